From an optimization exercise on the open Yosys and OpenROAD flow, aimed at small area; shortcuts taken in it are not production practice.
At most, simulation tests tie the RTL to the original design; equivalence was not proved.
The runs stand in the order in which they began. Some may have run side by side, so a run need not build on the results above it, and the first need not be the original design.
Not every run is shown, and edits may drop behaviour that the tests do not exercise.
The RTL of runs 5 and 8 was laid out without a check of its function.
No activity file was given, so power comes from the tool's default toggle rates.

===== flow/design.v =====
module key_control( input         Clk,                 
                             Reset,               
                             fe,                  
               input [7:0]   keycode,keycode_2,
               output logic  left,attack,thump,next,ok);
	 logic[1:0] left_in,left_in_1,attack_in,thump_in;
	 enum logic [10:0] {RIGHT,LEFT,ATTACK,ATTACK_1,ATTACK_2,ATTACK_3,ATTACK_4,ATTACK_5,THUMP} curr_state, next_state;
   logic[15:0] key;
	logic left_pre;
	assign key={keycode_2,keycode};
	always_ff @ (posedge Clk)
   begin
        if (Reset)
            curr_state<=RIGHT;
		  else
            curr_state<=next_state;
   end
	always_ff @ (posedge Clk)
	begin
		if (Reset)
		begin
			left_in_1<=2'b0;
			left_pre<=1'b0;
		end
		else if (fe)
		begin
			left_in_1 <= left_in;
			left_pre<=left;
		end
	end
   always_comb
    begin
	   next_state=curr_state;
	 	left_in=left_in_1;
			attack_in=2'b0;
			thump_in=2'b0;
			thump=1'b0;
			left=1'b0;
			attack=1'b0;
			next=1'b0;
			ok=1'b0;
	case (key)
		16'h04:  
		begin
			left_in=2'b1;
			attack_in=2'b0;
			thump_in=2'b0;
		end
		16'h28:
		begin
			ok=1'b1;
		end
		16'h07:  
		begin
			left_in=2'b0;
			attack_in=2'b0;
			thump_in=2'b0;
		end
		16'h0d:
		begin
			attack_in=2'b1;
			thump_in=2'b0;
		end
		16'h2c:
		begin
			next=1'b1;
		end
		16'h0e:
		begin
			thump_in=2'b1;
			attack_in=2'b0;
		end
		16'h041a, 16'h1a04, 16'h0416, 16'h1604, 16'h0704:
		begin
			left_in=2'b1;
			attack_in=2'b0;
			thump_in=2'b0;
		end
		16'h0716, 16'h1607, 16'h071a, 16'h1a07, 16'h0407:
		begin
			left_in=2'b0;
			attack_in=2'b0;
			thump_in=2'b0;
		end
		default : ;
	endcase
	 	case (curr_state)
		RIGHT:
		begin
		if(attack_in==2'b1)
			next_state=ATTACK;
		else if(thump_in==2'b1)
			next_state=THUMP;
		else if (left_in==2'b1)
			next_state=LEFT;
		end
		LEFT:
		begin
		if(attack_in==2'b1)
			next_state=ATTACK;
		else if(thump_in==2'b1)
			next_state=THUMP;
		else if(left_in==2'b0)
			next_state=RIGHT;
			end
		ATTACK:   next_state=ATTACK_1;
		ATTACK_1: next_state=ATTACK_2;
		ATTACK_2: next_state=ATTACK_3;
		ATTACK_3: next_state=ATTACK_4;
		ATTACK_4: next_state=ATTACK_5;
		ATTACK_5:
		begin
		next_state=RIGHT;
		if(left_pre)
			next_state=LEFT;
		end
		THUMP:
		begin
		next_state=RIGHT;
		if(left_pre)
			next_state=LEFT;
		end
		default: ;
	endcase
	case (curr_state)
		RIGHT:
		begin
			left=1'b0;
			attack=1'b0;
		end
		LEFT:
		begin
			left=1'b1;
			attack=1'b0;
		end
		ATTACK, ATTACK_1, ATTACK_2, ATTACK_3, ATTACK_4, ATTACK_5:
		begin
		   attack=1'b1;
			left=left_pre;
		end
		THUMP:
		begin
		   thump=1'b1;
			attack=1'b0;
			left=left_pre;
		end
		default: ;
	endcase
	 end
endmodule
module ISDU (  input logic Clk,Reset,fe,attack,
					input [7:0]   keycode,keycode_2,
				   output logic [7:0]  state,
					output logic fly
				);
   logic[15:0] key;
	assign key={keycode_2,keycode};
	typedef enum logic [10:0] {
						start1_1, 
						start1_2, 
						start2_1, 
						start2_2, 
						start3_1, 
						start3_2, 
						attack_11_1, 
						attack_11_2, 
						attack_12_1, 
						attack_12_2, 
                  attack_12_3, 
						attack_21_1, 
						attack_21_2, 
						attack_22_1, 
                  attack_22_2, 
						attack_23_1, 
						attack_23_2, 
                  attack_23_3 
						} isdu_state_t;
	isdu_state_t State, Next_state, Next_c;
	logic set_zero, set_zero_c, fly_c;
	logic [7:0] state_c;
	logic[5:0] counter;
   always_ff @ (posedge Clk)
	begin
	if (Reset)
		counter<=6'b0;
	else if (fe)
	begin
		counter<=counter+6'd1;
		if(set_zero)
			counter<=6'b0;
	end
	end
	always_ff @ (posedge Clk)
	begin
		if (Reset)
			State <= start1_1;
		else
			State <= Next_state;
	end
	always_ff @ (posedge Clk)
	begin
		if (Reset)
		begin
			Next_state <= start1_1;
			state <= 8'h01;
			fly <= 1'b0;
			set_zero <= 1'b0;
		end
		else if (fe)
		begin
			Next_state <= Next_c;
			state <= state_c;
			fly <= fly_c;
			set_zero <= set_zero_c;
		end
	end
	always_comb
	begin
		set_zero_c=1'b0;
      state_c=8'h01;
		fly_c=1'b0;
		Next_c = State;
		case (State)
			start1_1:
            begin
            if(attack==1'b1)
                Next_c=attack_11_1;
            else
                Next_c=start1_2;
            end
         start1_2:
				begin
            if(attack==1'b1)
                Next_c=attack_11_1;
            else if(counter==6'd30)
                Next_c=start2_1;
				end
			start2_1:
            begin
				if(attack==1'b1)
					 Next_c=attack_11_1;
				else
					Next_c=start2_2;
            end
			start2_2:
				begin
				if(attack==1'b1)
					 Next_c=attack_11_1;
				else if(counter==6'd30)
					 Next_c=start3_1;
				end
			start3_1:
			   Next_c=start3_2;
			start3_2:
			   Next_c=start1_1;
		  	attack_11_1:
				begin
				Next_c=attack_11_2;
				set_zero_c=1'b1;
				end
			attack_11_2:
				begin
				if(counter==6'd10)
					Next_c=attack_12_1;
				end
			attack_12_1:
				begin
				Next_c=attack_12_2;
				set_zero_c=1'b1;
				end
			attack_12_2:
				begin
				if(counter==6'd10)
					Next_c=attack_12_3;
				end
			attack_12_3:
			begin
				if(key==16'h0d)
					Next_c=attack_21_1;
				else
					Next_c=start1_1;
			end
			attack_21_1:
				Next_c=attack_21_2;
			attack_21_2:
				begin
				if(counter==6'd10)
					Next_c=attack_22_1;
				end
			attack_22_1:
				Next_c=attack_22_2;
			attack_22_2:
			begin
			if(counter==6'd10)
				Next_c=attack_23_1;
			end
			attack_23_1:
				Next_c=attack_23_2;
			attack_23_2:
				begin
				if(counter==6'd20)
					Next_c=attack_23_3;
				end
			attack_23_3:
			begin
			if(key==16'h0d)
				Next_c=attack_11_1;
		   else
				Next_c=start1_1;
			end
			default : ;
		endcase
		case (State)
			start1_1 :
					begin
					state_c=8'h01;
               set_zero_c=1'b1;
					end
			start1_2 :
					state_c=8'h01;
			start2_1:
					begin
					state_c=8'h02;
               set_zero_c=1'b1;
					end
			start2_2 :
					state_c=8'h02;
			start3_1 :
					begin
					state_c=8'h03;
               set_zero_c=1'b1;
					end
			start3_2 :
					state_c=8'h03;
			attack_11_1:
			begin
					state_c=8'h05;
					set_zero_c=1'b1;
			end
			attack_11_2:
					state_c=8'h05;
			attack_12_1:
			begin
					state_c=8'h06;
					set_zero_c=1'b1;
			end
			attack_12_2:
					state_c=8'h06;
         attack_12_3:
					state_c=8'h06;
			attack_21_1:
			begin
					state_c=8'h07;
					set_zero_c=1'b1;
			end
			attack_21_2:
					state_c=8'h07;
			attack_22_1:
			begin
					state_c=8'h08;
					set_zero_c=1'b1;
			end
         attack_22_2:
					state_c=8'h08;
			attack_23_1:
			begin
					state_c=8'h09;
					set_zero_c=1'b1;
			end
			attack_23_2:
			begin
					state_c=8'h09;
					fly_c=1'b1;
			end
			attack_23_3:
				   state_c=8'h09;
			default : ;
		endcase
	end
endmodule
module level_state (
input logic Clk,fe,next,Reset,ok,
output logic[10:0] offset,
output logic level_reset,success,level
);
logic me_dead;
assign me_dead=1'b0;
enum logic [3:0] {LEVEL1,TRAN12,LEVEL2,SUCCESS,FAIL} State, Next_state;
always_ff @ (posedge Clk)
	begin
		if (Reset)
			State <= LEVEL1;
		else if (fe)
			State <= Next_state;
	end
always_comb begin
	Next_state =State;
	offset=11'd0;
	success=1'b0;
	level=1'b0;
	level_reset=1'b0;
    case (State)
        LEVEL1:
            begin
            if(next)
              Next_state =  TRAN12;
            end
        TRAN12:
            begin
            Next_state =  LEVEL2;
				level_reset=1'b1;
            end
		  LEVEL2:
            begin
            if(ok)
                Next_state = SUCCESS;
				 else if(me_dead)
				    Next_state = FAIL;
            end
		  SUCCESS:
		  begin
				if(next)
				Next_state =  LEVEL1;
		  end
		  FAIL:
		  begin
				if(next)
				Next_state =  LEVEL1;
		  end
        default:
            Next_state = State;
	endcase
    case(State)
        LEVEL1:
            offset=11'd0;
        TRAN12:
				offset=11'd480;
        LEVEL2:
		  begin
				offset=11'd480;
				level=1'b1;
		  end
		  SUCCESS:
		  begin
				success=1'b1;
				offset=11'd480;
		  end
		  FAIL:
				offset=11'd480;
		  default: ;
	endcase
end
endmodule
module  ball ( input         Clk,                 
                             Reset,               
                             Pos_Reset,           
                             fe,                  
               input [9:0]   DrawX, DrawY,        
               input [7:0]   keycode,keycode_2,
					input [10:0]  Screen_X_Min,
					input [7:0]   state,
					input left,level,
               output logic  is_ball,
					output logic [10:0]  roll,
					output logic [15:0]  relative_address,
					output logic [10:0]  Ball_X_Pos,Ball_Y_Pos
					);
    parameter [10:0] Map_width = 11'd1000;
    logic     [10:0] Screen_X_Max;      
	 parameter [10:0] Screen_Y_Min = 11'd170;        
    parameter [10:0] Screen_Y_Max = 11'd479;      
    parameter [10:0] Ball_X_Step = 11'd5;       
    parameter [10:0] Ball_Y_Step = 11'd5;       
    parameter [10:0] Ball_X_Size = 11'd40;         
	 parameter [10:0] Ball_Y_Size = 11'd50;         
	 parameter [10:0] Attack_Width = 11'd100;
	 parameter [10:0] Attack_Height = 11'd100;
    parameter [10:0] zero = 11'd0;
    logic [10:0] Ball_X_Motion, Ball_Y_Motion, Ball_X_Motion_c, Ball_Y_Motion_c;
    logic [10:0] Ball_X_Pos_in,  Ball_Y_Pos_in ;
	 logic [10:0] roll_c;
	assign Screen_X_Max = Screen_X_Min + 11'd639;
    always_ff @ (posedge Clk)
    begin
        if (Pos_Reset)
        begin
            Ball_X_Pos <= 11'd100;
            Ball_Y_Pos <= 11'd230;
        end
        else
        begin
            Ball_X_Pos <= Ball_X_Pos_in;
            Ball_Y_Pos <= Ball_Y_Pos_in;
        end
    end
   logic[15:0] key;
	assign key={keycode_2,keycode};
	always_ff @ (posedge Clk)
	begin
		if (Reset)
		begin
			roll <= 11'd0;
			Ball_X_Motion <= 11'd0;
			Ball_Y_Motion <= 11'd0;
			Ball_X_Pos_in <= 11'd100;
			Ball_Y_Pos_in <= 11'd230;
		end
		else if (fe)
		begin
			roll <= roll_c;
			Ball_X_Motion <= Ball_X_Motion_c;
			Ball_Y_Motion <= Ball_Y_Motion_c;
			Ball_X_Pos_in <= Ball_X_Pos + Ball_X_Motion_c;
			Ball_Y_Pos_in <= Ball_Y_Pos + Ball_Y_Motion_c;
		end
	end
	always_comb
	begin
		roll_c = Ball_X_Motion;
		if(Ball_X_Pos_in<11'd320 || Ball_X_Pos_in>(Map_width-11'd320))
			roll_c = 11'b0;
	end
	always_comb
		begin
				Ball_X_Motion_c = Ball_X_Motion;
				Ball_Y_Motion_c = Ball_Y_Motion;
				if( Ball_Y_Pos + Ball_Y_Size >= Screen_Y_Max&&((keycode==8'h16)||(keycode_2==8'h16)))   
				begin
                Ball_Y_Motion_c = 11'd0;
					 Ball_X_Motion_c = 11'd0;
				end
            else if ( Ball_Y_Pos <= Screen_Y_Min + Ball_Y_Size &&((keycode==8'h1a)||(keycode_2==8'h1a)))   
				begin
                Ball_Y_Motion_c = 11'd0;
					 Ball_X_Motion_c = 11'd0;
				end
            else if( Ball_X_Pos + Ball_X_Size >= Screen_X_Max&&((keycode==8'h07)||(keycode_2==8'h07)))   
				begin
            	 Ball_X_Motion_c = 11'd0;
					 Ball_Y_Motion_c = 11'd0;
				end
            else if ( Ball_X_Pos <= Screen_X_Min +  Ball_X_Size&&((keycode==8'h04)||(keycode_2==8'h04)))  
				begin
                Ball_X_Motion_c = 11'd0;
					 Ball_Y_Motion_c = 11'd0;
				end
				else if( level&& (Ball_Y_Pos + Ball_Y_Size) == 11'd320 &&((keycode==8'h1a)||(keycode_2==8'h1a)) && Ball_X_Pos<=(11'd558+Ball_X_Size))
				begin
                Ball_Y_Motion_c = 11'd0;
				end
				else
				begin
             case (key)
					16'h04:  
					begin
								 Ball_X_Motion_c = (~(Ball_X_Step)+1'b1);
								 Ball_Y_Motion_c = zero;
					end
					16'h07:  
					begin
								 Ball_X_Motion_c = Ball_X_Step;
								 Ball_Y_Motion_c = zero;
					end
					16'h1a:  
					begin
								 Ball_Y_Motion_c = (~(Ball_Y_Step) + 1'b1);
								 Ball_X_Motion_c = zero;
					end
					16'h16:  
					begin
								 Ball_Y_Motion_c = Ball_Y_Step;
								 Ball_X_Motion_c = zero;
					end
					16'h041a, 16'h1a04:  
					begin
								 Ball_X_Motion_c = (~(Ball_X_Step)+1'b1);
								 Ball_Y_Motion_c = (~(Ball_Y_Step) + 1'b1);
					end
					16'h0416, 16'h1604:  
					begin
								 Ball_Y_Motion_c = Ball_Y_Step;
								 Ball_X_Motion_c = (~(Ball_X_Step)+1'b1);
					end
					16'h0716, 16'h1607:  
					begin
								 Ball_X_Motion_c = Ball_X_Step;
								 Ball_Y_Motion_c = Ball_Y_Step;
					end
					16'h071a, 16'h1a07:  
					begin
								 Ball_Y_Motion_c = (~(Ball_Y_Step) + 1'b1);
								 Ball_X_Motion_c = Ball_X_Step;
					end
					16'h0704:  
					begin
								 Ball_X_Motion_c = Ball_X_Step;
								 Ball_Y_Motion_c = zero;
					end
					16'h0407:  
					begin
								 Ball_X_Motion_c = (~(Ball_X_Step)+1'b1);
								 Ball_Y_Motion_c = zero;
					end
					16'h1a16:  
					begin
								 Ball_Y_Motion_c = (~(Ball_Y_Step) + 1'b1);
								 Ball_X_Motion_c = zero;
					end
					16'h161a:  
					begin
								 Ball_Y_Motion_c = Ball_Y_Step;
								 Ball_X_Motion_c = zero;
					end
					default:
					begin
								 Ball_Y_Motion_c = zero;
								 Ball_X_Motion_c = zero;
					end
				endcase
				end
        end
    int DistX, DistY;
	 int Width_left;
	 int Width_right;
	 int Width_half_height;
    assign DistX = DrawX+Screen_X_Min - Ball_X_Pos;
    assign DistY = DrawY - Ball_Y_Pos;
    always_comb begin
		  Width_left=Ball_X_Size;
		  Width_right=Ball_X_Size;
		  Width_half_height=Ball_Y_Size;
		  if(state>=8'h05)
			  begin
			  Width_left=Ball_X_Size;
			  Width_right=Attack_Width-Width_left;
			  Width_half_height=Attack_Height/11'd2;
			  if(left)
				  begin
				  Width_right=Ball_X_Size;
				  Width_left=Attack_Width-Width_right;
				  Width_half_height=Attack_Height/11'd2;
				  end
			  end
		  if (DistX<Width_right && DistX+Width_left>0 &&  DistY*DistY < Width_half_height*Width_half_height)
            is_ball = 1'b1;
        else
            is_ball = 1'b0;
		  relative_address=16'hffff;
        if(is_ball)
			  begin
			  relative_address=(DrawX+Screen_X_Min +Ball_X_Size- Ball_X_Pos)+ (DistY+Width_half_height)*(Width_left+Width_right);
			  if(left)
					relative_address=(Ball_X_Size-DrawX-Screen_X_Min + Ball_X_Pos)+ (DistY+Width_half_height)*(Width_left+Width_right);
			  end
	end
endmodule
module  Background( input    Clk,                 
                             Reset,               
                             fe,                  
					 input [10:0]   roll,offset,
                input [9:0]   DrawX, DrawY,        
			       output logic [19:0]  relative_address,
                output logic [10:0]  Screen_X_Min
                    );
    logic [10:0] Screen_X_Min_update, Screen_X_Min_c;
	 parameter[10:0] Map_width=11'd1000;
	 parameter[10:0] Screen_width=11'd640;
    always_ff @(posedge Clk ) begin
        if(Reset)
            Screen_X_Min<=11'd10;
        else
            Screen_X_Min<=Screen_X_Min_update;
    end
    always_ff @(posedge Clk ) begin
        if(Reset)
            Screen_X_Min_update<=11'd10;
        else if(fe)
            Screen_X_Min_update<=Screen_X_Min_c;
    end
    always_comb begin
        Screen_X_Min_c=Screen_X_Min+roll;
		  if(Screen_X_Min_c<11'd5)
                Screen_X_Min_c=11'd5;
		  else if(Screen_X_Min_c>(Map_width-Screen_width))
				    Screen_X_Min_c=Map_width-Screen_width;
	 end
 assign relative_address=(Screen_X_Min+DrawX)+(DrawY+offset)*Map_width;
endmodule
module  Little_Boss ( input         Clk,                 
                             Reset,               
                             frame_clk,           
               input [9:0]   DrawX, DrawY,        
					input logic [9:0] main_X_Pos,main_Y_Pos,
               output logic  is_enemy,
					output logic[15:0]  relative_address
              );
    parameter [9:0] Screen_X_Center = 10'd320;   
    parameter [9:0] Screen_Y_Center = 10'd240;   
    parameter [9:0] Ball_X_Step = 10'd2;       
    parameter [9:0] Ball_Y_Step = 10'd1;       
    parameter [9:0] Ball_X_Size = 10'd30;         
    parameter [9:0] Ball_Y_Size = 10'd46;         
    logic [9:0] Ball_X_Pos, Ball_X_Motion, Ball_Y_Pos, Ball_Y_Motion;
    logic [9:0] Ball_X_Pos_in, Ball_X_Motion_in, Ball_Y_Pos_in, Ball_Y_Motion_in;
    logic frame_clk_delayed, frame_clk_rising_edge;
    always_ff @ (posedge Clk) begin
        if (Reset) begin
            frame_clk_delayed <= 1'b0;
            frame_clk_rising_edge <= 1'b0;
        end else begin
            frame_clk_delayed <= frame_clk;
            frame_clk_rising_edge <= (frame_clk == 1'b1) && (frame_clk_delayed == 1'b0);
        end
    end
    always_ff @ (posedge Clk)
    begin
        if (Reset)
        begin
            Ball_X_Pos <= Screen_X_Center;
            Ball_Y_Pos <= Screen_Y_Center;
            Ball_X_Motion <= Ball_X_Step;
            Ball_Y_Motion <= Ball_Y_Step;
        end
        else
        begin
            Ball_X_Pos <= Ball_X_Pos_in;
            Ball_Y_Pos <= Ball_Y_Pos_in;
            Ball_X_Motion <= Ball_X_Motion_in;
            Ball_Y_Motion <= Ball_Y_Motion_in;
        end
    end
    always_comb
    begin
        Ball_X_Pos_in = Ball_X_Pos;
        Ball_Y_Pos_in = Ball_Y_Pos;
        Ball_X_Motion_in = Ball_X_Motion;
        Ball_Y_Motion_in = Ball_Y_Motion;
		 if (frame_clk_rising_edge)
		 begin
        if ((Ball_Y_Pos>main_Y_Pos-Ball_X_Size&&Ball_Y_Pos<main_Y_Pos+Ball_X_Size)&&(Ball_X_Pos>main_X_Pos-Ball_X_Size&&Ball_X_Pos<main_X_Pos+Ball_X_Size))
        begin
        Ball_X_Pos_in = Ball_X_Pos;
        Ball_Y_Pos_in = Ball_Y_Pos;
        end
		  else
		  begin
				Ball_Y_Motion_in = 10'd0;
				Ball_X_Motion_in = 10'd0;
				if(main_X_Pos>Ball_X_Pos)
					Ball_X_Motion_in=Ball_X_Step;
				if(main_Y_Pos>Ball_Y_Pos)
					Ball_Y_Motion_in=Ball_Y_Step;
				if(main_X_Pos<Ball_X_Pos)
					Ball_X_Motion_in=(~(Ball_X_Step) + 1'b1);
				if(main_Y_Pos<Ball_Y_Pos)
					Ball_Y_Motion_in=(~(Ball_Y_Step) + 1'b1);
				Ball_X_Pos_in = Ball_X_Pos + Ball_X_Motion;
				Ball_Y_Pos_in = Ball_Y_Pos + Ball_Y_Motion;
		  end
		  end
    end
    int DistX, DistY;
    assign DistX = DrawX - Ball_X_Pos;
    assign DistY = DrawY - Ball_Y_Pos;
    always_comb begin
        if ( DistX*DistX < 900 &&  DistY*DistY < 2116  )
            is_enemy = 1'b1;
        else
            is_enemy = 1'b0;
        relative_address=16'b0;
        if(is_enemy)
            relative_address=(DrawX-Ball_X_Pos+Ball_X_Size)+ (DrawY- Ball_Y_Pos+Ball_Y_Size)*10'd60;
	 end
endmodule
module enemy ( input         Clk,                 
                             Reset,               
                             frame_clk,           
                             fe,                  
               input [9:0]   DrawX, DrawY,        
               input [10:0]  Screen_X_Min,
					input [10:0]  S_X_Pos, S_Y_Pos,
					input [10:0]  Ball_X_Pos, Ball_Y_Pos,
					input attack,fly,left,
					output logic  is_enemy,enemy_left,beida,is_en_blood_bar,
					output logic[15:0]  relative_address,
               output logic[1:0] en_move
				  );
    localparam [10:0] Map_width=11'd1000;
	 localparam [10:0] Map_X_Min=11'd0000;
    parameter [10:0] Screen_Y_Min = 11'd170;        
    parameter [10:0] Screen_Y_Max = 11'd479;      
    parameter [10:0] En_X_Step = 11'd2;       
    parameter [10:0] En_Y_Step = 11'd2;       
    parameter [10:0] En_X_Size = 11'd30;         
    parameter [10:0] En_Y_Size = 11'd46;         
	 logic beida_t,enemy_left_in,back;
	 logic beida_c,enemy_left_in_c,back_c;
	 logic [1:0] en_move_c;
	 logic[9:0] inner_counter,counter;
    logic [10:0] En_X_Pos, En_Y_Pos, En_Y_Motion;
    logic [10:0] En_X_Pos_in, En_X_Motion, En_X_Motion_in, En_Y_Pos_in, En_Y_Motion_in;
	 int DX, DY;
    assign DX = Ball_X_Pos-En_X_Pos;
    assign DY = Ball_Y_Pos-En_Y_Pos;
	 assign beida_t=(attack && (DX*DX)<((32+50)*(32+50)) && (DY*DY)<((47+50)*(47+50)));
	 typedef enum logic [3:0] {NORMAL_11,NORMAL_12,NORMAL_21,NORMAL_22,NORMAL_31,NORMAL_32,BEIDA,BACK} en_state_t;
	 en_state_t curr_state, next_state, next_state_c;
	always_ff @ (posedge Clk)
	begin
	if(Reset)
	begin
		curr_state<=NORMAL_11;
		enemy_left<=1'b0;
	end
	else
	begin
		curr_state<=next_state;
		enemy_left<=enemy_left_in;
	end
	end
	always_ff @ (posedge Clk)
	begin
	if (Reset)
	begin
		counter<=10'd0;
		inner_counter<=10'd0;
		beida<=1'b0;
		back<=1'b0;
		next_state<=NORMAL_11;
		enemy_left_in<=1'b0;
		en_move<=2'b00;
	end
	else if (fe)
	begin
		counter<=inner_counter;
		inner_counter<=counter+10'd1;
		beida<=beida_c;
		back<=back_c;
		next_state<=next_state_c;
		enemy_left_in<=enemy_left_in_c;
		en_move<=en_move_c;
	end
	end
	always_comb
	begin
	 beida_c=1'b0;
	 back_c=1'b0;
	 next_state_c=curr_state;
	 enemy_left_in_c=~(En_X_Motion_in==En_X_Step);
	 en_move_c=2'b11;
	 case(curr_state)
     NORMAL_11, NORMAL_21, NORMAL_31:
                begin
					 if(curr_state==NORMAL_11) next_state_c=NORMAL_12;
					 if(curr_state==NORMAL_21) next_state_c=NORMAL_22;
					 if(curr_state==NORMAL_31) next_state_c=NORMAL_32;
					 if(beida_t)
						next_state_c=BEIDA;
                end
	  NORMAL_12:
                begin
					 if(counter==10'd10)
						next_state_c=NORMAL_21;
					 if(beida_t)
						next_state_c=BEIDA;
                end
	  NORMAL_22:
                begin
					 if(counter==10'd10)
						next_state_c=NORMAL_31;
					 if(beida_t)
						next_state_c=BEIDA;
                end
	  NORMAL_32:
                begin
					 if(counter==10'd10)
						next_state_c=NORMAL_11;
					 if(beida_t)
						next_state_c=BEIDA;
                end
	  BEIDA:
                begin
					 if(fly)
						next_state_c=BACK;
					 else if(counter==10'd25)
						next_state_c=NORMAL_11;
                end
		BACK:
						next_state_c=NORMAL_11;
		default: ;
	endcase
	case (curr_state)
	  NORMAL_11, NORMAL_12:
                en_move_c=2'b00;
     NORMAL_21, NORMAL_22:
                en_move_c=2'b01;
     NORMAL_31, NORMAL_32:
                en_move_c=2'b10;
	  BEIDA:
					 beida_c=1'b1;
	  BACK:
					 begin
					 back_c=1'b1;
					 beida_c=1'b1;
					 end
	  default: ;
	endcase
	end
    logic frame_clk_delayed, frame_clk_rising_edge;
    always_ff @ (posedge Clk) begin
        if (Reset) begin
            frame_clk_delayed <= 1'b0;
            frame_clk_rising_edge <= 1'b0;
        end else begin
            frame_clk_delayed <= frame_clk;
            frame_clk_rising_edge <= (frame_clk == 1'b1) && (frame_clk_delayed == 1'b0);
        end
    end
    always_ff @ (posedge Clk)
    begin
        if (Reset)
        begin
            En_X_Pos <= S_X_Pos;
            En_Y_Pos <= S_Y_Pos;
            En_X_Motion <= En_X_Step;
            En_Y_Motion <= En_Y_Step;
        end
        else
        begin
            En_X_Pos <= En_X_Pos_in;
            En_Y_Pos <= En_Y_Pos_in;
            En_X_Motion <= En_X_Motion_in;
            En_Y_Motion <= En_Y_Motion_in;
        end
    end
    always_comb
    begin
        En_X_Pos_in = En_X_Pos;
        En_Y_Pos_in = En_Y_Pos;
        En_X_Motion_in = En_X_Motion;
        En_Y_Motion_in = En_Y_Motion;
        if (frame_clk_rising_edge)
        begin
				if( En_Y_Pos + En_Y_Size >= Screen_Y_Max)   
                En_Y_Motion_in = (~(En_Y_Step) + 1'b1);
            else if ( En_Y_Pos <= Screen_Y_Min + En_Y_Size)   
                En_Y_Motion_in = En_Y_Step;
            else if( En_X_Pos + En_X_Size >= Map_width)   
                En_X_Motion_in = (~(En_X_Step) + 1'b1);
            else if ( En_X_Pos <= Map_X_Min +  En_X_Size)  
                En_X_Motion_in = En_X_Step;
				if(~beida)
				begin
				En_X_Pos_in = En_X_Pos + En_X_Motion;
				En_Y_Pos_in = En_Y_Pos + En_Y_Motion;
				end
				else if(back)
				begin
					if(~left)
						En_X_Pos_in = En_X_Pos +11'd7;
					else
						En_X_Pos_in = En_X_Pos +~(11'd7)+11'd1;
				end
        end
    end
    int DistX, DistY;
    assign DistX = DrawX+Screen_X_Min - En_X_Pos;
    assign DistY = DrawY - En_Y_Pos;
    always_comb
	 begin
	 is_en_blood_bar=1'b0;
	 if(DistY+60>=0 && DistY+50<=0 && DistX+25<=50 && DistX+25>=0)
			is_en_blood_bar=1'b1;
	  if ( DistX*DistX < 900 &&  DistY*DistY < 2116  )
			is_enemy = 1'b1;
	  else
			is_enemy = 1'b0;
	  relative_address=16'hffff;
	  if(is_enemy)
		  begin
		  relative_address=(Screen_X_Min+DrawX+En_X_Size-En_X_Pos)+ (DrawY+En_Y_Size- En_Y_Pos)*(En_X_Size*2);
		  if(enemy_left)
		  relative_address=(En_X_Pos+En_X_Size-Screen_X_Min-DrawX)+ (DrawY+En_Y_Size- En_Y_Pos)*(En_X_Size*2);
		  end
	 end
endmodule
module blood_bar (
    input Clk,
    input[6:0] blood,
    input [9:0] DrawX, DrawY,
    output logic is_blood_bar,
    output logic white_q,
    output logic [15:0] relative_addr
);
logic white;
always_ff @ (posedge Clk) begin
	white_q<=white;
	relative_addr<=DrawX+ DrawY*10'd68;
end
always_comb begin
    is_blood_bar=(DrawX<10'd68 && DrawY<10'd86);
    white=1'b0;
    if(DrawX>blood && DrawX<10'd64 && DrawY>10'd74 && DrawY<10'd82)
        white=1'b1;
end
endmodule
module RGB_SUCCESS (input success,
                  input [9:0]   DrawX, DrawY,        
                  output logic [17:0] address,
                  output logic show_success);
int DistX, DistY;
always_comb begin
DistX = DrawX - 300;
DistY = DrawY - 200;
address=DistX+145+(DistY+172)*(291);
show_success=1'b0;
if(success && (DistX*DistX) < (145 *145) &&  (DistY*DistY) < (172*172))
    show_success=1'b1;
end
endmodule
module dadnme_engine (
    input  logic        Clk,
    input  logic        Reset,         
    input  logic        vs,            
    input  logic [7:0]  keycode, keycode_2,
    input  logic [9:0]  DrawX, DrawY,  
    output logic        is_ball,
    output logic [15:0] me_addr,
    output logic [7:0]  me_state,
    output logic        is_enemy,
    output logic [15:0] en_addr,
    output logic [1:0]  en_move,
    output logic        en_beida,
    output logic        is_en_blood_bar,
    output logic        is_enemy3,
    output logic [15:0] en_addr3,
    output logic        is_blood_bar,
    output logic [15:0] bb_addr,
    output logic        bb_white,
    output logic [19:0] bg_addr,
    output logic        show_success,
    output logic [17:0] success_addr,
    output logic        level
);
    logic vs_q, fe;
    always_ff @ (posedge Clk) begin
        if (Reset) vs_q <= 1'b0;
        else       vs_q <= vs;
    end
    assign fe = vs & ~vs_q;
    logic left, attack, thump, next, ok, fly;
    logic [7:0] state;
    logic [10:0] Screen_X_Min, roll, offset;
    logic [10:0] Ball_X_Pos, Ball_Y_Pos;
    logic level_reset, success;
    key_control key_contro(.Clk(Clk), .Reset(Reset), .fe(fe), .keycode(keycode), .keycode_2(keycode_2),
                           .left(left), .attack(attack), .thump(thump), .next(next), .ok(ok));
    ISDU state_machine(.Clk(Clk), .Reset(Reset), .fe(fe), .attack(attack), .keycode(keycode), .keycode_2(keycode_2),
                       .state(state), .fly(fly));
    assign me_state = state;
    level_state ls(.Clk(Clk), .fe(fe), .next(next), .Reset(Reset), .ok(ok),
                   .offset(offset), .level_reset(level_reset), .success(success), .level(level));
    ball ball_instance(.Clk(Clk), .Reset(Reset), .Pos_Reset(Reset || level_reset), .fe(fe),
                       .DrawX(DrawX), .DrawY(DrawY), .keycode(keycode), .keycode_2(keycode_2),
                       .Screen_X_Min(Screen_X_Min), .state(state), .left(left), .level(level),
                       .is_ball(is_ball), .roll(roll), .relative_address(me_addr),
                       .Ball_X_Pos(Ball_X_Pos), .Ball_Y_Pos(Ball_Y_Pos));
    Background bg(.Clk(Clk), .Reset(Reset), .fe(fe), .roll(roll), .offset(offset),
                  .DrawX(DrawX), .DrawY(DrawY), .relative_address(bg_addr), .Screen_X_Min(Screen_X_Min));
    Little_Boss lb(.Clk(Clk), .Reset(Reset), .frame_clk(vs), .DrawX(DrawX), .DrawY(DrawY),
                   .main_X_Pos(Ball_X_Pos[9:0]), .main_Y_Pos(Ball_Y_Pos[9:0]),
                   .is_enemy(is_enemy3), .relative_address(en_addr3));
    logic is_enemy1, is_enemy2, enemy_left1, enemy_left2, beida1, beida2;
    logic is_en_blood_bar1, is_en_blood_bar2;
    logic [15:0] en_addr1, en_addr2;
    logic [1:0] en_move1, en_move2;
    enemy en2(.Clk(Clk), .Reset(Reset), .frame_clk(vs), .fe(fe), .DrawX(DrawX), .DrawY(DrawY),
              .Screen_X_Min(Screen_X_Min), .S_X_Pos(11'd100), .S_Y_Pos(11'd200),
              .Ball_X_Pos(Ball_X_Pos), .Ball_Y_Pos(Ball_Y_Pos), .attack(attack), .fly(fly), .left(left),
              .is_enemy(is_enemy2), .enemy_left(enemy_left2), .beida(beida2), .is_en_blood_bar(is_en_blood_bar2),
              .relative_address(en_addr2), .en_move(en_move2));
    enemy en1(.Clk(Clk), .Reset(Reset), .frame_clk(vs), .fe(fe), .DrawX(DrawX), .DrawY(DrawY),
              .Screen_X_Min(Screen_X_Min), .S_X_Pos(11'd200), .S_Y_Pos(11'd100),
              .Ball_X_Pos(Ball_X_Pos), .Ball_Y_Pos(Ball_Y_Pos), .attack(attack), .fly(fly), .left(left),
              .is_enemy(is_enemy1), .enemy_left(enemy_left1), .beida(beida1), .is_en_blood_bar(is_en_blood_bar1),
              .relative_address(en_addr1), .en_move(en_move1));
    assign is_en_blood_bar = is_en_blood_bar1 || is_en_blood_bar2;
    assign is_enemy = is_enemy1 || is_enemy2;
    always_comb begin
        if ({is_enemy2, is_enemy1} == 2'b10) begin
            en_addr  = en_addr2;
            en_move  = en_move2;
            en_beida = beida2;
        end else begin
            en_addr  = en_addr1;
            en_move  = en_move1;
            en_beida = beida1;
        end
    end
    blood_bar me_bb(.Clk(Clk), .blood(7'd0), .DrawX(DrawX), .DrawY(DrawY),
                    .is_blood_bar(is_blood_bar), .white_q(bb_white), .relative_addr(bb_addr));
    RGB_SUCCESS rgb_s(.success(success), .DrawX(DrawX), .DrawY(DrawY),
                      .address(success_addr), .show_success(show_success));
endmodule

===== flow/run.sh =====
#!/bin/bash
# synth_recipe.tcl (not shown) runs the flow's synth.tcl, then flattens the netlist and writes it again
# the make line also repeats each setting of config.mk as NAME=value (left out here)
make -C /OpenROAD-flow-scripts/flow DESIGN_CONFIG=/design/flow/config.mk WORK_HOME=/design/flow/orfs CLKGATE_MAP_FILE= SYNTH_SCRIPT=/design/flow/synth_recipe.tcl finish

===== flow/config.mk =====
export PLATFORM = sky130hd
export DESIGN_NAME = dadnme_engine
export DESIGN_NICKNAME = dadnme_engine
export VERILOG_FILES = /design/flow/design.v
export SDC_FILE = /design/flow/constraint.sdc
export NUM_CORES = 4
export LEC_CHECK = 0
export CAP_MARGIN = 20
export CORE_MARGIN = 2
export CORE_UTILIZATION = 40
export SLEW_MARGIN = 20

===== flow/constraint.sdc =====
create_clock -name core_clock -period 25.0 [get_ports {Clk}]
set_input_delay 5.0000 -clock core_clock [delete_from_list [all_inputs] [get_ports {Clk}]]
set_output_delay 5.0000 -clock core_clock [all_outputs]
set_load 0.01 [all_outputs]

==> results.txt, run 1 <==
FP Rows 207; leading area contributor after synthesis fa_1; Congestion Overflow GR 0; setup bufs post-CTS 0; Yosys cell types 103; predominant post-synthesis flop cell dfxtp_1; first-pass GRT wire length 572,000 um; slew margin rel. 17.2%; DIE AREA 0.323 mm2; Post-synth EDFFs 0; Crit Path Class in2out; total CTS buffers 43; period utilization 97.2%; antenna-violating nets left 0; # hold bufs at CTS 0; post-synthesis cell area 0.127 mm2; CTS Buffer Depth 3; Die H 568 um; fmax 41.1 MHz; Post-Place Cell Area 0.134 mm2; Avg Inst Size Synth 8.58 um2; DR top layer met5; Critical Path Sink Type output pin; Seq/Total Area, Yosys 4.95%; CTS tree yes; vias in the first global route 101,081; port bufs 155; drt wl/cell 18.7 um; Final Hold Fails 0; Pre-antenna DRT Iters 6; DR iter-0 viols 5,881; Routed WL 357,000 um; H-tree depth reported by CTS 2; share of cells above drive strength 1 2.45%; Final Cell Area 0.136 mm2; CP top delay family adder cells; final setup TNS 0 ps; Tmin final 24,310 ps; worst hold path depth 1; Worst path depth 47; Worst R2R Path Depth 34; post-synthesis register bit count 315; Critical Path Fanout Max 37; wl on met1 160,000 um; most common cell in the netlist inv_1; Final nets 19,008; clock slew at reported path FFs 60 ps; WL met3 16,800 um; Final GP Congestion 0.995; DPL Wire Length 310,000 um; Clock Sinks 315; Vias/cell 5.10; status complete, no violations; Synth area leaders fa_1, ha_1, inv_1; Synth Warn # 10; startpoint types primary input; worst slew pin tran 1230 ps; I/O pins 160; asr flop ratio synth 0%; Worst Path Arrival 19,310 ps; Largest stage delay, worst path 800 ps; Worst Hold Slack 394 ps; Die X 568 um; most used cell, CP fa_1; Setup-failing EPs final 0; top cells by count, synth inv_1, fa_1, ha_1; Cells after Synth 14,845; post-synth top area share 37.0%; Via Count 97,525; initial antenna violation count 14; max-slew violation count 0; flop2flop setup slack 14,480 ps; DR DRC count 0; filler cell count 32,086; clock skew 53.2 ps; Worst path slowest cell o311ai_1; area grow syn2layout 6.64%; Req. time, crit path 20,000 ps; root buffer cell clkbuf_16; Core Area 0.318 mm2; Total Routing Usage GR 22.4%; post-CTS sizing 0; pin count of the biggest net entering global routing 96; Finished Core Util 42.8%; unrepaired setup endpoints after global routing no; max_cap viols 0; met2 WL 163,000 um; Worst-Skew Late Latency 620 ps; Initial Utilization 40.1%; buffer and inverter count on the worst path 11; HP Class reg2reg
worst register-to-register path, delay by kind of cell (launching register included):
kind                       cells  cell delay, ps
AOI/OAI and AO/OA             14            3320
xor gates and xnor gates       2             620
adders and majority gates      7            3220
buffers and inverters          5            1190
DFF                            1             650
muxes                          1             140
and+or+nand+nor                5            1260
state kept, by name, indices dropped and copies added (netlist names), 11 cells and up, named ones only:
register / cells
me_bb.relative_addr: 16
ball_instance.Ball_X_Motion: 11
ball_instance.Ball_X_Pos: 11
ball_instance.Ball_X_Pos_in: 11
ball_instance.Ball_Y_Pos: 11
ball_instance.Ball_Y_Pos_in: 11
ball_instance.roll: 11
bg.Screen_X_Min: 11
bg.Screen_X_Min_update: 11
en1.En_X_Motion: 11
en1.En_X_Pos: 11
en2.En_X_Motion: 11
en2.En_X_Pos: 11
state_machine.Next_state: 11
state_machine.State: 11
final cells by class:
| class | instances | area (um2) | area share (%) |
|---|---|---|---|
| Tap cell | 4180 | 5230 | 3.85 |
| Sequential cell | 315 | 6310 | 4.64 |
| Timing Repair Buffer | 323 | 2800 | 2.06 |
| Clock inverter | 21 | 253 | 0.186 |
| Multi-Input combinational cell | 10547 | 106000 | 78.2 |
| Clock buffer | 57 | 1190 | 0.875 |
| Antenna cell | 7 | 17.5 | 0.0129 |
| Inverter | 3688 | 13800 | 10.2 |
worst paths after layout:
path | from | end
worst max-delay path | DrawX[1] | en_addr[8]
worst min register to register | ball_instance.Ball_Y_Pos_in[7] | ball_instance.Ball_Y_Pos[7]
worst min-delay path | ball_instance.Ball_Y_Pos_in[7] | ball_instance.Ball_Y_Pos[7]
worst max register to register | en1.En_X_Pos[1] | en1.next_state[2]
kinds of logic (layout without fill, tap and decap cells):
kind of cell | count (synthesis) | after routing | synth area share [%]
buffers and inverters | 3986 | 4089 | 11.8
muxes | 67 | 67 | 0.545
adders and majority gates | 4052 | 4052 | 53.6
other | 2 | 12 | 0.00589
DFF | 315 | 315 | 4.95
and+or+nand+nor | 3371 | 3371 | 12.2
AOI/OAI and AO/OA | 2297 | 2297 | 11.6
xor gates and xnor gates | 755 | 755 | 5.27
placed cells by master (no fill, tap or decap), types with 151 or more instances in the layout:
cell type / n
a21o_1: 243
xor2_1: 192
nor2_1: 1035
dfxtp_1: 315
nand2_1: 1095
nand3_1: 162
buf_4: 168
a21oi_1: 711
xnor2_1: 552
fa_1: 2352
o21ai_0: 421
clkdlybuf4s50_1: 151
nor3_1: 199
nor2b_1: 170
inv_1: 3630
ha_1: 1699
nand2b_1: 158
metal layers:
metal	global-route usage, %	vias up
li1	-	46889
met1	30.2	47995
met5	0	-
met4	8.88	8
met3	2.21	467
met2	36.9	2166
per-stage QoR:
step	instances	setup WS, ps
3_5_place_dp	19053	581
6_report	19138	688
3_3_place_gp	19053	728
4_1_cts	19131	549
2_1_floorplan	14848	3610
5_1_grt	19137	14.8
Power of run 1 is not shown: default switching activity piles up to over one toggle a cycle in this logic, so the estimate is an artifact.
==> inputs of run 2 (changes only) <==
==> flow/design.v (replaced) <==
module dadnme_engine (
    input  logic        Clk,
    input  logic        Reset,         
    input  logic        vs,            
    input  logic [7:0]  keycode, keycode_2,
    input  logic [9:0]  DrawX, DrawY,  
    output logic        is_ball,
    output logic [15:0] me_addr,
    output logic [7:0]  me_state,
    output logic        is_enemy,
    output logic [15:0] en_addr,
    output logic [1:0]  en_move,
    output logic        en_beida,
    output logic        is_en_blood_bar,
    output logic        is_enemy3,
    output logic [15:0] en_addr3,
    output logic        is_blood_bar,
    output logic [15:0] bb_addr,
    output logic        bb_white,
    output logic [19:0] bg_addr,
    output logic        show_success,
    output logic [17:0] success_addr,
    output logic        level
);
    logic vs_q, fe_d;
    wire  fe = vs & ~vs_q;
    always_ff @(posedge Clk) begin
        vs_q <= ~Reset & vs;
        fe_d <= ~Reset & fe;
    end
    wire [15:0] key = {keycode_2, keycode};
    wire k_next = (key == 16'h002c);
    wire k_ok   = (key == 16'h0028);
    wire k_att  = (key == 16'h000d);
    wire k_th   = (key == 16'h000e);
    wire set_l  = (key == 16'h0004) | (key == 16'h041a) | (key == 16'h1a04) |
                  (key == 16'h0416) | (key == 16'h1604) | (key == 16'h0704);
    wire set_r  = (key == 16'h0007) | (key == 16'h0716) | (key == 16'h1607) |
                  (key == 16'h071a) | (key == 16'h1a07) | (key == 16'h0407);
    wire kA = (keycode == 8'h04) | (keycode_2 == 8'h04);
    wire kD = (keycode == 8'h07) | (keycode_2 == 8'h07);
    wire kW = (keycode == 8'h1a) | (keycode_2 == 8'h1a);
    wire kS = (keycode == 8'h16) | (keycode_2 == 8'h16);
    logic [2:0] kc_ph;
    logic       kc_l, left_in_1, left_pre;
    wire left_in = set_l | (~set_r & left_in_1);
    wire left    = (kc_ph == 3'd0) ? kc_l : left_pre;
    wire attack  = (kc_ph != 3'd0) & (kc_ph != 3'd7);
    always_ff @(posedge Clk) begin
        if (Reset) begin
            kc_ph <= 3'd0;
            kc_l  <= 1'b0;
        end else if (kc_ph == 3'd0) begin
            if (k_att)      kc_ph <= 3'd1;
            else if (k_th)  kc_ph <= 3'd7;
            kc_l <= left_in;
        end else if (kc_ph == 3'd6 || kc_ph == 3'd7) begin
            kc_ph <= 3'd0;
            kc_l  <= left_pre;
        end else begin
            kc_ph <= kc_ph + 3'd1;
        end
    end
    always_ff @(posedge Clk) begin
        if (Reset) begin
            left_in_1 <= 1'b0;
            left_pre  <= 1'b0;
        end else if (fe) begin
            left_in_1 <= left_in;
            left_pre  <= left;
        end
    end
    localparam [4:0] S11 = 5'd0,  S12 = 5'd1,  S21 = 5'd2,  S22 = 5'd3,
                     S31 = 5'd4,  S32 = 5'd5,
                     A111 = 5'd6,  A112 = 5'd7,
                     A121 = 5'd8,  A122 = 5'd9,  A123 = 5'd10,
                     A211 = 5'd11, A212 = 5'd12,
                     A221 = 5'd13, A222 = 5'd14,
                     A231 = 5'd15, A232 = 5'd16, A233 = 5'd17;
    logic [4:0] is_n, is_nc;
    logic [3:0] is_st, is_stc;
    logic       fly, set_zero, is_szc;
    logic [5:0] is_cnt;
    wire c10 = (is_cnt == 6'd10);
    wire c20 = (is_cnt == 6'd20);
    wire c30 = (is_cnt == 6'd30);
    always_comb begin
        is_nc = is_n;
        case (is_n)
            S11:  is_nc = attack ? A111 : S12;
            S12:  if (attack) is_nc = A111; else if (c30) is_nc = S21;
            S21:  is_nc = attack ? A111 : S22;
            S22:  if (attack) is_nc = A111; else if (c30) is_nc = S31;
            S31:  is_nc = S32;
            S32:  is_nc = S11;
            A111: is_nc = A112;
            A112: if (c10) is_nc = A121;
            A121: is_nc = A122;
            A122: if (c10) is_nc = A123;
            A123: is_nc = k_att ? A211 : S11;
            A211: is_nc = A212;
            A212: if (c10) is_nc = A221;
            A221: is_nc = A222;
            A222: if (c10) is_nc = A231;
            A231: is_nc = A232;
            A232: if (c20) is_nc = A233;
            A233: is_nc = k_att ? A111 : S11;
            default: ;
        endcase
        case (is_n)
            S11, S12:             is_stc = 4'd1;
            S21, S22:             is_stc = 4'd2;
            S31, S32:             is_stc = 4'd3;
            A111, A112:           is_stc = 4'd5;
            A121, A122, A123:     is_stc = 4'd6;
            A211, A212:           is_stc = 4'd7;
            A221, A222:           is_stc = 4'd8;
            A231, A232, A233:     is_stc = 4'd9;
            default:              is_stc = 4'd1;
        endcase
        case (is_n)
            S11, S21, S31, A111, A121, A211, A221, A231: is_szc = 1'b1;
            default:                                     is_szc = 1'b0;
        endcase
    end
    always_ff @(posedge Clk) begin
        if (Reset) begin
            is_n     <= S11;
            is_st    <= 4'd1;
            fly      <= 1'b0;
            set_zero <= 1'b0;
            is_cnt   <= 6'd0;
        end else if (fe) begin
            is_n     <= is_nc;
            is_st    <= is_stc;
            fly      <= (is_n == A232);
            set_zero <= is_szc;
            is_cnt   <= set_zero ? 6'd0 : is_cnt + 6'd1;
        end
    end
    assign me_state = {4'd0, is_st};
    wire me_att = (is_st >= 4'd5);
    logic [1:0] ls;
    always_ff @(posedge Clk) begin
        if (Reset) ls <= 2'd0;
        else if (fe) begin
            case (ls)
                2'd0: if (k_next) ls <= 2'd1;
                2'd1: ls <= 2'd2;
                2'd2: if (k_ok) ls <= 2'd3;
                2'd3: if (k_next) ls <= 2'd0;
            endcase
        end
    end
    assign level = (ls == 2'd2);
    wire success   = (ls == 2'd3);
    wire pos_reset = (ls == 2'd1);
    logic [8:0] sxm;
    logic [1:0] roll;      
    logic [1:0] sxm_d;     
    always_ff @(posedge Clk) begin
        if (Reset) begin
            sxm   <= 9'd10;
            sxm_d <= 2'b00;
        end else begin
            if (fe)
                sxm_d <= (roll[1] & ~(roll[0] ? (sxm == 9'd5) : (sxm == 9'd360))) ? roll : 2'b00;
            if (fe_d && sxm_d[1])
                sxm <= sxm_d[0] ? sxm - 9'd5 : sxm + 9'd5;
        end
    end
    logic [10:0] bx;
    logic [8:0]  by;           
    logic [1:0]  bxm, bym;     
    logic        roll_off;     
    logic [1:0]  bxm_c, bym_c;
    always_comb begin
        if (((by >= 9'd429) & kS) | ((by <= 9'd220) & kW) |
            (((bx + 11'd40) >= ({2'b0, sxm} + 11'd639)) & kD) |
            ((bx <= ({2'b0, sxm} + 11'd40)) & kA)) begin
            bxm_c = 2'b00;
            bym_c = 2'b00;
        end else if (level & (by == 9'd270) & kW & (bx <= 11'd598)) begin
            bxm_c = bxm;
            bym_c = 2'b00;
        end else begin
            bxm_c = 2'b00;
            bym_c = 2'b00;
            case (key)
                16'h0004, 16'h0407:          bxm_c = 2'b11;
                16'h0007, 16'h0704:          bxm_c = 2'b10;
                16'h001a, 16'h1a16:          bym_c = 2'b11;
                16'h0016, 16'h161a:          bym_c = 2'b10;
                16'h041a, 16'h1a04: begin bxm_c = 2'b11; bym_c = 2'b11; end
                16'h0416, 16'h1604: begin bxm_c = 2'b11; bym_c = 2'b10; end
                16'h0716, 16'h1607: begin bxm_c = 2'b10; bym_c = 2'b10; end
                16'h071a, 16'h1a07: begin bxm_c = 2'b10; bym_c = 2'b11; end
                default: ;
            endcase
        end
    end
    wire [10:0] bx_n = bxm[1] ? (bxm[0] ? bx - 11'd5 : bx + 11'd5) : bx;
    wire [8:0]  by_n = bym[1] ? (bym[0] ? by - 9'd5 : by + 9'd5) : by;
    always_ff @(posedge Clk) begin
        if (Reset) begin
            bxm      <= 2'b00;
            bym      <= 2'b00;
            roll     <= 2'b00;
            roll_off <= 1'b1;
        end else begin
            if (fe) begin
                bxm  <= bxm_c;
                bym  <= bym_c;
                roll <= roll_off ? 2'b00 : bxm;
            end
            if (fe_d)
                roll_off <= (bx_n < 11'd320) | (bx_n > 11'd680);
        end
    end
    always_ff @(posedge Clk) begin
        if (Reset | pos_reset) begin
            bx <= 11'd100;
            by <= 9'd230;
        end else if (fe_d) begin
            bx <= bx_n;
            by <= by_n;
        end
    end
    wire [10:0] xs  = {1'b0, DrawX} + {2'b0, sxm};                  
    wire [11:0] bdx = {1'b0, xs} - {1'b0, bx};                      
    wire [12:0] ba  = left ? 13'd40 - {bdx[11], bdx} : 13'd40 + {bdx[11], bdx};
    wire [10:0] bb  = {1'b0, DrawY} + 11'd50 - {2'b0, by};          
    wire ba_ok = ~ba[12] & (ba != 13'd0) & (ba <= (me_att ? 13'd99 : 13'd79));
    wire bb_ok = ~bb[10] & (bb != 11'd0) & (bb <= 11'd99);
    assign is_ball = ba_ok & bb_ok;
    wire [8:0]  bb5   = {2'b0, bb[6:0]} + {bb[6:0], 2'b0};            
    wire [13:0] me_a  = {7'd0, ba[6:0]} + {1'b0, bb5, 4'd0} + (me_att ? {3'd0, bb5, 2'd0} : 14'd0);
    assign me_addr = is_ball ? {2'b00, me_a} : 16'hffff;
    logic [10:0] fcnt;
    always_ff @(posedge Clk) begin
        if (Reset)   fcnt <= 11'd0;
        else if (fe) fcnt <= fcnt + 11'd1;
    end
    wire ec10 = (fcnt[10:1] == 10'd10);
    wire ec25 = (fcnt[10:1] == 10'd25);
    logic        is_e1, is_e2, el1, el2, bar1, bar2;
    logic [5:0]  s1, s2;
    logic [6:0]  t1, t2;
    logic [2:0]  p1, p2;
    dn_enemy #(.SX(11'd200), .SY(9'd100)) en1 (
        .Clk(Clk), .Reset(Reset), .fe(fe), .fe_d(fe_d), .xs(xs), .DrawY(DrawY),
        .bx(bx), .by(by), .attack(attack), .fly(fly), .left(left), .c10(ec10), .c25(ec25),
        .hit(is_e1), .bar(bar1), .s(s1), .t(t1), .el(el1), .p(p1));
    dn_enemy #(.SX(11'd100), .SY(9'd200)) en2 (
        .Clk(Clk), .Reset(Reset), .fe(fe), .fe_d(fe_d), .xs(xs), .DrawY(DrawY),
        .bx(bx), .by(by), .attack(attack), .fly(fly), .left(left), .c10(ec10), .c25(ec25),
        .hit(is_e2), .bar(bar2), .s(s2), .t(t2), .el(el2), .p(p2));
    assign is_enemy        = is_e1 | is_e2;
    assign is_en_blood_bar = bar1 | bar2;
    wire        sel2 = is_e2 & ~is_e1;
    wire [5:0]  es   = sel2 ? s2 : s1;
    wire [6:0]  et   = sel2 ? t2 : t1;
    wire        eel  = sel2 ? el2 : el1;
    wire [2:0]  ep   = sel2 ? p2 : p1;
    wire [5:0]  esx  = eel ? 6'd60 - es : es;
    wire [12:0] en_a = {7'd0, esx} + {et, 6'd0} - {4'd0, et, 2'd0};
    assign en_addr  = is_enemy ? {3'b000, en_a} : 16'hffff;
    assign en_move  = ep[2:1];
    assign en_beida = ep[2] & ep[1];
    logic [9:0] lbx, lby;
    logic [1:0] lbxm, lbym;    
    wire  [9:0] mx = bx[9:0];
    wire  [9:0] my = {1'b0, by};
    always_ff @(posedge Clk) begin
        if (Reset) begin
            lbx  <= 10'd320;
            lby  <= 10'd240;
            lbxm <= 2'b10;
            lbym <= 2'b10;
        end else if (fe_d) begin
            if (!((lby > my - 10'd30) && (lby < my + 10'd30) &&
                  (lbx > mx - 10'd30) && (lbx < mx + 10'd30))) begin
                lbxm <= (mx > lbx) ? 2'b10 : (mx < lbx) ? 2'b11 : 2'b00;
                lbym <= (my > lby) ? 2'b10 : (my < lby) ? 2'b11 : 2'b00;
                lbx  <= lbxm[1] ? (lbxm[0] ? lbx - 10'd2 : lbx + 10'd2) : lbx;
                lby  <= lbym[1] ? (lbym[0] ? lby - 10'd1 : lby + 10'd1) : lby;
            end
        end
    end
    wire [10:0] lba = {1'b0, DrawX} + 11'd30 - {1'b0, lbx};
    wire [10:0] lbb = {1'b0, DrawY} + 11'd46 - {1'b0, lby};
    assign is_enemy3 = ~lba[10] & (lba != 11'd0) & (lba <= 11'd59) &
                       ~lbb[10] & (lbb != 11'd0) & (lbb <= 11'd91);
    wire [12:0] lb_a = {7'd0, lba[5:0]} + {lbb[6:0], 6'd0} - {4'd0, lbb[6:0], 2'd0};
    assign en_addr3 = is_enemy3 ? {3'b000, lb_a} : 16'h0000;
    wire [11:0] y3 = {2'b0, DrawY} + {1'b0, DrawY, 1'b0};             
    assign bg_addr = {DrawY, 10'd0} + {9'd0, xs} - {5'd0, y3, 3'd0} +
                     ((ls != 2'd0) ? 20'd480000 : 20'd0);
    wire [14:0] y17 = {5'd0, DrawY} + {1'b0, DrawY, 4'd0};                  
    always_ff @(posedge Clk) begin
        bb_addr  <= {6'd0, DrawX} + {y17[13:0], 2'd0};
        bb_white <= (DrawX != 10'd0) & (DrawX < 10'd64) & (DrawY > 10'd74) & (DrawY < 10'd82);
    end
    assign is_blood_bar = (DrawX < 10'd68) & (DrawY < 10'd86);
    assign success_addr = {8'd0, DrawX} + {y17[13:0], 4'd0} + {3'd0, y17} + {7'd0, DrawY, 1'b0} - 18'd8303;
    assign show_success = success & (DrawX >= 10'd156) & (DrawX <= 10'd444) &
                          (DrawY >= 10'd29) & (DrawY <= 10'd371);
endmodule
module dn_enemy #(parameter [10:0] SX = 11'd200, parameter [8:0] SY = 9'd100) (
    input  logic        Clk, Reset, fe, fe_d,
    input  logic [10:0] xs,           
    input  logic [9:0]  DrawY,
    input  logic [10:0] bx,
    input  logic [8:0]  by,
    input  logic        attack, fly, left, c10, c25,
    output logic        hit, bar, el,
    output logic [5:0]  s,            
    output logic [6:0]  t,            
    output logic [2:0]  p             
);
    localparam [2:0] N11 = 3'd0, N12 = 3'd1, N21 = 3'd2, N22 = 3'd3,
                     N31 = 3'd4, N32 = 3'd5, BEIDA = 3'd6, BACK = 3'd7;
    logic [2:0]  n, nc;
    logic [10:0] ex;
    logic [8:0]  ey;              
    logic        xm, ym;          
    wire [11:0] dx = {1'b0, bx} - {1'b0, ex};
    wire [9:0]  dy = {1'b0, by} - {1'b0, ey};
    wire [11:0] dxo = dx + 12'd81;
    wire [9:0]  dyo = dy + 10'd96;
    wire near = (dxo <= 12'd162) & (dyo <= 10'd192);
    wire beida_t = attack & near;
    always_comb begin
        nc = n;
        case (n)
            N11: nc = N12;
            N12: if (c10) nc = N21;
            N21: nc = N22;
            N22: if (c10) nc = N31;
            N31: nc = N32;
            N32: if (c10) nc = N11;
            BEIDA: if (fly) nc = BACK; else if (c25) nc = N11;
            BACK: nc = N11;
        endcase
        if (beida_t && !(n == BEIDA || n == BACK)) nc = BEIDA;
    end
    wire beida = p[2] & p[1];
    wire back  = &p;
    always_ff @(posedge Clk) begin
        if (Reset) begin
            n  <= N11;
            p  <= N11;
            el <= 1'b0;
            ex <= SX;
            ey <= SY;
            xm <= 1'b0;
            ym <= 1'b0;
        end else begin
            if (fe) begin
                n <= nc;
                p <= n;
            end
            if (fe_d) begin
                el <= xm;
                if (ey >= 9'd433)      ym <= 1'b1;
                else if (ey <= 9'd216) ym <= 1'b0;
                else if ((ex + 11'd30) >= 11'd1000) xm <= 1'b1;
                else if (ex <= 11'd30) xm <= 1'b0;
                if (!beida) begin
                    ex <= xm ? ex - 11'd2 : ex + 11'd2;
                    ey <= ym ? ey - 9'd2 : ey + 9'd2;
                end else if (back) begin
                    ex <= left ? ex - 11'd7 : ex + 11'd7;
                end
            end
        end
    end
    wire [12:0] sa = {2'b0, xs} + 13'd30 - {2'b0, ex};      
    wire [10:0] ta = {1'b0, DrawY} + 11'd46 - {2'b0, ey};    
    assign hit = ~sa[12] & (sa != 13'd0) & (sa <= 13'd59) &
                 ~ta[10] & (ta != 11'd0) & (ta <= 11'd91);
    wire [10:0] tao = ta + 11'd14;
    assign bar = ~sa[12] & (sa >= 13'd5) & (sa <= 13'd55) &
                 (tao <= 11'd10);
    assign s = sa[5:0];
    assign t = ta[6:0];
endmodule
==> run 2 against run 1 <==
Net effect: maximum frequency increased by 26%; critical endpoint is now en_addr[12]; synthesized cell count decreased by 76%; clock skew decreased by 36 ps; highest routed layer is now met4; register-to-register slack improved by 6000 ps; worst hold slack improved by 61 ps; core utilization increased by 2.3 points.
==> results.txt, run 2 <==
most used routing layer met2; grt met1 use 31.9% (+1.7 points); largest family of logic cells by synthesized area adder cells; slew margin rel. 35.1% (+18 points); unrepaired setup endpoints after global routing no; most common cell after layout, fill and taps aside ha_1; first-pass GRT wire length 129,000 um (-78%); H-tree depth reported by CTS 4 (+2); FP Rows 95 (-54%); asr flop ratio synth 0% (unchanged); Worst path slowest cell clkdlybuf4s50_1; post-CTS sizing 0 (unchanged); met3 GRT Util 2.55% (+0.33 points); predominant post-synthesis flop cell dfxtp_1; top cells by count, synth ha_1, inv_1, nor2_1; post-synthesis register bit count 173 (-45%); Final GP Congestion 0.968 (-2.6%); Critical Path Sink Type output pin; Seq/Total Area, Yosys 12.6% (+7.7 points); Total Routing Usage GR 22.8% (+0.42 points); fin cells 4,549 (-76%); max_cap viols 0 (unchanged); drt wl/cell 17.9 um (-3.9%); vias in the first global route 23,576 (-77%); DIE AREA 0.0706 mm2 (-78%); Die H 266 um (-53%); worst slew pin tran 959 ps (-270 ps); share of cells above drive strength 1 3.29% (+0.84 points); Worst Path Arrival 14,350 ps (-4960 ps); Clock Sinks 173 (-45%); DR DRC count 0 (unchanged); Synth area leaders ha_1, dfxtp_1, xnor2_1; Critical Path Fanout Max 16 (-57%); Initial Utilization 40.6% (+0.43 points); Post-synth EDFFs 0 (unchanged); Largest register FFs 16 (unchanged); leading area contributor after synthesis ha_1; diode count 0 (-7); XOR/XNOR Fraction of Synth Area 9.30% (+4.0 points); Core Area 0.0675 mm2 (-79%); Cells after Synth 3,555 (-76%); Max VDD drop 0.0463 mV; period utilization 77.4% (-20 points); port bufs 152 (-1.9%); max-slew violation count 0 (unchanged); startpoint types primary input; setup bufs post-CTS 0 (unchanged); Worst-Skew Late Latency 500 ps (-120 ps); Yosys cell types 99 (-3.9%); Req. time, crit path 20,000 ps (about the same); Crit Path Class in2out; Via Count 25,590 (-74%); DPL Wire Length 66,000 um (-79%); CTS tree yes; Tmin final 19,350 ps (-4970 ps); Final Hold Fails 0 (unchanged); clock slew at reported path FFs 70 ps (about the same); final setup TNS 0 ps (unchanged); Largest stage delay, worst path 680 ps (-120 ps); antenna-violating nets left 0 (unchanged); adder-cell share of the synthesized area 27.8% (-26 points); Synth Warn # 3 (-7); root buffer cell clkbuf_16; simple-gate share of the synthesized area 19.0% (+6.8 points); pin count of the biggest net entering global routing 62 (-35%); status complete, no violations; clock skew 17.4 ps (-35.8 ps); Most flops, register bb_addr; HP Class reg2reg; initial antenna violation count 1 (-13); Congestion Overflow GR 0 (unchanged); total CTS buffers 17 (-60%); Die X 266 um (-53%); post-synthesis cell area 0.0274 mm2 (-79%); most common cell in the netlist ha_1; Global Route met2 Usage 36.8% (-0.067 points); fmax 51.7 MHz (+26%); area grow syn2layout 11.2%; PD cells 58.0 mW/mm2; Avg Inst Size Synth 7.70 um2 (-10%); I/O pins 160 (unchanged); Setup-failing EPs final 0 (unchanged); mux share of post-synthesis cell area 1.59% (+1.0 points); CTS Buffer Depth 2 (-1); Compound-Gate Fraction of Synth Area 23.1% (+12 points); most frequent cells in the layout ha_1, inv_1, nor2_1; Vias/cell 5.63 (+10%); post-synth top area share 23.9% (-13 points); Final nets 4,278 (-77%); cell leakage power 13.5 nW; Pre-antenna DRT Iters 6 (unchanged); Routed WL 81,600 um (-77%); # hold bufs at CTS 0 (unchanged); placed insts 4,517 (-76%); DR iter-0 viols 1,723 (-71%)
[run 2: changes by cell type in the layout (fill, tap and decap cells not counted), moves of 166 or more]
cell     change
inv_1     -3265
fa_1      -2299
ha_1      -1176
nand2_1    -872
nor2_1     -749
a21oi_1    -452
xnor2_1    -340
o21ai_0    -233
a21o_1     -166
[run 2: layer usage]
metal  vias to the layer above  wire (um)
met5                         -          0
met4                         0       2070
met3                       106       3600
met2                       584      36200
met1                     11983      39700
li1                      12917          -
[run 2: worst paths after layout]
check,to,start,slack (ps),cells past startpoint
hold / removal,roll[1],roll[1],460,2
setup / recovery,en_addr[12],DrawX[0],5650,36
hold reg to reg,roll[1],roll[1],460,2
setup reg to reg,en2.n[0],bx[1],20440,16
[run 2: kinds of logic after synthesis]
kind of cell | Yosys count
AO/OA/AOI/OAI | 965
AND/OR/NAND/NOR | 1044
other | 1
XOR/XNOR | 290
adder cells (fa/ha/maj) | 576
multiplexers | 41
buffers and inverters | 465
flip-flops | 173
[run 2: cell type report]
class,instances,area (um2)
Tap cell,873,1090
Sequential cell,173,3460
Clock inverter,14,201
Clock buffer,18,439
Timing Repair Buffer,177,1710
Fill cell,6880,37100
Inverter,371,1390
Multi-Input combinational cell,2923,22200
[run 2: per-stage QoR]
step | total power [mW] | area, um2 | util [%] | hold slack (ps) | setup slack, ps
5_1_grt | 1.92 | 30500 | 45.1 | 489 | 5000
3_3_place_gp | 1.46 | 29800 | 44.2 | 439 | 5930
3_5_place_dp | 1.46 | 29800 | 44.2 | 445 | 5760
4_1_cts | 1.77 | 30500 | 45.1 | 455 | 5760
6_report | 1.77 | 30500 | 45.1 | 455 | 5650
2_1_floorplan | 1.13 | 27400 | - | 427 | 8000
[run 2: report_power, final]
group	internal [mW]	total (mW)	switching (mW)
Clock	0.164	0.302	0.138
Sequential	0.297	0.325	0.0280
Combinational	0.518	1.14	0.621
Total	0.979	1.77	0.787
[run 2: critical path: cells and delay by family]
family | cells | cell delay, ps
buf+inv | 2 | 1160
fa+ha+maj | 5 | 1690
compound gates | 16 | 3050
simple gates | 8 | 1920
mux | 3 | 1040
xor+xnor | 2 | 500
==> inputs of run 3 (changes only) <==
==> flow/design.v (replaced) <==
module dadnme_engine (
    input  logic        Clk,
    input  logic        Reset,         
    input  logic        vs,            
    input  logic [7:0]  keycode, keycode_2,
    input  logic [9:0]  DrawX, DrawY,  
    output logic        is_ball,
    output logic [15:0] me_addr,
    output logic [7:0]  me_state,
    output logic        is_enemy,
    output logic [15:0] en_addr,
    output logic [1:0]  en_move,
    output logic        en_beida,
    output logic        is_en_blood_bar,
    output logic        is_enemy3,
    output logic [15:0] en_addr3,
    output logic        is_blood_bar,
    output logic [15:0] bb_addr,
    output logic        bb_white,
    output logic [19:0] bg_addr,
    output logic        show_success,
    output logic [17:0] success_addr,
    output logic        level
);
    function automatic [24:0] add(input [23:0] x, input [23:0] y, input ci);
        logic c;
        c = ci;
        for (int i = 0; i < 24; i++) begin
            add[i] = x[i] ^ y[i] ^ c;
            c = (x[i] & y[i]) | (c & (x[i] ^ y[i]));
        end
        add[24] = c;
    endfunction
    function automatic logic uge(input [23:0] x, input [23:0] y);
        logic r;
        r = 1'b1;
        for (int i = 0; i < 24; i++)
            r = (x[i] ^ y[i]) ? x[i] : r;
        uge = r;
    endfunction
    function automatic logic sge(input [23:0] x, input [23:0] y);
        sge = uge({~x[23], x[22:0]}, {~y[23], y[22:0]});
    endfunction
    function automatic logic sin(input [23:0] x, input [23:0] lo, input [23:0] hi);
        sin = sge(x, lo) & sge(hi, x);
    endfunction
    logic vs_q, fe_d;
    wire  fe = vs & ~vs_q;
    always_ff @(posedge Clk) begin
        vs_q <= ~Reset & vs;
        fe_d <= ~Reset & fe;
    end
    wire [15:0] key = {keycode_2, keycode};
    wire k_next = (key == 16'h002c);
    wire k_ok   = (key == 16'h0028);
    wire k_att  = (key == 16'h000d);
    wire k_th   = (key == 16'h000e);
    wire set_l  = (key == 16'h0004) | (key == 16'h041a) | (key == 16'h1a04) |
                  (key == 16'h0416) | (key == 16'h1604) | (key == 16'h0704);
    wire set_r  = (key == 16'h0007) | (key == 16'h0716) | (key == 16'h1607) |
                  (key == 16'h071a) | (key == 16'h1a07) | (key == 16'h0407);
    wire kA = (keycode == 8'h04) | (keycode_2 == 8'h04);
    wire kD = (keycode == 8'h07) | (keycode_2 == 8'h07);
    wire kW = (keycode == 8'h1a) | (keycode_2 == 8'h1a);
    wire kS = (keycode == 8'h16) | (keycode_2 == 8'h16);
    logic [2:0] kc_ph;
    logic       kc_l, left_in_1, left_pre;
    wire left_in = set_l | (~set_r & left_in_1);
    wire left    = (kc_ph == 3'd0) ? kc_l : left_pre;
    wire attack  = (kc_ph != 3'd0) & (kc_ph != 3'd7);
    always_ff @(posedge Clk) begin
        if (Reset) begin
            kc_ph <= 3'd0;
            kc_l  <= 1'b0;
        end else if (kc_ph == 3'd0) begin
            if (k_att)      kc_ph <= 3'd1;
            else if (k_th)  kc_ph <= 3'd7;
            kc_l <= left_in;
        end else if (kc_ph == 3'd6 || kc_ph == 3'd7) begin
            kc_ph <= 3'd0;
            kc_l  <= left_pre;
        end else begin
            kc_ph <= add({21'd0, kc_ph}, 24'd0, 1'b1);
        end
    end
    always_ff @(posedge Clk) begin
        if (Reset) begin
            left_in_1 <= 1'b0;
            left_pre  <= 1'b0;
        end else if (fe) begin
            left_in_1 <= left_in;
            left_pre  <= left;
        end
    end
    localparam [4:0] S11  = {3'd1, 2'd0}, S12  = {3'd1, 2'd1},
                     S21  = {3'd2, 2'd0}, S22  = {3'd2, 2'd1},
                     S31  = {3'd3, 2'd0}, S32  = {3'd3, 2'd1},
                     A111 = {3'd5, 2'd0}, A112 = {3'd5, 2'd1},
                     A121 = {3'd6, 2'd0}, A122 = {3'd6, 2'd1}, A123 = {3'd6, 2'd2},
                     A211 = {3'd7, 2'd0}, A212 = {3'd7, 2'd1},
                     A221 = {3'd0, 2'd0}, A222 = {3'd0, 2'd1},
                     A231 = {3'd4, 2'd0}, A232 = {3'd4, 2'd1}, A233 = {3'd4, 2'd2};
    logic [4:0] is_n, is_nc, is_p;
    logic [5:0] is_cnt;
    wire c10 = (is_cnt == 6'd10);
    wire c20 = (is_cnt == 6'd20);
    wire c30 = (is_cnt == 6'd30);
    always_comb begin
        is_nc = is_n;
        case (is_n)
            S11:  is_nc = attack ? A111 : S12;
            S12:  if (attack) is_nc = A111; else if (c30) is_nc = S21;
            S21:  is_nc = attack ? A111 : S22;
            S22:  if (attack) is_nc = A111; else if (c30) is_nc = S31;
            S31:  is_nc = S32;
            S32:  is_nc = S11;
            A111: is_nc = A112;
            A112: if (c10) is_nc = A121;
            A121: is_nc = A122;
            A122: if (c10) is_nc = A123;
            A123: is_nc = k_att ? A211 : S11;
            A211: is_nc = A212;
            A212: if (c10) is_nc = A221;
            A221: is_nc = A222;
            A222: if (c10) is_nc = A231;
            A231: is_nc = A232;
            A232: if (c20) is_nc = A233;
            A233: is_nc = k_att ? A111 : S11;
            default: ;
        endcase
    end
    wire [2:0] is_g     = is_p[4:2];
    wire       set_zero = (is_p[1:0] == 2'd0);
    wire       fly      = (is_p == A232);
    always_ff @(posedge Clk) begin
        if (Reset) begin
            is_n   <= S11;
            is_p   <= S12;
            is_cnt <= 6'd0;
        end else if (fe) begin
            is_n   <= is_nc;
            is_p   <= is_n;
            is_cnt <= set_zero ? 6'd0 : add({18'd0, is_cnt}, 24'd0, 1'b1);
        end
    end
    assign me_state = {4'd0, ~is_g[1] & ~is_g[0], is_g[2] & (is_g[1] | is_g[0]),
                       is_g[1], is_g[0] | (is_g[2] & ~is_g[1])};
    wire me_att = is_g[2] | ~(is_g[1] | is_g[0]);       
    logic [1:0] ls;
    always_ff @(posedge Clk) begin
        if (Reset) ls <= 2'd0;
        else if (fe) begin
            case (ls)
                2'd0: if (k_next) ls <= 2'd1;
                2'd1: ls <= 2'd2;
                2'd2: if (k_ok) ls <= 2'd3;
                2'd3: if (k_next) ls <= 2'd0;
            endcase
        end
    end
    assign level = (ls == 2'd2);
    wire success   = (ls == 2'd3);
    wire pos_reset = (ls == 2'd1);
    logic [8:0] sxm30;
    logic [1:0] roll;      
    logic [1:0] sxm_d;     
    always_ff @(posedge Clk) begin
        if (Reset) begin
            sxm30 <= 9'd40;
        end else begin
            if (fe)
                sxm_d <= (roll[1] & ~(roll[0] ? (sxm30 == 9'd35) : (sxm30 == 9'd390))) ? roll : 2'b00;
            if (fe_d && sxm_d[1])
                sxm30 <= add({15'd0, sxm30}, sxm_d[0] ? 24'hfffffb : 24'd5, 1'b0);
        end
    end
    logic [10:0] bx;
    logic [8:0]  byq;
    logic [1:0]  bxm, bym;     
    logic        roll_off;     
    logic [1:0]  bxm_c, bym_c;
    wire  [24:0] bsx = add({13'd0, bx}, ~{15'd0, sxm30}, 1'b1);    
    always_comb begin
        if ((uge({15'd0, byq}, 24'd379) & kS) | (uge(24'd170, {15'd0, byq}) & kW) |
            (uge(24'd2007, {13'd0, bx}) & sge(bsx[23:0], 24'd569) & kD) |
            (sge(24'd10, bsx[23:0]) & kA)) begin
            bxm_c = 2'b00;
            bym_c = 2'b00;
        end else if (level & (byq == 9'd220) & kW & uge(24'd598, {13'd0, bx})) begin
            bxm_c = bxm;
            bym_c = 2'b00;
        end else begin
            bxm_c = 2'b00;
            bym_c = 2'b00;
            case (key)
                16'h0004, 16'h0407:          bxm_c = 2'b11;
                16'h0007, 16'h0704:          bxm_c = 2'b10;
                16'h001a, 16'h1a16:          bym_c = 2'b11;
                16'h0016, 16'h161a:          bym_c = 2'b10;
                16'h041a, 16'h1a04: begin bxm_c = 2'b11; bym_c = 2'b11; end
                16'h0416, 16'h1604: begin bxm_c = 2'b11; bym_c = 2'b10; end
                16'h0716, 16'h1607: begin bxm_c = 2'b10; bym_c = 2'b10; end
                16'h071a, 16'h1a07: begin bxm_c = 2'b10; bym_c = 2'b11; end
                default: ;
            endcase
        end
    end
    wire [24:0] bx_n  = add({13'd0, bx},  {24{bxm[1] & bxm[0]}} & 24'hfffffb | {24{bxm[1] & ~bxm[0]}} & 24'd5, 1'b0);
    wire [24:0] byq_n = add({15'd0, byq}, {24{bym[1] & bym[0]}} & 24'hfffffb | {24{bym[1] & ~bym[0]}} & 24'd5, 1'b0);
    always_ff @(posedge Clk) begin
        if (Reset) begin
            roll     <= 2'b00;
            roll_off <= 1'b1;
        end else begin
            if (fe)
                roll <= roll_off ? 2'b00 : bxm;
            if (fe_d)
                roll_off <= ~uge({13'd0, bx_n[10:0]}, 24'd320) | ~uge(24'd680, {13'd0, bx_n[10:0]});
        end
    end
    always_ff @(posedge Clk) begin
        if (fe) begin
            bxm <= bxm_c;
            bym <= bym_c;
        end
    end
    always_ff @(posedge Clk) begin
        if (Reset | pos_reset) begin
            bx  <= 11'd100;
            byq <= 9'd180;
        end else if (fe_d) begin
            bx  <= bx_n[10:0];
            byq <= byq_n[8:0];
        end
    end
    wire [24:0] xs30 = add({14'd0, DrawX}, {15'd0, sxm30}, 1'b0);            
    wire [24:0] d30  = add({13'd0, xs30[10:0]}, ~{13'd0, bx}, 1'b1);         
    wire [24:0] bb   = add({14'd0, DrawY}, ~{15'd0, byq}, 1'b1);             
    wire al = me_att & left, ar = me_att & ~left;
    wire ba_ok = (sge(d30[23:0], -24'sd9) | (al & sge(d30[23:0], -24'sd29))) &
                 (sge(24'd69, d30[23:0]) | (ar & sge(24'd89, d30[23:0])));
    wire bb_ok = sin(bb[23:0], 24'd1, 24'd99);
    assign is_ball = ba_ok & bb_ok;
    wire [24:0] ba   = add({17'd0, d30[6:0] ^ {7{left}}}, left ? 24'd71 : 24'd10, 1'b0);
    wire [24:0] bb5  = add({17'd0, bb[6:0]}, {15'd0, bb[6:0], 2'd0}, 1'b0);   
    wire [24:0] bbt  = add({11'd0, bb5[8:0], 4'd0}, me_att ? {13'd0, bb5[8:0], 2'd0} : 24'd0, 1'b0);
    wire [24:0] me_a = add({10'd0, bbt[13:0]}, {17'd0, ba[6:0]}, 1'b0);
    assign me_addr = is_ball ? {2'b00, me_a[13:0]} : 16'hffff;
    logic [10:0] fcnt;
    always_ff @(posedge Clk) begin
        if (Reset)   fcnt <= 11'd0;
        else if (fe) fcnt <= add({13'd0, fcnt}, 24'd0, 1'b1);
    end
    wire ec10 = (fcnt[10:1] == 10'd10);
    wire ec25 = (fcnt[10:1] == 10'd25);
    logic        is_e1, is_e2, el1, el2, bar1, bar2;
    logic [5:0]  s1, s2;
    logic [6:0]  t1, t2;
    logic [2:0]  p1, p2;
    dn_enemy #(.SX(11'd200), .SYQ(9'd54)) en1 (
        .Clk(Clk), .Reset(Reset), .fe(fe), .fe_d(fe_d), .xs30(xs30[10:0]), .DrawY(DrawY),
        .bx(bx), .byq(byq), .attack(attack), .fly(fly), .left(left), .c10(ec10), .c25(ec25),
        .hit(is_e1), .bar(bar1), .s(s1), .t(t1), .el(el1), .p(p1));
    dn_enemy #(.SX(11'd100), .SYQ(9'd154)) en2 (
        .Clk(Clk), .Reset(Reset), .fe(fe), .fe_d(fe_d), .xs30(xs30[10:0]), .DrawY(DrawY),
        .bx(bx), .byq(byq), .attack(attack), .fly(fly), .left(left), .c10(ec10), .c25(ec25),
        .hit(is_e2), .bar(bar2), .s(s2), .t(t2), .el(el2), .p(p2));
    assign is_enemy        = is_e1 | is_e2;
    assign is_en_blood_bar = bar1 | bar2;
    wire        sel2 = is_e2 & ~is_e1;
    wire [5:0]  es   = sel2 ? s2 : s1;
    wire [6:0]  et   = sel2 ? t2 : t1;
    wire        eel  = sel2 ? el2 : el1;
    wire [2:0]  ep   = sel2 ? p2 : p1;
    wire [24:0] esx  = add({18'd0, es ^ {6{eel}}}, eel ? 24'd61 : 24'd0, 1'b0);
    wire [24:0] et15 = add({13'd0, et, 4'd0}, ~{17'd0, et}, 1'b1);
    wire [24:0] en_a = add({11'd0, et15[10:0], 2'd0}, {18'd0, esx[5:0]}, 1'b0);
    assign en_addr  = is_enemy ? {3'b000, en_a[12:0]} : 16'hffff;
    assign en_move  = ep[2:1];
    assign en_beida = ep[2] & ep[1];
    logic [9:0] lbx;
    logic [8:0] lbyq;
    logic [1:0] lbxm, lbym;    
    wire  [24:0] lbdx = add({14'd0, bx[9:0]}, ~{14'd0, lbx}, 1'b1);     
    wire  [24:0] lbdy = add({15'd0, lbyq}, ~{15'd0, byq}, 1'b1);        
    wire  lb_near = uge({14'd0, bx[9:0]}, 24'd30) & uge(24'd993, {14'd0, bx[9:0]}) &
                    sin(lbdx[23:0], -24'sd29, 24'd29) & sin(lbdy[23:0], -24'sd25, 24'd33);
    wire  lbx_gt = sge(lbdx[23:0], 24'd1);      
    wire  lbx_lt = sge(-24'sd1, lbdx[23:0]);    
    wire  lby_gt = sge(24'd3, lbdy[23:0]);      
    wire  lby_lt = sge(lbdy[23:0], 24'd5);      
    wire  [24:0] lbx_n  = add({14'd0, lbx}, {24{lbxm[1] & lbxm[0]}} & 24'hfffffe | {24{lbxm[1] & ~lbxm[0]}} & 24'd2, 1'b0);
    wire  [24:0] lbyq_n = add({15'd0, lbyq}, {24{lbym[1] & lbym[0]}} | {23'd0, lbym[1] & ~lbym[0]}, 1'b0);
    always_ff @(posedge Clk) begin
        if (Reset) begin
            lbx  <= 10'd320;
            lbyq <= 9'd194;
            lbxm <= 2'b10;
            lbym <= 2'b10;
        end else if (fe_d && !lb_near) begin
            lbxm <= {lbx_gt | lbx_lt, lbx_lt};
            lbym <= {lby_gt | lby_lt, lby_lt};
            lbx  <= lbx_n[9:0];
            lbyq <= lbyq_n[8:0];
        end
    end
    wire [24:0] lba  = add({14'd0, DrawX}, ~{14'd0, lbx}, 1'b1);       
    wire [24:0] lbb  = add({14'd0, DrawY}, ~{15'd0, lbyq}, 1'b1);      
    assign is_enemy3 = sin(lba[23:0], -24'sd29, 24'd29) & sin(lbb[23:0], 24'd1, 24'd91);
    wire [24:0] lbs  = add({18'd0, lba[5:0]}, 24'd30, 1'b0);
    wire [24:0] lt15 = add({13'd0, lbb[6:0], 4'd0}, ~{17'd0, lbb[6:0]}, 1'b1);
    wire [24:0] lb_a = add({11'd0, lt15[10:0], 2'd0}, {18'd0, lbs[5:0]}, 1'b0);
    assign en_addr3 = is_enemy3 ? {3'b000, lb_a[12:0]} : 16'h0000;
    wire [24:0] y3  = add({14'd0, DrawY}, {13'd0, DrawY, 1'b0}, 1'b0);      
    wire [24:0] bg1 = add({4'd0, DrawY, 10'd0}, {13'd0, xs30[10:0]}, 1'b0);
    wire [24:0] bg2 = add(bg1[23:0], ~{9'd0, y3[11:0], 3'd0}, 1'b1);
    wire [24:0] bg3 = add(bg2[23:0], (ls != 2'd0) ? 24'd479970 : 24'hffffe2, 1'b0);
    assign bg_addr = bg3[19:0];
    wire [24:0] y17 = add({14'd0, DrawY}, {10'd0, DrawY, 4'd0}, 1'b0);      
    wire [24:0] bbx = add({14'd0, DrawX}, {8'd0, y17[13:0], 2'd0}, 1'b0);   
    always_ff @(posedge Clk) begin
        bb_addr  <= bbx[15:0];
        bb_white <= (DrawX != 10'd0) & ~DrawX[9] & ~DrawX[8] & ~DrawX[7] & ~DrawX[6] &
                    uge({14'd0, DrawY}, 24'd75) & uge(24'd81, {14'd0, DrawY});
    end
    assign is_blood_bar = ~uge({14'd0, DrawX}, 24'd68) & ~uge({14'd0, DrawY}, 24'd86);
    wire [24:0] sc1 = add({14'd0, DrawX}, {13'd0, DrawY, 1'b0}, 1'b0);
    wire [24:0] sc2 = add(sc1[23:0], {9'd0, y17[14:0]}, 1'b0);
    wire [24:0] sc3 = add(sc2[23:0], {6'd0, y17[13:0], 4'd0}, 1'b0);
    wire [24:0] sc4 = add(sc3[23:0], 24'hffdf91, 1'b0);
    assign success_addr = sc4[17:0];
    assign show_success = success & uge({14'd0, DrawX}, 24'd156) & uge(24'd444, {14'd0, DrawX}) &
                          uge({14'd0, DrawY}, 24'd29) & uge(24'd371, {14'd0, DrawY});
endmodule
module dn_enemy #(parameter [10:0] SX = 11'd200, parameter [8:0] SYQ = 9'd54) (
    input  logic        Clk, Reset, fe, fe_d,
    input  logic [10:0] xs30,         
    input  logic [9:0]  DrawY,
    input  logic [10:0] bx,
    input  logic [8:0]  byq,          
    input  logic        attack, fly, left, c10, c25,
    output logic        hit, bar, el,
    output logic [5:0]  s,            
    output logic [6:0]  t,            
    output logic [2:0]  p             
);
    function automatic [24:0] add(input [23:0] x, input [23:0] y, input ci);
        logic c;
        c = ci;
        for (int i = 0; i < 24; i++) begin
            add[i] = x[i] ^ y[i] ^ c;
            c = (x[i] & y[i]) | (c & (x[i] ^ y[i]));
        end
        add[24] = c;
    endfunction
    function automatic logic uge(input [23:0] x, input [23:0] y);
        logic r;
        r = 1'b1;
        for (int i = 0; i < 24; i++)
            r = (x[i] ^ y[i]) ? x[i] : r;
        uge = r;
    endfunction
    function automatic logic sge(input [23:0] x, input [23:0] y);
        sge = uge({~x[23], x[22:0]}, {~y[23], y[22:0]});
    endfunction
    function automatic logic sin(input [23:0] x, input [23:0] lo, input [23:0] hi);
        sin = sge(x, lo) & sge(hi, x);
    endfunction
    localparam [2:0] N11 = 3'd0, N12 = 3'd1, N21 = 3'd2, N22 = 3'd3,
                     N31 = 3'd4, N32 = 3'd5, BEIDA = 3'd6, BACK = 3'd7;
    logic [2:0]  n, nc;
    logic [10:0] ex;
    logic [8:0]  eyq;
    logic        xm, ym;          
    wire [24:0] dx = add({13'd0, bx}, ~{13'd0, ex}, 1'b1);       
    wire [24:0] dy = add({15'd0, byq}, ~{15'd0, eyq}, 1'b1);     
    wire near = sin(dx[23:0], -24'sd81, 24'd81) & sin(dy[23:0], -24'sd100, 24'd92);
    wire beida_t = attack & near;
    always_comb begin
        nc = n;
        case (n)
            N11: nc = N12;
            N12: if (c10) nc = N21;
            N21: nc = N22;
            N22: if (c10) nc = N31;
            N31: nc = N32;
            N32: if (c10) nc = N11;
            BEIDA: if (fly) nc = BACK; else if (c25) nc = N11;
            BACK: nc = N11;
        endcase
        if (beida_t && !(n == BEIDA || n == BACK)) nc = BEIDA;
    end
    wire beida = p[2] & p[1];
    wire back  = &p;
    wire [23:0] ex_step = ~beida ? (xm ? 24'hfffffe : 24'd2) :
                          back   ? (left ? 24'hfffff9 : 24'd7) : 24'd0;
    wire [24:0] ex_n  = add({13'd0, ex}, ex_step, 1'b0);
    wire [24:0] eyq_n = add({15'd0, eyq}, ~beida ? (ym ? 24'hfffffe : 24'd2) : 24'd0, 1'b0);
    always_ff @(posedge Clk) begin
        if (Reset) begin
            n   <= N11;
            p   <= N11;
            el  <= 1'b0;
            ex  <= SX;
            eyq <= SYQ;
            xm  <= 1'b0;
            ym  <= 1'b0;
        end else begin
            if (fe) begin
                n <= nc;
                p <= n;
            end
            if (fe_d) begin
                el <= xm;
                if (uge({15'd0, eyq}, 24'd387))      ym <= 1'b1;
                else if (uge(24'd170, {15'd0, eyq})) ym <= 1'b0;
                else if (uge({13'd0, ex}, 24'd970) & uge(24'd2017, {13'd0, ex})) xm <= 1'b1;
                else if (uge(24'd30, {13'd0, ex}))   xm <= 1'b0;
                ex  <= ex_n[10:0];
                eyq <= eyq_n[8:0];
            end
        end
    end
    wire [24:0] sa = add({13'd0, xs30}, ~{13'd0, ex}, 1'b1);       
    wire [24:0] ta = add({14'd0, DrawY}, ~{15'd0, eyq}, 1'b1);     
    assign hit = sin(sa[23:0], 24'd1, 24'd59) & sin(ta[23:0], 24'd1, 24'd91);
    assign bar = sin(sa[23:0], 24'd5, 24'd55) & sin(ta[23:0], -24'sd14, -24'sd4);
    assign s = sa[5:0];
    assign t = ta[6:0];
endmodule
==> run 3 against run 2 <==
Net effect: maximum frequency fell by 7.1%; worst hold slack better by 6.3 ps; sequential cell count down 3; sequential power shrank 1%; power shrank 22%; first-iteration DRC count is 50% lower; core utilization up 0.94 points; largest power group unchanged; critical path depth is 5 higher; critical path type unchanged.
==> results.txt, run 3 <==
Most flops, register bb_addr; predominant post-synthesis flop cell dfxtp_1; Initial Utilization 40.5% (-0.11 points); CTS Buffer Depth 2 (unchanged); final setup TNS 0 ps (unchanged); antenna-violating nets left 0 (unchanged); placed insts 2,691 (-40%); Total Routing Usage GR 22.3% (-0.47 points); fin cells 2,723 (-40%); Cells after Synth 1,986 (-44%); Max VDD drop 0.135 mV (+190%); DR top layer met4; Req. time, crit path 20,000 ps (about the same); HP Start roll[1]; DR iter-0 viols 857 (-50%); Worst-Skew Late Latency 460 ps (-40 ps); Crit Path Class in2out; FF-to-FF End en2.n[1]; Worst R2R Path Depth 24 (+8); Gate power share 56.9% (-7.6 points); leading area contributor after synthesis fa_1; Core Area 0.0465 mm2 (-31%); Worst path slowest cell clkdlybuf4s50_1; max_cap viols 0 (unchanged); Net Sw Frac 41.1% (-3.4 points); Yosys cell types 87 (-12%); I/O pins 160 (unchanged); Synth area leaders fa_1, dfxtp_1, ha_1; slew margin rel. 32.6% (-2.5 points); flop2flop setup slack 18,600 ps (-1840 ps); Critical Path Fanout Max 17 (+1); initial antenna violation count 0 (-1); Final Hold Fails 0 (unchanged); diode count 0 (unchanged); Final nets 2,601 (-39%); share of total power in sequential cells 23.3% (+4.9 points); Worst Hold End roll[1]; buffer and inverter count on the worst path 7 (+5); post-synth top area share 31.4% (+7.5 points); Critical Path Sink Type output pin; Vias/cell 5.25 (-6.7%); DR DRC count 0 (unchanged); vias in the first global route 14,693 (-38%); setup bufs post-CTS 0 (unchanged); most used cell, CP fa_1; pin count of the biggest net entering global routing 74 (+19%); post-CTS sizing 0 (unchanged); Largest stage delay, worst path 670 ps (about the same); Routed WL 52,400 um (-36%); Avg Inst Size Synth 9.46 um2 (+23%); Sw Pwr 0.567 mW (-28%); Tot Pwr 1.38 mW (-22%); filler cell count 4,489 (-35%); final setup slack of the worst path 4180 ps (-1480 ps); clock slew at reported path FFs 70 ps (about the same); max-slew violation count 0 (unchanged); CP top delay family adder cells; Largest register FFs 16 (unchanged); post-synthesis register bit count 170 (-1.7%); Synth Warn # 3 (unchanged); most frequent cells in the layout inv_1, fa_1, ha_1; Setup WS pre-CTS 4190 ps (-1570 ps); area grow syn2layout 13.8%; DIE AREA 0.0487 mm2 (-31%); most common cell in the netlist inv_1; reg2reg start bx[0]; met2 WL 24,600 um (-32%); PD cells 64.4 mW/mm2 (+11%); Seq/Total Area, Yosys 18.4% (+5.8 points); worst hold path depth 2 (unchanged); first-pass GRT wire length 82,700 um (-36%); Worst Path Arrival 15,820 ps (+1470 ps); fmax 48.0 MHz (-7.1%); startpoint types primary input; Die X 221 um (-17%); post-synthesis cell area 0.0188 mm2 (-31%); DPL Wire Length 43,000 um (-35%); Clock Sinks 170 (-1.7%); drt wl/cell 19.2 um (+7.3%); unrepaired setup endpoints after global routing no; H-tree depth reported by CTS 4 (unchanged); period utilization 83.3% (+5.9 points); total CTS buffers 17 (unchanged); Pint 0.811 mW (-17%); worst slew pin tran 1010 ps (+51.7 ps); root buffer cell clkbuf_16; Finished Core Util 46.1% (+0.94 points); Clock power frac 19.7% (+2.6 points); WL met3 3180 um (-12%); most common cell after layout, fill and taps aside inv_1; CTS tree yes; Congestion Overflow GR 0 (unchanged); Tmin final 20,820 ps (+1480 ps); # hold bufs at CTS 0 (unchanged); Setup-failing EPs final 0 (unchanged); share of cells above drive strength 1 3.64% (+0.35 points); HP Class reg2reg; Via Count 14,291 (-44%); clock skew 7.78 ps (-9.65 ps); asr flop ratio synth 0% (unchanged); Final GP Congestion 0.897 (-7.4%); Pre-antenna DRT Iters 7 (+1); cell leakage power 9.20 nW (-32%); top cells by count, synth inv_1, fa_1, dfxtp_1, ha_1, nand2_1; Post-synth EDFFs 6 (+6); Die H 221 um (-17%); port bufs 152 (unchanged); FP Rows 79 (-17%); wl on met1 23,600 um (-41%); status complete, no violations
[run 3: cell count changes after synthesis, moves of 69 or more]
cell and change:
a21oi_1 -182, nor2_1 -163, o21ai_0 -130, ha_1 -359
fa_1 +242, nand2_1 -77, nor3_1 -69, xnor2_1 -177
[run 3: worst max path at each step]
stage                   from     endpoint  slack (ps)  cells past startpoint
floorplan           DrawX[0]  en_addr[12]        6050                     41
detailed placement  DrawX[0]  en_addr[12]        4190                     39
global placement    DrawX[0]  en_addr[12]        4320                     41
global route        DrawX[0]  en_addr[12]        3430                     41
CTS                 DrawX[0]  en_addr[12]        4150                     39
finish              DrawX[0]  en_addr[12]        4180                     41
[run 3: kinds of logic after synthesis]
group / share of synthesized area (%)
AO/OA/AOI/OAI: 10.4
XOR/XNOR: 2.24
adder cells (fa/ha/maj): 42.3
buffers and inverters: 9.37
flip-flops: 18.4
multiplexers: 2.97
other: 0.0200
AND/OR/NAND/NOR: 14.2
[run 3: final cells by class]
class	instances	area [um2]	area share [%]
Tap cell	607	759	3.55
Timing Repair Buffer	165	1620	7.56
Multi-Input combinational cell	1381	13600	63.5
Inverter	368	1380	6.46
Sequential cell	170	3470	16.2
Clock buffer	18	429	2.01
Clock inverter	14	149	0.696
[run 3: power groups by stage]
stage	clock network (mW)	registers, mW	logic, mW
after CTS	0.276	0.321	0.794
after detailed placement	0	0.327	0.787
after global placement	0	0.327	0.775
after floorplan	0	0.318	0.486
after global routing	0.288	0.324	0.892
final	0.272	0.321	0.785
[run 3: through the flow]
stage | hold slack, ps | area [um2]
after detailed placement | 450 | 20800
after floorplan | 414 | 18800
after global placement | 447 | 20800
final | 462 | 21400
after CTS | 460 | 21400
after global routing | 475 | 21400
[run 3: tightest hold or removal path, stage by stage (launching register included)]
cell     delay, ps
dfxtp_1        320
nand2_1         50
a21oi_1         50
[run 3: routing by layer]
metal | track usage, % | vias up
met5 | 0 | -
li1 | - | 6759
met4 | 5.73 | 0
met1 | 30.0 | 7105
met2 | 36.8 | 372
met3 | 4.49 | 55
==> inputs of run 4 (changes only) <==
--- a/flow/config.mk
+++ b/flow/config.mk
@@ -7,5 +7,5 @@
 export LEC_CHECK = 0
 export CAP_MARGIN = 20
 export CORE_MARGIN = 2
-export CORE_UTILIZATION = 40
+export CORE_UTILIZATION = 70
 export SLEW_MARGIN = 20
==> run 4 against run 3 <==
Net effect: critical path depth unchanged; non-clock buffer count decreased by 3; clock skew increased by 14 ps; sequential cell count unchanged; clock power increased by 1%; synthesized cell count unchanged; area after synthesis unchanged; sequential share of layout area increased by 0.26 points; sequential power about the same; first-iteration DRC count increased by 61%.
==> results.txt, run 4 <==
Synth Warn # 3 (unchanged); worst slew pin tran 948 ps (-62.6 ps); drt wl/cell 21.4 um (+11%); Total Routing Usage GR 38.6% (+16 points); most common cell in the netlist inv_1; most frequent cells in the layout inv_1, fa_1, ha_1; Final GP Congestion 0.966 (+7.8%); Routed WL 52,400 um (+0.11%); Most flops, register bb_addr; Setup-failing EPs final 0 (unchanged); HP Class reg2reg; reg2reg start kc_ph[0]; Worst path slowest cell clkdlybuf4s50_1; crit path capture en_addr[12]; Synth area leaders fa_1, dfxtp_1, ha_1; total CTS buffers 17 (unchanged); DR DRC count 0 (unchanged); DR iter-0 viols 1,382 (+61%); Worst Hold Slack 475 ps (+13.6 ps); CP top delay family adder cells; max_cap viols 0 (unchanged); Die H 168 um (-24%); Seq/Total Area, Yosys 18.4% (unchanged); post-CTS sizing 0 (unchanged); first-pass GRT wire length 83,700 um (+1.2%); post-synthesis register bit count 170 (unchanged); Tmin final 21,240 ps (+421 ps); initial antenna violation count 1 (+1); DIE AREA 0.0282 mm2 (-42%); setup bufs post-CTS 0 (unchanged); startpoint types primary input; Worst Path Arrival 16,240 ps (+420 ps); Largest stage delay, worst path 680 ps (about the same); cell leakage power 9.20 nW (about the same); Congestion Overflow GR 0 (unchanged); worst hold path depth 2 (unchanged); fmax 47.1 MHz (-2.0%); flop2flop setup slack 18,500 ps (-100 ps); slew margin rel. 36.8% (+4.2 points); Worst-Skew Late Latency 460 ps (about the same); Avg Inst Size Synth 9.46 um2 (unchanged); post-synthesis cell area 0.0188 mm2 (unchanged); unrepaired setup endpoints after global routing no; CP startpoint DrawX[0]; Max VDD drop 0.100 mV (-26%); # hold bufs at CTS 0 (unchanged); pin count of the biggest net entering global routing 76 (+2.7%); Critical Path Fanout Max 17 (unchanged); CTS tree yes; port bufs 152 (unchanged); Post-synth EDFFs 6 (unchanged); period utilization 85.0% (+1.7 points); area grow syn2layout 12.0%; clock slew at reported path FFs 80 ps (about the same); Yosys cell types 87 (unchanged); Core Area 0.0262 mm2 (-44%); Final Hold Fails 0 (unchanged); DPL Wire Length 41,600 um (-3.4%); Via Count 15,310 (+7.1%); antenna-violating nets left 0 (unchanged); diode count 0 (unchanged); Die X 168 um (-24%); predominant post-synthesis flop cell dfxtp_1; status complete, no violations; most common cell after layout, fill and taps aside inv_1; root buffer cell clkbuf_16; FF-to-FF End en1.ex[10]; share of cells above drive strength 1 3.55% (-0.089 points); Final nets 2,598 (-0.12%); vias in the first global route 15,835 (+7.8%); CTS Buffer Depth 2 (unchanged); final setup TNS 0 ps (unchanged); I/O pins 160 (unchanged); Vias/cell 6.25 (+19%); most used cell, CP fa_1; H-tree depth reported by CTS 4 (unchanged); Worst path depth 41 (unchanged); FP Rows 59 (-25%); PD cells 65.5 mW/mm2 (+1.7%); Critical Path Sink Type output pin; Initial Utilization 71.7% (+31 points); Largest register FFs 16 (unchanged); buffer and inverter count on the worst path 7 (unchanged); clock skew 22.3 ps (+14.5 ps); Pre-antenna DRT Iters 8 (+1); Clock Sinks 170 (unchanged); Crit Path Class in2out; asr flop ratio synth 0% (unchanged); max-slew violation count 0 (unchanged); post-synth top area share 31.4% (unchanged); leading area contributor after synthesis fa_1; top cells by count, synth inv_1, fa_1, dfxtp_1, ha_1, nand2_1; Req. time, crit path 20,000 ps (about the same); Cells after Synth 1,986 (unchanged); Worst R2R Path Depth 19 (-21%)
-- run 4: cell counts after synthesis --
Identical to the previous run, type by type.
-- run 4: worst min-delay path by stage --
stage	slack, ps	end	startpoint
CTS	470	en2.p[0]	en2.p[0]
global route	500	en2.p[0]	en2.p[0]
floorplan	410	fe_d	vs_q
global placement	440	roll[1]	roll[1]
finish	480	en2.p[0]	en2.p[0]
detailed placement	460	en2.p[0]	en2.p[0]
-- run 4: kinds of logic (layout without fill, tap and decap cells) --
kind of cell / count (synthesis) / count (layout) / share of synthesized area (%)
AOI/OAI and AO/OA: 289 / 289 / 10.4
buffers and inverters: 441 / 562 / 9.37
xor gates and xnor gates: 48 / 48 / 2.24
and+or+nand+nor: 523 / 523 / 14.2
muxes: 55 / 55 / 2.97
DFF: 170 / 170 / 18.4
other: 1 / 7 / 0.0200
adders and majority gates: 459 / 459 / 42.3
-- run 4: routing by layer --
| metal | track usage, % | share of wire, % | up-vias |
|---|---|---|---|
| li1 | - | - | 6771 |
| met1 | 49.9 | 38 | 7514 |
| met2 | 64.3 | 48 | 833 |
| met3 | 8.09 | 9.8 | 192 |
| met4 | 15.5 | 4.1 | 0 |
| met5 | 0 | 0 | - |
-- run 4: cell type report --
type	instances	area, um2
clock buffer	17	425
clock inverter	15	176
fill	1631	5150
inverter	368	1380
multi-input combinational	1381	13600
sequential	170	3470
tap	335	419
timing repair buffer	162	1590
-- run 4: stage by stage --
step           setup slack (ps)  instances  instance area, um2  power (mW)  utilization [%]
2_1_floorplan              6050       1992               18800       0.804                -
3_3_place_gp               4340       2416               20500        1.07             78.0
3_5_place_dp               3970       2416               20500        1.10             78.0
4_1_cts                    3810       2448               21100        1.38             80.3
5_1_grt                    3080       2448               21100        1.49             80.3
6_report                   3760       2448               21100        1.38             80.3
-- run 4: power breakdown --
part	internal [mW]	switching, mW	leakage (nW)
Sequential	0.293	0.0296	1.40
Combinational	0.371	0.410	7.50
Clock	0.135	0.141	0.291
-- run 4: worst min-delay path: stages (launching register included) --
cell	delay [ps]
dfxtp_1	330
nand2_1	50
a21oi_1	50
==> inputs of run 5 (changes only) <==
--- a/flow/design.v
+++ b/flow/design.v
@@ -273,8 +273,7 @@
     wire        eel  = sel2 ? el2 : el1;
     wire [2:0]  ep   = sel2 ? p2 : p1;
     wire [24:0] esx  = add({18'd0, es ^ {6{eel}}}, eel ? 24'd61 : 24'd0, 1'b0);
-    wire [24:0] et15 = add({13'd0, et, 4'd0}, ~{17'd0, et}, 1'b1);
-    wire [24:0] en_a = add({11'd0, et15[10:0], 2'd0}, {18'd0, esx[5:0]}, 1'b0);
+    wire [24:0] en_a = add({11'd0, et, esx[5:0]}, ~{15'd0, et, 2'd0}, 1'b1);
     assign en_addr  = is_enemy ? {3'b000, en_a[12:0]} : 16'hffff;
     assign en_move  = ep[2:1];
     assign en_beida = ep[2] & ep[1];
@@ -308,8 +307,7 @@
     wire [24:0] lbb  = add({14'd0, DrawY}, ~{15'd0, lbyq}, 1'b1);      
     assign is_enemy3 = sin(lba[23:0], -24'sd29, 24'd29) & sin(lbb[23:0], 24'd1, 24'd91);
     wire [24:0] lbs  = add({18'd0, lba[5:0]}, 24'd30, 1'b0);
-    wire [24:0] lt15 = add({13'd0, lbb[6:0], 4'd0}, ~{17'd0, lbb[6:0]}, 1'b1);
-    wire [24:0] lb_a = add({11'd0, lt15[10:0], 2'd0}, {18'd0, lbs[5:0]}, 1'b0);
+    wire [24:0] lb_a = add({11'd0, lbb[6:0], lbs[5:0]}, ~{15'd0, lbb[6:0], 2'd0}, 1'b1);
     assign en_addr3 = is_enemy3 ? {3'b000, lb_a[12:0]} : 16'h0000;
     wire [24:0] y3  = add({14'd0, DrawY}, {13'd0, DrawY, 1'b0}, 1'b0);      
     wire [24:0] bg1 = add({4'd0, DrawY, 10'd0}, {13'd0, xs30[10:0]}, 1'b0);
==> flow/flow/run.sh (new file) <==
#!/bin/bash
# Standard layout; only the port buffers use the smallest buffer cell
# (buf_1) instead of the one buffer_ports picks by default.
set -euo pipefail
bash standard.sh "BUFFER_PORTS_ARGS=-buffer_cell sky130_fd_sc_hd__buf_1" finish > standard_flow.log 2>&1
==> flow/standard.sh (new file) <==
#!/bin/bash
# synth_recipe.tcl (not shown) runs the flow's synth.tcl, then flattens the netlist and writes it again
# the make line also repeats each setting of config.mk as NAME=value (left out here)
make -C /OpenROAD-flow-scripts/flow DESIGN_CONFIG=/design/flow/config.mk WORK_HOME=/design/flow/orfs CLKGATE_MAP_FILE= SYNTH_SCRIPT=/design/flow/synth_recipe.tcl "${@:-finish}"
removed: flow/run.sh
==> run 5 against run 4 <==
Net effect: still clean on timing, DRC and antenna; clock power fell by 2%; first-iteration DRC count grew 1.1%; global-route usage fell by 2.2 points; routed wire length down 6.0%; count of clock-buffer cells in the layout up 1; register-to-register slack improved by 250 ps; non-clock buffer count down 2; worst setup slack better by 490 ps; sequential cell count is the same; cell count fell by 1.2%; area after synthesis decreased by 1.7%; core utilization decreased by 4.2 points; critical endpoint unchanged; largest cell class unchanged; highest routed layer unchanged.
==> results.txt, run 5 <==
Synth area leaders fa_1, dfxtp_1, ha_1; Routed WL 49,300 um (-6.0%); Worst-Skew Late Latency 450 ps (about the same); Worst path slowest cell fa_1; total CTS buffers 17 (unchanged); diode count 0 (unchanged); Seq/Total Area, Yosys 18.7% (+0.32 points); Die H 166 um (-0.83%); drt wl/cell 20.4 um (-4.9%); status complete, no violations; Tot Pwr 1.25 mW (-9.2%); initial antenna violation count 0 (-1); worst slew pin tran 1060 ps (+109 ps); clock slew at reported path FFs 80 ps (about the same); CTS Buffer Depth 2 (unchanged); PD cells 63.3 mW/mm2 (-3.4%); cell leakage power 8.57 nW (-6.8%); Most flops, register bb_addr; worst hold path depth 2 (unchanged); Pre-antenna DRT Iters 6 (-2); Post-synth EDFFs 6 (unchanged); most common cell in the netlist inv_1; reg2reg start bx[1]; CP startpoint DrawX[0]; DR iter-0 viols 1,397 (+1.1%); FP Rows 59 (unchanged); DIE AREA 0.0277 mm2 (-1.7%); Core Area 0.0260 mm2 (-0.85%); most frequent cells in the layout inv_1, fa_1, nand2_1; leading area contributor after synthesis fa_1; Critical Path Fanout Max 24 (+7); Yosys cell types 99 (+14%); Req. time, crit path 20,000 ps (about the same); flop2flop setup slack 18,750 ps (+250 ps); vias in the first global route 15,022 (-5.1%); startpoint types primary input; Largest stage delay, worst path 540 ps (-140 ps); Setup-failing EPs final 0 (unchanged); root buffer cell clkbuf_16; max-slew violation count 0 (unchanged); Largest register FFs 16 (unchanged); predominant post-synthesis flop cell dfxtp_1; Clock Sinks 170 (unchanged); Tmin final 20,760 ps (-487 ps); Synth Warn # 3 (unchanged); Final nets 2,551 (-1.8%); Die X 166 um (-0.83%); Vias/cell 6.10 (-2.5%); HP Class reg2reg; Max VDD drop 0.109 mV (+8.8%); post-synth top area share 32.0% (+0.54 points); slew margin rel. 29.5% (-7.3 points); share of cells above drive strength 1 4.08% (+0.53 points); Crit Path Class in2out; final setup TNS 0 ps (unchanged); period utilization 83.0% (-1.9 points); port bufs 152 (unchanged); area grow syn2layout 7.14%; most used cell, CP fa_1; I/O pins 160 (unchanged); Via Count 14,751 (-3.7%); Initial Utilization 71.1% (-0.62 points); most common cell after layout, fill and taps aside inv_1; top cells by count, synth inv_1, fa_1, nand2_1; Worst R2R Path Depth 23 (+4); Post-Place Cell Area 0.0192 mm2 (-6.1%); post-synthesis cell area 0.0185 mm2 (-1.7%); H-tree depth reported by CTS 4 (unchanged); HP Start roll[1]; Cells after Synth 1,961 (-1.3%); fmax 48.2 MHz (+2.3%); Worst Hold End roll[1]; Avg Inst Size Synth 9.42 um2 (-0.45%); DR DRC count 0 (unchanged); pin count of the biggest net entering global routing 72 (-5.3%); setup bufs post-CTS 0 (unchanged); antenna-violating nets left 0 (unchanged); Critical Path Sink Type output pin; post-synthesis register bit count 170 (unchanged); FF-to-FF End en2.n[1]; Final GP Congestion 0.964 (-0.21%); Final Hold Fails 0 (unchanged); unrepaired setup endpoints after global routing no; Final Cell Area 0.0198 mm2 (-6.0%); asr flop ratio synth 0% (unchanged); # hold bufs at CTS 0 (unchanged); Congestion Overflow GR 0 (unchanged); DPL Wire Length 39,100 um (-5.9%); post-CTS sizing 0 (unchanged); Total Routing Usage GR 36.4% (-2.2 points); max_cap viols 0 (unchanged); CTS tree yes; Worst Path Arrival 15,760 ps (-480 ps); first-pass GRT wire length 78,800 um (-5.8%); clock skew 17.2 ps (-5.10 ps)
## run 5: cell count changes after synthesis, moves of 7 or more
cell,change
and2_1,-10
inv_1,-19
a211oi_1,-7
nand2_1,+23
ha_1,-18
and3_1,+7
nand3_1,-7
a221oi_1,-8
## run 5: area by class of cell
class                      count  area [um2]
multi-input combinational   1366       13400
fill                        1886        6190
sequential                   170        3470
inverter                     356        1340
timing repair buffer         160         634
clock buffer                  18         429
tap                          335         419
clock inverter                14         154
## run 5: power by group
part	total, mW	switching (mW)	internal, mW
combinational	0.660	0.394	0.266
sequential	0.322	0.0288	0.293
clock	0.271	0.137	0.134
total	1.25	0.560	0.693
## run 5: worst max-delay path by stage
stage,slack (ps),end
2_1_floorplan,5270,en_addr[12]
3_3_place_gp,4510,en_addr[12]
3_5_place_dp,4290,en_addr[12]
4_1_cts,4270,en_addr[12]
5_1_grt,3660,en_addr[12]
6_report,4240,en_addr[12]
## run 5: cell families (layout without fill, tap and decap cells)
kind of cell / Yosys count / after routing / synth area share, %
muxes: 48 / 48 / 2.66
other: 1 / 7 / 0.0203
xor gates and xnor gates: 47 / 47 / 2.23
and+or+nand+nor: 538 / 538 / 14.8
adders and majority gates: 441 / 441 / 41.9
DFF: 170 / 170 / 18.7
buffers and inverters: 431 / 548 / 9.11
AOI/OAI and AO/OA: 285 / 285 / 10.6
## run 5: worst max-delay path, delay by kind of cell
family                     cells  cell delay [ps]
AOI/OAI and AO/OA              5              950
xor gates and xnor gates       1              140
adders and majority gates     22             7400
buffers and inverters         11             1410
muxes                          1              140
and+or+nand+nor                4              690
## run 5: per-stage QoR
step / worst slack, ps / instances / hold WS, ps / util [%]
after floorplan: 5270 / 1967 / 432 / -
after global placement: 4510 / 2387 / 443 / 73.9
after detailed placement: 4290 / 2387 / 446 / 73.9
after CTS: 4270 / 2419 / 460 / 76.2
after global routing: 3660 / 2419 / 496 / 76.2
final: 4240 / 2419 / 465 / 76.2
## run 5: routing by layer
| layer | wire length [um] | global-route usage [%] | up-vias |
|---|---|---|---|
| met4 | 2550 | 16.9 | 0 |
| met3 | 3950 | 6.89 | 159 |
| met5 | 0 | 0 | - |
| met2 | 23300 | 59.3 | 652 |
| met1 | 19500 | 47.5 | 7288 |
| li1 | - | - | 6652 |
==> inputs of run 6 (changes only) <==
--- a/flow/design.v
+++ b/flow/design.v
@@ -219,7 +219,10 @@
         end
     end
     always_ff @(posedge Clk) begin
-        if (fe) begin
+        if (Reset) begin
+            bxm <= 2'b00;
+            bym <= 2'b00;
+        end else if (fe) begin
             bxm <= bxm_c;
             bym <= bym_c;
         end
@@ -277,34 +280,34 @@
     assign en_addr  = is_enemy ? {3'b000, en_a[12:0]} : 16'hffff;
     assign en_move  = ep[2:1];
     assign en_beida = ep[2] & ep[1];
-    logic [9:0] lbx;
-    logic [8:0] lbyq;
+    logic [8:0] nlh;           
+    logic [8:0] nlq;           
     logic [1:0] lbxm, lbym;    
-    wire  [24:0] lbdx = add({14'd0, bx[9:0]}, ~{14'd0, lbx}, 1'b1);     
-    wire  [24:0] lbdy = add({15'd0, lbyq}, ~{15'd0, byq}, 1'b1);        
+    wire  [24:0] lbdx = add({14'd0, bx[9:0]}, {{14{1'b1}}, nlh, 1'b1}, 1'b1);    
+    wire  [24:0] lbdy = add({15'd0, byq}, {{15{1'b1}}, nlq}, 1'b1);             
     wire  lb_near = uge({14'd0, bx[9:0]}, 24'd30) & uge(24'd993, {14'd0, bx[9:0]}) &
-                    sin(lbdx[23:0], -24'sd29, 24'd29) & sin(lbdy[23:0], -24'sd25, 24'd33);
+                    sin(lbdx[23:0], -24'sd29, 24'd29) & sin(lbdy[23:0], -24'sd33, 24'd25);
     wire  lbx_gt = sge(lbdx[23:0], 24'd1);      
     wire  lbx_lt = sge(-24'sd1, lbdx[23:0]);    
-    wire  lby_gt = sge(24'd3, lbdy[23:0]);      
-    wire  lby_lt = sge(lbdy[23:0], 24'd5);      
-    wire  [24:0] lbx_n  = add({14'd0, lbx}, {24{lbxm[1] & lbxm[0]}} & 24'hfffffe | {24{lbxm[1] & ~lbxm[0]}} & 24'd2, 1'b0);
-    wire  [24:0] lbyq_n = add({15'd0, lbyq}, {24{lbym[1] & lbym[0]}} | {23'd0, lbym[1] & ~lbym[0]}, 1'b0);
+    wire  lby_gt = sge(lbdy[23:0], -24'sd3);    
+    wire  lby_lt = sge(-24'sd5, lbdy[23:0]);    
+    wire  [24:0] nlh_n = add({15'd0, nlh}, {24{lbxm[1] & ~lbxm[0]}} | {23'd0, lbxm[1] & lbxm[0]}, 1'b0);
+    wire  [24:0] nlq_n = add({15'd0, nlq}, {24{lbym[1] & ~lbym[0]}} | {23'd0, lbym[1] & lbym[0]}, 1'b0);
     always_ff @(posedge Clk) begin
         if (Reset) begin
-            lbx  <= 10'd320;
-            lbyq <= 9'd194;
+            nlh  <= ~9'd160;
+            nlq  <= ~9'd194;
             lbxm <= 2'b10;
             lbym <= 2'b10;
         end else if (fe_d && !lb_near) begin
             lbxm <= {lbx_gt | lbx_lt, lbx_lt};
             lbym <= {lby_gt | lby_lt, lby_lt};
-            lbx  <= lbx_n[9:0];
-            lbyq <= lbyq_n[8:0];
+            nlh  <= nlh_n[8:0];
+            nlq  <= nlq_n[8:0];
         end
     end
-    wire [24:0] lba  = add({14'd0, DrawX}, ~{14'd0, lbx}, 1'b1);       
-    wire [24:0] lbb  = add({14'd0, DrawY}, ~{15'd0, lbyq}, 1'b1);      
+    wire [24:0] lba  = add({14'd0, DrawX}, {{14{1'b1}}, nlh, 1'b1}, 1'b1);    
+    wire [24:0] lbb  = add({14'd0, DrawY}, {{15{1'b1}}, nlq}, 1'b1);          
     assign is_enemy3 = sin(lba[23:0], -24'sd29, 24'd29) & sin(lbb[23:0], 24'd1, 24'd91);
     wire [24:0] lbs  = add({18'd0, lba[5:0]}, 24'd30, 1'b0);
     wire [24:0] lb_a = add({11'd0, lbb[6:0], lbs[5:0]}, ~{15'd0, lbb[6:0], 2'd0}, 1'b1);
@@ -367,11 +370,11 @@
     localparam [2:0] N11 = 3'd0, N12 = 3'd1, N21 = 3'd2, N22 = 3'd3,
                      N31 = 3'd4, N32 = 3'd5, BEIDA = 3'd6, BACK = 3'd7;
     logic [2:0]  n, nc;
-    logic [10:0] ex;
-    logic [8:0]  eyq;
+    logic [10:0] nex;             
+    logic [7:0]  neh;             
     logic        xm, ym;          
-    wire [24:0] dx = add({13'd0, bx}, ~{13'd0, ex}, 1'b1);       
-    wire [24:0] dy = add({15'd0, byq}, ~{15'd0, eyq}, 1'b1);     
+    wire [24:0] dx = add({13'd0, bx}, {{13{1'b1}}, nex}, 1'b1);          
+    wire [24:0] dy = add({15'd0, byq}, {{15{1'b1}}, neh, 1'b1}, 1'b1);   
     wire near = sin(dx[23:0], -24'sd81, 24'd81) & sin(dy[23:0], -24'sd100, 24'd92);
     wire beida_t = attack & near;
     always_comb begin
@@ -390,17 +393,17 @@
     end
     wire beida = p[2] & p[1];
     wire back  = &p;
-    wire [23:0] ex_step = ~beida ? (xm ? 24'hfffffe : 24'd2) :
-                          back   ? (left ? 24'hfffff9 : 24'd7) : 24'd0;
-    wire [24:0] ex_n  = add({13'd0, ex}, ex_step, 1'b0);
-    wire [24:0] eyq_n = add({15'd0, eyq}, ~beida ? (ym ? 24'hfffffe : 24'd2) : 24'd0, 1'b0);
+    wire [23:0] nex_step = ~beida ? (xm ? 24'd2 : 24'hfffffe) :
+                           back   ? (left ? 24'd7 : 24'hfffff9) : 24'd0;
+    wire [24:0] nex_n = add({13'd0, nex}, nex_step, 1'b0);
+    wire [24:0] neh_n = add({16'd0, neh}, ~beida ? (ym ? 24'd1 : 24'hffffff) : 24'd0, 1'b0);
     always_ff @(posedge Clk) begin
         if (Reset) begin
             n   <= N11;
             p   <= N11;
             el  <= 1'b0;
-            ex  <= SX;
-            eyq <= SYQ;
+            nex <= ~SX;
+            neh <= ~SYQ[8:1];
             xm  <= 1'b0;
             ym  <= 1'b0;
         end else begin
@@ -410,17 +413,17 @@
             end
             if (fe_d) begin
                 el <= xm;
-                if (uge({15'd0, eyq}, 24'd387))      ym <= 1'b1;
-                else if (uge(24'd170, {15'd0, eyq})) ym <= 1'b0;
-                else if (uge({13'd0, ex}, 24'd970) & uge(24'd2017, {13'd0, ex})) xm <= 1'b1;
-                else if (uge(24'd30, {13'd0, ex}))   xm <= 1'b0;
-                ex  <= ex_n[10:0];
-                eyq <= eyq_n[8:0];
+                if (uge(24'd61, {16'd0, neh}))       ym <= 1'b1;    
+                else if (uge({16'd0, neh}, 24'd170)) ym <= 1'b0;    
+                else if (uge({13'd0, nex}, 24'd30) & uge(24'd1077, {13'd0, nex})) xm <= 1'b1;   
+                else if (uge({13'd0, nex}, 24'd2017)) xm <= 1'b0;   
+                nex <= nex_n[10:0];
+                neh <= neh_n[7:0];
             end
         end
     end
-    wire [24:0] sa = add({13'd0, xs30}, ~{13'd0, ex}, 1'b1);       
-    wire [24:0] ta = add({14'd0, DrawY}, ~{15'd0, eyq}, 1'b1);     
+    wire [24:0] sa = add({13'd0, xs30}, {{13{1'b1}}, nex}, 1'b1);         
+    wire [24:0] ta = add({14'd0, DrawY}, {{15{1'b1}}, neh, 1'b1}, 1'b1);  
     assign hit = sin(sa[23:0], 24'd1, 24'd59) & sin(ta[23:0], 24'd1, 24'd91);
     assign bar = sin(sa[23:0], 24'd5, 24'd55) & sin(ta[23:0], -24'sd14, -24'sd4);
     assign s = sa[5:0];
==> flow/flow/run.sh (replaced) <==
#!/bin/bash
# The standard layout (standard.sh) with two changes:
# - synthesis runs Yosys's synth with -noabc, so the gate-level adders are
#   not restructured before ORFS's full-adder extraction (the final ABC
#   mapping still runs); registers and their names are unchanged;
# - the port buffers use the smallest buffer cell, buf_1.
set -euo pipefail
bash standard.sh "SYNTH_ARGS=-noabc" "BUFFER_PORTS_ARGS=-buffer_cell sky130_fd_sc_hd__buf_1" finish > standard_flow.log 2>&1
==> run 6 against run 5 <==
Net effect: clock power up 4%; global-route usage fell by 1.1 points; power down 5.9%; count of clock-buffer cells in the layout is 1 lower; sequential share of layout area grew 0.11 points; still clean.
==> results.txt, run 6 <==
HP Class reg2reg; post-synthesis register bit count 170 (unchanged); asr flop ratio synth 0% (unchanged); slew margin rel. 34.1% (+4.6 points); DR iter-0 viols 1,142 (-18%); Sw Pwr 0.509 mW (-9.0%); area grow syn2layout 8.34%; Clock Sinks 170 (unchanged); Vias/cell 6.13 (+0.56%); Setup-failing EPs final 0 (unchanged); top cells by count, synth fa_1, inv_1, dfxtp_1; Tmin final 22,220 ps (+1460 ps); cell leakage power 7.79 nW (-9.1%); fmax 45.0 MHz (-6.6%); DR DRC count 0 (unchanged); I/O pins 160 (unchanged); Yosys cell types 87 (-12%); reg2reg start bx[0]; Clock power frac 24.0% (+2.4 points); Cells after Synth 1,768 (-9.8%); Final nets 2,392 (-6.2%); Avg Inst Size Synth 10.1 um2 (+7.7%); drt wl/cell 20.3 um (-0.31%); most common cell after layout, fill and taps aside fa_1; Total Routing Usage GR 35.3% (-1.1 points); Routed WL 45,500 um (-7.7%); Most flops, register bb_addr; Max VDD drop 0.105 mV (-4.2%); FP Rows 58 (-1.7%); placed insts 2,207 (-7.5%); Die H 164 um (-1.4%); Die X 164 um (-1.4%); DIE AREA 0.0269 mm2 (-2.8%); Post-synth EDFFs 2 (-4); Pre-antenna DRT Iters 6 (unchanged); share of total power in sequential cells 26.5% (+0.8 points); H-tree depth reported by CTS 4 (unchanged); setup bufs post-CTS 0 (unchanged); Critical Path Sink Type output pin; Crit Path Class in2out; diode count 0 (unchanged); pin count of the biggest net entering global routing 54 (-25%); Tot Pwr 1.18 mW (-5.9%); worst slew pin tran 987 ps (-70.9 ps); share of cells above drive strength 1 4.61% (+0.53 points); DPL Wire Length 35,500 um (-9.3%); most common cell in the netlist fa_1; Final Hold Fails 0 (unchanged); Worst path slowest cell fa_1; Synth area leaders fa_1, dfxtp_1, ha_1; Worst Path Arrival 17,220 ps (+1460 ps); startpoint types primary input; post-synthesis cell area 0.0179 mm2 (-2.9%); port bufs 152 (unchanged); Worst Hold End roll[1]; total CTS buffers 17 (unchanged); FF-to-FF End en2.n[1]; post-synth top area share 33.5% (+1.5 points); HP Start roll[1]; unrepaired setup endpoints after global routing no; status complete, no violations; worst hold path depth 2 (unchanged); clock slew at reported path FFs 90 ps (about the same); Gate power share 49.5% (-3.2 points); # hold bufs at CTS 0 (unchanged); CTS Buffer Depth 2 (unchanged); max-slew violation count 0 (unchanged); filler cell count 1,734 (-8.1%); root buffer cell clkbuf_16; Req. time, crit path 20,000 ps (about the same); first-pass GRT wire length 72,500 um (-8.0%); Largest stage delay, worst path 530 ps (about the same); predominant post-synthesis flop cell dfxtp_1; final setup TNS 0 ps (unchanged); Final GP Congestion 0.929 (-3.7%); period utilization 88.9% (+5.8 points); Critical Path Fanout Max 20 (-17%); most frequent cells in the layout fa_1, inv_1, dfxtp_1; flop2flop setup slack 17,850 ps (-900 ps); clock skew 17.5 ps (+0.328 ps); most used cell, CP fa_1; Via Count 13,730 (-6.9%); Congestion Overflow GR 0 (unchanged); Pint 0.669 mW (-3.4%); Worst-Skew Late Latency 450 ps (about the same); antenna-violating nets left 0 (unchanged); Synth Warn # 3 (unchanged); Worst R2R Path Depth 19 (-17%); Net Sw Frac 43.2% (-1.5 points); PD cells 60.6 mW/mm2 (-4.2%); Core Area 0.0252 mm2 (-3.1%); CTS tree yes; leading area contributor after synthesis fa_1; initial antenna violation count 0 (unchanged); vias in the first global route 13,817 (-8.0%); post-CTS sizing 0 (unchanged); max_cap viols 0 (unchanged); Seq/Total Area, Yosys 19.1% (+0.33 points); fin cells 2,239 (-7.4%); Initial Utilization 71.3% (+0.16 points); Largest register FFs 16 (unchanged)
run 6: changes by cell type in the layout (fill, tap and decap cells not counted), sizes merged, moves of 7 or more:
cell    delta
nand3b    +10
xnor2     -12
nor2b     +13
nor4       -8
mux2i     +33
inv      -178
a211oi     -8
buf       +15
ha        +11
and3       -7
nor2      -21
nand2     -14
o21ai     -11
nand2b     -9
run 6: worst max-delay path, delay by kind of cell:
family / cells / cell delay, ps
mux: 2 / 800
simple gates: 4 / 1230
fa+ha+maj: 25 / 9390
buf+inv: 4 / 760
run 6: logic make-up (layout without fill, tap and decap cells):
kind of cell / Yosys count / in the layout / synth area share (%)
other cells: 1 / 7 / 0.0209
flops: 170 / 170 / 19.1
simple gates: 509 / 509 / 14.8
compound gates: 259 / 259 / 9.42
buf+inv: 250 / 385 / 5.61
xor+xnor: 39 / 39 / 1.90
fa+ha+maj: 457 / 457 / 44.4
mux: 83 / 83 / 4.75
run 6: final cells by class:
cell class              instances  area (um2)  share of cell area [%]
multi-input cells            1354       13600                    69.8
inverters                     179         672                    3.46
clock buffers                  17         425                    2.19
flip-flops and latches        170        3430                    17.6
repair buffers                174         737                    3.79
well taps                     330         413                    2.12
clock inverters                15         196                    1.01
run 6: layer usage:
| metal | part of all wire [%] | global-route usage, % |
|---|---|---|
| met1 | 40 | 45.9 |
| met3 | 8.7 | 7.35 |
| met2 | 48 | 58.0 |
| met4 | 4.0 | 14.2 |
| met5 | 0 | 0 |
run 6: per-stage QoR:
stage	instance area, um2	hold WS, ps	utilization [%]	setup WS, ps
after detailed placement	18800	441	74.6	2830
after global routing	19400	470	77.2	2280
after global placement	18800	435	74.6	3060
final	19400	453	77.2	2780
after floorplan	18000	428	-	4010
after CTS	19400	453	77.1	2790
run 6: power groups by stage:
stage / Clock (mW) / Sequential (mW) / Combinational (mW)
2_1_floorplan: 0 / 0.310 / 0.408
3_3_place_gp: 0 / 0.318 / 0.556
3_5_place_dp: 0 / 0.318 / 0.574
4_1_cts: 0.285 / 0.312 / 0.583
5_1_grt: 0.295 / 0.315 / 0.667
6_report: 0.283 / 0.312 / 0.584
run 6: worst max path at each step:
stage / from / endpoint / slack (ps) / cells past startpoint
after floorplan: DrawX[0] / en_addr[12] / 4010 / 33
after global placement: DrawX[0] / en_addr[12] / 3060 / 35
after detailed placement: DrawX[0] / en_addr[12] / 2830 / 35
after CTS: DrawX[0] / en_addr[12] / 2790 / 35
after global routing: DrawX[0] / en_addr[12] / 2280 / 35
final: DrawX[0] / en_addr[12] / 2780 / 35
==> inputs of run 7 (changes only) <==
--- a/flow/config.mk
+++ b/flow/config.mk
@@ -8,4 +8,5 @@
 export CAP_MARGIN = 20
 export CORE_MARGIN = 2
 export CORE_UTILIZATION = 70
+export CTS_BUF_LIST = sky130_fd_sc_hd__clkbuf_8 sky130_fd_sc_hd__clkbuf_16
 export SLEW_MARGIN = 20
==> run 7 against run 6 <==
Net effect: die area is the same; worst hold slack is the same; count of clock-buffer cells in the layout is the same; area after synthesis is the same; sequential cell count is the same; highest routed layer unchanged; critical endpoint unchanged; design area is the same; power is the same.
==> results.txt, run 7 <==
Avg Inst Size Synth 10.1 um2 (unchanged); Worst path slowest cell fa_1; clock skew 17.5 ps (unchanged); most common cell in the netlist fa_1; Total Routing Usage GR 35.3% (unchanged); Die H 164 um (unchanged); H-tree depth reported by CTS 4 (unchanged); I/O pins 160 (unchanged); total CTS buffers 17 (unchanged); Cells after Synth 1,768 (unchanged); grt met1 use 45.9% (unchanged); Core Area 0.0252 mm2 (unchanged); Gate power share 49.5% (about the same); # hold bufs at CTS 0 (unchanged); PD cells 60.6 mW/mm2 (unchanged); Synth Warn # 3 (unchanged); Global Route met2 Usage 58.0% (unchanged); post-synthesis cell area 0.0179 mm2 (unchanged); Post-synth EDFFs 2 (unchanged); Most flops, register bb_addr; Via Count 13,730 (unchanged); setup bufs post-CTS 0 (unchanged); asr flop ratio synth 0% (unchanged); FP Rows 58 (unchanged); CTS Buffer Depth 2 (unchanged); Die X 164 um (unchanged); most used routing layer met2; Req. time, crit path 20,000 ps (about the same); startpoint types primary input; Clock Sinks 170 (unchanged); slew margin rel. 34.1% (unchanged); Critical Path Sink Type output pin; final setup TNS 0 ps (unchanged); status complete, no violations; most frequent cells in the layout fa_1, inv_1, dfxtp_1; Max VDD drop 0.105 mV (unchanged); share of cells above drive strength 1 4.61% (unchanged); Largest stage delay, worst path 530 ps (about the same); worst slew pin tran 987 ps (unchanged); pin count of the biggest net entering global routing 54 (unchanged); most common cell after layout, fill and taps aside fa_1; DR DRC count 0 (unchanged); Sw Pwr 0.509 mW (unchanged); max-slew violation count 0 (unchanged); DIE AREA 0.0269 mm2 (unchanged); predominant post-synthesis flop cell dfxtp_1; Pre-antenna DRT Iters 6 (unchanged); Tmin final 22,220 ps (unchanged); Net Sw Frac 43.2% (unchanged); share of total power in sequential cells 26.5% (about the same); cell leakage power 7.79 nW (unchanged); Clock power frac 24.0% (about the same); Final nets 2,392 (unchanged); top cells by count, synth fa_1, inv_1, dfxtp_1; final setup slack of the worst path 2780 ps (unchanged); most used cell, CP fa_1; Worst Path Arrival 17,220 ps (about the same); diode count 0 (unchanged); Setup WS pre-CTS 2830 ps (unchanged); Seq/Total Area, Yosys 19.1% (unchanged); Pint 0.669 mW (unchanged); port bufs 152 (unchanged); Crit Path Class in2out; Final GP Congestion 0.929 (unchanged); Final Hold Fails 0 (unchanged); Worst-Skew Late Latency 450 ps (about the same); HP Class reg2reg; unrepaired setup endpoints after global routing no; Critical Path Fanout Max 20 (unchanged); first-pass GRT wire length 72,500 um (unchanged); Vias/cell 6.13 (unchanged); area grow syn2layout 8.34% (unchanged); period utilization 88.9% (unchanged); fin cells 2,239 (unchanged); antenna-violating nets left 0 (unchanged); post-synthesis register bit count 170 (unchanged); Setup-failing EPs final 0 (unchanged); DR iter-0 viols 1,142 (unchanged); buffer and inverter count on the worst path 4 (unchanged); Congestion Overflow GR 0 (unchanged); initial antenna violation count 0 (unchanged); vias in the first global route 13,817 (unchanged); Worst Hold Slack 453 ps (unchanged); clock slew at reported path FFs 90 ps (about the same); Routed WL 45,500 um (unchanged); post-CTS sizing 0 (unchanged); drt wl/cell 20.3 um (unchanged); met3 GRT Util 7.35% (unchanged); Yosys cell types 87 (unchanged); Initial Utilization 71.3% (unchanged); max_cap viols 0 (unchanged); leading area contributor after synthesis fa_1; root buffer cell clkbuf_16; post-synth top area share 33.5% (unchanged); Largest register FFs 16 (unchanged); fmax 45.0 MHz (unchanged); CP top delay family adder cells; Synth area leaders fa_1, dfxtp_1, ha_1; filler cell count 1,734 (unchanged); placed insts 2,207 (unchanged); CTS tree yes; DPL Wire Length 35,500 um (unchanged)
run 7: cell type report:
type / count / area (um2) / share of cell area [%]
timing repair buffer: 174 / 737 / 3.79
inverter: 179 / 672 / 3.46
multi-input combinational: 1354 / 13600 / 69.8
clock buffer: 17 / 425 / 2.19
sequential: 170 / 3430 / 17.6
clock inverter: 15 / 196 / 1.01
tap: 330 / 413 / 2.12
run 7: metrics by stage:
stage | total power, mW | area (um2) | util [%]
after floorplan | 0.718 | 18000 | -
after global placement | 0.874 | 18800 | 74.6
after detailed placement | 0.893 | 18800 | 74.6
after CTS | 1.18 | 19400 | 77.1
after global routing | 1.28 | 19400 | 77.2
final | 1.18 | 19400 | 77.2
run 7: cells by family (layout without fill, tap and decap cells):
group           Yosys count  count (layout)  share of synthesized area, %
mux                      83              83                          4.75
buf+inv                 250             385                          5.61
simple gates            509             509                          14.8
flops                   170             170                          19.1
fa+ha+maj               457             457                          44.4
other cells               1               7                        0.0209
compound gates          259             259                          9.42
xor+xnor                 39              39                          1.90
run 7: power groups by stage:
stage	clock (mW)	combinational (mW)	sequential [mW]
after global placement	0	0.556	0.318
after floorplan	0	0.408	0.310
final	0.283	0.584	0.312
after detailed placement	0	0.574	0.318
after global routing	0.295	0.667	0.315
after CTS	0.285	0.583	0.312
run 7: layer usage:
| layer | wire length (um) | part of all wire, % |
|---|---|---|
| met1 | 18100 | 40 |
| met5 | 0 | 0 |
| met4 | 1800 | 4.0 |
| met2 | 21600 | 48 |
| met3 | 3940 | 8.7 |
run 7: tightest hold or removal path, stage by stage, from the launching register on:
cell	delay, ps
dfxtp_1	320
nand2_1	50
a21oi_1	50
run 7: final timing paths:
kind	start	cells past startpoint	endpoint	slack, ps
min reg2reg	roll[1]	2	roll[1]	450
min	roll[1]	2	roll[1]	450
max	DrawX[0]	35	en_addr[12]	2780
max reg2reg	bx[0]	19	en2.n[1]	17850
==> inputs of run 8 (changes only) <==
--- a/flow/design.v
+++ b/flow/design.v
@@ -256,18 +256,33 @@
     end
     wire ec10 = (fcnt[10:1] == 10'd10);
     wire ec25 = (fcnt[10:1] == 10'd25);
+    wire ec10_d = (fcnt == 11'd21) | (fcnt == 11'd22);
+    wire ec25_d = (fcnt == 11'd51) | (fcnt == 11'd52);
+    logic        attack_d, fly_d;
+    always_ff @(posedge Clk)
+        if (fe) begin
+            attack_d <= attack;
+            fly_d    <= fly;
+        end
+    logic [10:0] nex1, nex2;
+    logic [7:0]  neh1, neh2;
+    wire  [10:0] nex_s = fe_d ? nex2 : nex1;
+    wire  [7:0]  neh_s = fe_d ? neh2 : neh1;
+    wire  [24:0] e_dx  = add({13'd0, bx}, {{13{1'b1}}, nex_s}, 1'b1);            
+    wire  [24:0] e_dy  = add({15'd0, byq}, {{15{1'b1}}, neh_s, 1'b1}, 1'b1);     
+    wire  e_near = sin(e_dx[23:0], -24'sd81, 24'd81) & sin(e_dy[23:0], -24'sd100, 24'd92);
     logic        is_e1, is_e2, el1, el2, bar1, bar2;
     logic [5:0]  s1, s2;
     logic [6:0]  t1, t2;
     logic [2:0]  p1, p2;
     dn_enemy #(.SX(11'd200), .SYQ(9'd54)) en1 (
         .Clk(Clk), .Reset(Reset), .fe(fe), .fe_d(fe_d), .xs30(xs30[10:0]), .DrawY(DrawY),
-        .bx(bx), .byq(byq), .attack(attack), .fly(fly), .left(left), .c10(ec10), .c25(ec25),
-        .hit(is_e1), .bar(bar1), .s(s1), .t(t1), .el(el1), .p(p1));
+        .upd(fe), .beida_t(attack & e_near), .fly(fly), .left(left), .c10(ec10), .c25(ec25),
+        .hit(is_e1), .bar(bar1), .s(s1), .t(t1), .el(el1), .p(p1), .nex(nex1), .neh(neh1));
     dn_enemy #(.SX(11'd100), .SYQ(9'd154)) en2 (
         .Clk(Clk), .Reset(Reset), .fe(fe), .fe_d(fe_d), .xs30(xs30[10:0]), .DrawY(DrawY),
-        .bx(bx), .byq(byq), .attack(attack), .fly(fly), .left(left), .c10(ec10), .c25(ec25),
-        .hit(is_e2), .bar(bar2), .s(s2), .t(t2), .el(el2), .p(p2));
+        .upd(fe_d), .beida_t(attack_d & e_near), .fly(fly_d), .left(left), .c10(ec10_d), .c25(ec25_d),
+        .hit(is_e2), .bar(bar2), .s(s2), .t(t2), .el(el2), .p(p2), .nex(nex2), .neh(neh2));
     assign is_enemy        = is_e1 | is_e2;
     assign is_en_blood_bar = bar1 | bar2;
     wire        sel2 = is_e2 & ~is_e1;
@@ -335,12 +350,14 @@
 endmodule
 module dn_enemy #(parameter [10:0] SX = 11'd200, parameter [8:0] SYQ = 9'd54) (
     input  logic        Clk, Reset, fe, fe_d,
+    input  logic        upd,          
     input  logic [10:0] xs30,         
     input  logic [9:0]  DrawY,
-    input  logic [10:0] bx,
-    input  logic [8:0]  byq,          
-    input  logic        attack, fly, left, c10, c25,
+    input  logic        beida_t,      
+    input  logic        fly, left, c10, c25,
     output logic        hit, bar, el,
+    output logic [10:0] nex,          
+    output logic [7:0]  neh,          
     output logic [5:0]  s,            
     output logic [6:0]  t,            
     output logic [2:0]  p             
@@ -370,13 +387,7 @@
     localparam [2:0] N11 = 3'd0, N12 = 3'd1, N21 = 3'd2, N22 = 3'd3,
                      N31 = 3'd4, N32 = 3'd5, BEIDA = 3'd6, BACK = 3'd7;
     logic [2:0]  n, nc;
-    logic [10:0] nex;             
-    logic [7:0]  neh;             
     logic        xm, ym;          
-    wire [24:0] dx = add({13'd0, bx}, {{13{1'b1}}, nex}, 1'b1);          
-    wire [24:0] dy = add({15'd0, byq}, {{15{1'b1}}, neh, 1'b1}, 1'b1);   
-    wire near = sin(dx[23:0], -24'sd81, 24'd81) & sin(dy[23:0], -24'sd100, 24'd92);
-    wire beida_t = attack & near;
     always_comb begin
         nc = n;
         case (n)
@@ -407,10 +418,10 @@
             xm  <= 1'b0;
             ym  <= 1'b0;
         end else begin
-            if (fe) begin
-                n <= nc;
+            if (fe)
                 p <= n;
-            end
+            if (upd)
+                n <= nc;
             if (fe_d) begin
                 el <= xm;
                 if (uge(24'd61, {16'd0, neh}))       ym <= 1'b1;    
==> flow/flow/run.sh (replaced) <==
#!/bin/bash
# The standard layout (standard.sh) with these changes, none of which
# touches the registers or their names:
# - Yosys's synth runs with -noabc, so the gate-level adders reach ORFS's
#   full-adder extraction as written (the final ABC mapping still runs);
# - the final ABC mapping uses a copy of ORFS's scripts in which the
#   speed script's &nf mapping relaxes delay (-R 1000, -p) and the
#   closing buffer/upsize steps are dropped: the clock period is 25 ns and
#   the placer's repair still buffers and sizes what it needs;
# - the port buffers use the smallest buffer cell, buf_1.
set -euo pipefail
here=$(pwd)
rm -rf "$here/scripts_mod"
cp -r "$FLOW_HOME/scripts" "$here/scripts_mod"
python3 - "$here/scripts_mod/abc_speed.script" <<'PY'
import sys
p = sys.argv[1]
lines = open(p).read().split('\n')
out = []
for l in lines:
    t = l.strip()
    if t in ('buffer -c', 'upsize -c'):
        continue
    out.append('&nf -R 1000 -p' if t == '&nf' else l)
open(p, 'w').write('\n'.join(out))
PY
bash standard.sh "SCRIPTS_DIR=$here/scripts_mod" "SYNTH_ARGS=-noabc" \
    "BUFFER_PORTS_ARGS=-buffer_cell sky130_fd_sc_hd__buf_1" finish > standard_flow.log 2>&1
--- a/flow/config.mk
+++ b/flow/config.mk
@@ -8,5 +8,4 @@
 export CAP_MARGIN = 20
 export CORE_MARGIN = 2
 export CORE_UTILIZATION = 70
-export CTS_BUF_LIST = sky130_fd_sc_hd__clkbuf_8 sky130_fd_sc_hd__clkbuf_16
 export SLEW_MARGIN = 20
==> run 8 against run 7 <==
Net effect: design area shrank 2.7%; largest cell class unchanged; largest power group unchanged; worst hold slack gained 19 ps; power grew 0.35%; still clean on timing, DRC and antenna; register-to-register slack gained 150 ps; critical path type unchanged.
==> results.txt, run 8 <==
worst slew pin tran 1000 ps (+18.0 ps); Worst Path Arrival 17,340 ps (+120 ps); fin cells 2,260 (+0.94%); Initial Utilization 71.0% (-0.27 points); antenna-violating nets left 0 (unchanged); DPL Wire Length 35,500 um (+0.11%); max-slew violation count 0 (unchanged); Cells after Synth 1,740 (-1.6%); Synth area leaders fa_1, dfxtp_1, ha_1; Pre-antenna DRT Iters 6 (unchanged); Synth Warn # 3 (unchanged); Sw Pwr 0.511 mW (+0.36%); Avg Inst Size Synth 9.89 um2 (-2.5%); Max VDD drop 0.0671 mV (-36%); FP Rows 57 (-1.7%); final setup TNS 0 ps (unchanged); predominant post-synthesis flop cell dfxtp_1; max_cap viols 0 (unchanged); CTS Buffer Depth 2 (unchanged); Net Sw Frac 43.2% (about the same); # hold bufs at CTS 0 (unchanged); CP startpoint DrawX[0]; vias in the first global route 13,649 (-1.2%); PD cells 62.6 mW/mm2 (+3.2%); fmax 44.8 MHz (-0.55%); share of total power in sequential cells 26.7% (+0.2 points); Final nets 2,404 (+0.50%); initial antenna violation count 0 (unchanged); H-tree depth reported by CTS 4 (unchanged); Pint 0.672 mW (+0.35%); filler cell count 1,675 (-3.4%); post-synthesis cell area 0.0172 mm2 (-4.1%); Die H 161 um (-2.0%); Most flops, register bb_addr; Clock power frac 23.1% (-0.9 points); clock skew 17.2 ps (-0.314 ps); most frequent cells in the layout fa_1, nand2_1, clkinv_1; Final Hold Fails 0 (unchanged); pin count of the biggest net entering global routing 73 (+35%); leading area contributor after synthesis fa_1; slew margin rel. 32.8% (-1.3 points); Tmin final 22,340 ps (+123 ps); Routed WL 45,600 um (+0.34%); most common cell in the netlist fa_1; Via Count 13,836 (+0.77%); share of cells above drive strength 1 3.05% (-1.6 points); CTS tree yes; Largest register FFs 16 (unchanged); HP Start en1.p[2]; Yosys cell types 62 (-29%); DIE AREA 0.0259 mm2 (-4.0%); Largest stage delay, worst path 530 ps (about the same); placed insts 2,228 (+0.95%); Congestion Overflow GR 0 (unchanged); area grow syn2layout 9.86%; Vias/cell 6.12 (-0.16%); most used cell, CP fa_1; Critical Path Sink Type output pin; I/O pins 160 (unchanged); setup bufs post-CTS 0 (unchanged); Gate power share 50.2% (+0.7 points); Crit Path Class in2out; HP Class reg2reg; asr flop ratio synth 0% (unchanged); diode count 0 (unchanged); Setup-failing EPs final 0 (unchanged); multi-input logic area 0.0130 mm2 (-4.3%); unrepaired setup endpoints after global routing no; Final GP Congestion 0.914 (-1.6%); drt wl/cell 20.2 um (-0.59%); total CTS buffers 17 (unchanged); Post-synth EDFFs 4 (+2); Core Area 0.0242 mm2 (-3.7%); Die X 161 um (-2.0%); clock slew at reported path FFs 70 ps (-20 ps); Clock Sinks 172 (+1.2%); period utilization 89.4% (+0.49 points); post-CTS sizing 0 (unchanged); Critical Path Fanout Max 17 (-15%); Worst-Skew Late Latency 440 ps (about the same); root buffer cell clkbuf_16; Final Cell Area 0.0189 mm2 (-2.7%); Seq/Total Area, Yosys 20.2% (+1.2 points); post-synthesis register bit count 172 (+1.2%); port bufs 152 (unchanged); Register Area 0.00349 mm2 (+1.8%); most common cell after layout, fill and taps aside fa_1; Worst path slowest cell fa_1; Total Routing Usage GR 36.6% (+1.4 points); top cells by count, synth fa_1, nand2_1, clkinv_1; post-synth top area share 32.9% (-0.56 points); first-pass GRT wire length 73,100 um (+0.84%); DR iter-0 viols 1,270 (+11%); Req. time, crit path 20,000 ps (about the same); reg2reg start fe_d; startpoint types primary input; status complete, no violations; Post-Place Cell Area 0.0183 mm2 (-2.7%); cell leakage power 7.21 nW (-7.4%); DR DRC count 0 (unchanged)
[run 8: cell families (layout without fill, tap and decap cells)]
family | count (synthesis) | in the layout | share of synthesized area, %
buffers and inverters | 200 | 390 | 4.62
DFF | 172 | 172 | 20.2
muxes | 68 | 68 | 4.01
xor gates and xnor gates | 38 | 38 | 1.93
and+or+nand+nor | 577 | 577 | 16.0
other | 1 | 7 | 0.0218
AOI/OAI and AO/OA | 242 | 242 | 8.68
adders and majority gates | 442 | 442 | 44.5
[run 8: area by class of cell]
cell class / instances / share of cell area [%]
Tap cell: 324 / 2.14
Timing Repair Buffer: 174 / 3.91
Multi-Input combinational cell: 1374 / 68.7
Sequential cell: 172 / 18.4
Inverter: 184 / 3.65
Clock buffer: 17 / 2.25
Clock inverter: 15 / 0.913
[run 8: worst max-delay path: cells and delay by family]
| kind | cells | cell delay, ps |
|---|---|---|
| AND/OR/NAND/NOR | 4 | 1250 |
| multiplexers | 2 | 710 |
| buffers and inverters | 5 | 990 |
| adder cells (fa/ha/maj) | 24 | 9370 |
[run 8: stage by stage]
| step | worst slack, ps | total power [mW] | hold slack (ps) | util, % |
|---|---|---|---|---|
| 2_1_floorplan | 3420 | 0.726 | 422 | - |
| 3_3_place_gp | 3100 | 0.888 | 455 | 75.4 |
| 5_1_grt | 2250 | 1.28 | 506 | 78.0 |
| 3_5_place_dp | 2720 | 0.909 | 462 | 75.4 |
| 4_1_cts | 2700 | 1.18 | 473 | 77.9 |
| 6_report | 2660 | 1.18 | 473 | 78.0 |
[run 8: per-layer routing]
| layer | track usage, % | vias up | wire [um] |
|---|---|---|---|
| met5 | 0 | - | 0 |
| met4 | 14.5 | 0 | 1750 |
| met3 | 6.15 | 120 | 3470 |
| met2 | 60.1 | 638 | 22100 |
| met1 | 49.1 | 6817 | 18300 |
| li1 | - | 6261 | - |
[run 8: worst paths after layout]
kind,to,slack (ps),cells after the start
setup / recovery,en_addr[12],2660,35
hold / removal,en1.p[2],470,2
setup reg to reg,en1.n[0],18000,25
hold reg to reg,en1.p[2],470,2
[run 8: power by group through the flow]
stage | sequential (mW) | clock [mW] | combinational, mW
after floorplan | 0.320 | 0 | 0.405
after global placement | 0.322 | 0 | 0.567
after detailed placement | 0.322 | 0 | 0.587
after CTS | 0.316 | 0.275 | 0.593
after global routing | 0.319 | 0.284 | 0.675
final | 0.316 | 0.273 | 0.594
==> inputs of run 9 (changes only) <==
--- a/flow/design.v
+++ b/flow/design.v
@@ -161,17 +161,17 @@
     assign level = (ls == 2'd2);
     wire success   = (ls == 2'd3);
     wire pos_reset = (ls == 2'd1);
-    logic [8:0] sxm30;
+    logic [8:0] sxm;
     logic [1:0] roll;      
     logic [1:0] sxm_d;     
     always_ff @(posedge Clk) begin
         if (Reset) begin
-            sxm30 <= 9'd40;
+            sxm   <= 9'd10;
         end else begin
             if (fe)
-                sxm_d <= (roll[1] & ~(roll[0] ? (sxm30 == 9'd35) : (sxm30 == 9'd390))) ? roll : 2'b00;
+                sxm_d <= (roll[1] & ~(roll[0] ? (sxm == 9'd5) : (sxm == 9'd360))) ? roll : 2'b00;
             if (fe_d && sxm_d[1])
-                sxm30 <= add({15'd0, sxm30}, sxm_d[0] ? 24'hfffffb : 24'd5, 1'b0);
+                sxm   <= add({15'd0, sxm}, sxm_d[0] ? 24'hfffffb : 24'd5, 1'b0);
         end
     end
     logic [10:0] bx;
@@ -179,11 +179,11 @@
     logic [1:0]  bxm, bym;     
     logic        roll_off;     
     logic [1:0]  bxm_c, bym_c;
-    wire  [24:0] bsx = add({13'd0, bx}, ~{15'd0, sxm30}, 1'b1);    
+    wire  [24:0] bsx = add({13'd0, bx}, ~{15'd0, sxm}, 1'b1);      
     always_comb begin
         if ((uge({15'd0, byq}, 24'd379) & kS) | (uge(24'd170, {15'd0, byq}) & kW) |
-            (uge(24'd2007, {13'd0, bx}) & sge(bsx[23:0], 24'd569) & kD) |
-            (sge(24'd10, bsx[23:0]) & kA)) begin
+            (uge(24'd2007, {13'd0, bx}) & sge(bsx[23:0], 24'd599) & kD) |
+            (sge(24'd40, bsx[23:0]) & kA)) begin
             bxm_c = 2'b00;
             bym_c = 2'b00;
         end else if (level & (byq == 9'd220) & kW & uge(24'd598, {13'd0, bx})) begin
@@ -236,15 +236,15 @@
             byq <= byq_n[8:0];
         end
     end
-    wire [24:0] xs30 = add({14'd0, DrawX}, {15'd0, sxm30}, 1'b0);            
-    wire [24:0] d30  = add({13'd0, xs30[10:0]}, ~{13'd0, bx}, 1'b1);         
+    wire [24:0] xs   = add({14'd0, DrawX}, {15'd0, sxm}, 1'b0);              
+    wire [24:0] d0   = add({13'd0, xs[10:0]}, ~{13'd0, bx}, 1'b1);           
     wire [24:0] bb   = add({14'd0, DrawY}, ~{15'd0, byq}, 1'b1);             
     wire al = me_att & left, ar = me_att & ~left;
-    wire ba_ok = (sge(d30[23:0], -24'sd9) | (al & sge(d30[23:0], -24'sd29))) &
-                 (sge(24'd69, d30[23:0]) | (ar & sge(24'd89, d30[23:0])));
+    wire ba_ok = (sge(d0[23:0], -24'sd39) | (al & sge(d0[23:0], -24'sd59))) &
+                 (sge(24'd39, d0[23:0]) | (ar & sge(24'd59, d0[23:0])));
     wire bb_ok = sin(bb[23:0], 24'd1, 24'd99);
     assign is_ball = ba_ok & bb_ok;
-    wire [24:0] ba   = add({17'd0, d30[6:0] ^ {7{left}}}, left ? 24'd71 : 24'd10, 1'b0);
+    wire [24:0] ba   = add({17'd0, d0[6:0] ^ {7{left}}}, left ? 24'd41 : 24'd40, 1'b0);
     wire [24:0] bb5  = add({17'd0, bb[6:0]}, {15'd0, bb[6:0], 2'd0}, 1'b0);   
     wire [24:0] bbt  = add({11'd0, bb5[8:0], 4'd0}, me_att ? {13'd0, bb5[8:0], 2'd0} : 24'd0, 1'b0);
     wire [24:0] me_a = add({10'd0, bbt[13:0]}, {17'd0, ba[6:0]}, 1'b0);
@@ -276,11 +276,11 @@
     logic [6:0]  t1, t2;
     logic [2:0]  p1, p2;
     dn_enemy #(.SX(11'd200), .SYQ(9'd54)) en1 (
-        .Clk(Clk), .Reset(Reset), .fe(fe), .fe_d(fe_d), .xs30(xs30[10:0]), .DrawY(DrawY),
+        .Clk(Clk), .Reset(Reset), .fe(fe), .fe_d(fe_d), .xs(xs[10:0]), .DrawY(DrawY),
         .upd(fe), .beida_t(attack & e_near), .fly(fly), .left(left), .c10(ec10), .c25(ec25),
         .hit(is_e1), .bar(bar1), .s(s1), .t(t1), .el(el1), .p(p1), .nex(nex1), .neh(neh1));
     dn_enemy #(.SX(11'd100), .SYQ(9'd154)) en2 (
-        .Clk(Clk), .Reset(Reset), .fe(fe), .fe_d(fe_d), .xs30(xs30[10:0]), .DrawY(DrawY),
+        .Clk(Clk), .Reset(Reset), .fe(fe), .fe_d(fe_d), .xs(xs[10:0]), .DrawY(DrawY),
         .upd(fe_d), .beida_t(attack_d & e_near), .fly(fly_d), .left(left), .c10(ec10_d), .c25(ec25_d),
         .hit(is_e2), .bar(bar2), .s(s2), .t(t2), .el(el2), .p(p2), .nex(nex2), .neh(neh2));
     assign is_enemy        = is_e1 | is_e2;
@@ -290,7 +290,7 @@
     wire [6:0]  et   = sel2 ? t2 : t1;
     wire        eel  = sel2 ? el2 : el1;
     wire [2:0]  ep   = sel2 ? p2 : p1;
-    wire [24:0] esx  = add({18'd0, es ^ {6{eel}}}, eel ? 24'd61 : 24'd0, 1'b0);
+    wire [24:0] esx  = add({18'd0, es ^ {6{eel}}}, eel ? 24'd31 : 24'd30, 1'b0);    
     wire [24:0] en_a = add({11'd0, et, esx[5:0]}, ~{15'd0, et, 2'd0}, 1'b1);
     assign en_addr  = is_enemy ? {3'b000, en_a[12:0]} : 16'hffff;
     assign en_move  = ep[2:1];
@@ -328,21 +328,21 @@
     wire [24:0] lb_a = add({11'd0, lbb[6:0], lbs[5:0]}, ~{15'd0, lbb[6:0], 2'd0}, 1'b1);
     assign en_addr3 = is_enemy3 ? {3'b000, lb_a[12:0]} : 16'h0000;
     wire [24:0] y3  = add({14'd0, DrawY}, {13'd0, DrawY, 1'b0}, 1'b0);      
-    wire [24:0] bg1 = add({4'd0, DrawY, 10'd0}, {13'd0, xs30[10:0]}, 1'b0);
+    wire [24:0] bg1 = add({4'd0, DrawY, 10'd0}, {13'd0, xs[10:0]}, 1'b0);
     wire [24:0] bg2 = add(bg1[23:0], ~{9'd0, y3[11:0], 3'd0}, 1'b1);
-    wire [24:0] bg3 = add(bg2[23:0], (ls != 2'd0) ? 24'd479970 : 24'hffffe2, 1'b0);
+    wire [24:0] bg3 = add(bg2[23:0], (ls != 2'd0) ? 24'd480000 : 24'd0, 1'b0);
     assign bg_addr = bg3[19:0];
-    wire [24:0] y17 = add({14'd0, DrawY}, {10'd0, DrawY, 4'd0}, 1'b0);      
-    wire [24:0] bbx = add({14'd0, DrawX}, {8'd0, y17[13:0], 2'd0}, 1'b0);   
+    wire [24:0] bb1 = add({14'd0, DrawX}, {12'd0, DrawY, 2'd0}, 1'b0);
+    wire [24:0] bbx = add(bb1[23:0], {8'd0, DrawY, 6'd0}, 1'b0);
     always_ff @(posedge Clk) begin
         bb_addr  <= bbx[15:0];
         bb_white <= (DrawX != 10'd0) & ~DrawX[9] & ~DrawX[8] & ~DrawX[7] & ~DrawX[6] &
                     uge({14'd0, DrawY}, 24'd75) & uge(24'd81, {14'd0, DrawY});
     end
     assign is_blood_bar = ~uge({14'd0, DrawX}, 24'd68) & ~uge({14'd0, DrawY}, 24'd86);
-    wire [24:0] sc1 = add({14'd0, DrawX}, {13'd0, DrawY, 1'b0}, 1'b0);
-    wire [24:0] sc2 = add(sc1[23:0], {9'd0, y17[14:0]}, 1'b0);
-    wire [24:0] sc3 = add(sc2[23:0], {6'd0, y17[13:0], 4'd0}, 1'b0);
+    wire [24:0] sc1 = add({14'd0, DrawX}, {12'd0, y3[11:0]}, 1'b0);
+    wire [24:0] sc2 = add(sc1[23:0], {9'd0, DrawY, 5'd0}, 1'b0);
+    wire [24:0] sc3 = add(sc2[23:0], {6'd0, DrawY, 8'd0}, 1'b0);
     wire [24:0] sc4 = add(sc3[23:0], 24'hffdf91, 1'b0);
     assign success_addr = sc4[17:0];
     assign show_success = success & uge({14'd0, DrawX}, 24'd156) & uge(24'd444, {14'd0, DrawX}) &
@@ -351,7 +351,7 @@
 module dn_enemy #(parameter [10:0] SX = 11'd200, parameter [8:0] SYQ = 9'd54) (
     input  logic        Clk, Reset, fe, fe_d,
     input  logic        upd,          
-    input  logic [10:0] xs30,         
+    input  logic [10:0] xs,           
     input  logic [9:0]  DrawY,
     input  logic        beida_t,      
     input  logic        fly, left, c10, c25,
@@ -433,10 +433,10 @@
             end
         end
     end
-    wire [24:0] sa = add({13'd0, xs30}, {{13{1'b1}}, nex}, 1'b1);         
+    wire [24:0] sa = add({13'd0, xs}, {{13{1'b1}}, nex}, 1'b1);           
     wire [24:0] ta = add({14'd0, DrawY}, {{15{1'b1}}, neh, 1'b1}, 1'b1);  
-    assign hit = sin(sa[23:0], 24'd1, 24'd59) & sin(ta[23:0], 24'd1, 24'd91);
-    assign bar = sin(sa[23:0], 24'd5, 24'd55) & sin(ta[23:0], -24'sd14, -24'sd4);
+    assign hit = sin(sa[23:0], -24'sd29, 24'd29) & sin(ta[23:0], 24'd1, 24'd91);
+    assign bar = sin(sa[23:0], -24'sd25, 24'd25) & sin(ta[23:0], -24'sd14, -24'sd4);
     assign s = sa[5:0];
     assign t = ta[6:0];
 endmodule
==> run 9 against run 8 <==
Net effect: critical endpoint unchanged; largest power group unchanged; synthesized cell count rose by 0.80%; first-iteration DRC count fell by 3.1%; power rose by 0.35%; die area fell by 0.71%; sequential share of layout area rose by 0.16 points.
==> results.txt, run 9 <==
Critical Path Fanout Max 23 (+6); Seq/Total Area, Yosys 20.4% (+0.15 points); Req. time, crit path 20,000 ps (about the same); diode count 0 (unchanged); asr flop ratio synth 0% (unchanged); post-CTS sizing 0 (unchanged); antenna-violating nets left 0 (unchanged); Cells after Synth 1,754 (+0.80%); setup bufs post-CTS 0 (unchanged); HP Start roll[1]; most used cell, CP fa_1; total CTS buffers 17 (unchanged); placed insts 2,234 (+0.27%); post-synth top area share 32.0% (-0.93 points); Clock Sinks 172 (unchanged); fin cells 2,266 (+0.27%); Finished Core Util 77.8% (-0.21 points); status complete, no violations; Yosys cell types 63 (+1.6%); filler cell count 1,727 (+3.1%); period utilization 87.8% (-1.6 points); Worst path slowest cell nor2_2; Core Area 0.0241 mm2 (-0.59%); DPL Wire Length 34,800 um (-2.0%); Worst Hold End roll[1]; slew margin rel. 30.6% (-2.2 points); Die H 160 um (-0.36%); Pre-antenna DRT Iters 7 (+1); DR DRC count 0 (unchanged); CTS tree yes; drt wl/cell 19.6 um (-2.7%); Final GP Congestion 0.958 (+4.8%); clock skew 18.2 ps (+0.998 ps); clock slew at reported path FFs 70 ps (about the same); DIE AREA 0.0257 mm2 (-0.71%); Critical Path Sink Type output pin; vias in the first global route 13,898 (+1.8%); Worst-Skew Late Latency 440 ps (about the same); Tmin final 21,950 ps (-393 ps); Most flops, register bb_addr; reg2reg start fe_d; Total Routing Usage GR 35.9% (-0.67 points); Avg Inst Size Synth 9.74 um2 (-1.5%); H-tree depth reported by CTS 4 (unchanged); Crit Path Class in2out; Final Cell Area 0.0187 mm2 (-0.85%); first-pass GRT wire length 72,400 um (-1.0%); Congestion Overflow GR 0 (unchanged); I/O pins 160 (unchanged); Synth area leaders fa_1, dfxtp_1, ha_1; most frequent cells in the layout fa_1, nand2_1, clkinv_1; Via Count 13,919 (+0.60%); worst slew pin tran 1040 ps (+32.7 ps); Post-synth EDFFs 4 (unchanged); Post-Place Cell Area 0.0181 mm2 (-1.0%); startpoint types primary input; initial antenna violation count 0 (unchanged); unrepaired setup endpoints after global routing no; Setup-failing EPs final 0 (unchanged); top cells by count, synth fa_1, nand2_1, clkinv_1; HP Class reg2reg; DR iter-0 viols 1,231 (-3.1%); post-synthesis register bit count 172 (unchanged); Worst Hold Slack 462 ps (-10.1 ps); Setup WS pre-CTS 3130 ps (+412 ps); Largest register FFs 16 (unchanged); Vias/cell 6.14 (+0.33%); Max VDD drop 0.0648 mV (-3.4%); Worst R2R Path Depth 23 (-8.0%); FF-to-FF End en1.n[2]; max_cap viols 0 (unchanged); share of cells above drive strength 1 3.04% (-0.0094 points); flop2flop setup slack 17,780 ps (-220 ps); most common cell after layout, fill and taps aside fa_1; root buffer cell clkbuf_16; Initial Utilization 70.9% (-0.10 points); Final nets 2,388 (-0.67%); max-slew violation count 0 (unchanged); final setup slack of the worst path 3050 ps (+393 ps); Tot Pwr 1.19 mW (+0.35%); FP Rows 57 (unchanged); Worst Path Arrival 16,950 ps (-390 ps); area grow syn2layout 9.73%; Final Hold Fails 0 (unchanged); leading area contributor after synthesis fa_1; final setup TNS 0 ps (unchanged); most common cell in the netlist fa_1; Largest stage delay, worst path 810 ps (+280 ps); predominant post-synthesis flop cell dfxtp_1; worst hold path depth 2 (unchanged); port bufs 152 (unchanged); Die X 160 um (-0.36%); pin count of the biggest net entering global routing 52 (-29%); PD cells 63.3 mW/mm2 (+1.2%); post-synthesis cell area 0.0171 mm2 (-0.73%); # hold bufs at CTS 0 (unchanged); Routed WL 44,500 um (-2.5%); CTS Buffer Depth 2 (unchanged); cell leakage power 7.07 nW (-2.0%); Synth Warn # 3 (unchanged); fmax 45.6 MHz (+1.8%)
## run 9: worst max-delay path by stage
stage / cells past startpoint / start / to
2_1_floorplan: 33 / DrawX[0] / en_addr[12]
3_3_place_gp: 35 / DrawX[0] / en_addr[12]
3_5_place_dp: 35 / DrawX[0] / en_addr[12]
4_1_cts: 35 / DrawX[0] / en_addr[12]
5_1_grt: 35 / DrawX[0] / en_addr[12]
6_report: 35 / DrawX[0] / en_addr[12]
## run 9: layout make-up
class | count | area (um2) | area share [%]
tap | 324 | 405 | 2.16
sequential | 172 | 3490 | 18.6
clock inverter | 15 | 216 | 1.15
clock buffer | 17 | 425 | 2.27
timing repair buffer | 173 | 729 | 3.89
inverter | 182 | 683 | 3.64
multi-input combinational | 1383 | 12800 | 68.3
## run 9: kinds of logic (layout without fill, tap and decap cells)
family	after synthesis	in the layout	synth area share (%)
xor+xnor	50	50	2.56
simple gates	571	571	15.8
compound gates	272	272	9.83
mux	63	63	3.76
buf+inv	205	387	4.92
fa+ha+maj	420	420	42.8
other cells	1	7	0.0219
flops	172	172	20.4
## run 9: critical path: cells and delay by family
| kind | cells | cell delay (ps) |
|---|---|---|
| AO/OA/AOI/OAI | 1 | 140 |
| adder cells (fa/ha/maj) | 25 | 8950 |
| buffers and inverters | 3 | 590 |
| multiplexers | 2 | 590 |
| AND/OR/NAND/NOR | 4 | 1660 |
## run 9: per-layer routing
layer / up-vias / share of wire (%) / global-route usage, %
met5: - / 0 / 0
met4: 0 / 3.3 / 12.7
met3: 113 / 8.4 / 5.95
met2: 685 / 49 / 60.2
met1: 6802 / 40 / 47.9
li1: 6319 / - / -
## run 9: where the power goes
| part | internal [mW] | total, mW | leakage [nW] | switching [mW] |
|---|---|---|---|---|
| Clock | 0.147 | 0.287 | 0.305 | 0.140 |
| Sequential | 0.295 | 0.322 | 1.41 | 0.0273 |
| Combinational | 0.236 | 0.578 | 5.36 | 0.342 |
| Total | 0.678 | 1.19 | 7.07 | 0.509 |
==> inputs of run 10 (changes only) <==
--- a/flow/flow/run.sh
+++ b/flow/flow/run.sh
@@ -25,4 +25,5 @@
 open(p, 'w').write('\n'.join(out))
 PY
 bash standard.sh "SCRIPTS_DIR=$here/scripts_mod" "SYNTH_ARGS=-noabc" \
-    "BUFFER_PORTS_ARGS=-buffer_cell sky130_fd_sc_hd__buf_1" finish > standard_flow.log 2>&1
+    "BUFFER_PORTS_ARGS=-buffer_cell sky130_fd_sc_hd__buf_1" \
+    "CTS_ARGS=-sink_clustering_enable -repair_clock_nets -dont_use_dummy_load" finish > standard_flow.log 2>&1
==> run 10 against run 9 <==
Net effect: combinational power hardly changed; sequential power is essentially flat; maximum frequency about the same; critical path type unchanged.
==> results.txt, run 10 <==
Crit Path Class in2out; post-synthesis cell area 0.0171 mm2 (unchanged); top cells by count, synth fa_1, nand2_1, clkinv_1; first-pass GRT wire length 71,900 um (-0.69%); most used cell, CP fa_1; port bufs 152 (unchanged); Congestion Overflow GR 0 (unchanged); final setup TNS 0 ps (unchanged); Final Hold Fails 0 (unchanged); simple-gate share of the synthesized area 15.8% (unchanged); period utilization 87.8% (about the same); unrepaired setup endpoints after global routing no; Pre-antenna DRT Iters 5 (-2); Tmin final 21,960 ps (+9.93 ps); FP Rows 57 (unchanged); CTS tree yes; XOR/XNOR Fraction of Synth Area 2.56% (unchanged); Largest register FFs 16 (unchanged); Die H 160 um (unchanged); PD cells 60.6 mW/mm2 (-4.3%); leading area contributor after synthesis fa_1; HP Class reg2reg; Via Count 13,825 (-0.68%); Clock Sinks 172 (unchanged); startpoint types primary input; clock slew at reported path FFs 50 ps (-20 ps); Worst Path Arrival 16,960 ps (about the same); setup bufs post-CTS 0 (unchanged); Compound-Gate Fraction of Synth Area 9.83% (unchanged); share of cells above drive strength 1 2.28% (-0.75 points); post-CTS sizing 0 (unchanged); DR iter-0 viols 1,075 (-13%); antenna-violating nets left 0 (unchanged); post-synth top area share 32.0% (unchanged); DR DRC count 0 (unchanged); diode count 0 (unchanged); pin count of the biggest net entering global routing 52 (unchanged); Max VDD drop 0.0643 mV (-0.80%); most common cell after layout, fill and taps aside fa_1; Critical Path Fanout Max 23 (unchanged); Req. time, crit path 20,000 ps (about the same); most common cell in the netlist fa_1; asr flop ratio synth 0% (unchanged); Total Routing Usage GR 35.8% (-0.16 points); Critical Path Sink Type output pin; most frequent cells in the layout fa_1, nand2_1, clkinv_1; slew margin rel. 26.4% (-4.2 points); worst slew pin tran 1100 ps (+62.9 ps); H-tree depth reported by CTS 4 (unchanged); Vias/cell 6.14 (about the same); Seq/Total Area, Yosys 20.4% (unchanged); Core Area 0.0241 mm2 (unchanged); Worst path slowest cell nor2_2; post-synthesis register bit count 172 (unchanged); I/O pins 160 (unchanged); max-slew violation count 0 (unchanged); status complete, no violations; DIE AREA 0.0257 mm2 (unchanged); Initial Utilization 70.9% (unchanged); mux share of post-synthesis cell area 3.76% (unchanged); vias in the first global route 13,858 (-0.29%); Synth area leaders fa_1, dfxtp_1, ha_1; adder-cell share of the synthesized area 42.8% (unchanged); fmax 45.5 MHz (about the same); total CTS buffers 17 (unchanged); clock skew 30.8 ps (+12.6 ps); Worst-Skew Late Latency 440 ps (about the same); Most flops, register bb_addr; cell leakage power 6.98 nW (-1.3%); Setup-failing EPs final 0 (unchanged); Die X 160 um (unchanged); fin cells 2,251 (-0.66%); largest family of logic cells by synthesized area adder cells; placed insts 2,234 (unchanged); predominant post-synthesis flop cell dfxtp_1; initial antenna violation count 0 (unchanged); root buffer cell clkbuf_16; Cells after Synth 1,754 (unchanged); Avg Inst Size Synth 9.74 um2 (unchanged); # hold bufs at CTS 0 (unchanged); CTS Buffer Depth 2 (unchanged); Post-synth EDFFs 4 (unchanged); Synth Warn # 3 (unchanged); Final GP Congestion 0.958 (unchanged); drt wl/cell 19.7 um (+0.26%); area grow syn2layout 8.47%; max_cap viols 0 (unchanged); Largest stage delay, worst path 820 ps (about the same); DPL Wire Length 34,800 um (unchanged); Final nets 2,388 (unchanged); Routed WL 44,300 um (-0.40%); Yosys cell types 63 (unchanged)
run 10: logic make-up (layout without fill, tap and decap cells):
kind of cell    after synthesis  after routing
simple gates                571            571
fa+ha+maj                   420            420
compound gates              272            272
buf+inv                     205            372
flops                       172            172
mux                          63             63
xor+xnor                     50             50
other cells                   1              7
run 10: critical path: cells and delay by family:
| family | cells | cell delay (ps) |
|---|---|---|
| fa+ha+maj | 25 | 8950 |
| simple gates | 4 | 1680 |
| buf+inv | 3 | 600 |
| mux | 2 | 590 |
| compound gates | 1 | 150 |
run 10: cell type report:
cell class	instances	area, um2
Clock buffer	17	425
Fill cell	1777	5570
Inverter	182	683
Multi-Input combinational cell	1383	12800
Sequential cell	172	3490
Tap cell	324	405
Timing Repair Buffer	173	729
run 10: power breakdown:
part / internal, mW / total [mW] / switching [mW]
Clock: 0.118 / 0.223 / 0.105
Combinational: 0.236 / 0.578 / 0.341
Sequential: 0.295 / 0.322 / 0.0273
run 10: routing by layer:
| metal | vias to the layer above | share of wire (%) | GRT usage (%) |
|---|---|---|---|
| li1 | 6308 | - | - |
| met1 | 6775 | 40 | 46.9 |
| met2 | 620 | 48 | 60.2 |
| met3 | 122 | 7.8 | 6.83 |
| met4 | 0 | 3.6 | 12.6 |
| met5 | - | 0 | 0 |
run 10: per-stage QoR:
| stage | hold slack [ps] | setup slack (ps) | instance area [um2] | utilization (%) | total power, mW |
|---|---|---|---|---|---|
| after floorplan | 424 | 4000 | 17100 | - | 0.731 |
| after global placement | 443 | 3580 | 18100 | 75.1 | 0.876 |
| after detailed placement | 450 | 3130 | 18100 | 75.1 | 0.900 |
| after CTS | 458 | 3110 | 18500 | 76.8 | 1.12 |
| after global routing | 470 | 2530 | 18500 | 76.9 | 1.21 |
| final | 456 | 3040 | 18500 | 76.9 | 1.12 |
run 10: worst paths after layout:
path / cells past startpoint / endpoint / from / slack [ps]
min: 2 / roll[1] / roll[1] / 460
max: 35 / en_addr[12] / DrawX[0] / 3040
min reg2reg: 2 / roll[1] / roll[1] / 460
max reg2reg: 23 / en1.n[2] / fe_d / 17740
==> inputs of run 11 (changes only) <==
==> flow/flow/run.sh (replaced) <==
#!/bin/bash
# The standard layout (standard.sh) with these changes, none of which
# touches the registers or their names:
# - Yosys's synth runs with -noabc, so the gate-level adders reach ORFS's
#   full-adder extraction as written (the final ABC mapping still runs);
# - the final ABC mapping uses a copy of ORFS's scripts whose speed script
#   is turned towards area: &dc2 in place of &syn2, &nf with delay
#   relaxed (-R 1000 -p), four more rounds, and no closing buffer/upsize
#   (the clock period is 25 ns; the placer's repair still buffers and
#   sizes what it needs);
# - the port buffers use the smallest buffer cell, buf_1;
# - clock tree synthesis adds no dummy loads.
# Each tool's output is in standard_flow.log (and ORFS's own logs).
set -euo pipefail
here=$(pwd)
rm -rf "$here/scripts_mod"
cp -r "$FLOW_HOME/scripts" "$here/scripts_mod"
python3 - "$here/scripts_mod/abc_speed.script" <<'PY'
import sys
p = sys.argv[1]
out = []
for l in open(p).read().split('\n'):
    t = l.strip()
    if t in ('buffer -c', 'upsize -c'):
        continue
    if t == '&nf':
        l = '&nf -R 1000 -p'
    elif t == '&syn2':
        l = '&dc2'
    elif t == '&put':
        out += ['&st', '&dc2', '&if -g -K 6', '&synch2', '&nf -R 1000 -p'] * 4
    out.append(l)
open(p, 'w').write('\n'.join(out))
PY
bash standard.sh "SCRIPTS_DIR=$here/scripts_mod" "SYNTH_ARGS=-noabc" \
    "BUFFER_PORTS_ARGS=-buffer_cell sky130_fd_sc_hd__buf_1" \
    "CTS_ARGS=-sink_clustering_enable -repair_clock_nets -dont_use_dummy_load" \
    finish > standard_flow.log 2>&1
==> run 11 against run 10 <==
Net effect: global-route usage grew 0.39 points; sequential power grew 3%; worst setup slack gained 250 ps; via count shrank 1.6%; count of clock-buffer cells in the layout is the same; non-clock buffer count grew 3; sequential cell count is the same; routed wire length grew 0.34%; design area shrank 1.4%; still clean on timing, DRC and antenna; area after synthesis shrank 1.7%; power grew 3.8%; combinational power grew 6.2%.
==> results.txt, run 11 <==
most common cell in the netlist fa_1; worst slew pin tran 1030 ps (-71.8 ps); Cells after Synth 1,691 (-3.6%); initial antenna violation count 1 (+1); most common cell after layout, fill and taps aside fa_1; Via Count 13,610 (-1.6%); top cells by count, synth fa_1, clkinv_1, dfxtp_1; most frequent cells in the layout fa_1, clkinv_1, dfxtp_1; Initial Utilization 71.3% (+0.47 points); Crit Path Class in2out; Worst Hold End lbym[0]; share of total power in sequential cells 28.4% (-0.3 points); Synth Warn # 3 (unchanged); Most flops, register bb_addr; Critical Path Fanout Max 22 (-4.3%); DR DRC count 0 (unchanged); Final GP Congestion 0.944 (-1.5%); Avg Inst Size Synth 9.93 um2 (+2.0%); CTS tree yes; asr flop ratio synth 0% (unchanged); Worst Hold Slack 471 ps (+15.0 ps); Post-synth EDFFs 4 (unchanged); max_cap viols 0 (unchanged); DIE AREA 0.0252 mm2 (-1.7%); Die X 159 um (-0.83%); Die H 159 um (-0.83%); Critical Path Sink Type output pin; cell leakage power 6.99 nW (+0.17%); first-pass GRT wire length 71,300 um (-0.72%); Clock power frac 19.0% (-0.9 points); Final nets 2,328 (-2.5%); HP Class reg2reg; leading area contributor after synthesis fa_1; CTS Buffer Depth 2 (unchanged); clock skew 32.5 ps (+1.75 ps); FF-to-FF End en2.nex[10]; area grow syn2layout 8.74%; setup bufs post-CTS 0 (unchanged); pin count of the biggest net entering global routing 65 (+25%); share of cells above drive strength 1 2.46% (+0.18 points); DPL Wire Length 34,800 um (about the same); post-synth top area share 32.5% (+0.55 points); flop2flop setup slack 17,850 ps (+110 ps); unrepaired setup endpoints after global routing no; PD cells 63.8 mW/mm2 (+5.3%); port bufs 152 (unchanged); Worst path slowest cell o31a_1; Max VDD drop 0.0530 mV (-18%); Largest register FFs 16 (unchanged); period utilization 86.8% (-1.0 points); buffer and inverter count on the worst path 3 (unchanged); startpoint types primary input; fmax 46.1 MHz (+1.2%); H-tree depth reported by CTS 4 (unchanged); FP Rows 56 (-1.8%); worst hold path depth 2 (unchanged); post-synthesis cell area 0.0168 mm2 (-1.7%); Vias/cell 6.23 (+1.4%); drt wl/cell 20.3 um (+3.3%); status complete, no violations; Synth area leaders fa_1, dfxtp_1, ha_1; max-slew violation count 0 (unchanged); Req. time, crit path 20,000 ps (about the same); Sw Pwr 0.492 mW (+3.9%); Yosys cell types 63 (unchanged); root buffer cell clkbuf_16; Core Area 0.0235 mm2 (-2.3%); vias in the first global route 13,738 (-0.87%); I/O pins 160 (unchanged); Net Sw Frac 42.2% (+0.052 points); Tot Pwr 1.17 mW (+3.8%); reg2reg start kc_ph[0]; Worst-Skew Late Latency 450 ps (about the same); Routed WL 44,500 um (+0.34%); HP Start lbym[0]; diode count 0 (unchanged); CP top delay family adder cells; total CTS buffers 17 (unchanged); filler cell count 1,724 (-3.0%); clock slew at reported path FFs 80 ps (+30 ps); Total Routing Usage GR 36.2% (+0.39 points); Final Hold Fails 0 (unchanged); post-synthesis register bit count 172 (unchanged); Largest stage delay, worst path 720 ps (-100 ps); Pre-antenna DRT Iters 7 (+2); Seq/Total Area, Yosys 20.7% (+0.35 points); Worst R2R Path Depth 21 (-8.7%); Gate power share 52.7% (+1.3 points); Congestion Overflow GR 0 (unchanged); most used cell, CP fa_1; slew margin rel. 30.5% (+4.2 points); Worst Path Arrival 16,700 ps (-260 ps); post-CTS sizing 0 (unchanged); # hold bufs at CTS 0 (unchanged); Pint 0.674 mW (+3.7%); Setup-failing EPs final 0 (unchanged); Tmin final 21,700 ps (-254 ps); predominant post-synthesis flop cell dfxtp_1; final setup TNS 0 ps (unchanged); Clock Sinks 172 (unchanged); antenna-violating nets left 0 (unchanged); DR iter-0 viols 1,106 (+2.9%)
[run 11: changes by cell type after synthesis, moves of 14 or more]
cell and change:
a21oi_1 +17, mux2i_1 -34, a211o_1 +14, a22o_1 +17
nand2_1 -84, o21ai_0 +32, nor2_1 -23
[run 11: worst min-delay path, stage by stage, from the launching register on]
cell	delay (ps)
dfxtp_1	320
nand2_1	50
a21oi_1	50
[run 11: cells by family (layout without fill, tap and decap cells)]
kind of cell,Yosys count,in the layout,share of synthesized area (%)
buffers and inverters,216,386,5.25
xor gates and xnor gates,42,42,2.19
DFF,172,172,20.7
AOI/OAI and AO/OA,330,330,12.2
adders and majority gates,420,420,43.5
other,1,7,0.0223
muxes,27,27,1.66
and+or+nand+nor,483,483,14.4
[run 11: cell type report]
| class | instances | area [um2] | share of cell area (%) |
|---|---|---|---|
| Clock buffer | 17 | 425 | 2.33 |
| Timing Repair Buffer | 176 | 754 | 4.13 |
| Inverter | 193 | 724 | 3.97 |
| Tap cell | 319 | 399 | 2.19 |
| Multi-Input combinational cell | 1309 | 12500 | 68.3 |
| Sequential cell | 172 | 3480 | 19.1 |
[run 11: power groups by stage]
stage	registers [mW]	logic (mW)	clock network, mW
after floorplan	0.331	0.429	0
after global placement	0.335	0.585	0
after detailed placement	0.336	0.606	0
after CTS	0.330	0.611	0.223
after global routing	0.334	0.692	0.233
final	0.331	0.614	0.221
[run 11: metal layers]
layer / up-vias / wire length [um] / global-route usage [%] / share of wire, %
met2: 618 / 21000 / 58.8 / 47
met3: 111 / 3710 / 7.31 / 8.3
met4: 2 / 1640 / 14.0 / 3.7
met1: 6721 / 18100 / 48.5 / 41
met5: - / 13 / 0 / 0.029
li1: 6158 / - / - / -
[run 11: worst max-delay path by stage]
stage / start / end / slack, ps / cells after the start
floorplan: DrawX[0] / en_addr[12] / 4470 / 35
global placement: DrawX[0] / en_addr[12] / 3570 / 38
detailed placement: DrawX[0] / en_addr[12] / 3380 / 38
CTS: DrawX[0] / en_addr[12] / 3320 / 38
global route: DrawX[0] / en_addr[12] / 2710 / 38
finish: DrawX[0] / en_addr[12] / 3300 / 38
[run 11: per-stage QoR]
| step | setup WS (ps) | util [%] | cells | area [um2] |
|---|---|---|---|---|
| floorplan | 4470 | - | 1697 | 16800 |
| global placement | 3570 | 75.8 | 2169 | 17800 |
| detailed placement | 3380 | 75.8 | 2169 | 17800 |
| CTS | 3320 | 77.6 | 2186 | 18300 |
| global route | 2710 | 77.6 | 2186 | 18300 |
| finish | 3300 | 77.6 | 2186 | 18300 |
==> inputs of run 12 (changes only) <==
--- a/flow/flow/run.sh
+++ b/flow/flow/run.sh
@@ -34,5 +34,5 @@
 PY
 bash standard.sh "SCRIPTS_DIR=$here/scripts_mod" "SYNTH_ARGS=-noabc" \
     "BUFFER_PORTS_ARGS=-buffer_cell sky130_fd_sc_hd__buf_1" \
-    "CTS_ARGS=-sink_clustering_enable -repair_clock_nets -dont_use_dummy_load" \
+    "CTS_ARGS=-sink_clustering_enable -repair_clock_nets -dont_use_dummy_load -clustering_exponent 6" \
     finish > standard_flow.log 2>&1
==> run 12 against run 11 <==
Net effect: maximum frequency hardly changed; area after synthesis stayed put; via count is 0.24% higher; register-to-register slack worse by 20 ps; sequential power hardly changed; worst hold slack hardly changed; highest routed layer unchanged; combinational power hardly changed; count of clock-buffer cells in the layout stayed put; cell count stayed put; synthesized cell count stayed put; sequential share of layout area stayed put; largest cell class unchanged; critical endpoint unchanged; still clean; clock skew is 1.2 ps higher.
==> results.txt, run 12 <==
diode count 0 (unchanged); share of cells above drive strength 1 2.46% (unchanged); port bufs 152 (unchanged); final setup TNS 0 ps (unchanged); Pre-antenna DRT Iters 7 (unchanged); asr flop ratio synth 0% (unchanged); unrepaired setup endpoints after global routing no; top cells by count, synth fa_1, clkinv_1, dfxtp_1; Crit Path Class in2out; max_cap viols 0 (unchanged); post-synth top area share 32.5% (unchanged); Tot Pwr 1.17 mW (about the same); DPL Wire Length 34,800 um (unchanged); Routed WL 44,600 um (+0.16%); Yosys cell types 63 (unchanged); most common cell after layout, fill and taps aside fa_1; Most flops, register bb_addr; post-synthesis register bit count 172 (unchanged); pin count of the biggest net entering global routing 65 (unchanged); Sw Pwr 0.493 mW (+0.17%); post-synthesis cell area 0.0168 mm2 (unchanged); fmax 46.1 MHz (about the same); Finished Core Util 77.6% (unchanged); Total Routing Usage GR 36.2% (about the same); Synth Warn # 3 (unchanged); Req. time, crit path 20,000 ps (about the same); Critical Path Fanout Max 22 (unchanged); most common cell in the netlist fa_1; Worst-Skew Late Latency 460 ps (about the same); Seq/Total Area, Yosys 20.7% (unchanged); post-CTS sizing 0 (unchanged); Final GP Congestion 0.944 (unchanged); Gate power share 52.7% (about the same); Worst Path Arrival 16,700 ps (about the same); most used cell, CP fa_1; DIE AREA 0.0252 mm2 (unchanged); Congestion Overflow GR 0 (unchanged); clock slew at reported path FFs 70 ps (about the same); Largest stage delay, worst path 720 ps (about the same); Critical Path Sink Type output pin; period utilization 86.8% (about the same); CTS tree yes; HP Class reg2reg; CTS Buffer Depth 2 (unchanged); first-pass GRT wire length 71,300 um (unchanged); worst slew pin tran 991 ps (-37.7 ps); # hold bufs at CTS 0 (unchanged); worst hold path depth 2 (unchanged); Post-synth EDFFs 4 (unchanged); Max VDD drop 0.0538 mV (+1.5%); Clock Sinks 172 (unchanged); startpoint types primary input; predominant post-synthesis flop cell dfxtp_1; most frequent cells in the layout fa_1, clkinv_1, dfxtp_1; slew margin rel. 33.7% (+3.1 points); status complete, no violations; Largest register FFs 16 (unchanged); vias in the first global route 13,739 (+0.0073%); setup bufs post-CTS 0 (unchanged); Worst R2R Path Depth 21 (unchanged); Pint 0.674 mW (about the same); DR DRC count 0 (unchanged); leading area contributor after synthesis fa_1; H-tree depth reported by CTS 4 (unchanged); Vias/cell 6.24 (+0.24%); Clock power frac 19.0% (about the same); cell leakage power 6.99 nW (unchanged); DR iter-0 viols 1,159 (+4.8%); share of total power in sequential cells 28.4% (about the same); Avg Inst Size Synth 9.93 um2 (unchanged); area grow syn2layout 8.74% (unchanged); Tmin final 21,700 ps (-1.01 ps); root buffer cell clkbuf_16; clock skew 33.7 ps (+1.19 ps); flop2flop setup slack 17,830 ps (-20 ps); Die X 159 um (unchanged); Worst path slowest cell o31a_1; PD cells 63.9 mW/mm2 (about the same); max-slew violation count 0 (unchanged); Setup-failing EPs final 0 (unchanged); I/O pins 160 (unchanged); Worst Hold Slack 471 ps (-0.226 ps); Net Sw Frac 42.3% (about the same); FP Rows 56 (unchanged); total CTS buffers 17 (unchanged); initial antenna violation count 1 (unchanged); Die H 159 um (unchanged); Final Hold Fails 0 (unchanged); Synth area leaders fa_1, dfxtp_1, ha_1; Final nets 2,328 (unchanged); Via Count 13,643 (+0.24%); Initial Utilization 71.3% (unchanged); Cells after Synth 1,691 (unchanged); antenna-violating nets left 0 (unchanged); Core Area 0.0235 mm2 (unchanged); drt wl/cell 20.4 um (+0.16%)
## run 12: cell type report
class / count / area [um2]
inverters: 193 / 724
multi-input cells: 1309 / 12500
repair buffers: 176 / 754
clock buffers: 17 / 425
flip-flops and latches: 172 / 3480
fillers: 1723 / 5280
well taps: 319 / 399
## run 12: critical path, delay by kind of cell
family / cells / cell delay, ps
fa+ha+maj: 25 / 8950
compound gates: 5 / 1310
buf+inv: 3 / 580
simple gates: 4 / 450
mux: 1 / 410
## run 12: kinds of logic after synthesis
kind of cell | Yosys count | synth area share [%]
adder cells (fa/ha/maj) | 420 | 43.5
XOR/XNOR | 42 | 2.19
other | 1 | 0.0223
AND/OR/NAND/NOR | 483 | 14.4
multiplexers | 27 | 1.66
AO/OA/AOI/OAI | 330 | 12.2
buffers and inverters | 216 | 5.25
flip-flops | 172 | 20.7
## run 12: path summary, 6_finish.rpt
kind | end | startpoint
max | en_addr[12] | DrawX[0]
min | lbym[0] | lbym[0]
max reg2reg | en2.nex[10] | kc_ph[0]
min reg2reg | lbym[0] | lbym[0]
## run 12: power groups by stage
stage          logic [mW]  registers [mW]  clock network [mW]
2_1_floorplan       0.429           0.331                   0
3_3_place_gp        0.585           0.335                   0
3_5_place_dp        0.606           0.336                   0
4_1_cts             0.611           0.330               0.223
5_1_grt             0.692           0.334               0.233
6_report            0.614           0.331               0.222
## run 12: metrics by stage
stage	setup slack [ps]	cells	area, um2
2_1_floorplan	4470	1697	16800
5_1_grt	2710	2186	18300
6_report	3300	2186	18300
4_1_cts	3320	2186	18300
3_5_place_dp	3380	2169	17800
3_3_place_gp	3570	2169	17800
## run 12: per-layer routing
| metal | part of all wire, % | routed length [um] | track usage (%) |
|---|---|---|---|
| met2 | 47 | 21000 | 58.8 |
| met5 | 0.029 | 13 | 0 |
| met4 | 4.0 | 1760 | 14.0 |
| met1 | 40 | 18000 | 48.3 |
| met3 | 8.6 | 3830 | 7.45 |
==> inputs of run 13 (changes only) <==
--- a/flow/flow/run.sh
+++ b/flow/flow/run.sh
@@ -34,5 +34,5 @@
 PY
 bash standard.sh "SCRIPTS_DIR=$here/scripts_mod" "SYNTH_ARGS=-noabc" \
     "BUFFER_PORTS_ARGS=-buffer_cell sky130_fd_sc_hd__buf_1" \
-    "CTS_ARGS=-sink_clustering_enable -repair_clock_nets -dont_use_dummy_load -clustering_exponent 6" \
+    "CTS_ARGS=-sink_clustering_enable -repair_clock_nets -dont_use_dummy_load -sink_clustering_size 40 -sink_clustering_max_diameter 150" \
     finish > standard_flow.log 2>&1
==> run 13 against run 12 <==
Net effect: still clean on timing, DRC and antenna; area after synthesis did not move; count of clock-buffer cells in the layout did not move; first-iteration DRC count is 4.6% lower; core utilization did not move; design area unchanged; routed wire length fell by 0.16%; power hardly changed; non-clock buffer count is the same.
==> results.txt, run 13 <==
status complete, no violations; pin count of the biggest net entering global routing 65 (unchanged); asr flop ratio synth 0% (unchanged); share of cells above drive strength 1 2.46% (unchanged); final setup slack of the worst path 3300 ps (-1.01 ps); leading area contributor after synthesis fa_1; setup bufs post-CTS 0 (unchanged); Finished Core Util 77.6% (unchanged); most common cell after layout, fill and taps aside fa_1; Crit Path Class in2out; post-synthesis register bit count 172 (unchanged); Cells after Synth 1,691 (unchanged); most used cell, CP fa_1; I/O pins 160 (unchanged); H-tree depth reported by CTS 4 (unchanged); post-CTS sizing 0 (unchanged); Die H 159 um (unchanged); final setup TNS 0 ps (unchanged); Worst path slowest cell o31a_1; area grow syn2layout 8.74% (unchanged); Die X 159 um (unchanged); reg2reg start kc_ph[0]; fmax 46.1 MHz (about the same); Setup WS pre-CTS 3380 ps (unchanged); Worst-Skew Late Latency 450 ps (about the same); HP Start lbym[0]; placed insts 2,169 (unchanged); Final Cell Area 0.0183 mm2 (unchanged); WL met3 3710 um (-3.1%); HP Class reg2reg; initial antenna violation count 1 (unchanged); Tot Pwr 1.17 mW (about the same); unrepaired setup endpoints after global routing no; worst hold path depth 2 (unchanged); worst slew pin tran 1030 ps (+37.7 ps); flop2flop setup slack 17,850 ps (+20 ps); CTS tree yes; DIE AREA 0.0252 mm2 (unchanged); Synth area leaders fa_1, dfxtp_1, ha_1; diode count 0 (unchanged); Critical Path Fanout Max 22 (unchanged); DR DRC count 0 (unchanged); share of total power in sequential cells 28.4% (about the same); period utilization 86.8% (about the same); # hold bufs at CTS 0 (unchanged); Initial Utilization 71.3% (unchanged); post-synth top area share 32.5% (unchanged); post-synthesis cell area 0.0168 mm2 (unchanged); Clock Sinks 172 (unchanged); Gate power share 52.7% (about the same); Yosys cell types 63 (unchanged); DR iter-0 viols 1,106 (-4.6%); Tmin final 21,700 ps (+1.01 ps); Pint 0.674 mW (about the same); Avg Inst Size Synth 9.93 um2 (unchanged); Vias/cell 6.23 (-0.24%); Most flops, register bb_addr; DR top layer met5; Core Area 0.0235 mm2 (unchanged); met2 WL 21,000 um (+0.18%); total CTS buffers 17 (unchanged); Post-Place Cell Area 0.0178 mm2 (unchanged); Routed WL 44,500 um (-0.16%); Worst Hold Slack 471 ps (+0.226 ps); FP Rows 56 (unchanged); Critical Path Sink Type output pin; Largest stage delay, worst path 720 ps (about the same); fin cells 2,186 (unchanged); root buffer cell clkbuf_16; antenna-violating nets left 0 (unchanged); vias in the first global route 13,738 (-0.0073%); Worst Hold End lbym[0]; first-pass GRT wire length 71,300 um (unchanged); most common cell in the netlist fa_1; Final GP Congestion 0.944 (unchanged); filler cell count 1,724 (+0.058%); PD cells 63.8 mW/mm2 (about the same); cell leakage power 6.99 nW (unchanged); DPL Wire Length 34,800 um (unchanged); CTS Buffer Depth 2 (unchanged); slew margin rel. 30.5% (-3.1 points); top cells by count, synth fa_1, clkinv_1, dfxtp_1; Final Hold Fails 0 (unchanged); FF-to-FF End en2.nex[10]; max_cap viols 0 (unchanged); predominant post-synthesis flop cell dfxtp_1; Seq/Total Area, Yosys 20.7% (unchanged); Worst R2R Path Depth 21 (unchanged); Sw Pwr 0.492 mW (-0.17%); wl on met1 18,100 um (+0.76%); max-slew violation count 0 (unchanged); Total Routing Usage GR 36.2% (about the same); Synth Warn # 3 (unchanged); Setup-failing EPs final 0 (unchanged); Net Sw Frac 42.2% (about the same); most frequent cells in the layout fa_1, clkinv_1, dfxtp_1; Req. time, crit path 20,000 ps (about the same); Largest register FFs 16 (unchanged); drt wl/cell 20.3 um (-0.16%); Max VDD drop 0.0530 mV (-1.5%); clock slew at reported path FFs 80 ps (about the same); Final nets 2,328 (unchanged); Congestion Overflow GR 0 (unchanged); Via Count 13,610 (-0.24%); clock skew 32.5 ps (-1.19 ps); Clock power frac 19.0% (about the same); Worst Path Arrival 16,700 ps (about the same); port bufs 152 (unchanged); Pre-antenna DRT Iters 7 (unchanged); Post-synth EDFFs 4 (unchanged); startpoint types primary input
## run 13: logic make-up (layout without fill, tap and decap cells)
logic type,Yosys count,in the layout,synth area share [%]
AO/OA/AOI/OAI,330,330,12.2
buffers and inverters,216,386,5.25
flip-flops,172,172,20.7
multiplexers,27,27,1.66
AND/OR/NAND/NOR,483,483,14.4
XOR/XNOR,42,42,2.19
other,1,7,0.0223
adder cells (fa/ha/maj),420,420,43.5
## run 13: metal layers
metal  global-route usage [%]  up-vias
met3                     7.31      111
met2                     58.8      618
met5                        0        -
met1                     48.5     6721
li1                         -     6158
met4                     14.0        2
## run 13: worst max-delay path, delay by kind of cell
family | cells | cell delay (ps)
AO/OA/AOI/OAI | 5 | 1300
adder cells (fa/ha/maj) | 25 | 8940
AND/OR/NAND/NOR | 4 | 460
buffers and inverters | 3 | 590
multiplexers | 1 | 410
## run 13: worst max path at each step
stage                   from     endpoint  slack [ps]  cells after the start
floorplan           DrawX[0]  en_addr[12]        4470                     35
global placement    DrawX[0]  en_addr[12]        3570                     38
detailed placement  DrawX[0]  en_addr[12]        3380                     38
CTS                 DrawX[0]  en_addr[12]        3320                     38
global route        DrawX[0]  en_addr[12]        2710                     38
finish              DrawX[0]  en_addr[12]        3300                     38
## run 13: cell type report
cell class                 instances  area, um2  share of cell area, %
tap                              319        399                   2.19
clock buffer                      17        425                   2.33
inverter                         193        724                   3.97
timing repair buffer             176        754                   4.13
multi-input combinational       1309      12500                   68.3
sequential                       172       3480                   19.1
## run 13: power groups by stage
| stage | Clock (mW) | Combinational [mW] | Sequential [mW] |
|---|---|---|---|
| global route | 0.233 | 0.692 | 0.334 |
| finish | 0.221 | 0.614 | 0.331 |
| CTS | 0.223 | 0.611 | 0.330 |
| global placement | 0 | 0.585 | 0.335 |
| floorplan | 0 | 0.429 | 0.331 |
| detailed placement | 0 | 0.606 | 0.336 |
==> inputs of run 14 (changes only) <==
--- a/flow/flow/run.sh
+++ b/flow/flow/run.sh
@@ -34,5 +34,5 @@
 PY
 bash standard.sh "SCRIPTS_DIR=$here/scripts_mod" "SYNTH_ARGS=-noabc" \
     "BUFFER_PORTS_ARGS=-buffer_cell sky130_fd_sc_hd__buf_1" \
-    "CTS_ARGS=-sink_clustering_enable -repair_clock_nets -dont_use_dummy_load -sink_clustering_size 40 -sink_clustering_max_diameter 150" \
+    "CTS_ARGS=-repair_clock_nets -dont_use_dummy_load" \
     finish > standard_flow.log 2>&1
==> run 14 against run 13 <==
Net effect: still clean on timing, DRC and antenna; synthesized cell count is the same; routed wire length is the same; clock power is essentially flat; first-iteration DRC count is the same; global-route usage is the same; cell count is the same; highest routed layer unchanged.
==> results.txt, run 14 <==
period utilization 86.8% (unchanged); Req. time, crit path 20,000 ps (about the same); post-synth top area share 32.5% (unchanged); Core Area 0.0235 mm2 (unchanged); top cells by count, synth fa_1, clkinv_1, dfxtp_1; Initial Utilization 71.3% (unchanged); setup bufs post-CTS 0 (unchanged); startpoint types primary input; port bufs 152 (unchanged); Via Count 13,610 (unchanged); Largest stage delay, worst path 720 ps (about the same); share of cells above drive strength 1 2.46% (unchanged); HP Start lbym[0]; initial antenna violation count 1 (unchanged); most common cell after layout, fill and taps aside fa_1; slew margin rel. 30.5% (unchanged); antenna-violating nets left 0 (unchanged); Die H 159 um (unchanged); HP Class reg2reg; root buffer cell clkbuf_16; pin count of the biggest net entering global routing 65 (unchanged); Worst path slowest cell o31a_1; Critical Path Fanout Max 22 (unchanged); Crit Path Class in2out; Post-Place Cell Area 0.0178 mm2 (unchanged); final setup TNS 0 ps (unchanged); CTS Buffer Depth 2 (unchanged); max_cap viols 0 (unchanged); Critical Path Sink Type output pin; post-synthesis cell area 0.0168 mm2 (unchanged); Yosys cell types 63 (unchanged); reg2reg start kc_ph[0]; Clock Sinks 172 (unchanged); DIE AREA 0.0252 mm2 (unchanged); Post-synth EDFFs 4 (unchanged); status complete, no violations; Final nets 2,328 (unchanged); largest family of logic cells by synthesized area adder cells; most common cell in the netlist fa_1; CTS tree yes; I/O pins 160 (unchanged); H-tree depth reported by CTS 4 (unchanged); Avg Inst Size Synth 9.93 um2 (unchanged); Largest register FFs 16 (unchanged); DR iter-0 viols 1,106 (unchanged); most frequent cells in the layout fa_1, clkinv_1, dfxtp_1; cell leakage power 6.99 nW (unchanged); first-pass GRT wire length 71,300 um (unchanged); vias in the first global route 13,738 (unchanged); # hold bufs at CTS 0 (unchanged); PD cells 63.8 mW/mm2 (unchanged); most used cell, CP fa_1; unrepaired setup endpoints after global routing no; predominant post-synthesis flop cell dfxtp_1; clock slew at reported path FFs 80 ps (about the same); leading area contributor after synthesis fa_1; Synth Warn # 3 (unchanged); adder-cell share of the synthesized area 43.5% (unchanged); clock skew 32.5 ps (unchanged); Most flops, register bb_addr; fmax 46.1 MHz (unchanged); Congestion Overflow GR 0 (unchanged); Routed WL 44,500 um (unchanged); Worst-Skew Late Latency 450 ps (about the same); Synth area leaders fa_1, dfxtp_1, ha_1; Seq/Total Area, Yosys 20.7% (unchanged); Compound-Gate Fraction of Synth Area 12.2% (unchanged); Setup-failing EPs final 0 (unchanged); post-CTS sizing 0 (unchanged); Worst Path Arrival 16,700 ps (about the same); Vias/cell 6.23 (unchanged); DPL Wire Length 34,800 um (unchanged); Final Cell Area 0.0183 mm2 (unchanged); total CTS buffers 17 (unchanged); max-slew violation count 0 (unchanged); Cells after Synth 1,691 (unchanged); Final Hold Fails 0 (unchanged); post-synthesis register bit count 172 (unchanged); Total Routing Usage GR 36.2% (unchanged); simple-gate share of the synthesized area 14.4% (unchanged); mux share of post-synthesis cell area 1.66% (unchanged); DR DRC count 0 (unchanged); Max VDD drop 0.0530 mV (unchanged); area grow syn2layout 8.74% (unchanged); worst slew pin tran 1030 ps (unchanged); Tot Pwr 1.17 mW (unchanged); Die X 159 um (unchanged); Tmin final 21,700 ps (unchanged); Worst Hold Slack 471 ps (unchanged); asr flop ratio synth 0% (unchanged); diode count 0 (unchanged); Final GP Congestion 0.944 (unchanged); drt wl/cell 20.3 um (unchanged); CP startpoint DrawX[0]; Pre-antenna DRT Iters 7 (unchanged); FP Rows 56 (unchanged); XOR/XNOR Fraction of Synth Area 2.19% (unchanged)
## run 14: final timing paths
path | depth (start not counted) | slack, ps | end
min | 2 | 470 | lbym[0]
min reg2reg | 2 | 470 | lbym[0]
max | 38 | 3300 | en_addr[12]
max reg2reg | 21 | 17850 | en2.nex[10]
## run 14: stage by stage
stage / utilization, % / setup slack, ps / cells
floorplan: - / 4470 / 1697
global placement: 75.8 / 3570 / 2169
detailed placement: 75.8 / 3380 / 2169
CTS: 77.6 / 3320 / 2186
global route: 77.6 / 2710 / 2186
finish: 77.6 / 3300 / 2186
## run 14: kinds of logic (layout without fill, tap and decap cells)
family                   count (synthesis)  in the layout
adder cells (fa/ha/maj)                420            420
other                                    1              7
multiplexers                            27             27
flip-flops                             172            172
AO/OA/AOI/OAI                          330            330
buffers and inverters                  216            386
XOR/XNOR                                42             42
AND/OR/NAND/NOR                        483            483
## run 14: layer usage
metal	up-vias	share of wire [%]	track usage, %	wire (um)
met2	618	47	58.8	21000
met1	6721	41	48.5	18100
met4	2	3.7	14.0	1640
li1	6158	-	-	-
met3	111	8.3	7.31	3710
met5	-	0.029	0	13
## run 14: area by class of cell
class / instances / area [um2]
tap: 319 / 399
fill: 1724 / 5280
multi-input combinational: 1309 / 12500
inverter: 193 / 724
timing repair buffer: 176 / 754
clock buffer: 17 / 425
sequential: 172 / 3480
## run 14: power by group
part           switching, mW  internal [mW]  total [mW]  leakage (nW)
clock                  0.103          0.118       0.221         0.209
sequential            0.0332          0.298       0.331          1.41
combinational          0.356          0.258       0.614          5.36
## run 14: critical path, delay by kind of cell
kind / cells / cell delay [ps]
adder cells (fa/ha/maj): 25 / 8940
AO/OA/AOI/OAI: 5 / 1300
buffers and inverters: 3 / 590
AND/OR/NAND/NOR: 4 / 460
multiplexers: 1 / 410
==> inputs of run 15 (changes only) <==
--- a/flow/flow/run.sh
+++ b/flow/flow/run.sh
@@ -34,5 +34,5 @@
 PY
 bash standard.sh "SCRIPTS_DIR=$here/scripts_mod" "SYNTH_ARGS=-noabc" \
     "BUFFER_PORTS_ARGS=-buffer_cell sky130_fd_sc_hd__buf_1" \
-    "CTS_ARGS=-repair_clock_nets -dont_use_dummy_load" \
+    "CTS_ARGS=-sink_clustering_enable -repair_clock_nets -dont_use_dummy_load -buf_list sky130_fd_sc_hd__clkbuf_8 -root_buf sky130_fd_sc_hd__clkbuf_16" \
     finish > standard_flow.log 2>&1
--- a/flow/config.mk
+++ b/flow/config.mk
@@ -7,5 +7,6 @@
 export LEC_CHECK = 0
 export CAP_MARGIN = 20
 export CORE_MARGIN = 2
-export CORE_UTILIZATION = 70
+export CORE_UTILIZATION = 50
+export PLACE_DENSITY = 0.9
 export SLEW_MARGIN = 20
==> run 15 against run 14 <==
Net effect: maximum frequency decreased by 1.3%; sequential share of layout area barely moved; area after synthesis did not move; cell count grew 5.7%; critical path depth unchanged; register-to-register slack got worse by 360 ps; global-route usage down 9.1 points; die area grew 39%; clock power is 28% lower; count of clock-buffer cells in the layout did not move; combinational power is 3.6% higher; sequential cell count unchanged; largest cell class unchanged.
==> results.txt, run 15 <==
status complete, no violations; setup bufs post-CTS 0 (unchanged); root buffer cell clkbuf_16; fmax 45.5 MHz (-1.3%); post-synthesis register bit count 172 (unchanged); Die X 187 um (+18%); DIE AREA 0.0351 mm2 (+39%); predominant post-synthesis flop cell dfxtp_1; # hold bufs at CTS 0 (unchanged); Worst Path Arrival 16,990 ps (+290 ps); Final nets 2,323 (-0.21%); Net Sw Frac 45.0% (+2.7 points); Final Hold Fails 0 (unchanged); Via Count 14,183 (+4.2%); Critical Path Fanout Max 22 (unchanged); share of cells above drive strength 1 2.15% (-0.32 points); unrepaired setup endpoints after global routing no; worst slew pin tran 1210 ps (+179 ps); Die H 187 um (+18%); I/O pins 160 (unchanged); initial antenna violation count 0 (-1); max_cap viols 0 (unchanged); Req. time, crit path 20,000 ps (about the same); slew margin rel. 19.2% (-11 points); post-CTS sizing 0 (unchanged); most common cell after layout, fill and taps aside fa_1; DR DRC count 0 (unchanged); Tmin final 21,990 ps (+290 ps); Congestion Overflow GR 0 (unchanged); CTS tree yes; most used cell, CP fa_1; DPL Wire Length 36,900 um (+5.9%); DR iter-0 viols 1,452 (+31%); Routed WL 47,000 um (+5.6%); Clock Sinks 172 (unchanged); Initial Utilization 50.5% (-21 points); Pre-antenna DRT Iters 8 (+1); H-tree depth reported by CTS 4 (unchanged); top cells by count, synth fa_1, clkinv_1, dfxtp_1; Largest stage delay, worst path 720 ps (about the same); CP startpoint DrawX[0]; Finished Core Util 54.7% (-23 points); clock slew at reported path FFs 60 ps (-20 ps); Seq/Total Area, Yosys 20.7% (unchanged); max-slew violation count 0 (unchanged); post-synthesis cell area 0.0168 mm2 (unchanged); share of total power in sequential cells 29.4% (+1.0 points); period utilization 88.0% (+1.2 points); Crit Path Class in2out; antenna-violating nets left 0 (unchanged); startpoint types primary input; HP Start en1.ym; CTS Buffer Depth 2 (unchanged); Setup WS pre-CTS 3140 ps (-242 ps); Avg Inst Size Synth 9.93 um2 (unchanged); Worst path slowest cell o31a_1; Largest register FFs 16 (unchanged); Setup-failing EPs final 0 (unchanged); drt wl/cell 20.3 um (about the same); most common cell in the netlist fa_1; leading area contributor after synthesis fa_1; area grow syn2layout 8.45%; pin count of the biggest net entering global routing 70 (+7.7%); first-pass GRT wire length 75,400 um (+5.6%); vias in the first global route 14,705 (+7.0%); port bufs 152 (unchanged); Max VDD drop 0.0510 mV (-3.8%); Gate power share 56.5% (+3.8 points); Critical Path Sink Type output pin; FP Rows 67 (+20%); Synth Warn # 3 (unchanged); diode count 0 (unchanged); cell leakage power 6.88 nW (-1.5%); total CTS buffers 17 (unchanged); HP Class reg2reg; final setup TNS 0 ps (unchanged); Cells after Synth 1,691 (unchanged); Most flops, register bb_addr; asr flop ratio synth 0% (unchanged); Tot Pwr 1.13 mW (-3.3%); Yosys cell types 63 (unchanged); reg2reg start kc_ph[0]; Final GP Congestion 0.955 (+1.2%); Worst-Skew Late Latency 420 ps (-30 ps); flop2flop setup slack 17,490 ps (-360 ps); Clock power frac 14.2% (-4.8 points); post-synth top area share 32.5% (unchanged); PD cells 61.9 mW/mm2 (-3.1%); Total Routing Usage GR 27.1% (-9.1 points); clock skew 49.7 ps (+17.2 ps); most frequent cells in the layout fa_1, clkinv_1, dfxtp_1; Core Area 0.0333 mm2 (+41%); Post-synth EDFFs 4 (unchanged); final setup slack of the worst path 3010 ps (-290 ps); Sw Pwr 0.507 mW (+2.9%); Vias/cell 6.14 (-1.4%); Pint 0.620 mW (-7.9%); Synth area leaders fa_1, dfxtp_1, ha_1
## run 15: changes by cell type in the layout (fill, tap and decap cells not counted)
| cell | change |
|---|---|
| a311oi_4 | +1 |
| clkbuf_16 | -16 |
| clkbuf_8 | +16 |
| a311oi_2 | -1 |
| nor2b_1 | +1 |
| buf_4 | -5 |
| nor2b_2 | -1 |
## run 15: final timing paths
| check | to | cells after the start |
|---|---|---|
| worst min-delay path | en1.ym | 2 |
| worst min register to register | en1.ym | 2 |
| worst max-delay path | en_addr[12] | 38 |
| worst max register to register | en2.nex[10] | 20 |
## run 15: worst max-delay path: cells and delay by family
kind	cells	cell delay (ps)
AOI/OAI and AO/OA	5	1300
adders and majority gates	25	9190
buffers and inverters	3	590
muxes	1	420
and+or+nand+nor	4	500
## run 15: area by class of cell
type | count | area, um2
Sequential cell | 172 | 3480
Multi-Input combinational cell | 1309 | 12500
Clock buffer | 17 | 245
Tap cell | 448 | 561
Inverter | 193 | 724
Timing Repair Buffer | 171 | 717
Fill cell | 2722 | 15100
## run 15: cell families after synthesis
| group | synth area share [%] |
|---|---|
| adder cells (fa/ha/maj) | 43.5 |
| flip-flops | 20.7 |
| XOR/XNOR | 2.19 |
| other | 0.0223 |
| AO/OA/AOI/OAI | 12.2 |
| multiplexers | 1.66 |
| AND/OR/NAND/NOR | 14.4 |
| buffers and inverters | 5.25 |
## run 15: stage by stage
step                cells  hold WS (ps)  instance area [um2]
floorplan            1697           426                16800
global placement     2293           444                18000
detailed placement   2293           467                18000
CTS                  2310           478                18200
global route         2310           499                18200
finish               2310           479                18200
## run 15: power groups by stage
stage	Combinational, mW	Clock (mW)	Sequential, mW
floorplan	0.429	0	0.331
CTS	0.626	0.159	0.330
detailed placement	0.618	0	0.336
global placement	0.571	0	0.335
global route	0.700	0.169	0.334
finish	0.636	0.160	0.331
## run 15: layer usage
layer / up-vias / track usage [%] / share of wire, %
met5: - / 0 / 0
met1: 6870 / 32.3 / 36
met2: 891 / 45.2 / 48
li1: 6148 / - / -
met4: 0 / 14.8 / 6.1
met3: 274 / 6.40 / 9.9
==> inputs of run 16 (changes only) <==
--- a/flow/config.mk
+++ b/flow/config.mk
@@ -7,6 +7,6 @@
 export LEC_CHECK = 0
 export CAP_MARGIN = 20
 export CORE_MARGIN = 2
-export CORE_UTILIZATION = 50
-export PLACE_DENSITY = 0.9
+export CORE_UTILIZATION = 70
+export PLACE_DENSITY = 0.85
 export SLEW_MARGIN = 20
==> run 16 against run 15 <==
Net effect: worst hold slack lost 5.0 ps; maximum frequency grew 0.85%; register-to-register slack gained 170 ps; global-route usage grew 9.8 points; clock skew shrank 12 ps; synthesized cell count is the same; core utilization grew 22 points; power shrank 0.90%; routed wire length shrank 4.3%; combinational power shrank 2%; critical path depth is the same; critical path type unchanged.
==> results.txt, run 16 <==
Core Area 0.0235 mm2 (-29%); flop2flop setup slack 17,660 ps (+170 ps); worst hold path depth 2 (unchanged); CTS tree yes; first-pass GRT wire length 73,500 um (-2.4%); Initial Utilization 71.3% (+21 points); post-CTS sizing 0 (unchanged); Pre-antenna DRT Iters 9 (+1); Die X 159 um (-15%); Max VDD drop 0.0523 mV (+2.5%); drt wl/cell 20.6 um (+1.3%); Worst Path Arrival 16,810 ps (-180 ps); Critical Path Sink Type output pin; DIE AREA 0.0252 mm2 (-28%); final setup TNS 0 ps (unchanged); pin count of the biggest net entering global routing 76 (+8.6%); Clock Sinks 172 (unchanged); FF-to-FF End en2.nex[10]; total CTS buffers 17 (unchanged); Cells after Synth 1,691 (unchanged); Synth area leaders fa_1, dfxtp_1, ha_1; most used cell, CP fa_1; worst slew pin tran 1030 ps (-177 ps); vias in the first global route 14,347 (-2.4%); Via Count 13,832 (-2.5%); Most flops, register bb_addr; crit path capture en_addr[12]; HP Class reg2reg; asr flop ratio synth 0% (unchanged); Final GP Congestion 1.01 (+5.9%); Setup-failing EPs final 0 (unchanged); setup bufs post-CTS 0 (unchanged); Seq/Total Area, Yosys 20.7% (unchanged); Worst R2R Path Depth 20 (unchanged); Post-synth EDFFs 4 (unchanged); initial antenna violation count 0 (unchanged); Req. time, crit path 20,000 ps (about the same); post-synthesis cell area 0.0168 mm2 (unchanged); cell leakage power 6.89 nW (about the same); root buffer cell clkbuf_16; I/O pins 160 (unchanged); Largest stage delay, worst path 790 ps (+70 ps); PD cells 61.8 mW/mm2 (about the same); Die H 159 um (-15%); diode count 0 (unchanged); Routed WL 44,900 um (-4.3%); Yosys cell types 63 (unchanged); CP top delay family adder cells; clock skew 37.4 ps (-12.3 ps); antenna-violating nets left 0 (unchanged); Synth Warn # 3 (unchanged); top cells by count, synth fa_1, clkinv_1, dfxtp_1; FP Rows 56 (-16%); post-synthesis register bit count 172 (unchanged); port bufs 152 (unchanged); area grow syn2layout 7.55%; unrepaired setup endpoints after global routing no; max-slew violation count 0 (unchanged); filler cell count 1,642 (-40%); Worst Hold Slack 474 ps (-5.00 ps); period utilization 87.2% (-0.74 points); slew margin rel. 31.1% (+12 points); buffer and inverter count on the worst path 3 (unchanged); Total Routing Usage GR 36.9% (+9.8 points); Final nets 2,324 (+0.043%); Worst path slowest cell o31a_1; DPL Wire Length 35,300 um (-4.3%); Crit Path Class in2out; fmax 45.9 MHz (+0.85%); startpoint types primary input; reg2reg start kc_ph[0]; Largest register FFs 16 (unchanged); leading area contributor after synthesis fa_1; status complete, no violations; Worst-Skew Late Latency 400 ps (-20 ps); DR DRC count 0 (unchanged); clock slew at reported path FFs 100 ps (+40 ps); share of cells above drive strength 1 2.25% (+0.11 points); most common cell in the netlist fa_1; Vias/cell 6.34 (+3.2%); DR iter-0 viols 1,410 (-2.9%); # hold bufs at CTS 0 (unchanged); Critical Path Fanout Max 22 (unchanged); Final Hold Fails 0 (unchanged); most frequent cells in the layout fa_1, clkinv_1, dfxtp_1; CTS Buffer Depth 2 (unchanged); CP startpoint DrawX[0]; max_cap viols 0 (unchanged); Tmin final 21,810 ps (-185 ps); post-synth top area share 32.5% (unchanged); predominant post-synthesis flop cell dfxtp_1; most common cell after layout, fill and taps aside fa_1; Congestion Overflow GR 0 (unchanged); Worst path depth 38 (unchanged); H-tree depth reported by CTS 4 (unchanged); Avg Inst Size Synth 9.93 um2 (unchanged)
==> run 16: cell counts after synthesis <==
Identical to the previous run, type by type.
==> run 16: layout make-up <==
type | count | area [um2] | share of cell area [%]
Multi-Input combinational cell | 1309 | 12500 | 69.1
Tap cell | 319 | 399 | 2.21
Timing Repair Buffer | 172 | 724 | 4.01
Clock buffer | 17 | 245 | 1.36
Sequential cell | 172 | 3480 | 19.3
Inverter | 193 | 724 | 4.01
==> run 16: worst min-delay path, cell delays in order (launching register included) <==
cell,delay (ps)
dfxtp_1,330
nand2_1,50
a21oi_1,50
==> run 16: logic make-up (layout without fill, tap and decap cells) <==
kind of cell	Yosys count	count (layout)	share of synthesized area, %
mux	27	27	1.66
simple gates	483	483	14.4
buf+inv	216	382	5.25
compound gates	330	330	12.2
fa+ha+maj	420	420	43.5
flops	172	172	20.7
xor+xnor	42	42	2.19
other cells	1	7	0.0223
==> run 16: metal layers <==
layer  global-route usage [%]  routed length, um  part of all wire [%]
met1                     48.2              17500                    39
met2                     60.4              21500                    48
met3                     7.24               4000                   8.9
met4                     16.3               1880                   4.2
met5                        0                  0                     0
==> run 16: metrics by stage <==
step	util [%]	instance area [um2]	power, mW	cells	setup slack (ps)
after detailed placement	75.6	17800	0.944	2165	3310
after global routing	76.7	18100	1.20	2182	2670
final	76.7	18100	1.12	2182	3190
after floorplan	-	16800	0.760	1697	4470
after global placement	75.6	17800	0.909	2165	3500
after CTS	76.7	18100	1.11	2182	3270
==> run 16: worst min-delay path by stage <==
stage / start / to / slack, ps
floorplan: lbym[0] / lbym[0] / 430
global placement: lbym[0] / lbym[0] / 440
detailed placement: lbym[0] / lbym[0] / 450
CTS: fe_d / en1.nex[1] / 470
global route: lbxm[1] / lbxm[1] / 500
finish: lbym[0] / lbym[0] / 470
==> run 16: report_power, final <==
| group | switching (mW) | internal [mW] |
|---|---|---|
| clock | 0.0997 | 0.0647 |
| sequential | 0.0326 | 0.297 |
| combinational | 0.366 | 0.257 |
==> inputs of run 17 (changes only) <==
--- a/flow/config.mk
+++ b/flow/config.mk
@@ -8,5 +8,6 @@
 export CAP_MARGIN = 20
 export CORE_MARGIN = 2
 export CORE_UTILIZATION = 70
+export GPL_TIMING_DRIVEN = 0
 export PLACE_DENSITY = 0.85
 export SLEW_MARGIN = 20
==> run 17 against run 16 <==
Net effect: still clean; clock skew fell by 2.9 ps; sequential share of layout area fell by 0.15 points; first-iteration DRC count fell by 12%; count of clock-buffer cells in the layout did not move; largest cell class unchanged.
==> results.txt, run 17 <==
area grow syn2layout 8.48%; buffer and inverter count on the worst path 3 (unchanged); DPL Wire Length 34,300 um (-2.8%); unrepaired setup endpoints after global routing no; Synth area leaders fa_1, dfxtp_1, ha_1; Largest stage delay, worst path 800 ps (about the same); CTS tree yes; total CTS buffers 17 (unchanged); Sw Pwr 0.483 mW (-3.0%); antenna-violating nets left 0 (unchanged); DR iter-0 viols 1,244 (-12%); Setup WS pre-CTS 3020 ps (-290 ps); FP Rows 56 (unchanged); Core Area 0.0235 mm2 (unchanged); post-synthesis register bit count 172 (unchanged); Synth Warn # 3 (unchanged); period utilization 88.5% (+1.3 points); vias in the first global route 13,834 (-3.6%); HP Class reg2reg; max_cap viols 0 (unchanged); Congestion Overflow GR 0 (unchanged); Initial Utilization 71.3% (unchanged); Final GP Congestion 0.950 (-6.1%); drt wl/cell 20.0 um (-3.0%); startpoint types primary input; multi-input logic area 0.0125 mm2 (about the same); Crit Path Class in2out; post-synthesis cell area 0.0168 mm2 (unchanged); worst slew pin tran 985 ps (-45.8 ps); Die X 159 um (unchanged); Critical Path Fanout Max 22 (unchanged); top cells by count, synth fa_1, clkinv_1, dfxtp_1; Die H 159 um (unchanged); Routed WL 43,900 um (-2.4%); PD cells 60.6 mW/mm2 (-2.0%); most common cell in the netlist fa_1; Final Hold Fails 0 (unchanged); Worst Hold Slack 485 ps (+10.9 ps); most frequent cells in the layout fa_1, clkinv_1, dfxtp_1; Cells after Synth 1,691 (unchanged); root buffer cell clkbuf_16; Critical Path Sink Type output pin; final setup TNS 0 ps (unchanged); port bufs 152 (unchanged); Post-synth EDFFs 4 (unchanged); Largest register FFs 16 (unchanged); most used cell, CP fa_1; Req. time, crit path 20,000 ps (about the same); Via Count 13,859 (+0.20%); status complete, no violations; Clock power frac 14.6% (about the same); clock slew at reported path FFs 60 ps (-40 ps); max-slew violation count 0 (unchanged); # hold bufs at CTS 0 (unchanged); Worst-Skew Late Latency 400 ps (about the same); leading area contributor after synthesis fa_1; share of total power in sequential cells 29.9% (+0.4 points); Pre-antenna DRT Iters 6 (-3); fmax 45.2 MHz (-1.5%); Yosys cell types 63 (unchanged); Most flops, register bb_addr; Register Area 0.00349 mm2 (about the same); initial antenna violation count 0 (unchanged); Finished Core Util 77.4% (+0.66 points); Worst path slowest cell o31a_1; asr flop ratio synth 0% (unchanged); I/O pins 160 (unchanged); Seq/Total Area, Yosys 20.7% (unchanged); pin count of the biggest net entering global routing 70 (-7.9%); clock skew 34.4 ps (-2.94 ps); most common cell after layout, fill and taps aside fa_1; predominant post-synthesis flop cell dfxtp_1; Vias/cell 6.31 (-0.44%); Worst Path Arrival 17,130 ps (+320 ps); first-pass GRT wire length 70,900 um (-3.5%); Net Sw Frac 43.7% (-0.84 points); DIE AREA 0.0252 mm2 (unchanged); CP top delay family adder cells; Avg Inst Size Synth 9.93 um2 (unchanged); Tmin final 22,130 ps (+321 ps); post-CTS sizing 0 (unchanged); Gate power share 55.5% (-0.2 points); Clock Sinks 172 (unchanged); final setup slack of the worst path 2870 ps (-321 ps); Total Routing Usage GR 35.5% (-1.4 points); slew margin rel. 34.1% (+3.0 points); cell leakage power 6.98 nW (+1.3%); Final nets 2,337 (+0.56%); share of cells above drive strength 1 3.30% (+1.1 points); post-synth top area share 32.5% (unchanged); H-tree depth reported by CTS 4 (unchanged); CTS Buffer Depth 2 (unchanged); setup bufs post-CTS 0 (unchanged); DR DRC count 0 (unchanged); Max VDD drop 0.0491 mV (-6.0%); filler cell count 1,592 (-3.0%); Setup-failing EPs final 0 (unchanged); Pint 0.621 mW (+0.38%)
-- run 17: cell counts after synthesis --
Identical to the previous run, type by type.
-- run 17: kinds of logic after synthesis --
kind of cell             after synthesis  share of synthesized area, %
multiplexers                          27                          1.66
adder cells (fa/ha/maj)              420                          43.5
buffers and inverters                216                          5.25
AO/OA/AOI/OAI                        330                          12.2
flip-flops                           172                          20.7
other                                  1                        0.0223
AND/OR/NAND/NOR                      483                          14.4
XOR/XNOR                              42                          2.19
-- run 17: layout make-up --
type,count,area share [%]
Timing Repair Buffer,162,3.95
Clock buffer,17,1.35
Inverter,193,3.98
Sequential cell,172,19.1
Antenna cell,1,0.0137
Multi-Input combinational cell,1309,68.5
Tap cell,319,2.19
Buffer,23,0.865
-- run 17: final timing paths --
| path | from | endpoint | slack, ps | depth (start not counted) |
|---|---|---|---|---|
| setup / recovery | DrawX[0] | en_addr[12] | 2870 | 38 |
| hold reg to reg | en2.ym | en2.ym | 490 | 2 |
| hold / removal | en2.ym | en2.ym | 490 | 2 |
| setup reg to reg | fe_d | en2.n[2] | 17570 | 20 |
-- run 17: metrics by stage --
step / area [um2] / std cells / total power [mW]
3_3_place_gp: 17800 / 2168 / 0.900
3_5_place_dp: 18000 / 2178 / 0.939
6_report: 18200 / 2196 / 1.10
5_1_grt: 18200 / 2195 / 1.19
4_1_cts: 18200 / 2195 / 1.10
2_1_floorplan: 16800 / 1697 / 0.760
-- run 17: power groups by stage --
| stage | clock network (mW) | logic (mW) | registers (mW) |
|---|---|---|---|
| after floorplan | 0 | 0.429 | 0.331 |
| after global placement | 0 | 0.563 | 0.336 |
| after detailed placement | 0 | 0.603 | 0.336 |
| after CTS | 0.162 | 0.609 | 0.330 |
| after global routing | 0.171 | 0.689 | 0.334 |
| final | 0.161 | 0.613 | 0.331 |
-- run 17: worst reg2reg max path, stage by stage, from the launching register on --
cell,delay (ps)
dfxtp_4,570
buf_16,310
clkinv_2,600
nand2_1,260
o21ai_0,230
fa_1,490
fa_1,400
fa_1,390
fa_1,390
fa_1,400
fa_1,420
fa_1,400
fa_1,390
fa_1,390
fa_1,460
nor3_1,160
and4b_1,210
o21ai_0,180
nor2_1,250
and3b_1,220
a221oi_1,240
-- run 17: per-layer routing --
layer  share of wire, %  up-vias  GRT usage [%]
met5                  0        -              0
met4                4.2        0           15.6
met3                8.6      157           6.43
met2                 49      704           58.5
met1                 38     6814           46.4
li1                   -     6184              -
==> inputs of run 18 (changes only) <==
--- a/flow/config.mk
+++ b/flow/config.mk
@@ -5,9 +5,8 @@
 export SDC_FILE = /design/flow/constraint.sdc
 export NUM_CORES = 4
 export LEC_CHECK = 0
-export CAP_MARGIN = 20
+export CAP_MARGIN = 0
 export CORE_MARGIN = 2
 export CORE_UTILIZATION = 70
-export GPL_TIMING_DRIVEN = 0
 export PLACE_DENSITY = 0.85
-export SLEW_MARGIN = 20
+export SLEW_MARGIN = 0
==> run 18 against run 17 <==
Net effect: first-iteration DRC count up 13%; still clean; count of clock-buffer cells in the layout did not move; critical path type unchanged; clock power is essentially flat.
==> results.txt, run 18 <==
Die H 159 um (unchanged); Setup-failing EPs final 0 (unchanged); CTS Buffer Depth 2 (unchanged); Setup WS pre-CTS 3310 ps (+290 ps); FP Rows 56 (unchanged); Largest stage delay, worst path 790 ps (about the same); first-pass GRT wire length 73,500 um (+3.7%); asr flop ratio synth 0% (unchanged); Req. time, crit path 20,000 ps (about the same); startpoint types primary input; Seq/Total Area, Yosys 20.7% (unchanged); most used cell, CP fa_1; post-synth top area share 32.5% (unchanged); Most flops, register bb_addr; HP Class reg2reg; most frequent cells in the layout fa_1, clkinv_1, dfxtp_1; Worst-Skew Late Latency 400 ps (about the same); clock slew at reported path FFs 90 ps (+30 ps); Worst path slowest cell o31a_1; total CTS buffers 17 (unchanged); unrepaired setup endpoints after global routing no; port bufs 152 (unchanged); Yosys cell types 63 (unchanged); drt wl/cell 20.6 um (+2.9%); Post-synth EDFFs 4 (unchanged); root buffer cell clkbuf_16; slew margin rel. 16.1% (-18 points); DPL Wire Length 35,300 um (+2.9%); diode count 0 (-1); fmax 45.9 MHz (+1.5%); worst slew pin tran 1260 ps (+273 ps); leading area contributor after synthesis fa_1; most common cell after layout, fill and taps aside fa_1; PD cells 61.7 mW/mm2 (+1.8%); Max VDD drop 0.0524 mV (+6.6%); setup bufs post-CTS 0 (unchanged); Largest register FFs 16 (unchanged); clock skew 41.8 ps (+7.36 ps); Vias/cell 6.35 (+0.59%); max_cap viols 0 (unchanged); Final nets 2,324 (-0.56%); Die X 159 um (unchanged); final setup slack of the worst path 3190 ps (+324 ps); status complete, no violations; DIE AREA 0.0252 mm2 (unchanged); initial antenna violation count 0 (unchanged); filler cell count 1,650 (+3.6%); Total Routing Usage GR 36.9% (+1.4 points); Pre-antenna DRT Iters 8 (+2); Congestion Overflow GR 0 (unchanged); Critical Path Sink Type output pin; post-CTS sizing 0 (unchanged); CTS tree yes; antenna-violating nets left 0 (unchanged); final setup TNS 0 ps (unchanged); Final GP Congestion 1.01 (+6.5%); Synth area leaders fa_1, dfxtp_1, ha_1; Initial Utilization 71.3% (unchanged); Core Area 0.0235 mm2 (unchanged); Clock Sinks 172 (unchanged); I/O pins 160 (unchanged); Avg Inst Size Synth 9.93 um2 (unchanged); post-synthesis register bit count 172 (unchanged); DR DRC count 0 (unchanged); H-tree depth reported by CTS 4 (unchanged); Crit Path Class in2out; most common cell in the netlist fa_1; predominant post-synthesis flop cell dfxtp_1; vias in the first global route 14,347 (+3.7%); area grow syn2layout 7.47%; period utilization 87.2% (-1.3 points); Critical Path Fanout Max 22 (unchanged); Routed WL 44,900 um (+2.3%); Worst Path Arrival 16,810 ps (-320 ps); share of cells above drive strength 1 2.20% (-1.1 points); Tot Pwr 1.11 mW (+0.88%); Via Count 13,852 (-0.051%); post-synthesis cell area 0.0168 mm2 (unchanged); DR iter-0 viols 1,411 (+13%); cell leakage power 6.88 nW (-1.4%); Cells after Synth 1,691 (unchanged); max-slew violation count 0 (unchanged); Final Hold Fails 0 (unchanged); Tmin final 21,810 ps (-324 ps); Synth Warn # 3 (unchanged); top cells by count, synth fa_1, clkinv_1, dfxtp_1; # hold bufs at CTS 0 (unchanged); pin count of the biggest net entering global routing 76 (+8.6%)
## run 18: cell counts after synthesis
No cell type changed its count.
## run 18: per-layer routing
layer / share of wire (%) / track usage (%)
met4: 4.4 / 16.3
met2: 48 / 60.4
met3: 9.0 / 7.24
met5: 0 / 0
met1: 39 / 48.2
## run 18: cell type report
class	count	area (um2)	share of cell area, %
multi-input combinational	1309	12500	69.1
timing repair buffer	172	724	4.01
sequential	172	3480	19.3
inverter	193	724	4.01
clock buffer	17	245	1.36
tap	319	399	2.21
## run 18: critical path: cells and delay by family
kind / cells / cell delay (ps)
multiplexers: 1 / 410
buffers and inverters: 3 / 580
AO/OA/AOI/OAI: 5 / 1480
adder cells (fa/ha/maj): 25 / 8920
AND/OR/NAND/NOR: 4 / 390
## run 18: metrics by stage
| step | cell area [um2] | std cells | utilization [%] | hold WS, ps |
|---|---|---|---|---|
| after floorplan | 16800 | 1697 | - | 426 |
| after detailed placement | 17800 | 2165 | 75.6 | 453 |
| final | 18100 | 2182 | 76.7 | 474 |
| after global routing | 18100 | 2182 | 76.7 | 503 |
| after global placement | 17800 | 2165 | 75.6 | 443 |
| after CTS | 18100 | 2182 | 76.7 | 472 |
## run 18: logic make-up after synthesis
logic type,Yosys count,share of synthesized area [%]
simple gates,483,14.4
compound gates,330,12.2
xor+xnor,42,2.19
fa+ha+maj,420,43.5
buf+inv,216,5.25
mux,27,1.66
other cells,1,0.0223
flops,172,20.7
## run 18: path summary, 6_finish.rpt
| check | from | end | slack (ps) | cells past startpoint |
|---|---|---|---|---|
| max | DrawX[0] | en_addr[12] | 3190 | 38 |
| min | lbym[0] | lbym[0] | 470 | 2 |
| max reg2reg | kc_ph[0] | en2.nex[10] | 17660 | 20 |
| min reg2reg | lbym[0] | lbym[0] | 470 | 2 |
## run 18: power breakdown
part           internal (mW)  total [mW]  switching [mW]
Clock                 0.0647       0.163          0.0982
Combinational          0.257       0.621           0.365
Sequential             0.297       0.330          0.0324
Total                  0.619        1.11           0.495

==> what the ideal ports hide <==
How much do the figures lean on ideal ports? The routed layouts below were timed once more, with nothing changed but the port constraints.
Step 1, drivers: a clkbuf_16 drives Clk and a buf_2 each remaining input, both assumed.
Step 2 moves the port delays by t, midway between the first and last clock arrival at a register: inputs arrive t later, outputs are due t later. That takes back most of the time a late clock gives input paths.
a / b / c = ideal / step 1 / step 2; a / b = the first two.
run	t, ns	slack for setup (ns)	latest minus earliest clock arrival (ns)
run 1	0.653	0.688 / 0.658 / 0.658	0.055 / 0.055
run 2	0.548	5.654 / 5.631 / 5.631	0.023 / 0.022
run 3	0.506	4.177 / 4.155 / 4.155	0.010 / 0.009
run 4	0.502	3.755 / 3.732 / 3.732	0.022 / 0.023
run 5	0.493	4.242 / 4.219 / 4.219	0.018 / 0.018
run 6	0.487	2.784 / 2.763 / 2.763	0.017 / 0.017
run 7	0.487	2.784 / 2.763 / 2.763	0.017 / 0.017
run 8	0.487	2.661 / 2.638 / 2.638	0.018 / 0.018
run 9	0.485	3.053 / 3.031 / 3.031	0.024 / 0.025
run 10	0.482	3.043 / 3.021 / 3.021	0.041 / 0.042
run 11	0.485	3.297 / 3.269 / 3.269	0.039 / 0.039
run 12	0.486	3.298 / 3.270 / 3.270	0.040 / 0.041
run 13	0.485	3.297 / 3.269 / 3.269	0.039 / 0.039
run 14	0.485	3.297 / 3.269 / 3.269	0.039 / 0.039
run 15	0.450	3.007 / 2.982 / 2.982	0.051 / 0.050
run 16	0.435	3.192 / 3.162 / 3.162	0.039 / 0.040
run 17	0.429	2.871 / 2.841 / 2.841	0.035 / 0.034
run 18	0.433	3.195 / 3.164 / 3.164	0.043 / 0.042
After both steps every run listed still meets setup and hold. For run 18, which loses most, drivers alone change the setup slack by -0.031 ns; drivers and shift together by -0.031 ns.
